Context: an optimization exercise on an open-source flow, tuned for small area. The choices shown serve that exercise and are no tape-out recipe.
At most, simulation tests tie the RTL to the original design; equivalence was not proved.
Runs are listed by start time; runs that overlapped did not see each other's results, and the first one shown may already differ from the original design.
The series may have gaps, and a smaller design here may also do less where the tests do not look.
Function not checked in runs 2 to 5, 7, 8, 10, 15, 16 and 19 to 21: the RTL went through the layout flow alone.
In runs 8 to 26 the design's own scripts or RTL, not TritonCTS, make the clock network.
The clock port is modelled as an ideal driver, which makes a skipped or thinned clock tree look cheaper than it is; a real chip needs a root buffer or a tree.
No activity file was given, so power comes from the tool's default toggle rates.

[flow/config.mk]
export PLATFORM = sky130hd
export DESIGN_NAME = top
export DESIGN_NICKNAME = top
export VERILOG_FILES = /design/flow/design.v
export SDC_FILE = /design/flow/constraint.sdc
export NUM_CORES = 4
export LEC_CHECK = 0
export CAP_MARGIN = 20
export CORE_MARGIN = 2
export CORE_UTILIZATION = 40
export SLEW_MARGIN = 20
[flow/constraint.sdc]
create_clock -name core_clock -period 10.0 [get_ports {ck}]
set_input_delay 2.0000 -clock core_clock [delete_from_list [all_inputs] [get_ports {ck}]]
set_output_delay 2.0000 -clock core_clock [all_outputs]
set_load 0.01 [all_outputs]
[flow/design.v]
`timescale 1ns/1ps
module count24(
    input ck, reset,
    input up24,
    output reg [3:0] display3, display4
);
    reg [7:0] display3_next, display4_next;
    always @(posedge ck, posedge reset) begin
        if (reset) begin
            display4 <= 0;
            display3 <= 0;
        end
        else begin
            display4 <= display4_next;
            display3 <= display3_next;
        end
    end
    always @(up24, display3, display4) begin
        if (up24) begin
            if (display4 == 2 && display3 == 3) begin
                {display4_next, display3_next} = 8'd0;
            end
            else if (display3 == 9) begin
                display4_next = display4 + 1;
                display3_next = 4'd0;
            end
            else begin
                display4_next = display4;
                display3_next = display3 + 1;
            end
        end
        else begin
            display4_next = display4;
            display3_next = display3;
        end
    end
endmodule
`timescale 1ns/1ps
module count10(
    input ck, reset,
    input inc,
    output carry_out,
    output reg [3:0] count
);
    reg [3:0] count_next;
    always @(posedge ck, posedge reset) begin
        if (reset) count <= 0;
        else count <= count_next;
    end
    always @(count, inc) begin
        if (inc) begin
            if (count == 9) count_next = 0;
            else count_next = count + 1;
        end
        else begin
            count_next = count;
        end
    end
    assign carry_out = (count == 9 && inc) ? 1 : 0;
endmodule
module count6(
    input ck, reset,
    input inc,
    output carry_out,
    output reg [3:0] count
);
    reg [3:0] count_next;
    always @(posedge ck, posedge reset) begin
        if (reset) count <= 0;
        else count <= count_next;
    end
    always @(count, inc) begin
        if (inc) begin
            if (count == 5) count_next = 0;
            else count_next = count + 1;
        end
        else begin
            count_next = count;
        end
    end
    assign carry_out = (count == 5 && inc) ? 1 : 0;
endmodule
module count60(
    input ck, reset,
    input up60,
    output carry_to_hours,
    output [3:0] display0, display1
);
    wire carry_out;
    count10 u0(ck, reset, up60, carry_out, display0);
    count6  u1(ck, reset, carry_out, carry_to_hours, display1);
endmodule
`timescale 1ns/1ps
module count_ms(
    input ck, reset,
    input clear,
    output hit
);
    parameter [16:0] COUNT_MAX = 17'd10;
    reg [16:0] count, count_next;
    always @(posedge ck, posedge reset) begin
        if (reset) count <= 0;
        else count <= count_next;
    end
    always @(count, clear) begin
        if (count == COUNT_MAX || clear) count_next = 0;
        else count_next = count + 1;
    end
    assign hit = (count == COUNT_MAX) ? 1 : 0;
endmodule
module debounce_control(
    input ck, reset,
    input button, ms,
    output reg clear, button_deb
);
    parameter [1:0]
        IDLE = 0,
        PUSH = 1,
        STILL_PUSH = 2,
        NOT_PUSH = 3;
    reg [1:0] state, state_next;
    always @(posedge ck, posedge reset) begin
        if (reset) state <= IDLE;
        else state <= state_next;
    end
    always @(state, ms, button) begin
        case (state)
            IDLE: begin
                if (button) state_next = PUSH;
                else state_next = IDLE;
            end
            PUSH: begin
                if (ms) state_next = STILL_PUSH;
                else state_next = PUSH;
            end
            STILL_PUSH: begin
                if (button) state_next = STILL_PUSH;
                else state_next = NOT_PUSH;
            end
            NOT_PUSH: begin
                if (ms) state_next = IDLE;
                else state_next = NOT_PUSH;
            end
            default: state_next = IDLE;
        endcase
    end
    always @(state) begin
        case (state)
            IDLE: begin
                clear = 1;
                button_deb = 0;
            end
            PUSH: begin
                clear = 0;
                button_deb = 1;
            end
            STILL_PUSH: begin
                clear = 1;
                button_deb = 1;
            end
            NOT_PUSH: begin
                clear = 0;
                button_deb = 0;
            end
            default: begin
                clear = 0;
                button_deb = 0;
            end
        endcase
    end
endmodule
module debounce(
    input ck, reset,
    input button,
    output button_deb
);
    wire ms, clear;
    debounce_control u0(ck, reset, button, ms, clear, button_deb);
    count_ms u1(ck, reset, clear, ms);
endmodule
`timescale 1ns/1ps
module cnt_4(
    input ck, reset,
    input refresh,
    output reg [1:0] sel
    );
    reg [1:0] sel_next;
    always @(posedge ck, posedge reset) begin
        if (reset) sel <= 0;
        else sel <= sel_next;
    end
    always @(sel, refresh) begin
        if (refresh) sel_next = sel + 1;
        else sel_next = sel;
    end
endmodule
module dec2_4(
    input [1:0] sel,
    output reg [7:0] an
    );
    always @(sel) begin
        case (sel)
            3'h0: an = 8'b1111_1110;
            3'h1: an = 8'b1111_1101;
            3'h2: an = 8'b1111_1011;
            3'h3: an = 8'b1111_0111;
            default: an = 8'b1111_1111;
        endcase
    end
endmodule
module mux_4(
    input [3:0] seg0, seg1, seg2, seg3,
    input [1:0] sel,
    output reg [3:0] in_seg
    );
    always @(seg0, seg1, seg2, seg3, sel) begin
        case (sel)
            4'h0: in_seg = seg0;
            4'h1: in_seg = seg1;
            4'h2: in_seg = seg2;
            4'h3: in_seg = seg3;
            default: in_seg = 4'h0;
        endcase
    end
endmodule
module seven_segments(
	input [3:0] in_seg,
	output reg [6:0] c  
    );
	always @(in_seg) begin
		case (in_seg)
			4'h0: c = 7'b0000001;
			4'h1: c = 7'b1001111;
			4'h2: c = 7'b0010010;
			4'h3: c = 7'b0000110;
			4'h4: c = 7'b1001100;
			4'h5: c = 7'b0100100;
			4'h6: c = 7'b0100000;
			4'h7: c = 7'b0001111;
			4'h8: c = 7'b0000000;
			4'h9: c = 7'b0000100;
			4'hA: c = 7'b0001000;
			4'hB: c = 7'b1100000;
			4'hC: c = 7'b0110001;
			4'hD: c = 7'b1000010;
			4'hE: c = 7'b0110000;
			4'hF: c = 7'b0111000;
			default: c = 7'b1111111;
		endcase
	end
endmodule
module four_display(
    input ck, reset,
    input refresh,
    input [3:0] seg0, seg1, seg2, seg3,
    output [7:0] an,
    output [6:0] c
    );
    wire [1:0] sel;
    wire [3:0] in_seg;
    cnt_4 u1(ck, reset, refresh, sel);
    mux_4 u2(seg0, seg1, seg2, seg3, sel, in_seg);
    dec2_4 u3(sel, an);
    seven_segments u4(in_seg, c);
endmodule
`timescale 1ns/1ps
module half_seconds_enable(
    input ck, reset,
    input clear,
    output hit
);
    parameter [25:0] MAX_COUNT = 26'd5_000;
    reg [25:0] count, count_next;
    always @(posedge ck, posedge reset) begin
        if (reset) count <= 0;
        else count <= count_next;
    end
    always @(count, clear) begin
        if (count == MAX_COUNT || clear) count_next = 0;
        else count_next = count + 1;
    end
    assign hit = (count == MAX_COUNT) ? 1 : 0;
endmodule
`timescale 1ns/1ps
module minutes_enable(
    input ck, reset,
    output hit
);
    parameter [32:0] MAX_COUNT = 33'd600_000;
    reg [32:0] count, count_next;
    always @(posedge ck, posedge reset) begin
        if (reset) count <= 0;
        else count <= count_next;
    end
    always @(count) begin
        if (count == MAX_COUNT) count_next = 0;
        else count_next = count + 1;
    end
    assign hit = (count == MAX_COUNT) ? 1 : 0;
endmodule
`timescale 1ns/1ps
module refresh_enable(
    input ck, reset,
    output refresh
);
    reg [16:0] cnt, cnt_next;
    parameter [16:0] MAX_CNT = 17'd9;
    always @(posedge ck, posedge reset) begin
        if (reset) cnt <= 0;
        else cnt <= cnt_next;
    end
    always @(cnt) begin
        if (cnt == MAX_CNT) cnt_next = 0;
        else cnt_next = cnt + 1;
    end
    assign refresh = (cnt == MAX_CNT) ? 1 : 0;
endmodule
`timescale 1ns/1ps
module time_gen(
    input ck, reset,
    output sec, min, refresh
);
    wire clear = 0;
    half_seconds_enable u0(ck, reset, clear, sec);
    minutes_enable u1(ck, reset, min);
    refresh_enable u2(ck, reset, refresh);
endmodule
`timescale 1ns/1ps
module toggle(
    input ck, reset,
    input signal,
    output reg signal_tog
    );
    reg signal_tog_next;
    always @(posedge ck, posedge reset) begin
        if (reset) signal_tog <= 0;
        else signal_tog <= signal_tog_next;
    end
    always @(signal_tog, signal) begin
        if (signal) signal_tog_next = ~signal_tog;
        else signal_tog_next = signal_tog;
    end
endmodule
`timescale 1ns/1ps
module mode_control(
    input ck, reset,
    input mode,
    output reg clock_alarm
);
    parameter [1:0]
        IDLE_CLOCK = 0,
        ALARM = 1,
        IDLE_ALARM = 2,
        CLOCK = 3;
    reg [1:0] state, state_next;
    always @(posedge ck, posedge reset) begin
        if (reset) state <= IDLE_CLOCK;
        else state <= state_next;
    end
    always @(state, mode) begin
        case (state)
            IDLE_CLOCK: begin
                if (mode) state_next = ALARM;
                else state_next = IDLE_CLOCK;
            end
            ALARM: begin
                if (mode) state_next = ALARM;
                else state_next = IDLE_ALARM;
            end
            IDLE_ALARM: begin
                if (mode) state_next = CLOCK;
                else state_next = IDLE_ALARM;
            end
            CLOCK: begin
                if (mode) state_next = CLOCK;
                else state_next = IDLE_CLOCK;
            end
            default: state_next = IDLE_CLOCK;
        endcase
    end
    always @(state) begin
        case (state)
            IDLE_CLOCK: clock_alarm = 1;
            CLOCK:      clock_alarm = 1;
            IDLE_ALARM: clock_alarm = 0;
            ALARM:      clock_alarm = 0;
            default:    clock_alarm = 1;
        endcase
    end
endmodule
`timescale 1ns/1ps
module hh_control(
    input ck, reset,
    input hh,
    input clock_alarm, carry_from_minutes,
    output reg up_clock24, up_alarm24
);
    parameter [1:0]
        IDLE = 0,
        UP_CLOCK = 1,
        UP_ALARM = 2,
        WAIT = 3;
    reg [1:0] state, state_next;
    always @(posedge ck, posedge reset) begin
        if (reset) state <= IDLE;
        else state <= state_next;
    end
    always @(state, clock_alarm, hh) begin
        case (state)
            IDLE: begin
                if (hh && clock_alarm) state_next = UP_CLOCK;
                else if (hh && !clock_alarm) state_next = UP_ALARM;
                else state_next = IDLE;
            end
            UP_CLOCK: state_next = WAIT;
            UP_ALARM: state_next = WAIT;
            WAIT: begin
                if (hh) state_next = WAIT;
                else state_next = IDLE;
            end
            default: state_next = IDLE;
        endcase
    end
    always @(state, carry_from_minutes) begin
        case (state)
            IDLE: begin
                up_clock24 = carry_from_minutes;
                up_alarm24 = 0;
            end
            UP_CLOCK: begin
                up_clock24 = 1;
                up_alarm24 = 0;
            end
            UP_ALARM: begin
                up_clock24 = carry_from_minutes;
                up_alarm24 = 1;
            end
            WAIT: begin
                up_clock24 = carry_from_minutes;
                up_alarm24 = 0;
            end
            default: begin
                up_clock24 = carry_from_minutes;
                up_alarm24 = 0;
            end
        endcase
    end
endmodule
`timescale 1ns/1ps
module mm_control(
    input ck, reset,
    input mm,
    input clock_alarm, min,
    output reg up_clock60, up_alarm60
);
    reg clear;
    wire hit;
    half_seconds_enable u0(ck, reset, clear, hit);
    parameter [2:0]
        IDLE = 0,
        EN_MM = 1,
        WAIT_SEC = 2,
        AUTO1 = 3,
        INC_UP1 = 4,
        AUTO2 = 5,
        INC_UP2 = 6,
        STOP_AUTO = 7;
    reg [2:0] state, state_next;
    always @(posedge ck, posedge reset) begin
        if (reset) state <= IDLE;
        else state <= state_next;
    end
    always @(state, mm, hit) begin
        case (state)
            IDLE: begin
                if (mm) state_next = EN_MM;
                else state_next = IDLE;
            end
            EN_MM: begin
                state_next = WAIT_SEC;
            end
            WAIT_SEC: begin
                if (hit && mm) state_next = AUTO1;
                else if (!mm) state_next = IDLE;
                else state_next = WAIT_SEC;
            end
            AUTO1: begin
                if (!mm) state_next = AUTO2;
                else if (hit) state_next = INC_UP1;
                else state_next = AUTO1;
            end
            INC_UP1: begin
                state_next = AUTO1;
            end
            AUTO2: begin
                if (mm) state_next = STOP_AUTO;
                else if (hit) state_next = INC_UP2;
                else state_next = AUTO2;
            end
            INC_UP2: begin
                state_next = AUTO2;
            end
            STOP_AUTO: begin
                if (!mm) state_next = IDLE;
                else state_next = STOP_AUTO;
            end
            default: state_next = IDLE;
        endcase
    end
    always @(state, min, clock_alarm) begin
        case (state)
            IDLE: begin
                up_clock60 = min;
                up_alarm60 = 0;
                clear = 1'bx;
            end
            EN_MM: begin
                up_clock60 = clock_alarm | min;
                up_alarm60 = ~clock_alarm;
                clear = 1'b1;
            end
            WAIT_SEC: begin
                up_clock60 = min;
                up_alarm60 = 0;
                clear = 0;
            end
            AUTO1: begin
                up_clock60 = 0;
                up_alarm60 = 0;
                clear = 0;
            end
            INC_UP1: begin
                up_clock60 = clock_alarm;
                up_alarm60 = ~clock_alarm;
                clear = 0;
            end
            AUTO2: begin
                up_clock60 = 0;
                up_alarm60 = 0;
                clear = 0;
            end
            INC_UP2: begin
                up_clock60 = clock_alarm;
                up_alarm60 = ~clock_alarm;
                clear = 0;
            end
            STOP_AUTO: begin
                up_clock60 = min;
                up_alarm60 = 0;
                clear = 1'bx;
            end
            default: begin
                up_clock60 = min;
                up_alarm60 = 0;
                clear = 1'bx;
            end
        endcase
    end
endmodule
`timescale 1ns/1ps
module top(
    input ck, reset,
    input mode, hh, mm, switch,
    output alarm, mode0, mode1,
    output CA, CB, CC, CD, CE, CF, CG, DP,
    output [7:0] AN
    );
    wire mode_deb, hh_deb, mm_deb, switch_deb;
    debounce u0(ck, reset, mode, mode_deb);
    debounce u1(ck, reset, hh, hh_deb);
    debounce u2(ck, reset, mm, mm_deb);
    debounce u3(ck, reset, switch, switch_deb);
    wire clock_alarm;
    mode_control u4(ck, reset, mode_deb, clock_alarm);
    wire sec, min, refresh;
    time_gen u5(ck, reset, sec, min, refresh);
    wire up_clock60, up_alarm60, up_clock24, up_alarm24, carry, carry_null;
    mm_control u6(ck, reset, mm_deb, clock_alarm, min, up_clock60, up_alarm60);
    hh_control u7(ck, reset, hh_deb, clock_alarm, carry, up_clock24, up_alarm24);
    wire [3:0] h0, h1, h2, h3, a0, a1, a2, a3;
    count24 clock24(ck, reset, up_clock24, h2, h3);
    count60 clock60(ck, reset, up_clock60, carry, h0, h1);
    count24 alarm24(ck, reset, up_alarm24, a2, a3);
    count60 alarm60(ck, reset, up_alarm60, carry_null, a0, a1);
    wire [3:0] seg0, seg1, seg2, seg3;
    assign seg0 = (clock_alarm) ? h0 : a0;
    assign seg1 = (clock_alarm) ? h1 : a1;
    assign seg2 = (clock_alarm) ? h2 : a2;
    assign seg3 = (clock_alarm) ? h3 : a3;
    four_display u8(ck, reset, refresh, seg0, seg1, seg2, seg3, AN, {CA, CB, CC, CD, CE, CF, CG});
    wire sec_tog;
    toggle u9(ck, reset, sec, sec_tog);
    assign DP = (clock_alarm) ? ~(sec_tog & ~AN[2]) : AN[2];
    assign alarm = (switch_deb && ({h3, h2, h1, h0} == {a3, a2, a1, a0})) ? 1 : 0;
    assign mode0 = clock_alarm;
    assign mode1 = ~clock_alarm;
endmodule
[flow/run.sh]
#!/bin/bash
# synth_recipe.tcl (not shown) runs the flow's synth.tcl, then flattens the netlist and writes it again
# the make line also repeats each setting of config.mk as NAME=value (left out here)
make -C /OpenROAD-flow-scripts/flow DESIGN_CONFIG=/design/flow/config.mk WORK_HOME=/design/flow/orfs CLKGATE_MAP_FILE= SYNTH_SCRIPT=/design/flow/synth_recipe.tcl finish
==> run_results.csv, run 1 <==
group,metric,value,unit
route,top_layer,"met4",
cts,post_cts_buffers,0,
cells_and_area,areaGrowthSynthToFinish,11.87,%
cells_and_area,drive_above_1_share,0.06777,
synth,yosysTopAreaCellShare,0.4537,
power,pwr-share-seq,0.376,
critical_path,worstPathMaxFanout,19,
synth,synthTopCellsByArea,"dfrtp_1 45%, xnor2_1 7.6%, ha_1 6.1%",
floorplanning,die_w,178.2,um
worst_hold_path,hold_class,"reg -> reg",
floorplanning,die_area,31740,um^2
worst_hold_path,min_path_cells,1,
critical_path,crit_path_end_kind,"output pin",
cts,cts_buffers,26,
power,power.clock.fraction,0.320,
timing,tightest_slew,1.043,ns
global_route,grt_usage,0.1575,
cts,postCtsHoldBufs,0,
synth,yosysSeqAreaShare,0.4537,
cts,cts_tree,"done",
global_route,antenna_found_initial,0,
power,ir_drop,0.1200,mV
power,leakage,5.816,nW
cells_and_area,antennaDiodeCount,0,
timing,post-route-min-period,5.802,ns
synth,synth_ff_type,"dfrtp_1",
power,finalPower,2.969,mW
timing,setup_tns,0,ns
cts,clk_pin_slew,0.06,ns
power,swShare,0.3375,
critical_path,crit_type,"reg -> out",
power,power_switching,1.002,mW
placed_design,place.gp.congestion,0.8390,
cts,clockBufferDepth,3,
timing,hold_violations,0,
synth,ys_seq_elements,220,
synth,async_flop_share,1.000,
timing,fmax,172.4,MHz
power,p_comb_frac,0.303,
synth,syn_avg_cell_area,9.857,um^2
worst_hold_path,holdCritStartpoint,"u5.u2.cnt[16]$_DFF_PP0_",
route,viasPerCell,5.190,
timing,fin_hold_ws,0.4759,ns
timing,slew_headroom,0.3000,
cells_and_area,fill_cells,2779,
cts,clock-root-buffer,"clkbuf_16",
critical_path,reg2reg_slack,7.34,ns
timing,clock_skew,0.008803,ns
critical_path,cp-start-kind,"flip-flop",
placed_design,dpl.hpwl,16340,um
floorplanning,io_pins,25,
run,drv_cap,0,
route,routedWlPerCell,14.44,um
global_route,grt_first_pass_wirelength,41770,um
critical_path,cp.arrival,3.80,ns
global_route,grt_pass1_vias,8435,
route,ant_nets,0,
critical_path,r2r_start,"u4.state[0]$_DFF_PP0_",
route,wl,23960,um
floorplanning,rows,63,
synth,yosysUniqueCellTypes,72,
synth,ys_warn_count,16,
cts,cts_htree_levels,1,
route,vias,8611,
route,wl_met1,11550,um
floorplanning,core-area,29720,um^2
cells_and_area,final_common_cell,"dfrtp_1",
power,power_density,218.7,nW/um^2
critical_path,r2r_cells,7,
synth,yosys.area.top_type,"dfrtp_1",
timing,final-setup-viol-count,0,
floorplanning,fp.dieH,178.2,um
worst_hold_path,whs_endpoint,"u5.u2.cnt[16]$_DFF_PP0_",
cts,cts.sinks,220,
outcome,status,"finished clean",
timing,finalCritPeriodShare,0.5802,
cells_and_area,final_cell_mix,"220 x dfrtp_1, 152 x nor2_1, 105 x xnor2_1, 72 x nand2_1, 72 x nand3_1",
timing,rsz0062_at_grt,"no",
route,drc,0,
timing,setup_ws,4.198,ns
synth,netlist_area,12130,um^2
critical_path,worstPathRequired,8.00,ns
global_route,grt_max_degree,81,
cts,cts_resized,0,
global_route,grt_overflow_total,0,
placed_design,preCtsSetupSlack,4.742,ns
route,wl_met2,11130,um
route,drtIter0Drc,501,
critical_path,r2r_end,"clock24.display3[0]$_DFFE_PP0P_",
synth,synth_edf_count,0,
cells_and_area,fin_nets,1315,
route,met3_length,922,um
floorplanning,initial_core_util,0.4083,
synth,syn_inst,1231,
cts,clk_latency,0.52,ns
route,first_pass_iters,5,
power,p_int,1.967,mW
placed_design,port_buffers,20,
timing,drv_slew,0,
-- kinds of logic (layout without fill, tap and decap cells) --
logic type	after synthesis	in the layout	share of synthesized area
other cells	1	4	0.0003090
mux	27	27	0.02475
buf+inv	110	145	0.03753
compound gates	123	123	0.06785
simple gates	521	521	0.2323
xor+xnor	170	170	0.1227
flops	220	220	0.4537
fa+ha+maj	59	59	0.06084
-- synth_stat cells (8+ instances only) --
cell type  instances
nor2_1           152
and4_1            15
nor4b_1           19
and3_1            19
a21oi_1           23
nor4_1            28
xnor2_1          105
nand2b_1           8
o21ai_0           36
clkbuf_1          22
ha_1              59
dfrtp_1          220
a22oi_1            8
nand3_1           72
or3_1             13
mux2i_1           12
inv_1             72
nor2b_1            9
mux2_2             9
nand4_1           54
xor2_1            65
nor3_1            22
nand2_1           72
-- per-layer routing --
| metal | vias up | track usage |
|---|---|---|
| met5 | - | 0 |
| met4 | 0 | 0.03523 |
| met3 | 24 | 0.02856 |
| met2 | 88 | 0.2624 |
| met1 | 4168 | 0.2141 |
| li1 | 4331 | - |
-- critical path, stage by stage (launching register included) --
cell and delay [ns]:
dfrtp_1 0.38, inv_1 0.08, ha_1 0.74, nand3_1 0.14, o21ai_1 0.84, xnor2_1 0.13
a211oi_1 0.29, clkdlybuf4s50_1 0.66
-- stage by stage --
step,util,area (um^2),std cells
2_1_floorplan,-,12150,1234
3_3_place_gp,0.4276,12710,1612
3_5_place_dp,0.4276,12710,1612
4_1_cts,0.4567,13570,1659
5_1_grt,0.4568,13570,1659
6_report,0.4568,13570,1659
-- power groups by stage --
stage	Combinational, mW	Sequential, mW	Clock [mW]
2_1_floorplan	0.686	1.07	0
3_3_place_gp	0.889	1.13	0
3_5_place_dp	0.906	1.13	0
4_1_cts	0.912	1.12	0.986
5_1_grt	1.02	1.14	1.02
6_report	0.900	1.12	0.951
-- sequential cells by signal, indices dropped and copies added (netlist names), 17 cells and up --
register,flops
u0.u1.count,17
u1.u1.count,17
u2.u1.count,17
u3.u1.count,17
u5.u0.count,26
u5.u1.count,33
u5.u2.cnt,17
u6.u0.count,26
-- worst max path at each step --
stage / from / to / slack, ns
after floorplan: reset / alarm24.display3[0]$_DFFE_PP0P_ / 1.98
after global placement: u4.state[0]$_DFF_PP0_ / CG / 4.86
after detailed placement: u4.state[0]$_DFF_PP0_ / CA / 4.74
after CTS: u4.state[0]$_DFF_PP0_ / CA / 4.16
after global routing: u4.state[0]$_DFF_PP0_ / CA / 3.92
final: u4.state[0]$_DFF_PP0_ / CA / 4.20
-- layout make-up --
cell class / count / area, um^2 / area share
clock buffers: 41 / 778.2 / 0.05733
repair buffers: 26 / 249.0 / 0.01834
well taps: 390 / 488.0 / 0.03595
clock inverters: 6 / 86.33 / 0.006360
inverters: 72 / 277.8 / 0.02046
multi-input cells: 904 / 6190 / 0.4560
flip-flops and latches: 220 / 5505 / 0.4056
==> inputs of run 2 (changes only) <==
==> flow/design.v (replaced) <==
`timescale 1ns/1ps
module deb(
    input ck, reset,
    input button,
    output reg d,
    output p0, p1           
);
    reg [3:0] c;
    wire hold = (c == 4'd0);
    always @(posedge ck, posedge reset) begin
        if (reset) begin
            d <= 1'b0;
            c <= 4'd0;
        end else begin
            if (hold) begin
                if (button != d) begin
                    d <= button;
                    c <= 4'd11;
                end
            end else
                c <= c - 4'd1;
        end
    end
    assign p0 = d & c[3] & c[1] & c[0];
    assign p1 = d & c[3] & c[1] & ~c[0];
endmodule
module lfsr #(parameter W = 4, parameter K = 0, parameter XN = 0, parameter [W-1:0] E = 0, parameter [W-1:0] X = 0) (
    input ck, reset,
    input clear,
    output hit
);
    reg [W-1:0] q;
    assign hit = (q == E);
    wire fb = q[W-1] ^ q[K] ^ XN[0] ^ hit;
    always @(posedge ck, posedge reset)
        if (reset) q <= X;
        else if (clear) q <= X;
        else q <= {q[W-2:0], fb};
endmodule
module top(
    input ck, reset,
    input mode, hh, mm, switch,
    output alarm, mode0, mode1,
    output CA, CB, CC, CD, CE, CF, CG, DP,
    output [7:0] AN
    );
    wire mode_d, mode_p0, mode_p1;
    wire hh_d, hh_p0, hh_p1;
    wire mm_d, mm_p0, mm_p1;
    wire sw_d, sw_p0, sw_p1;
    deb u0(ck, reset, mode, mode_d, mode_p0, mode_p1);
    deb u1(ck, reset, hh, hh_d, hh_p0, hh_p1);
    deb u2(ck, reset, mm, mm_d, mm_p0, mm_p1);
    deb u3(ck, reset, switch, sw_d, sw_p0, sw_p1);
    reg ca;
    always @(posedge ck, posedge reset)
        if (reset) ca <= 1'b1;
        else if (mode_p0) ca <= ~ca;
    wire sec, min, refresh, hit;
    lfsr #(13, 9, 0, 13'h23, 13'h47) t_hs(ck, reset, 1'b0, sec);
    lfsr #(20, 0, 1, 20'h58b0a, 20'hb1614) t_mn(ck, reset, 1'b0, min);
    lfsr #(4, 2, 1, 4'hc, 4'h8) t_rf(ck, reset, 1'b0, refresh);
    lfsr #(13, 9, 0, 13'h23, 13'h47) t_mt(ck, reset, mm_p1, hit);
    localparam IDLE = 3'b000, WAIT = 3'b001, A1 = 3'b100, I1 = 3'b101, A2 = 3'b110, I2 = 3'b111;
    reg [2:0] s;
    always @(posedge ck, posedge reset)
        if (reset) s <= IDLE;
        else case (s)
            IDLE: if (mm_p0) s <= WAIT;
            WAIT: if (!mm_d) s <= IDLE;
                  else if (hit && !mm_p1) s <= A1;
            A1:   if (!mm_d) s <= A2;
                  else if (hit) s <= I1;
            I1:   s <= A1;
            A2:   if (mm_d) s <= IDLE;
                  else if (hit) s <= I2;
            I2:   s <= A2;
            default: s <= IDLE;
        endcase
    wire inc = s[0] & (s[2] | mm_p1);
    wire up_clock60 = (inc & ca) | (min & ~s[2]);
    wire up_alarm60 = inc & ~ca;
    wire ca_prev = ca ^ mode_p1;
    wire up_alarm24 = hh_p1 & ~ca_prev;
    reg [3:0] h0, h2, a0, a2;
    reg [2:0] h1, a1;
    reg [1:0] h3, a3;
    wire c0 = up_clock60 & (h0 == 4'd9);
    wire carry = c0 & (h1 == 3'd5);
    wire up_clock24 = carry | (hh_p1 & ca_prev);
    wire ac0 = up_alarm60 & (a0 == 4'd9);
    always @(posedge ck, posedge reset)
        if (reset) begin
            h0 <= 0; h1 <= 0; h2 <= 0; h3 <= 0;
            a0 <= 0; a1 <= 0; a2 <= 0; a3 <= 0;
        end else begin
            if (up_clock60) h0 <= (h0 == 4'd9) ? 4'd0 : h0 + 4'd1;
            if (c0) h1 <= (h1 == 3'd5) ? 3'd0 : h1 + 3'd1;
            if (up_clock24) begin
                if (h3 == 2'd2 && h2 == 4'd3) begin h3 <= 0; h2 <= 0; end
                else if (h2 == 4'd9) begin h3 <= h3 + 2'd1; h2 <= 0; end
                else h2 <= h2 + 4'd1;
            end
            if (up_alarm60) a0 <= (a0 == 4'd9) ? 4'd0 : a0 + 4'd1;
            if (ac0) a1 <= (a1 == 3'd5) ? 3'd0 : a1 + 3'd1;
            if (up_alarm24) begin
                if (a3 == 2'd2 && a2 == 4'd3) begin a3 <= 0; a2 <= 0; end
                else if (a2 == 4'd9) begin a3 <= a3 + 2'd1; a2 <= 0; end
                else a2 <= a2 + 4'd1;
            end
        end
    reg [1:0] sel;
    always @(posedge ck, posedge reset)
        if (reset) sel <= 0;
        else if (refresh) sel <= sel + 2'd1;
    reg [3:0] dig;
    always @(*)
        case (sel)
            2'd0: dig = ca ? h0 : a0;
            2'd1: dig = ca ? {1'b0, h1} : {1'b0, a1};
            2'd2: dig = ca ? h2 : a2;
            default: dig = ca ? {2'b0, h3} : {2'b0, a3};
        endcase
    reg [6:0] c;
    always @(*)
        case (dig)
            4'h0: c = 7'b0000001;
            4'h1: c = 7'b1001111;
            4'h2: c = 7'b0010010;
            4'h3: c = 7'b0000110;
            4'h4: c = 7'b1001100;
            4'h5: c = 7'b0100100;
            4'h6: c = 7'b0100000;
            4'h7: c = 7'b0001111;
            4'h8: c = 7'b0000000;
            4'h9: c = 7'b0000100;
            default: c = 7'b0000000;
        endcase
    assign {CA, CB, CC, CD, CE, CF, CG} = c;
    assign AN = {4'b1111, ~(4'b0001 << sel)};
    reg sec_tog;
    always @(posedge ck, posedge reset)
        if (reset) sec_tog <= 1'b0;
        else if (sec) sec_tog <= ~sec_tog;
    assign DP = ~((sel == 2'd2) & (~ca | sec_tog));
    assign alarm = sw_d & ({h3, h2, h1, h0} == {a3, a2, a1, a0});
    assign mode0 = ca;
    assign mode1 = ~ca;
endmodule
==> run 2 against run 1 <==
Against the previous run:
- critical endpoint is now CE
- synthesized cell count down 65%
- routed wire length is 65% lower
- combinational power down 61%
- cell area decreased by 60%
- area after synthesis shrank 61%
- register-to-register slack better by 0.40 ns
- first-iteration DRC count down 46%
==> run_results.csv, run 2 <==
group,metric,value,unit
placed_design,place.gp.congestion,0.8244,
synth,ys_warn_count,5,
synth,yosysTopAreaCellShare,0.4442,
power,p_int,900.5,uW
critical_path,worstPathRequired,8.00,ns
power,p_comb_frac,0.263,
timing,fmax,192.2,MHz
floorplanning,die_area,12860,um^2
critical_path,cp.arrival,3.20,ns
timing,post-route-min-period,5.202,ns
route,viasPerCell,5.206,
synth,synth_adder_area_share,0.03920,
global_route,antenna_found_initial,0,
critical_path,crit_type,"reg -> out",
timing,clock_skew,0.01070,ns
synth,yosysUniqueCellTypes,62,
critical_path,cp-start-kind,"flip-flop",
critical_path,r2r_cells,6,
critical_path,worstPathMaxFanout,8,
floorplanning,die_w,113.4,um
worst_hold_path,min_path_cells,0,
cts,clockBufferDepth,2,
floorplanning,rows,39,
worst_hold_path,hold_class,"reg -> reg",
floorplanning,initial_core_util,0.4140,
cells_and_area,instances_no_fill,598,
worst_hold_path,holdCritStartpoint,"t_mn.q[16]$_DFF_PP1_",
route,drtIter0Drc,273,
global_route,grt_usage,0.1412,
synth,async_flop_share,1.000,
timing,rsz0062_at_grt,"no",
run,drv_cap,0,
route,first_pass_iters,4,
global_route,grt_overflow_total,0,
cts,cts.sinks,103,
critical_path,r2r_start,"u2.c[0]$_DFFE_PP0P_",
worst_hold_path,whs_endpoint,"t_mn.q[17]$_DFF_PP1_",
route,drc,0,
cells_and_area,fin_nets,471,
synth,syn_avg_cell_area,11.19,um^2
cells_and_area,top_regs,"t_mn.q (20), t_hs.q (13), t_mt.q (13)",
cts,cts_buffers,9,
cells_and_area,areaGrowthSynthToFinish,12.96,%
power,power.clock.fraction,0.258,
route,routedWlPerCell,13.98,um
synth,synthTopCellsByArea,"dfrtp_1 44%, dfstp_2 9.9%, xnor2_1 4.4%",
power,leakage,2.350,nW
cells_and_area,drive_above_1_share,0.1209,
power,swShare,0.3301,
timing,slew_headroom,0.4912,
synth,syn_inst,428,
power,pwr-share-seq,0.479,
synth,post-synth-top-count-cell,"dfrtp_1",
critical_path,startpoint,"sel[0]$_DFFE_PP0P_",
cells_and_area,final_cell_mix,"85 x dfrtp_1, 33 x inv_1, 31 x nor2_1, 24 x xnor2_1, 21 x nand2_1",
synth,yosys.area.top_type,"dfrtp_1",
synth,synth-simple-area-share,0.1633,
timing,final-setup-viol-count,0,
timing,setup_tns,0,ns
timing,finalCritPeriodShare,0.5202,
placed_design,preCtsSetupSlack,5.204,ns
placed_design,dpl.hpwl,6059,um
global_route,grt_pass1_vias,3042,
floorplanning,io_pins,25,
power,power_density,248.5,nW/um^2
timing,drv_slew,0,
route,vias,3113,
cts,clk_pin_slew,0.07,ns
route,ant_nets,0,
cts,clk_latency,0.34,ns
synth,synth_ff_type,"dfrtp_1",
cells_and_area,regMostFlops,"t_mn.q",
critical_path,r2r_end,"h2[3]$_DFFE_PP0P_",
synth,ys_seq_elements,103,
cts,clock-root-buffer,"clkbuf_16",
synth,synth_top_family_by_area,"simple AND/OR/NAND/NOR gates",
timing,hold_violations,0,
synth,yosysSeqAreaShare,0.5430,
timing,tightest_slew,0.7632,ns
placed_design,port_buffers,20,
outcome,status,"finished clean",
floorplanning,core-area,11560,um^2
cells_and_area,antennaDiodeCount,0,
cells_and_area,final_common_cell,"dfrtp_1",
power,power_switching,443.8,uW
synth,synth_compound_gate_area_share,0.1011,
synth,synth_edf_count,0,
cts,post_cts_buffers,0,
cts,cts_htree_levels,3,
global_route,grt_max_degree,64,
cells_and_area,largest_reg_flops,20,
global_route,grt_first_pass_wirelength,14660,um
cts,postCtsHoldBufs,0,
route,wl,8361,um
critical_path,reg2reg_slack,7.74,ns
critical_path,crit_path_end_kind,"output pin",
cts,cts_resized,0,
synth,synth-xor-area-share,0.06036,
timing,setup_ws,4.798,ns
synth,netlist_area,4788,um^2
synth,synth.area.mux_share,0.04965,
floorplanning,fp.dieH,113.4,um
power,ir_drop,0.09453,mV
cts,cts_tree,"done",
placed_design,placed_cells,582,
synth,synth_commonest_cells,"85 x dfrtp_1, 34 x inv_1, 31 x nor2_1",
power,finalPower,1.344,mW
[run 2: cell types whose count changed in the layout (fill, tap and decap cells not counted), moves of 20 or more]
cell     before  now
dfrtp_1     220   85
ha_1         59   15
inv_1        71   33
nand2_1      72   21
nand3_1      72    8
nand4_1      54    8
nor2_1      152   31
nor4_1       28    8
xnor2_1     105   24
xor2_1       65    9
[run 2: cell families after synthesis]
logic type,after synthesis
buffers and inverters,47
and+or+nand+nor,138
xor gates and xnor gates,33
muxes,20
AOI/OAI and AO/OA,71
adders and majority gates,15
other,1
DFF,103
[run 2: worst max-delay path by stage]
stage,end,slack (ns),cells after the start
after floorplan,a0[0]$_DFFE_PP0N_,5.33,1
after global placement,CE,5.33,10
after detailed placement,CE,5.20,10
after CTS,CE,4.82,10
after global routing,CE,4.65,10
final,CE,4.80,10
[run 2: area by class of cell]
type / instances / area, um^2
Fill cell: 1041 / 6156
Sequential cell: 103 / 2600
Multi-Input combinational cell: 281 / 1996
Clock buffer: 11 / 232.7
Timing Repair Buffer: 21 / 207.7
Tap cell: 143 / 178.9
Inverter: 34 / 130.1
Clock inverter: 5 / 63.81
[run 2: worst max-delay path, cell delays in order (launching register included)]
cell and delay (ns):
dfrtp_1 0.43, inv_1 0.14, ha_1 0.33, a222oi_1 0.17
mux4_2 0.54, inv_1 0.12, ha_1 0.19, nor2b_1 0.14
a21oi_1 0.07, o22ai_1 0.17, clkdlybuf4s50_1 0.56
[run 2: power groups by stage]
stage / combinational [mW] / clock (mW) / sequential (mW)
finish: 0.354 / 0.347 / 0.643
global placement: 0.349 / 0 / 0.647
global route: 0.406 / 0.375 / 0.661
floorplan: 0.306 / 0 / 0.595
CTS: 0.360 / 0.360 / 0.642
detailed placement: 0.359 / 0 / 0.648
[run 2: routing by layer]
layer | global-route usage | up-vias | routed length (um)
met5 | 0 | - | 0
met4 | 0.05366 | 0 | 155
met3 | 0.03029 | 15 | 226
met2 | 0.2112 | 42 | 3755
met1 | 0.2029 | 1528 | 4224
li1 | - | 1528 | -
[run 2: metrics by stage]
| step | util | hold WS (ns) | area (um^2) |
|---|---|---|---|
| floorplan | - | 0.3465 | 4800 |
| global placement | 0.4421 | 0.3540 | 5112 |
| detailed placement | 0.4421 | 0.3544 | 5112 |
| CTS | 0.4677 | 0.3662 | 5409 |
| global route | 0.4677 | 0.3732 | 5409 |
| finish | 0.4677 | 0.3642 | 5409 |
==> inputs of run 3 (changes only) <==
==> flow/design.v (replaced) <==
`timescale 1ns/1ps
module deb #(parameter ASYNC = 0) (
    input ck, reset,
    input button,
    output reg d,
    output p0, p1           
);
    localparam [3:0] P = 4'b1010;
    reg [3:0] s;
    wire [3:0] c = s ^ P;
    wire hold = (c == 4'd0);
    wire go = hold & (button ^ d);
    wire g = (~c[3] & ~c[2] & (c[1] | c[0])) | (c[3] & c[2] & ~c[1]);
    wire [3:0] nc = {c[2:0], g | go};
    always @(posedge ck)
        s <= reset ? P : (nc ^ P);
    if (ASYNC) begin : g_async
        always @(posedge ck, posedge reset)
            if (reset) d <= 1'b0;
            else d <= d ^ go;
    end else begin : g_sync
        always @(posedge ck)
            d <= ~reset & (d ^ go);
    end
    assign p0 = d & c[0] & ~c[1] & ~c[2] & ~c[3];
    assign p1 = d & c[0] & c[1] & ~c[2];
endmodule
module lfsr #(parameter W = 4, parameter K = 0, parameter XN = 0,
              parameter [W-1:0] E = 0, parameter [W-1:0] X = 0) (
    input ck,
    input load,
    output hit
);
    localparam [W-1:0] P = {(W+1)/2{2'b10}};
    reg [W-1:0] s;
    wire [W-1:0] q = s ^ P;
    assign hit = (q == E);
    wire fb = q[W-1] ^ q[K] ^ XN[0] ^ hit;
    always @(posedge ck)
        s <= load ? (X ^ P) : ({q[W-2:0], fb} ^ P);
endmodule
module top(
    input ck, reset,
    input mode, hh, mm, switch,
    output alarm, mode0, mode1,
    output CA, CB, CC, CD, CE, CF, CG, DP,
    output [7:0] AN
    );
    wire mode_d, mode_p0, mode_p1;
    wire hh_d, hh_p0, hh_p1;
    wire mm_d, mm_p0, mm_p1;
    wire sw_d, sw_p0, sw_p1;
    deb #(0) u0(ck, reset, mode, mode_d, mode_p0, mode_p1);
    deb #(0) u1(ck, reset, hh, hh_d, hh_p0, hh_p1);
    deb #(0) u2(ck, reset, mm, mm_d, mm_p0, mm_p1);
    deb #(1) u3(ck, reset, switch, sw_d, sw_p0, sw_p1);
    reg ca;
    always @(posedge ck, posedge reset)
        if (reset) ca <= 1'b1;
        else ca <= ca ^ mode_p0;
    wire sec, min, refresh, hit;
    lfsr #(13, 9, 0, 13'h23, 13'h47) t_hs(ck, reset, sec);
    lfsr #(20, 0, 1, 20'h58b0a, 20'hb1614) t_mn(ck, reset, min);
    lfsr #(4, 2, 1, 4'hc, 4'h8) t_rf(ck, reset, refresh);
    lfsr #(13, 9, 0, 13'h23, 13'h47) t_mt(ck, mm_p1, hit);
    localparam IDLE = 3'b000, WAIT = 3'b001, A1 = 3'b100, I1 = 3'b101, A2 = 3'b110, I2 = 3'b111;
    reg [2:0] s;
    reg [2:0] s_next;
    always @(*)
        case (s)
            IDLE: s_next = mm_p0 ? WAIT : IDLE;
            WAIT: s_next = !mm_d ? IDLE : (hit && !mm_p1) ? A1 : WAIT;
            A1:   s_next = !mm_d ? A2 : hit ? I1 : A1;
            I1:   s_next = A1;
            A2:   s_next = mm_d ? IDLE : hit ? I2 : A2;
            I2:   s_next = A2;
            default: s_next = IDLE;
        endcase
    always @(posedge ck)
        s <= reset ? IDLE : s_next;
    wire inc = s[0] & (s[2] | mm_p1);
    wire up_clock60 = (inc & ca) | (min & ~s[2]);
    wire up_alarm60 = inc & ~ca;
    wire ca_prev = ca ^ mode_p1;
    wire up_alarm24 = hh_p1 & ~ca_prev;
    reg [3:0] h0, h2, a0, a2;
    reg [2:0] h1, a1;
    reg [1:0] h3, a3;
    wire c0 = up_clock60 & h0[3] & h0[0];
    wire carry = c0 & h1[2] & h1[0];
    wire up_clock24 = carry | (hh_p1 & ca_prev);
    wire ac0 = up_alarm60 & a0[3] & a0[0];
    wire hw = h3[1] & h2[1] & h2[0];            
    wire aw = a3[1] & a2[1] & a2[0];
    always @(posedge ck, posedge reset)
        if (reset) begin
            h0 <= 0; h1 <= 0; h2 <= 0; h3 <= 0;
            a0 <= 0; a1 <= 0; a2 <= 0; a3 <= 0;
        end else begin
            h0 <= h0 ^ ({4{up_clock60}} & {h0[0] & (h0[1] & h0[2] | h0[3]), h0[0] & h0[1], h0[0] & ~h0[3], 1'b1});
            h1 <= h1 ^ ({3{c0}} & {h1[0] & (h1[1] | h1[2]), h1[0] & ~h1[2], 1'b1});
            h2 <= hw ? (up_clock24 ? 4'd0 : h2) : h2 ^ ({4{up_clock24}} & {h2[0] & (h2[1] & h2[2] | h2[3]), h2[0] & h2[1], h2[0] & ~h2[3], 1'b1});
            h3 <= hw ? (up_clock24 ? 2'd0 : h3) : h3 ^ ({2{up_clock24 & h2[3] & h2[0]}} & {h3[0], 1'b1});
            a0 <= a0 ^ ({4{up_alarm60}} & {a0[0] & (a0[1] & a0[2] | a0[3]), a0[0] & a0[1], a0[0] & ~a0[3], 1'b1});
            a1 <= a1 ^ ({3{ac0}} & {a1[0] & (a1[1] | a1[2]), a1[0] & ~a1[2], 1'b1});
            a2 <= aw ? (up_alarm24 ? 4'd0 : a2) : a2 ^ ({4{up_alarm24}} & {a2[0] & (a2[1] & a2[2] | a2[3]), a2[0] & a2[1], a2[0] & ~a2[3], 1'b1});
            a3 <= aw ? (up_alarm24 ? 2'd0 : a3) : a3 ^ ({2{up_alarm24 & a2[3] & a2[0]}} & {a3[0], 1'b1});
        end
    reg [1:0] sel;
    always @(posedge ck, posedge reset)
        if (reset) sel <= 0;
        else sel <= sel ^ {refresh & sel[0], refresh};
    reg [3:0] dig;
    always @(*)
        case (sel)
            2'd0: dig = ca ? h0 : a0;
            2'd1: dig = ca ? {1'b0, h1} : {1'b0, a1};
            2'd2: dig = ca ? h2 : a2;
            default: dig = ca ? {2'b0, h3} : {2'b0, a3};
        endcase
    reg [6:0] c;
    always @(*)
        case (dig)
            4'h0: c = 7'b0000001;
            4'h1: c = 7'b1001111;
            4'h2: c = 7'b0010010;
            4'h3: c = 7'b0000110;
            4'h4: c = 7'b1001100;
            4'h5: c = 7'b0100100;
            4'h6: c = 7'b0100000;
            4'h7: c = 7'b0001111;
            4'h8: c = 7'b0000000;
            4'h9: c = 7'b0000100;
            default: c = 7'b0000000;
        endcase
    assign {CA, CB, CC, CD, CE, CF, CG} = c;
    assign AN = {4'b1111, ~(4'b0001 << sel)};
    reg sec_tog;
    always @(posedge ck, posedge reset)
        if (reset) sec_tog <= 1'b0;
        else sec_tog <= sec_tog ^ sec;
    assign DP = ~((sel == 2'd2) & (~ca | sec_tog));
    assign alarm = sw_d & ({h3, h2, h1, h0} == {a3, a2, a1, a0});
    assign mode0 = ca;
    assign mode1 = ~ca;
endmodule
==> run 3 against run 2 <==
Against the previous run:
- still clean on timing, DRC and antenna
- routed wire length decreased by 4.1%
- global-route usage up 1.1 points
- count of clock-buffer cells in the layout increased by 1
- sequential cell count unchanged
- sequential power fell by 17%
- first-iteration DRC count shrank 63%
- via count decreased by 6.6%
- synthesized cell count is 1.9% higher
- clock power decreased by about 30%
- hold slack improved by 0.016 ns
- highest routed layer unchanged
==> run_results.csv, run 3 <==
group,metric,value,unit
cts,cts_resized,0,
cells_and_area,regMostFlops,"t_mn.s",
synth,async_flop_share,0.3010,
synth,ys_seq_elements,103,
route,drc,0,
synth,netlist_area,4310,um^2
cells_and_area,final_common_cell,"dfxtp_1",
cts,cts_tree,"done",
cells_and_area,top_regs,"t_mn.s (20), t_hs.s (13), t_mt.s (13)",
power,ir_drop,0.09512,mV
critical_path,crit_type,"reg -> out",
synth,yosys.area.top_type,"dfxtp_1",
global_route,grt_usage,0.1525,
synth,synthTopCellsByArea,"dfxtp_1 33%, dfrtp_1 17%, nand2_1 5.7%",
critical_path,cp_top_family,"buffers and inverters",
outcome,status,"finished clean",
floorplanning,die_area,11620,um^2
floorplanning,io_pins,25,
cells_and_area,fin_nets,463,
worst_hold_path,hold_class,"reg -> reg",
synth,synth_ff_type,"dfxtp_1",
route,first_pass_iters,4,
cells_and_area,drive_above_1_share,0.07301,
synth,syn_avg_cell_area,9.886,um^2
timing,slew_headroom,0.5197,
timing,setup_ws,4.865,ns
global_route,grt_max_degree,36,
route,ant_nets,0,
placed_design,place.gp.congestion,0.8129,
floorplanning,core-area,10420,um^2
placed_design,port_buffers,20,
timing,finalCritPeriodShare,0.5135,
timing,rsz0062_at_grt,"no",
critical_path,cp.arrival,3.14,ns
timing,hold_violations,0,
critical_path,cp_cell_sequence,"nor2b_1 > inv_1 > o22ai_1 > a211oi_1 > inv_1 > ha_1 > nor2_1 > nor2_1 > a21oi_1 > clkdlybuf4s50_1",
cells_and_area,final_cell_mix,"72 x dfxtp_1, 65 x nand2_1, 51 x nor2_1, 30 x dfrtp_1, 21 x xnor2_1",
cts,clk_pin_slew,0.09,ns
synth,synth_commonest_cells,"72 x dfxtp_1, 65 x nand2_1, 51 x nor2_1",
floorplanning,rows,37,
cells_and_area,largest_reg_flops,20,
cts,postCtsHoldBufs,0,
timing,setup_tns,0,ns
critical_path,worstPathRequired,8.00,ns
timing,drv_slew,0,
global_route,grt_pass1_vias,2867,
floorplanning,initial_core_util,0.4138,
timing,post-route-min-period,5.135,ns
timing,tightest_slew,0.7156,ns
synth,ys_warn_count,6,
cts,cts.sinks,103,
cts,cts_htree_levels,3,
timing,final-setup-viol-count,0,
global_route,antenna_found_initial,0,
cells_and_area,antennaDiodeCount,0,
critical_path,max_stage_delay,0.69,ns
route,routedWlPerCell,13.63,um
cts,clk_latency,0.36,ns
critical_path,cp-start-kind,"flip-flop",
timing,clock_skew,0.009768,ns
timing,fmax,194.7,MHz
placed_design,preCtsSetupSlack,5.224,ns
critical_path,crit_path_end_kind,"output pin",
cts,post_cts_buffers,0,
synth,yosysTopAreaCellShare,0.3344,
power,power_density,215.5,nW/um^2
route,viasPerCell,4.942,
route,wl,8016,um
global_route,grt_first_pass_wirelength,13940,um
synth,post-synth-top-count-cell,"dfxtp_1",
global_route,grt_overflow_total,0,
cells_and_area,fin_util,0.4572,
floorplanning,die_w,107.8,um
critical_path,worstPathMaxFanout,15,
synth,yosysUniqueCellTypes,58,
route,drtIter0Drc,102,
synth,synth_edf_count,0,
route,vias,2906,
critical_path,worst-path-buf-inv,3,
synth,yosysSeqAreaShare,0.5147,
synth,syn_inst,436,
power,leakage,2.087,nW
cts,clockBufferDepth,2,
run,drv_cap,0,
placed_design,dpl.hpwl,5738,um
floorplanning,fp.dieH,107.8,um
cts,clock-root-buffer,"clkbuf_8",
critical_path,cp_slowest_cell,"dfrtp_1",
cts,cts_buffers,9,
cells_and_area,areaGrowthSynthToFinish,10.48,%
run 3: worst reg2reg max path, cell delays in order (launching register included):
cell and delay [ns]:
dfxtp_1 0.43, and4bb_1 0.31, o2111a_1 0.28, a21o_4 0.22, a41oi_4 0.37, nand2b_4 0.22, nor2_1 0.05, ha_1 0.28
nand2_1 0.05, o21ai_0 0.07
run 3: layout make-up:
class                   instances  area [um^2]
clock buffers                  12        165.2
flip-flops and latches        103         2218
clock inverters                 3        16.27
well taps                     136        170.2
multi-input cells             300         1932
inverters                      12        45.04
fillers                      1000         5654
repair buffers                 22        215.2
run 3: report_power, final:
part	switching [mW]	internal [mW]
Sequential	0.0645	0.469
Combinational	0.113	0.138
Clock	0.133	0.109
Total	0.311	0.716
run 3: worst paths after layout:
| check | slack (ns) | endpoint | cells after the start | startpoint |
|---|---|---|---|---|
| max in group asynchronous | 6.93 | ca$_DFF_PP1_ | 4 | reset |
| min in group asynchronous | 2.72 | h0[0]$_DFF_PP0_ | 4 | reset |
| worst min register to register | 0.38 | t_rf.s[1]$_SDFF_PP1_ | 1 | t_rf.s[0]$_SDFF_PP0_ |
| worst max register to register | 7.61 | h3[0]$_DFFE_PP0P_ | 9 | u2.s[2]$_SDFF_PP0_ |
| worst min-delay path | 0.38 | t_rf.s[1]$_SDFF_PP1_ | 1 | t_rf.s[0]$_SDFF_PP0_ |
| worst max-delay path | 4.86 | CE | 10 | sel[0]$_DFF_PP0_ |
run 3: through the flow:
stage | hold slack, ns | total power, mW | area, um^2 | std cells
2_1_floorplan | 0.3532 | 0.6890 | 4322 | 439
3_3_place_gp | 0.3585 | 0.7890 | 4581 | 573
3_5_place_dp | 0.3628 | 0.7957 | 4581 | 573
4_1_cts | 0.3848 | 1.039 | 4762 | 588
5_1_grt | 0.3970 | 1.094 | 4762 | 588
6_report | 0.3803 | 1.026 | 4762 | 588
run 3: kinds of logic after synthesis:
logic type | after synthesis | synth area share
buf+inv | 36 | 0.03977
other cells | 1 | 0.0008700
fa+ha+maj | 9 | 0.02613
simple gates | 185 | 0.2157
compound gates | 47 | 0.07634
mux | 18 | 0.05138
xor+xnor | 37 | 0.07518
flops | 103 | 0.5147
run 3: metal layers:
| layer | global-route usage | wire length, um |
|---|---|---|
| met5 | 0 | 0 |
| met4 | 0.05220 | 135 |
| met3 | 0.03269 | 209 |
| met2 | 0.2345 | 3578 |
| met1 | 0.2123 | 4092 |
==> inputs of run 4 (changes only) <==
--- a/flow/config.mk
+++ b/flow/config.mk
@@ -8,4 +8,6 @@
 export CAP_MARGIN = 20
 export CORE_MARGIN = 2
 export CORE_UTILIZATION = 40
+export CTS_CLUSTER_DIAMETER = 200
+export CTS_CLUSTER_SIZE = 50
 export SLEW_MARGIN = 20
==> run 4 against run 3 <==
Against the previous run:
- sequential power about the same
- area after synthesis is the same
- die area stayed put
- clock power about the same
- largest power group unchanged
- first-iteration DRC count did not move
- cell area stayed put
- highest routed layer unchanged
- combinational power barely moved
- fmax unchanged
- still clean
- utilization did not move
- critical path depth unchanged
- largest cell class unchanged
==> run_results.csv, run 4 <==
group,metric,value,unit
critical_path,cp-start-kind,"flip-flop",
cts,post_cts_buffers,0,
timing,fin_hold_ws,0.3803,ns
synth,ys_seq_elements,103,
cts,clk_latency,0.36,ns
cts,cts_tree,"done",
cells_and_area,antennaDiodeCount,0,
floorplanning,io_pins,25,
synth,async_flop_share,0.3010,
worst_hold_path,hold_class,"reg -> reg",
global_route,antenna_found_initial,0,
timing,drv_slew,0,
synth,synth_commonest_cells,"72 x dfxtp_1, 65 x nand2_1, 51 x nor2_1",
cts,postCtsHoldBufs,0,
synth,syn_inst,436,
critical_path,worstPathMaxFanout,15,
timing,tightest_slew,0.7156,ns
floorplanning,fp.dieH,107.8,um
cts,clock-root-buffer,"clkbuf_8",
critical_path,cp_slowest_cell,"dfrtp_1",
cts,cts.sinks,103,
cells_and_area,fin_nets,463,
global_route,grt_usage,0.1525,
cells_and_area,regMostFlops,"t_mn.s",
route,drtIter0Drc,102,
cells_and_area,fill_cells,1000,
cells_and_area,final_cell_mix,"72 x dfxtp_1, 65 x nand2_1, 51 x nor2_1, 30 x dfrtp_1, 21 x xnor2_1",
cells_and_area,final_common_cell,"dfxtp_1",
floorplanning,die_w,107.8,um
cells_and_area,top_regs,"t_mn.s (20), t_hs.s (13), t_mt.s (13)",
synth,yosysUniqueCellTypes,58,
synth,netlist_area,4310,um^2
synth,synth_ff_type,"dfxtp_1",
global_route,grt_pass1_vias,2867,
floorplanning,initial_core_util,0.4138,
synth,yosysTopAreaCellShare,0.3344,
placed_design,port_buffers,20,
route,drc,0,
floorplanning,rows,37,
route,vias,2906,
cells_and_area,drive_above_1_share,0.07301,
timing,slew_headroom,0.5197,
cells_and_area,fin_util,0.4572,
placed_design,dpl.hpwl,5738,um
critical_path,r2r_cells,9,
critical_path,cp_cell_sequence,"nor2b_1 > inv_1 > o22ai_1 > a211oi_1 > inv_1 > ha_1 > nor2_1 > nor2_1 > a21oi_1 > clkdlybuf4s50_1",
timing,hold_violations,0,
critical_path,reg2reg_slack,7.61,ns
global_route,grt_overflow_total,0,
synth,ys_warn_count,6,
cells_and_area,areaGrowthSynthToFinish,10.48,%
timing,post-route-min-period,5.135,ns
critical_path,max_stage_delay,0.69,ns
route,viasPerCell,4.942,
critical_path,crit_path_end_kind,"output pin",
placed_design,place.gp.congestion,0.8129,
synth,synth_edf_count,0,
timing,finalCritPeriodShare,0.5135,
cts,cts_htree_levels,3,
timing,final-setup-viol-count,0,
cells_and_area,largest_reg_flops,20,
floorplanning,core-area,10420,um^2
route,ant_nets,0,
cts,clockBufferDepth,2,
power,power_density,215.5,nW/um^2
timing,clock_skew,0.009768,ns
cells_and_area,seq_area,2218,um^2
synth,post-synth-top-count-cell,"dfxtp_1",
route,first_pass_iters,4,
synth,synthTopCellsByArea,"dfxtp_1 33%, dfrtp_1 17%, nand2_1 5.7%",
critical_path,crit_type,"reg -> out",
timing,fmax,194.7,MHz
outcome,status,"finished clean",
run,drv_cap,0,
timing,setup_tns,0,ns
synth,yosysSeqAreaShare,0.5147,
power,finalPower,1.026,mW
global_route,grt_first_pass_wirelength,13940,um
power,ir_drop,0.09512,mV
critical_path,worstPathRequired,8.00,ns
route,routedWlPerCell,13.63,um
cells_and_area,design_area,4762,um^2
placed_design,dpl-instance-area,4581,um^2
global_route,grt_max_degree,36,
synth,syn_avg_cell_area,9.886,um^2
route,wl,8016,um
cts,cts_buffers,9,
cts,clk_pin_slew,0.09,ns
cts,cts_resized,0,
worst_hold_path,min_path_cells,1,
floorplanning,die_area,11620,um^2
synth,yosys.area.top_type,"dfxtp_1",
timing,rsz0062_at_grt,"no",
cells_and_area,multi_input_area,1932,um^2
critical_path,cp.arrival,3.14,ns
power,leakage,2.087,nW
[run 4: cell type report]
cell class	count	share of cell area
clock buffer	12	0.03468
clock inverter	3	0.003416
inverter	12	0.009459
multi-input combinational	300	0.4057
sequential	103	0.4658
tap	136	0.03573
timing repair buffer	22	0.04519
[run 4: power breakdown]
group          total (mW)  switching [mW]  leakage [nW]  internal (mW)
clock network       0.242           0.133        0.0986          0.109
registers           0.533          0.0645          1.02          0.469
logic               0.251           0.113         0.969          0.138
total                1.03           0.311          2.09          0.716
[run 4: path summary, 6_finish.rpt]
path / start / to
worst max-delay path: sel[0]$_DFF_PP0_ / CE
worst min-delay path: t_rf.s[0]$_SDFF_PP0_ / t_rf.s[1]$_SDFF_PP1_
worst max register to register: u2.s[2]$_SDFF_PP0_ / h3[0]$_DFFE_PP0P_
worst min register to register: t_rf.s[0]$_SDFF_PP0_ / t_rf.s[1]$_SDFF_PP1_
max in group asynchronous: reset / ca$_DFF_PP1_
min in group asynchronous: reset / h0[0]$_DFF_PP0_
[run 4: cell families after synthesis]
group           count (synthesis)  synth area share
compound gates                 47           0.07634
xor+xnor                       37           0.07518
fa+ha+maj                       9           0.02613
buf+inv                        36           0.03977
flops                         103            0.5147
mux                            18           0.05138
other cells                     1         0.0008700
simple gates                  185            0.2157
[run 4: per-layer routing]
metal  track usage  wire length, um
met5             0                0
met4       0.05220              135
met3       0.03269              209
met2        0.2345             3578
met1        0.2123             4092
[run 4: through the flow]
step,instances,setup slack [ns]
3_3_place_gp,573,5.362
5_1_grt,588,4.469
6_report,588,4.865
4_1_cts,588,4.819
3_5_place_dp,573,5.224
2_1_floorplan,439,5.897
[run 4: worst max-delay path: cells and delay by family (launching register included)]
kind | cells | cell delay [ns]
buf+inv | 3 | 0.83
compound gates | 3 | 0.71
flops | 1 | 0.69
simple gates | 3 | 0.34
fa+ha+maj | 1 | 0.23
==> inputs of run 5 (changes only) <==
==> flow/flow/run.sh (new file) <==
#!/bin/bash
# Layout flow: the standard layout (standard.sh), with smaller port
# buffers, a clock tree without dummy loads, and power recovery (downsizing
# of cells off the critical paths) after global routing.
set -euo pipefail
export BUFFER_PORTS_ARGS="-buffer_cell sky130_fd_sc_hd__buf_1"
export CTS_ARGS="-sink_clustering_enable -repair_clock_nets -dont_use_dummy_load"
export RECOVER_POWER=100
bash standard.sh finish > standard_flow.log 2>&1
==> flow/standard.sh (new file) <==
#!/bin/bash
# synth_recipe.tcl (not shown) runs the flow's synth.tcl, then flattens the netlist and writes it again
# the make line also repeats each setting of config.mk as NAME=value (left out here)
make -C /OpenROAD-flow-scripts/flow DESIGN_CONFIG=/design/flow/config.mk WORK_HOME=/design/flow/orfs CLKGATE_MAP_FILE= SYNTH_SCRIPT=/design/flow/synth_recipe.tcl "${@:-finish}"
--- a/flow/config.mk
+++ b/flow/config.mk
@@ -8,6 +8,4 @@
 export CAP_MARGIN = 20
 export CORE_MARGIN = 2
 export CORE_UTILIZATION = 40
-export CTS_CLUSTER_DIAMETER = 200
-export CTS_CLUSTER_SIZE = 50
 export SLEW_MARGIN = 20
removed: flow/run.sh
==> run 5 against run 4 <==
Against the previous run:
- the layout now fails its checks (max-capacitance violations, max-slew violations)
- hold slack got worse by 0.0086 ns
- non-clock buffer count did not move
- total power fell by 8.7%
==> run_results.csv, run 5 <==
group,metric,value,unit
critical_path,crit_cells,5,
critical_path,cp_slowest_cell,"clkbuf_1",
placed_design,dpl.hpwl,5506,um
critical_path,crit_type,"in -> reg",
global_route,grt_overflow_total,0,
critical_path,crit_path_end_kind,"flip-flop",
synth,synth_adder_area_share,0.02612,
synth,ys_warn_count,6,
global_route,grt_usage,0.1473,
cells_and_area,largest_reg_flops,20,
synth,synth_top_family_by_area,"simple AND/OR/NAND/NOR gates",
cts,cts_resized,0,
timing,tightest_slew,2.266,ns
critical_path,reg2reg_slack,7.13,ns
synth,yosysSeqAreaShare,0.5147,
timing,drv_slew,46,
placed_design,place.gp.congestion,0.8130,
global_route,use_met1,0.1980,
cts,clk_pin_slew,0.09,ns
power,power_density,206.4,nW/um^2
floorplanning,rows,37,
global_route,antenna_found_initial,0,
power,finalPower,936.6,uW
route,wl,7678,um
placed_design,dpl-instance-area,4456,um^2
synth,synth_edf_count,0,
timing,final-setup-viol-count,0,
synth,synth_compound_gate_area_share,0.07634,
cells_and_area,design_area,4538,um^2
cells_and_area,fill_cells,1036,
power,leakage,1.984,nW
worst_hold_path,holdCritStartpoint,"t_hs.s[10]$_SDFF_PP0_",
synth,ys_seq_elements,103,
cts,postCtsHoldBufs,0,
cts,clock-root-buffer,"clkbuf_8",
timing,post-route-min-period,4.968,ns
worst_hold_path,hold_class,"reg -> reg",
critical_path,cp_common_cell,"clkbuf_1",
route,routedWlPerCell,13.19,um
cells_and_area,fin_nets,463,
route,viasPerCell,5.005,
cells_and_area,drive_above_1_share,0.04484,
timing,hold_violations,0,
global_route,grt_max_degree,46,
synth,yosysUniqueCellTypes,58,
synth,netlist_area,4310,um^2
synth,yosys.area.top_type,"dfxtp_1",
cts,post_cts_buffers,0,
cts,cts_tree,"done",
timing,slew_headroom,-0.5108,
outcome,status,"failed layout checks",
run,drv_cap,1,
synth,synth.area.mux_share,0.05138,
cts,cts_buffers,9,
synth,syn_avg_cell_area,9.886,um^2
route,vias,2913,
route,first_pass_iters,4,
cells_and_area,final_cell_mix,"72 x dfxtp_1, 65 x nand2_1, 51 x nor2_1, 30 x dfrtp_1, 21 x xnor2_1",
cells_and_area,areaGrowthSynthToFinish,5.283,%
global_route,grtUsageMet2,0.2332,
synth,yosysTopAreaCellShare,0.3344,
synth,synth-simple-area-share,0.2157,
global_route,top_usage_layer,"met2",
critical_path,cp.arrival,5.25,ns
cts,clk_latency,0.35,ns
cts,cts.sinks,103,
cells_and_area,regMostFlops,"t_mn.s",
route,ant_nets,0,
timing,finalCritPeriodShare,0.4968,
critical_path,startpoint,"reset",
power,ir_drop,0.08981,mV
critical_path,cp_top_family,"buffers and inverters",
synth,syn_inst,436,
route,drc,0,
synth,async_flop_share,0.3010,
global_route,grt_pass1_vias,2874,
critical_path,r2r_end,"h3[0]$_DFFE_PP0P_",
global_route,use_met3,0.03632,
critical_path,worstPathMaxFanout,45,
global_route,grt_first_pass_wirelength,13610,um
timing,clock_skew,0.02075,ns
cells_and_area,fin_util,0.4357,
cts,cts_htree_levels,3,
critical_path,worstPathRequired,10.28,ns
outcome,so.violations,"max-capacitance violations, max-slew violations",
floorplanning,core-area,10420,um^2
critical_path,worst-path-buf-inv,4,
synth,synthTopCellsByArea,"dfxtp_1 33%, dfrtp_1 17%, nand2_1 5.7%",
critical_path,r2r_start,"ca$_DFF_PP1_",
critical_path,endpoint,"s[1]$_SDFF_PP0_",
cells_and_area,top_regs,"t_mn.s (20), t_hs.s (13), t_mt.s (13)",
route,drtIter0Drc,161,
critical_path,r2r_cells,9,
timing,setup_tns,0,ns
timing,fmax,201.3,MHz
cts,clockBufferDepth,2,
floorplanning,die_w,107.8,um
placed_design,port_buffers,20,
critical_path,cp-start-kind,"input pin",
floorplanning,io_pins,25,
floorplanning,die_area,11620,um^2
critical_path,cp_cell_sequence,"buf_1 > clkbuf_1 > inv_1 > clkbuf_1 > and3_1",
timing,rsz0062_at_grt,"no",
synth,synth-xor-area-share,0.07518,
floorplanning,initial_core_util,0.4138,
floorplanning,fp.dieH,107.8,um
synth,synth_ff_type,"dfxtp_1",
critical_path,max_stage_delay,1.67,ns
synth,synth_commonest_cells,"72 x dfxtp_1, 65 x nand2_1, 51 x nor2_1",
synth,post-synth-top-count-cell,"dfxtp_1",
cells_and_area,final_common_cell,"dfxtp_1",
cells_and_area,antennaDiodeCount,0,
## run 5: worst min-delay path by stage
stage,end,cells after the start
CTS,t_hs.s[11]$_SDFF_PP1_,1
finish,t_hs.s[11]$_SDFF_PP1_,1
global route,t_hs.s[11]$_SDFF_PP1_,1
floorplan,t_mn.s[2]$_SDFF_PP1_,1
detailed placement,t_mt.s[2]$_SDFF_PP1_,1
global placement,t_rf.s[1]$_SDFF_PP1_,1
## run 5: metal layers
metal,up-vias,share of wire
li1,1477,-
met1,1387,0.51
met4,0,0.0091
met5,-,0
met2,43,0.45
met3,6,0.035
## run 5: power by group
| group | switching, mW | internal (mW) | total (mW) |
|---|---|---|---|
| Combinational | 0.112 | 0.0920 | 0.204 |
| Clock | 0.121 | 0.0811 | 0.202 |
| Sequential | 0.0627 | 0.468 | 0.531 |
| Total | 0.295 | 0.641 | 0.937 |
## run 5: final cells by class
cell class,count,area [um^2],area share
well taps,136,170.2,0.03750
flip-flops and latches,103,2218,0.4888
clock buffers,9,123.9,0.02730
repair buffers,22,82.58,0.01820
inverters,12,45.04,0.009926
multi-input cells,300,1898,0.4183
## run 5: kinds of logic after synthesis
group           after synthesis
simple gates                185
flops                       103
mux                          18
buf+inv                      36
fa+ha+maj                     9
other cells                   1
compound gates               47
xor+xnor                     37
## run 5: per-stage QoR
stage | hold slack [ns] | setup WS (ns) | cells
floorplan | 0.3532 | 5.897 | 439
CTS | 0.3777 | 5.254 | 582
global route | 0.3954 | 4.503 | 582
finish | 0.3717 | 5.032 | 582
global placement | 0.3578 | 5.750 | 573
detailed placement | 0.3612 | 5.646 | 573
==> inputs of run 6 (changes only) <==
--- a/flow/design.v
+++ b/flow/design.v
@@ -131,7 +131,12 @@
             4'h7: c = 7'b0001111;
             4'h8: c = 7'b0000000;
             4'h9: c = 7'b0000100;
-            default: c = 7'b0000000;
+            4'hA: c = 7'b0010000;
+            4'hB: c = 7'b0000110;
+            4'hC: c = 7'b0000100;
+            4'hD: c = 7'b0100100;
+            4'hE: c = 7'b0100000;
+            default: c = 7'b0001111;
         endcase
     assign {CA, CB, CC, CD, CE, CF, CG} = c;
     assign AN = {4'b1111, ~(4'b0001 << sel)};
==> flow/flow/run.sh (replaced) <==
#!/bin/bash
# Layout flow: the standard layout (standard.sh) with three changes:
#  1. after the standard synthesis, the combinational logic is mapped again
#     for area (flow/area.abc); the flip-flops are kept exactly as the
#     standard synthesis made them (same instances, names and cells);
#  2. the port buffers are buf_1 cells;
#  3. the clock tree is built without dummy loads.
# Each tool's output goes to a log file of its own in this folder.
set -euo pipefail
export BUFFER_PORTS_ARGS="-buffer_cell sky130_fd_sc_hd__buf_1"
export CTS_ARGS="-sink_clustering_enable -repair_clock_nets -dont_use_dummy_load"
R="orfs/results/${FLOW_PLATFORM}/top/base"
LIB="${FLOW_HOME}/platforms/${FLOW_PLATFORM}/lib/sky130_fd_sc_hd__tt_025C_1v80.lib"
YOSYS="$(command -v yosys || echo "${FLOW_HOME}/../tools/install/yosys/bin/yosys")"

bash standard.sh synth > standard_synth.log 2>&1

cp "$R/1_2_yosys.v" "$R/1_2_yosys_standard.v"
DU="-dont_use sky130_fd_sc_hd__probe_p_8 -dont_use sky130_fd_sc_hd__probec_p_8 -dont_use sky130_fd_sc_hd__lpflow_*"
"$YOSYS" -p "read_liberty -ignore_miss_func $LIB; blackbox sky130_fd_sc_hd__df*; \
  read_verilog $R/1_2_yosys_standard.v; hierarchy -top $FLOW_TOP; flatten; opt_clean; \
  abc -liberty $LIB $DU -script flow/area.abc; opt_clean -purge; splitnets; opt_clean -purge; \
  hilomap -singleton -hicell sky130_fd_sc_hd__conb_1 HI -locell sky130_fd_sc_hd__conb_1 LO; \
  insbuf -buf sky130_fd_sc_hd__buf_4 A X; \
  read_liberty -lib -overwrite -ignore_miss_func $LIB; hierarchy -top $FLOW_TOP; \
  check -assert -mapped; tee -o resynth_stat.txt stat -liberty $LIB; \
  write_verilog -noattr -nohex -nodec $R/1_2_yosys.v" > resynth.log 2>&1

bash standard.sh finish > standard_finish.log 2>&1
==> flow/flow/area.abc (new file) <==
strash
dc2
dch -f
amap
strash
dc2
dch -f
amap
topo
==> run 6 against run 5 <==
Against the previous run:
- now clean on timing, DRC and antenna
- fmax fell by 1.9%
- critical path depth rose by 5
- cell count grew 7.0%
- critical path type is now reg -> out
- critical endpoint is now CD
- largest cell class unchanged
==> run_results.csv, run 6 <==
group,metric,value,unit
cts,cts_tree,"done",
cts,clk_pin_slew,0.08,ns
outcome,status,"finished clean",
global_route,antenna_found_initial,0,
cells_and_area,final_common_cell,"nor2_1",
critical_path,crit_type,"reg -> out",
synth,syn_avg_cell_area,8.551,um^2
critical_path,r2r_end,"h2[3]$_DFFE_PP0P_",
power,power_density,210.1,nW/um^2
cts,postCtsHoldBufs,0,
route,met3_length,485,um
placed_design,place.gp.congestion,0.8961,
route,top_layer,"met4",
cts,cts_buffers,9,
worst_hold_path,holdCritStartpoint,"t_mt.s[8]$_SDFF_PP0_",
placed_design,port_buffers,20,
floorplanning,die_area,10620,um^2
timing,final-setup-viol-count,0,
timing,drv_slew,0,
timing,post-route-min-period,5.066,ns
cts,post_cts_buffers,0,
cells_and_area,areaGrowthSynthToFinish,9.404,%
synth,netlist_area,3925,um^2
route,wl_met2,3699,um
cells_and_area,antennaDiodeCount,0,
critical_path,worstPathMaxFanout,6,
floorplanning,core-area,9639,um^2
critical_path,cp.arrival,3.07,ns
cells_and_area,top_regs,"t_mn.s (20), t_hs.s (13), t_mt.s (13)",
critical_path,cp_cell_sequence,"clkinv_1 > nor2_1 > clkinv_1 > o22ai_1 > a2111oi_0 > a31oi_1 > nor2_1 > a2111oi_0 > o21bai_1 > buf_1",
cells_and_area,seq_area,2218,um^2
critical_path,worstPathRequired,8.00,ns
cells_and_area,regMostFlops,"t_mn.s",
floorplanning,rows,36,
timing,rsz0062_at_grt,"no",
worst_hold_path,min_path_cells,1,
synth,syn_inst,459,
power,leakage,1.703,nW
timing,fmax,197.4,MHz
cells_and_area,largest_reg_flops,20,
route,ant_nets,0,
global_route,grt_first_pass_wirelength,13660,um
cells_and_area,fin_nets,498,
cts,clk_latency,0.37,ns
route,routedWlPerCell,12.94,um
timing,clock_skew,0.03130,ns
route,wl,8059,um
timing,tightest_slew,0.6979,ns
floorplanning,io_pins,25,
critical_path,cp-start-kind,"flip-flop",
route,vias,3171,
global_route,grt_usage,0.1663,
floorplanning,fp.dieH,103.1,um
synth,ys_warn_count,6,
floorplanning,die_w,103.1,um
placed_design,dpl.hpwl,5898,um
cts,cts_htree_levels,3,
timing,slew_headroom,0.5348,
critical_path,cp_slowest_cell,"a2111oi_0",
floorplanning,initial_core_util,0.4072,
cells_and_area,final_cell_mix,"84 x nor2_1, 72 x dfxtp_1, 67 x nand2_1, 58 x clkinv_1, 30 x dfrtp_1",
critical_path,max_stage_delay,0.52,ns
placed_design,placed_cells,614,
route,drtIter0Drc,162,
timing,setup_tns,0,ns
timing,fin_hold_ws,0.3841,ns
run,drv_cap,0,
cts,clockBufferDepth,2,
cells_and_area,fill_cells,999,
timing,finalCritPeriodShare,0.5066,
global_route,grt_pass1_vias,2969,
route,viasPerCell,5.090,
power,ir_drop,0.1113,mV
worst_hold_path,whs_endpoint,"t_mt.s[9]$_SDFF_PP1_",
route,first_pass_iters,4,
critical_path,r2r_cells,15,
cts,clock-root-buffer,"clkbuf_8",
route,wl_met1,3765,um
worst_hold_path,hold_class,"reg -> reg",
power,finalPower,902.4,uW
cells_and_area,multi_input_area,1466,um^2
cells_and_area,drive_above_1_share,0.02857,
global_route,grt_overflow_total,0,
global_route,grt_max_degree,65,
critical_path,reg2reg_slack,6.48,ns
cts,cts_resized,0,
critical_path,r2r_start,"t_mn.s[14]$_SDFF_PP0_",
timing,hold_violations,0,
route,drc,0,
cts,cts.sinks,103,
critical_path,crit_path_end_kind,"output pin",
cells_and_area,instances_no_fill,623,
[run 6: cell types whose count changed in the layout (fill, tap and decap cells not counted), moves of 7 or more]
cell      previous run  this run
mux2i_1             12         0
a21oi_1              5        24
ha_1                 9         0
clkinv_1             0        58
xnor2_1             21         0
o22ai_1              2        20
inv_1               12         0
xor2_1              16         0
nor2_1              51        84
o21a_1               0         7
nor2b_1              9         2
[run 6: area by class of cell]
| cell class | instances | share of cell area |
|---|---|---|
| tap | 133 | 0.03875 |
| clock buffer | 9 | 0.02885 |
| sequential | 103 | 0.5166 |
| timing repair buffer | 23 | 0.02273 |
| inverter | 59 | 0.05157 |
| multi-input combinational | 296 | 0.3415 |
[run 6: critical path, delay by kind of cell, from the launching register on]
kind            cells  cell delay (ns)
flops               1             0.39
simple gates        2             0.45
compound gates      5             1.36
buf+inv             3             0.52
[run 6: where the power goes]
part | leakage [nW] | internal (mW) | switching (mW)
Combinational | 0.618 | 0.0673 | 0.122
Clock | 0.0647 | 0.0810 | 0.123
Sequential | 1.02 | 0.468 | 0.0415
[run 6: how the worst max path moves through the flow]
stage	slack, ns	cells past startpoint	endpoint	start
after floorplan	5.37	9	CD	sel[1]$_DFF_PP0_
after global placement	5.53	10	CD	sel[1]$_DFF_PP0_
after detailed placement	5.33	10	CD	sel[1]$_DFF_PP0_
after CTS	4.93	10	CD	sel[1]$_DFF_PP0_
after global routing	4.67	10	CD	sel[1]$_DFF_PP0_
final	4.93	10	CD	sel[1]$_DFF_PP0_
[run 6: per-stage QoR]
| stage | setup WS (ns) | area, um^2 | utilization |
|---|---|---|---|
| 2_1_floorplan | 5.371 | 3936 | - |
| 3_3_place_gp | 5.530 | 4170 | 0.4326 |
| 3_5_place_dp | 5.332 | 4170 | 0.4326 |
| 4_1_cts | 4.928 | 4294 | 0.4455 |
| 5_1_grt | 4.667 | 4294 | 0.4455 |
| 6_report | 4.934 | 4294 | 0.4455 |
[run 6: layer usage]
metal / up-vias / global-route usage
met5: - / 0
met4: 0 / 0.05364
met3: 11 / 0.05627
met2: 70 / 0.2652
met1: 1470 / 0.2131
li1: 1620 / -
==> inputs of run 7 (changes only) <==
--- a/flow/design.v
+++ b/flow/design.v
@@ -93,11 +93,13 @@
     wire hw = h3[1] & h2[1] & h2[0];            
     wire aw = a3[1] & a2[1] & a2[0];
     always @(posedge ck, posedge reset)
+        if (reset) h0 <= 0;
+        else h0 <= h0 ^ ({4{up_clock60}} & {h0[0] & (h0[1] & h0[2] | h0[3]), h0[0] & h0[1], h0[0] & ~h0[3], 1'b1});
+    always @(posedge ck)
         if (reset) begin
-            h0 <= 0; h1 <= 0; h2 <= 0; h3 <= 0;
+            h1 <= 0; h2 <= 0; h3 <= 0;
             a0 <= 0; a1 <= 0; a2 <= 0; a3 <= 0;
         end else begin
-            h0 <= h0 ^ ({4{up_clock60}} & {h0[0] & (h0[1] & h0[2] | h0[3]), h0[0] & h0[1], h0[0] & ~h0[3], 1'b1});
             h1 <= h1 ^ ({3{c0}} & {h1[0] & (h1[1] | h1[2]), h1[0] & ~h1[2], 1'b1});
             h2 <= hw ? (up_clock24 ? 4'd0 : h2) : h2 ^ ({4{up_clock24}} & {h2[0] & (h2[1] & h2[2] | h2[3]), h2[0] & h2[1], h2[0] & ~h2[3], 1'b1});
             h3 <= hw ? (up_clock24 ? 2'd0 : h3) : h3 ^ ({2{up_clock24 & h2[3] & h2[0]}} & {h3[0], 1'b1});
@@ -141,9 +143,8 @@
     assign {CA, CB, CC, CD, CE, CF, CG} = c;
     assign AN = {4'b1111, ~(4'b0001 << sel)};
     reg sec_tog;
-    always @(posedge ck, posedge reset)
-        if (reset) sec_tog <= 1'b0;
-        else sec_tog <= sec_tog ^ sec;
+    always @(posedge ck)
+        sec_tog <= ~reset & (sec_tog ^ sec);
     assign DP = ~((sel == 2'd2) & (~ca | sec_tog));
     assign alarm = sw_d & ({h3, h2, h1, h0} == {a3, a2, a1, a0});
     assign mode0 = ca;
==> run 7 against run 6 <==
Against the previous run:
- fmax increased by 2.9%
- area after synthesis fell by 1.1%
- first-iteration DRC count increased by 5.6%
- sequential share of layout area is 2.0 points lower
- clock skew down 0.0054 ns
- count of clock-buffer cells in the layout unchanged
- register-to-register slack gained 0.13 ns
- global-route usage is 0.11 points lower
- routed wire length decreased by 1.9%
- setup slack better by 0.14 ns
- critical endpoint unchanged
- largest power group unchanged
==> run_results.csv, run 7 <==
group,metric,value,unit
outcome,status,"finished clean",
power,ir_drop,0.1037,mV
critical_path,crit_path_end_kind,"output pin",
cells_and_area,top_regs,"t_mn.s (20), t_hs.s (13), t_mt.s (13)",
cts,postCtsHoldBufs,0,
timing,finalCritPeriodShare,0.4922,
timing,drv_slew,0,
route,wl,7904,um
cts,cts_resized,0,
timing,setup_ws,5.078,ns
global_route,top_usage_layer,"met2",
synth,syn_avg_cell_area,8.220,um^2
floorplanning,fp.dieH,102.5,um
global_route,grt_first_pass_wirelength,13710,um
placed_design,preCtsSetupSlack,5.451,ns
timing,hold_violations,0,
cts,cts_buffers,9,
timing,fmax,203.2,MHz
critical_path,cp-start-kind,"flip-flop",
cells_and_area,drive_above_1_share,0.02590,
global_route,grt_max_degree,40,
floorplanning,initial_core_util,0.4160,
timing,slew_headroom,0.4170,
power,power.clock.fraction,0.230,
cells_and_area,fin_nets,510,
critical_path,worstPathMaxFanout,12,
cells_and_area,largest_reg_flops,20,
synth,ys_warn_count,6,
cells_and_area,fill_cells,951,
timing,post-route-min-period,4.922,ns
placed_design,dpl-instance-area,4114,um^2
placed_design,dpl.hpwl,5734,um
cts,cts_tree,"done",
synth,netlist_area,3880,um^2
cts,clock-root-buffer,"clkbuf_8",
route,ant_nets,0,
power,leakage,1.555,nW
critical_path,reg2reg_slack,6.61,ns
global_route,grtUsageMet2,0.2655,
route,drtIter0Drc,171,
cts,cts_htree_levels,3,
cts,clk_pin_slew,0.10,ns
timing,fin_hold_ws,0.3792,ns
floorplanning,io_pins,25,
cts,clockBufferDepth,2,
power,p_int,606.9,uW
cts,post_cts_buffers,0,
route,viasPerCell,5.130,
timing,setup_tns,0,ns
placed_design,place.gp.congestion,0.9363,
global_route,use_met1,0.2092,
run,drv_cap,0,
cells_and_area,antennaDiodeCount,0,
power,power_density,207.0,nW/um^2
synth,syn_inst,472,
cells_and_area,final_cell_mix,"95 x dfxtp_1, 94 x nor2_1, 62 x clkinv_1, 57 x nand2_1, 22 x a21oi_1",
timing,rsz0062_at_grt,"no",
floorplanning,die_w,102.5,um
power,swShare,0.3082,
global_route,grt_usage,0.1653,
cells_and_area,areaGrowthSynthToFinish,9.223,%
cells_and_area,regMostFlops,"t_mn.s",
global_route,grt_pass1_vias,3039,
critical_path,crit_type,"reg -> out",
timing,tightest_slew,0.8745,ns
timing,final-setup-viol-count,0,
floorplanning,core-area,9328,um^2
global_route,antenna_found_initial,0,
critical_path,r2r_start,"t_mn.s[11]$_SDFF_PP1_",
timing,clock_skew,0.02592,ns
route,first_pass_iters,4,
worst_hold_path,hold_class,"reg -> reg",
floorplanning,die_area,10500,um^2
global_route,use_met3,0.05424,
critical_path,startpoint,"ca$_DFF_PP1_",
critical_path,cp.arrival,2.92,ns
cells_and_area,design_area,4238,um^2
floorplanning,rows,35,
critical_path,worstPathRequired,8.00,ns
global_route,grt_overflow_total,0,
route,drc,0,
power,power_switching,270.4,uW
cts,clk_latency,0.37,ns
route,vias,3237,
placed_design,port_buffers,20,
cts,cts.sinks,103,
power,p_comb_frac,0.206,
cells_and_area,final_common_cell,"dfxtp_1",
route,routedWlPerCell,12.53,um
worst_hold_path,holdCritStartpoint,"t_mn.s[2]$_SDFF_PP1_",
power,pwr-share-seq,0.564,
run 7: through the flow:
stage / util / total power [mW] / instances
after global routing: 0.4543 / 0.9311 / 631
after detailed placement: 0.4410 / 0.6860 / 622
after global placement: 0.4410 / 0.6809 / 622
after floorplan: - / 0.6257 / 475
after CTS: 0.4543 / 0.8893 / 631
final: 0.4543 / 0.8773 / 631
run 7: cell type report:
type,count,area (um^2),area share
Sequential cell,103,2103,0.4963
Inverter,62,232.7,0.05492
Tap cell,129,161.4,0.03809
Clock buffer,9,123.9,0.02923
Multi-Input combinational cell,306,1525,0.3599
Timing Repair Buffer,22,91.34,0.02155
run 7: critical path: stages, from the launching register on:
cell and delay, ns:
dfstp_2 0.64, clkinv_1 0.36, a2111oi_0 0.47, a21oi_1 0.17, a2111oi_0 0.64, a21o_1 0.15
buf_1 0.15
run 7: final timing paths:
path | to | depth (start not counted)
worst min-delay path | t_mn.s[3]$_SDFF_PP1_ | 1
worst max register to register | h2[2]$_SDFFE_PP0P_ | 15
worst max-delay path | CD | 6
worst min register to register | t_mn.s[3]$_SDFF_PP1_ | 1
min in group asynchronous | asynchronous set/reset pin | 3
max in group asynchronous | ca$_DFF_PP1_ | 3
run 7: metal layers:
layer | share of wire | wire, um
met5 | 0 | 0
met4 | 0.015 | 117
met3 | 0.062 | 487
met2 | 0.44 | 3501
met1 | 0.48 | 3798
run 7: power by group through the flow:
stage / combinational (mW) / sequential [mW] / clock [mW]
finish: 0.181 / 0.495 / 0.202
global route: 0.205 / 0.501 / 0.225
CTS: 0.182 / 0.495 / 0.212
detailed placement: 0.182 / 0.504 / 0
global placement: 0.177 / 0.504 / 0
floorplan: 0.130 / 0.496 / 0
==> inputs of run 8 (changes only) <==
--- a/flow/flow/run.sh
+++ b/flow/flow/run.sh
@@ -4,11 +4,15 @@
 #     for area (flow/area.abc); the flip-flops are kept exactly as the
 #     standard synthesis made them (same instances, names and cells);
 #  2. the port buffers are buf_1 cells;
-#  3. the clock tree is built without dummy loads.
+#  3. the clock tree is built by flow/manual_cts.tcl: four clkbuf_16 driven
+#     by the clock port, each driving the flip-flops of a quarter of the die.
 # Each tool's output goes to a log file of its own in this folder.
 set -euo pipefail
 export BUFFER_PORTS_ARGS="-buffer_cell sky130_fd_sc_hd__buf_1"
-export CTS_ARGS="-sink_clustering_enable -repair_clock_nets -dont_use_dummy_load"
+export PRE_CTS_TCL="$PWD/flow/manual_cts.tcl"
+export MCTS_ROOT=none
+export MCTS_LEAVES=4
+export MCTS_LEAF=sky130_fd_sc_hd__clkbuf_16
 R="orfs/results/${FLOW_PLATFORM}/top/base"
 LIB="${FLOW_HOME}/platforms/${FLOW_PLATFORM}/lib/sky130_fd_sc_hd__tt_025C_1v80.lib"
 YOSYS="$(command -v yosys || echo "${FLOW_HOME}/../tools/install/yosys/bin/yosys")"
==> flow/flow/manual_cts.tcl (new file) <==
# Replaces clock_tree_synthesis: the clock port drives one root clock buffer
# (MCTS_ROOT, or none) which drives MCTS_LEAVES leaf clock buffers (MCTS_LEAF), each driving the flip-flops nearest to it
# (or, with NB = 0, the root drives every flip-flop).
proc clock_tree_synthesis {args} {
  set block [ord::get_db_block]
  set db [ord::get_db]
  set clk [$block findNet ck]
  set rootm ""
  if {$::env(MCTS_ROOT) ne "none"} { set rootm [$db findMaster $::env(MCTS_ROOT)] }
  set sinks [$clk getITerms]
  set xs 0; set ys 0; set n 0
  foreach it $sinks {
    set loc [[$it getInst] getLocation]
    set xs [expr {$xs + [lindex $loc 0]}]; set ys [expr {$ys + [lindex $loc 1]}]; incr n
  }
  set cx [expr {int($xs / $n)}]; set cy [expr {int($ys / $n)}]
  if {$rootm eq "NULL" || $rootm eq ""} {
    set rnet $clk
  } else {
    set root [odb::dbInst_create $block $rootm clkbuf_root]
    set rnet [odb::dbNet_create $block clknet_root]
    $rnet setSigType CLOCK
    [$root findITerm A] connect $clk
    [$root findITerm X] connect $rnet
    $root setLocation $cx $cy
    $root setPlacementStatus PLACED
  }
  set nb $::env(MCTS_LEAVES)
  if {$nb == 0} {
    foreach it $sinks { $it disconnect; $it connect $rnet }
    return
  }
  # split sinks into a grid of nb groups: columns by x, then rows by y
  set lst {}
  foreach it $sinks { set loc [[$it getInst] getLocation]; lappend lst [list [lindex $loc 0] [lindex $loc 1] $it] }
  set lst [lsort -integer -index 0 $lst]
  set ncol [expr {int(ceil(sqrt($nb)))}]
  set nrow [expr {int(ceil(double($nb) / $ncol))}]
  set groups {}
  set percol [expr {int(ceil(double([llength $lst]) / $ncol))}]
  for {set c 0} {$c < $ncol} {incr c} {
    set col [lsort -integer -index 1 [lrange $lst [expr {$c*$percol}] [expr {($c+1)*$percol - 1}]]]
    set per [expr {int(ceil(double([llength $col]) / $nrow))}]
    for {set r 0} {$r < $nrow} {incr r} {
      lappend groups [lrange $col [expr {$r*$per}] [expr {($r+1)*$per - 1}]]
    }
  }
  set nb [llength $groups]
  set leafm [$db findMaster $::env(MCTS_LEAF)]
  for {set g 0} {$g < $nb} {incr g} {
    set grp [lindex $groups $g]
    if {[llength $grp] == 0} continue
    set xs 0; set ys 0
    foreach e $grp { set xs [expr {$xs + [lindex $e 0]}]; set ys [expr {$ys + [lindex $e 1]}] }
    set lx [expr {int($xs / [llength $grp])}]; set ly [expr {int($ys / [llength $grp])}]
    set b [odb::dbInst_create $block $leafm clkbuf_leaf_$g]
    set nn [odb::dbNet_create $block clknet_leaf_$g]
    $nn setSigType CLOCK
    [$b findITerm A] connect $rnet
    [$b findITerm X] connect $nn
    $b setLocation $lx $ly
    $b setPlacementStatus PLACED
    foreach e $grp { set it [lindex $e 2]; $it disconnect; $it connect $nn }
  }
}
==> run 8 against run 7 <==
Against the previous run:
- still clean on timing, DRC and antenna
- synthesized cell count unchanged
- cell count fell by 0.79%
- largest cell class unchanged
- clock skew is 0.015 ns lower
- hold slack improved by 0.014 ns
- die area is the same
- largest power group unchanged
- global-route usage fell by 1.3 points
- setup slack improved by 0.19 ns
- critical path type unchanged
- critical path depth did not move
- sequential power about the same
==> run_results.csv, run 8 <==
group,metric,value,unit
global_route,grt_usage,0.1527,
route,drc,0,
synth,netlist_area,3880,um^2
global_route,grt_pass1_vias,2977,
placed_design,place.gp.congestion,0.9363,
cts,clk_pin_slew,0.09,ns
route,routedWlPerCell,12.46,um
synth,syn_inst,472,
cells_and_area,areaGrowthSynthToFinish,8.610,%
cts,post_cts_buffers,0,
critical_path,cp-start-kind,"flip-flop",
synth,syn_avg_cell_area,8.220,um^2
cells_and_area,fin_nets,505,
timing,drv_slew,0,
power,ir_drop,0.1127,mV
critical_path,worstPathMaxFanout,12,
route,wl,7803,um
global_route,grt_first_pass_wirelength,13540,um
timing,fin_hold_ws,0.3929,ns
placed_design,dpl-instance-area,4114,um^2
cells_and_area,top_regs,"t_mn.s (20), t_hs.s (13), t_mt.s (13)",
global_route,antenna_found_initial,0,
worst_hold_path,holdCritStartpoint,"t_mn.s[9]$_SDFF_PP0_",
cells_and_area,design_area,4214,um^2
global_route,grt_max_degree,40,
critical_path,r2r_cells,15,
floorplanning,io_pins,25,
global_route,grt_overflow_total,0,
route,viasPerCell,5.112,
placed_design,port_buffers,20,
timing,hold_violations,0,
worst_hold_path,min_path_cells,1,
timing,final-setup-viol-count,0,
route,drtIter0Drc,156,
cells_and_area,regMostFlops,"t_mn.s",
timing,rsz0062_at_grt,"no",
route,ant_nets,0,
floorplanning,rows,35,
power,leakage,1.539,nW
floorplanning,die_w,102.5,um
floorplanning,core-area,9328,um^2
timing,finalCritPeriodShare,0.4732,
cts,postCtsHoldBufs,0,
cells_and_area,final_cell_mix,"95 x dfxtp_1, 94 x nor2_1, 62 x clkinv_1, 57 x nand2_1, 22 x a21oi_1",
route,vias,3200,
worst_hold_path,hold_class,"reg -> reg",
timing,fmax,211.3,MHz
timing,setup_tns,0,ns
cts,clk_latency,0.16,ns
critical_path,worstPathRequired,8.00,ns
outcome,status,"finished clean",
power,power_density,201.4,nW/um^2
timing,slew_headroom,0.4038,
cells_and_area,final_common_cell,"dfxtp_1",
cells_and_area,largest_reg_flops,20,
critical_path,reg2reg_slack,6.62,ns
cells_and_area,antennaDiodeCount,0,
critical_path,crit_path_end_kind,"output pin",
cts,cts_resized,0,
cells_and_area,fill_cells,939,
critical_path,r2r_start,"t_mn.s[11]$_SDFF_PP1_",
route,first_pass_iters,4,
run,drv_cap,0,
timing,tightest_slew,0.8943,ns
placed_design,dpl.hpwl,5734,um
timing,clock_skew,0.01063,ns
floorplanning,initial_core_util,0.4160,
synth,ys_warn_count,6,
floorplanning,fp.dieH,102.5,um
floorplanning,die_area,10500,um^2
cells_and_area,drive_above_1_share,0.01610,
timing,post-route-min-period,4.732,ns
worst_hold_path,whs_endpoint,"t_mn.s[10]$_SDFF_PP1_",
critical_path,r2r_end,"h2[2]$_SDFFE_PP0P_",
critical_path,crit_type,"reg -> out",
critical_path,cp.arrival,2.73,ns
## run 8: where the power goes
part	switching (mW)	internal, mW
Combinational	0.117	0.0636
Clock	0.0993	0.0736
Sequential	0.0323	0.462
Total	0.249	0.599
## run 8: stage by stage
| stage | util | cells | total power [mW] | setup slack, ns |
|---|---|---|---|---|
| 5_1_grt | 0.4518 | 626 | 0.8995 | 5.119 |
| 2_1_floorplan | - | 475 | 0.6257 | 5.613 |
| 4_1_cts | 0.4518 | 626 | 0.8221 | 5.457 |
| 3_3_place_gp | 0.4410 | 622 | 0.6809 | 5.566 |
| 3_5_place_dp | 0.4410 | 622 | 0.6860 | 5.451 |
| 6_report | 0.4518 | 626 | 0.8485 | 5.268 |
## run 8: final cells by class
cell class	instances	area [um^2]	share of cell area
multi-input cells	306	1525	0.3619
flip-flops and latches	103	2103	0.4991
inverters	62	232.7	0.05523
repair buffers	22	91.34	0.02167
well taps	129	161.4	0.03830
plain buffers	4	100.1	0.02375
## run 8: metal layers
metal	GRT usage	share of wire	vias to the layer above
met3	0.01153	0.051	10
li1	-	-	1658
met2	0.2594	0.44	86
met5	0	0	-
met1	0.2149	0.49	1446
met4	0.03179	0.018	0
## run 8: worst max-delay path by stage
stage          slack [ns]  end              from
2_1_floorplan        5.61   CD      ca$_DFF_PP1_
3_3_place_gp         5.57   CD      ca$_DFF_PP1_
3_5_place_dp         5.45   CD      ca$_DFF_PP1_
4_1_cts              5.46   CD      ca$_DFF_PP1_
5_1_grt              5.12   CD  sel[0]$_DFF_PP0_
6_report             5.27   CD      ca$_DFF_PP1_
## run 8: worst max-delay path, cell delays in order (launching register included)
cell and delay [ns]:
dfstp_2 0.64, clkinv_1 0.35, a2111oi_0 0.48, a21oi_1 0.17, a2111oi_0 0.64, a21o_1 0.15
buf_1 0.15
==> inputs of run 9 (changes only) <==
--- a/flow/design.v
+++ b/flow/design.v
@@ -112,14 +112,15 @@
     always @(posedge ck, posedge reset)
         if (reset) sel <= 0;
         else sel <= sel ^ {refresh & sel[0], refresh};
-    reg [3:0] dig;
+    reg [3:0] hd, ad;
     always @(*)
         case (sel)
-            2'd0: dig = ca ? h0 : a0;
-            2'd1: dig = ca ? {1'b0, h1} : {1'b0, a1};
-            2'd2: dig = ca ? h2 : a2;
-            default: dig = ca ? {2'b0, h3} : {2'b0, a3};
+            2'd0: begin hd = h0; ad = a0; end
+            2'd1: begin hd = {1'b0, h1}; ad = {1'b0, a1}; end
+            2'd2: begin hd = h2; ad = a2; end
+            default: begin hd = {2'b0, h3}; ad = {2'b0, a3}; end
         endcase
+    wire [3:0] dig = ca ? hd : ad;
     reg [6:0] c;
     always @(*)
         case (dig)
==> run 9 against run 8 <==
Against the previous run:
- clock skew down 0.0025 ns
- total power rose by 1.5%
- setup slack improved by 0.059 ns
- critical path depth rose by 2
- die area down 0.28%
- combinational power is 4% higher
- cell area down 0.27%
- critical path type unchanged
- critical endpoint unchanged
==> run_results.csv, run 9 <==
group,metric,value,unit
synth,netlist_area,3869,um^2
power,ir_drop,0.1077,mV
floorplanning,rows,35,
cells_and_area,design_area,4203,um^2
placed_design,port_buffers,20,
placed_design,dpl.hpwl,5734,um
critical_path,crit_path_end_kind,"output pin",
global_route,grt_overflow_total,0,
power,finalPower,861.0,uW
worst_hold_path,hold_class,"reg -> reg",
timing,tightest_slew,0.8695,ns
cts,postCtsHoldBufs,0,
cts,post_cts_buffers,0,
cells_and_area,fin_nets,500,
synth,syn_inst,467,
floorplanning,die_w,102.3,um
cells_and_area,final_common_cell,"dfxtp_1",
timing,rsz0062_at_grt,"no",
timing,slew_headroom,0.4204,
timing,hold_violations,0,
floorplanning,fp.dieH,102.3,um
route,drtIter0Drc,241,
cells_and_area,top_regs,"t_mn.s (20), t_hs.s (13), t_mt.s (13)",
global_route,grt_max_degree,41,
cells_and_area,antennaDiodeCount,0,
power,swShare,0.3006,
timing,fin_hold_ws,0.3889,ns
global_route,grt_usage,0.1529,
power,pwr-share-seq,0.579,
route,vias,3150,
run,drv_cap,0,
cells_and_area,fill_cells,925,
timing,fmax,214.0,MHz
cells_and_area,regMostFlops,"t_mn.s",
route,first_pass_iters,4,
cts,clk_pin_slew,0.09,ns
global_route,grt_pass1_vias,2862,
critical_path,cp-start-kind,"flip-flop",
power,p_comb_frac,0.219,
timing,drv_slew,0,
critical_path,cp.arrival,2.67,ns
outcome,status,"finished clean",
cts,cts_resized,0,
placed_design,dpl-instance-area,4103,um^2
cells_and_area,final_cell_mix,"95 x dfxtp_1, 85 x nor2_1, 61 x clkinv_1, 55 x nand2_1, 24 x nor3_1",
synth,syn_avg_cell_area,8.284,um^2
critical_path,worstPathRequired,8.00,ns
timing,setup_tns,0,ns
power,power_switching,258.8,uW
timing,final-setup-viol-count,0,
route,ant_nets,0,
power,leakage,1.524,nW
cells_and_area,drive_above_1_share,0.01626,
cells_and_area,areaGrowthSynthToFinish,8.635,%
timing,clock_skew,0.008148,ns
floorplanning,core-area,9328,um^2
route,viasPerCell,5.072,
cts,clk_latency,0.16,ns
floorplanning,io_pins,25,
global_route,grt_first_pass_wirelength,13430,um
power,p_int,602.2,uW
synth,ys_warn_count,6,
global_route,antenna_found_initial,0,
route,drc,0,
route,wl,7889,um
power,power_density,204.9,nW/um^2
route,routedWlPerCell,12.70,um
critical_path,worstPathMaxFanout,6,
timing,finalCritPeriodShare,0.4673,
floorplanning,initial_core_util,0.4148,
cells_and_area,largest_reg_flops,20,
critical_path,crit_type,"reg -> out",
placed_design,place.gp.congestion,0.8282,
floorplanning,die_area,10470,um^2
power,power.clock.fraction,0.202,
timing,post-route-min-period,4.673,ns
run 9: path summary, 6_finish.rpt:
kind / from / endpoint / slack [ns] / cells past startpoint
max: sel[1]$_DFF_PP0_ / CD / 5.33 / 8
min: t_hs.s[1]$_SDFF_PP0_ / t_hs.s[2]$_SDFF_PP1_ / 0.39 / 1
max reg2reg: t_mn.s[2]$_SDFF_PP1_ / h3[1]$_SDFFE_PP0P_ / 6.64 / 12
min reg2reg: t_hs.s[1]$_SDFF_PP0_ / t_hs.s[2]$_SDFF_PP1_ / 0.39 / 1
max in group asynchronous: reset / ca$_DFF_PP1_ / 6.82 / 3
min in group asynchronous: reset / h0[3]$_DFF_PP0_ / 2.92 / 3
run 9: power groups by stage:
stage	Sequential (mW)	Combinational [mW]	Clock, mW
global route	0.506	0.217	0.193
detailed placement	0.508	0.189	0
global placement	0.507	0.185	0
finish	0.499	0.189	0.174
floorplan	0.499	0.134	0
CTS	0.509	0.190	0.135
run 9: layer usage:
metal / GRT usage / vias up / share of wire
met1: 0.2214 / 1433 / 0.50
met5: 0 / - / 0
met3: 0.01573 / 6 / 0.041
li1: - / 1656 / -
met4: 0.02154 / 0 / 0.012
met2: 0.2540 / 55 / 0.45
run 9: critical path, cell delays in order, from the launching register on:
cell and delay, ns:
dfrtp_1 0.41, clkinv_1 0.11, nor2_1 0.36, a222oi_1 0.19, a21oi_1 0.34, clkinv_1 0.21
a2111oi_0 0.61, a21o_1 0.14, buf_1 0.15
run 9: area by class of cell:
type | instances | area, um^2 | share of cell area
Multi-Input combinational cell | 302 | 1518 | 0.3611
Tap cell | 129 | 161.4 | 0.03840
Inverter | 61 | 229.0 | 0.05448
Timing Repair Buffer | 22 | 91.34 | 0.02173
Buffer | 4 | 100.1 | 0.02382
Sequential cell | 103 | 2103 | 0.5004
run 9: metrics by stage:
step / setup slack (ns) / cells / utilization
2_1_floorplan: 5.696 / 470 / -
3_3_place_gp: 5.492 / 617 / 0.4398
3_5_place_dp: 5.468 / 617 / 0.4398
4_1_cts: 5.461 / 621 / 0.4506
5_1_grt: 5.034 / 621 / 0.4506
6_report: 5.327 / 621 / 0.4506
==> inputs of run 10 (changes only) <==
--- a/flow/design.v
+++ b/flow/design.v
@@ -63,7 +63,7 @@
     lfsr #(20, 0, 1, 20'h58b0a, 20'hb1614) t_mn(ck, reset, min);
     lfsr #(4, 2, 1, 4'hc, 4'h8) t_rf(ck, reset, refresh);
     lfsr #(13, 9, 0, 13'h23, 13'h47) t_mt(ck, mm_p1, hit);
-    localparam IDLE = 3'b000, WAIT = 3'b001, A1 = 3'b100, I1 = 3'b101, A2 = 3'b110, I2 = 3'b111;
+    localparam IDLE = 3'b000, WAIT = 3'b001, A1 = 3'b011, I1 = 3'b111, A2 = 3'b010, I2 = 3'b110;
     reg [2:0] s;
     reg [2:0] s_next;
     always @(*)
@@ -78,8 +78,9 @@
         endcase
     always @(posedge ck)
         s <= reset ? IDLE : s_next;
-    wire inc = s[0] & (s[2] | mm_p1);
-    wire up_clock60 = (inc & ca) | (min & ~s[2]);
+    wire autom = (s == A1) | (s == I1) | (s == A2) | (s == I2);
+    wire inc = (s == I1) | (s == I2) | ((s == WAIT) & mm_p1);
+    wire up_clock60 = (inc & ca) | (min & ~autom);
     wire up_alarm60 = inc & ~ca;
     wire ca_prev = ca ^ mode_p1;
     wire up_alarm24 = hh_p1 & ~ca_prev;
--- a/flow/config.mk
+++ b/flow/config.mk
@@ -7,5 +7,5 @@
 export LEC_CHECK = 0
 export CAP_MARGIN = 20
 export CORE_MARGIN = 2
-export CORE_UTILIZATION = 40
+export CORE_UTILIZATION = 65
 export SLEW_MARGIN = 20
==> run 10 against run 9 <==
Against the previous run:
- global-route usage up 7.9 points
- register-to-register slack worse by 0.95 ns
- still clean
- fmax down 4.1%
- sequential power about the same
- sequential share of layout area up 0.94 points
- via count up 3.2%
- critical endpoint unchanged
- clock power down 2%
- setup slack worse by 0.20 ns
==> run_results.csv, run 10 <==
group,metric,value,unit
outcome,status,"finished clean",
global_route,grt_first_pass_wirelength,12520,um
cells_and_area,drive_above_1_share,0.01639,
route,wl,7623,um
power,power.clock.fraction,0.200,
cts,postCtsHoldBufs,0,
critical_path,worst-path-buf-inv,4,
route,first_pass_iters,5,
cells_and_area,fill_cells,490,
cells_and_area,final_common_cell,"dfxtp_1",
power,p_int,599.7,uW
critical_path,r2r_end,"h3[1]$_SDFFE_PP0P_",
worst_hold_path,min_path_cells,1,
critical_path,cp_top_family,"compound AO/OA/AOI/OAI gates",
critical_path,cp-start-kind,"flip-flop",
floorplanning,initial_core_util,0.6635,
critical_path,cp_common_cell,"clkinv_1",
power,swShare,0.2938,
critical_path,worstPathRequired,8.00,ns
synth,netlist_area,3859,um^2
worst_hold_path,holdCritStartpoint,"t_mt.s[8]$_SDFF_PP0_",
power,pwr-share-seq,0.588,
power,power_switching,249.5,uW
placed_design,dpl.hpwl,5581,um
route,ant_nets,0,
global_route,grt_pass1_vias,2815,
cells_and_area,fin_nets,496,
global_route,grt_overflow_total,0,
timing,final-setup-viol-count,0,
synth,syn_avg_cell_area,8.334,um^2
cells_and_area,seq_area,2103,um^2
critical_path,cp_slowest_cell,"a2111oi_0",
timing,hold_violations,0,
floorplanning,rows,28,
route,vias,3251,
critical_path,crit_path_end_kind,"output pin",
route,drtIter0Drc,209,
global_route,grt_max_degree,49,
cts,clk_pin_slew,0.10,ns
cells_and_area,areaGrowthSynthToFinish,6.907,%
timing,clock_skew,0.01480,ns
critical_path,cp_cell_sequence,"clkinv_1 > nor2_1 > clkinv_1 > o22ai_1 > nor4_1 > a31oi_1 > clkinv_1 > a2111oi_0 > a21o_1 > buf_1",
global_route,antenna_found_initial,0,
synth,ys_warn_count,6,
floorplanning,io_pins,25,
route,routedWlPerCell,13.54,um
critical_path,crit_type,"reg -> out",
timing,slew_headroom,0.4144,
floorplanning,core-area,5816,um^2
timing,finalCritPeriodShare,0.4873,
power,power_density,205.9,nW/um^2
critical_path,cp.arrival,2.87,ns
cells_and_area,largest_reg_flops,20,
cells_and_area,antennaDiodeCount,0,
critical_path,max_stage_delay,0.61,ns
floorplanning,die_area,6569,um^2
timing,drv_slew,0,
critical_path,worstPathMaxFanout,6,
critical_path,r2r_cells,16,
critical_path,r2r_start,"u2.d$_DFF_P_",
power,p_comb_frac,0.211,
route,drc,0,
cts,cts_resized,0,
cts,post_cts_buffers,0,
timing,post-route-min-period,4.873,ns
floorplanning,fp.dieH,81.05,um
power,leakage,1.541,nW
global_route,grt_usage,0.2318,
power,ir_drop,0.1983,mV
route,viasPerCell,5.774,
synth,syn_inst,463,
placed_design,place.gp.congestion,0.9948,
timing,setup_tns,0,ns
cells_and_area,multi_input_area,1526,um^2
run,drv_cap,0,
power,finalPower,849.2,uW
timing,tightest_slew,0.8704,ns
placed_design,port_buffers,20,
cells_and_area,regMostFlops,"t_mn.s",
cts,clk_latency,0.16,ns
critical_path,reg2reg_slack,5.69,ns
cells_and_area,top_regs,"t_mn.s (20), t_hs.s (13), t_mt.s (13)",
floorplanning,die_w,81.05,um
worst_hold_path,whs_endpoint,"t_mt.s[9]$_SDFF_PP1_",
worst_hold_path,hold_class,"reg -> reg",
cells_and_area,final_cell_mix,"95 x dfxtp_1, 89 x nor2_1, 60 x nand2_1, 56 x clkinv_1, 22 x nor3_1",
timing,rsz0062_at_grt,"no",
timing,fmax,205.2,MHz
run 10: through the flow:
step | std cells | hold slack, ns | utilization | area (um^2) | worst slack (ns)
6_report | 563 | 0.3894 | 0.7093 | 4125 | 5.127
5_1_grt | 563 | 0.4096 | 0.7093 | 4125 | 4.828
4_1_cts | 563 | 0.3669 | 0.7093 | 4125 | 5.377
3_5_place_dp | 559 | 0.3671 | 0.6921 | 4025 | 5.392
3_3_place_gp | 559 | 0.3598 | 0.6921 | 4025 | 5.643
2_1_floorplan | 466 | 0.3527 | - | 3870 | 5.493
run 10: metal layers:
metal  track usage  vias up  wire length, um
met5             0        -                0
met4       0.04068        0              111
met3       0.01556       15              357
met2        0.3992       88             3476
met1        0.3264     1506             3678
li1              -     1642                -
run 10: worst max path at each step:
stage	from	endpoint	cells past startpoint
detailed placement	sel[1]$_DFF_PP0_	CD	10
global route	sel[1]$_DFF_PP0_	CD	10
finish	sel[1]$_DFF_PP0_	CD	10
CTS	sel[1]$_DFF_PP0_	CD	10
floorplan	sel[1]$_DFF_PP0_	CD	9
global placement	sel[1]$_DFF_PP0_	CD	10
run 10: cell type report:
type | instances | share of cell area
Buffer | 4 | 0.02426
Inverter | 56 | 0.05096
Multi-Input combinational cell | 303 | 0.3700
Sequential cell | 103 | 0.5099
Tap cell | 75 | 0.02275
Timing Repair Buffer | 22 | 0.02214
run 10: power groups by stage:
stage          Combinational (mW)  Clock [mW]  Sequential, mW
2_1_floorplan               0.127           0           0.498
3_5_place_dp                0.179           0           0.508
6_report                    0.179       0.170           0.500
5_1_grt                     0.203       0.187           0.507
4_1_cts                     0.179       0.135           0.509
3_3_place_gp                0.173           0           0.507
==> inputs of run 11 (changes only) <==
--- a/flow/design.v
+++ b/flow/design.v
@@ -59,10 +59,10 @@
         if (reset) ca <= 1'b1;
         else ca <= ca ^ mode_p0;
     wire sec, min, refresh, hit;
-    lfsr #(13, 9, 0, 13'h23, 13'h47) t_hs(ck, reset, sec);
-    lfsr #(20, 0, 1, 20'h58b0a, 20'hb1614) t_mn(ck, reset, min);
+    lfsr #(13, 8, 1, 13'h1d7, 13'h3af) t_hs(ck, reset, sec);
+    lfsr #(20, 0, 0, 20'ha74f5, 20'h4e9eb) t_mn(ck, reset, min);
     lfsr #(4, 2, 1, 4'hc, 4'h8) t_rf(ck, reset, refresh);
-    lfsr #(13, 9, 0, 13'h23, 13'h47) t_mt(ck, mm_p1, hit);
+    lfsr #(13, 8, 1, 13'h1d7, 13'h3af) t_mt(ck, mm_p1, hit);
     localparam IDLE = 3'b000, WAIT = 3'b001, A1 = 3'b011, I1 = 3'b111, A2 = 3'b010, I2 = 3'b110;
     reg [2:0] s;
     reg [2:0] s_next;
@@ -102,12 +102,12 @@
             a0 <= 0; a1 <= 0; a2 <= 0; a3 <= 0;
         end else begin
             h1 <= h1 ^ ({3{c0}} & {h1[0] & (h1[1] | h1[2]), h1[0] & ~h1[2], 1'b1});
-            h2 <= hw ? (up_clock24 ? 4'd0 : h2) : h2 ^ ({4{up_clock24}} & {h2[0] & (h2[1] & h2[2] | h2[3]), h2[0] & h2[1], h2[0] & ~h2[3], 1'b1});
-            h3 <= hw ? (up_clock24 ? 2'd0 : h3) : h3 ^ ({2{up_clock24 & h2[3] & h2[0]}} & {h3[0], 1'b1});
+            h2 <= h2 ^ ({4{up_clock24}} & {h2[0] & (h2[1] & h2[2] | h2[3]), h2[0] & h2[1] & ~h3[1], h2[0] & ~h2[3], 1'b1});
+            h3 <= h3 ^ ({2{up_clock24}} & {h2[3] & h2[0] & h3[0] | hw, h2[3] & h2[0]});
             a0 <= a0 ^ ({4{up_alarm60}} & {a0[0] & (a0[1] & a0[2] | a0[3]), a0[0] & a0[1], a0[0] & ~a0[3], 1'b1});
             a1 <= a1 ^ ({3{ac0}} & {a1[0] & (a1[1] | a1[2]), a1[0] & ~a1[2], 1'b1});
-            a2 <= aw ? (up_alarm24 ? 4'd0 : a2) : a2 ^ ({4{up_alarm24}} & {a2[0] & (a2[1] & a2[2] | a2[3]), a2[0] & a2[1], a2[0] & ~a2[3], 1'b1});
-            a3 <= aw ? (up_alarm24 ? 2'd0 : a3) : a3 ^ ({2{up_alarm24 & a2[3] & a2[0]}} & {a3[0], 1'b1});
+            a2 <= a2 ^ ({4{up_alarm24}} & {a2[0] & (a2[1] & a2[2] | a2[3]), a2[0] & a2[1] & ~a3[1], a2[0] & ~a2[3], 1'b1});
+            a3 <= a3 ^ ({2{up_alarm24}} & {a2[3] & a2[0] & a3[0] | aw, a2[3] & a2[0]});
         end
     reg [1:0] sel;
     always @(posedge ck, posedge reset)
--- a/flow/flow/run.sh
+++ b/flow/flow/run.sh
@@ -3,12 +3,14 @@
 #  1. after the standard synthesis, the combinational logic is mapped again
 #     for area (flow/area.abc); the flip-flops are kept exactly as the
 #     standard synthesis made them (same instances, names and cells);
-#  2. the port buffers are buf_1 cells;
+#  2. the port buffers are buf_1 cells, and one tie cell drives all the
+#     constant outputs;
 #  3. the clock tree is built by flow/manual_cts.tcl: four clkbuf_16 driven
 #     by the clock port, each driving the flip-flops of a quarter of the die.
 # Each tool's output goes to a log file of its own in this folder.
 set -euo pipefail
 export BUFFER_PORTS_ARGS="-buffer_cell sky130_fd_sc_hd__buf_1"
+export SKIP_REPAIR_TIE_FANOUT=1
 export PRE_CTS_TCL="$PWD/flow/manual_cts.tcl"
 export MCTS_ROOT=none
 export MCTS_LEAVES=4
--- a/flow/config.mk
+++ b/flow/config.mk
@@ -7,5 +7,5 @@
 export LEC_CHECK = 0
 export CAP_MARGIN = 20
 export CORE_MARGIN = 2
-export CORE_UTILIZATION = 65
+export CORE_UTILIZATION = 70
 export SLEW_MARGIN = 20
==> run 11 against run 10 <==
Against the previous run:
- via count about the same
- clock skew down 0.0023 ns
- sequential power about the same
- fmax up 4.9%
- synthesized cell count is 0.22% lower
- cell area shrank 1.3%
- hold slack better by 0.00090 ns
- global-route usage increased by 3.7 points
- critical path type unchanged
- critical endpoint unchanged
- highest routed layer unchanged
==> run_results.csv, run 11 <==
group,metric,value,unit
outcome,status,"finished clean",
timing,rsz0062_at_grt,"no",
power,ir_drop,0.2089,mV
cells_and_area,final_cell_mix,"100 x nor2_1, 95 x dfxtp_1, 55 x clkinv_1, 53 x nand2_1, 24 x a21oi_1",
critical_path,cp-start-kind,"flip-flop",
critical_path,crit_path_end_kind,"output pin",
cells_and_area,design_area,4070,um^2
cells_and_area,drive_above_1_share,0.01653,
floorplanning,rows,26,
route,wl,7872,um
cts,postCtsHoldBufs,0,
floorplanning,die_area,6066,um^2
cells_and_area,final_common_cell,"nor2_1",
cells_and_area,antennaDiodeCount,0,
global_route,grt_overflow_total,0,
timing,hold_violations,0,
critical_path,crit_type,"reg -> out",
cells_and_area,fin_util,0.7869,
global_route,grt_first_pass_wirelength,13610,um
floorplanning,die_w,77.89,um
power,leakage,1.491,nW
critical_path,worstPathRequired,8.00,ns
floorplanning,core-area,5172,um^2
cells_and_area,seq_area,2103,um^2
route,first_pass_iters,5,
timing,setup_ws,5.356,ns
critical_path,crit_cells,11,
synth,ys_warn_count,6,
route,drc,0,
cells_and_area,multi_input_area,1481,um^2
timing,tightest_slew,0.5342,ns
floorplanning,fp.dieH,77.89,um
critical_path,cp_top_family,"compound AO/OA/AOI/OAI gates",
global_route,antenna_found_initial,0,
placed_design,dpl.hpwl,5825,um
critical_path,worst-path-buf-inv,3,
cts,clk_pin_slew,0.10,ns
critical_path,cp_cell_sequence,"clkinv_1 > nor2_1 > clkinv_1 > o22ai_1 > a2111oi_0 > a31oi_1 > a22oi_1 > nor3_1 > nor2_1 > nor2_1 > buf_1",
timing,drv_slew,0,
floorplanning,io_pins,25,
route,vias,3252,
route,ant_nets,0,
cells_and_area,largest_reg_flops,20,
timing,setup_tns,0,ns
critical_path,r2r_cells,14,
synth,netlist_area,3821,um^2
cells_and_area,fin_nets,492,
critical_path,max_stage_delay,0.44,ns
critical_path,cp_common_cell,"nor2_1",
timing,fmax,215.3,MHz
synth,syn_avg_cell_area,8.271,um^2
timing,post-route-min-period,4.644,ns
global_route,grt_pass1_vias,3138,
placed_design,place.gp.congestion,1.041,
critical_path,reg2reg_slack,6.79,ns
cells_and_area,areaGrowthSynthToFinish,6.516,%
global_route,use_met1,0.3425,
critical_path,cp_slowest_cell,"dfrtp_1",
global_route,grt_max_degree,54,
critical_path,worstPathMaxFanout,6,
global_route,grtUsageMet2,0.4879,
critical_path,r2r_end,"h2[2]$_SDFF_PP0_",
cts,post_cts_buffers,0,
critical_path,endpoint,"CD",
synth,syn_inst,462,
cells_and_area,top_regs,"t_mn.s (20), t_hs.s (13), t_mt.s (13)",
route,drtIter0Drc,238,
timing,finalCritPeriodShare,0.4644,
cts,clk_latency,0.16,ns
critical_path,cp.arrival,2.64,ns
worst_hold_path,holdCritStartpoint,"t_mn.s[16]$_SDFF_PP0_",
cells_and_area,regMostFlops,"t_mn.s",
run,drv_cap,0,
route,routedWlPerCell,14.21,um
route,viasPerCell,5.870,
timing,clock_skew,0.01255,ns
floorplanning,initial_core_util,0.7388,
cells_and_area,fill_cells,361,
critical_path,startpoint,"sel[1]$_DFF_PP0_",
timing,slew_headroom,0.6425,
placed_design,preCtsSetupSlack,5.690,ns
power,finalPower,855.3,uW
power,power_density,210.1,nW/um^2
placed_design,port_buffers,20,
global_route,top_usage_layer,"met2",
cts,cts_resized,0,
worst_hold_path,hold_class,"reg -> reg",
global_route,use_met3,0.03023,
placed_design,dpl-instance-area,3970,um^2
critical_path,r2r_start,"t_mn.s[16]$_SDFF_PP0_",
global_route,grt_usage,0.2683,
timing,final-setup-viol-count,0,
run 11: how the worst min path moves through the flow:
stage,cells after the start,slack [ns],end
6_report,1,0.39,t_mn.s[17]$_SDFF_PP1_
3_3_place_gp,1,0.37,t_rf.s[1]$_SDFF_PP1_
3_5_place_dp,1,0.37,t_rf.s[1]$_SDFF_PP1_
2_1_floorplan,1,0.36,t_hs.s[8]$_SDFF_PP1_
5_1_grt,1,0.41,t_rf.s[1]$_SDFF_PP1_
4_1_cts,1,0.37,t_rf.s[1]$_SDFF_PP1_
run 11: power by group:
| group | switching (mW) | internal, mW | leakage [nW] |
|---|---|---|---|
| sequential | 0.0382 | 0.463 | 0.886 |
| combinational | 0.121 | 0.0636 | 0.556 |
| clock | 0.0956 | 0.0734 | 0.0493 |
run 11: cell type report:
cell class	count	area share
buffer	4	0.02459
timing repair buffer	22	0.02244
tap	70	0.02152
inverter	55	0.05072
multi-input combinational	300	0.3640
sequential	103	0.5168
run 11: worst register-to-register path: cells and delay by family, from the launching register on:
kind	cells	cell delay, ns
DFF	1	0.32
AOI/OAI and AO/OA	3	0.60
buffers and inverters	3	0.40
and+or+nand+nor	8	1.82
run 11: metal layers:
metal	routed length (um)	vias up
li1	-	1630
met3	470	26
met2	3767	121
met1	3448	1475
met4	185	0
met5	0	-
run 11: through the flow:
step	std cells	hold WS, ns
2_1_floorplan	462	0.3611
3_3_place_gp	550	0.3663
3_5_place_dp	550	0.3702
4_1_cts	554	0.3713
5_1_grt	554	0.4117
6_report	554	0.3903
==> inputs of run 12 (changes only) <==
--- a/flow/config.mk
+++ b/flow/config.mk
@@ -7,5 +7,5 @@
 export LEC_CHECK = 0
 export CAP_MARGIN = 20
 export CORE_MARGIN = 2
-export CORE_UTILIZATION = 70
+export CORE_UTILIZATION = 40
 export SLEW_MARGIN = 20
==> run 12 against run 11 <==
Against the previous run:
- highest routed layer unchanged
- critical path type unchanged
- combinational power about the same
- global-route usage down 11 points
- critical endpoint is now CF
- area after synthesis unchanged
- setup slack better by 0.031 ns
==> run_results.csv, run 12 <==
group,metric,value,unit
placed_design,port_buffers,20,
floorplanning,die_area,10350,um^2
global_route,grt_overflow_total,0,
synth,syn_avg_cell_area,8.271,um^2
power,p_comb_frac,0.214,
power,finalPower,857.8,uW
global_route,grt_usage,0.1573,
critical_path,crit_type,"reg -> out",
cells_and_area,final_cell_mix,"100 x nor2_1, 95 x dfxtp_1, 55 x clkinv_1, 53 x nand2_1, 24 x a21oi_1",
cells_and_area,antennaDiodeCount,0,
cts,postCtsHoldBufs,0,
route,routedWlPerCell,13.13,um
cells_and_area,fin_nets,492,
cells_and_area,fill_cells,924,
critical_path,cp_slowest_cell,"dfrtp_1",
critical_path,reg2reg_slack,6.63,ns
placed_design,placed_cells,609,
placed_design,preCtsSetupSlack,5.688,ns
synth,syn_inst,462,
cts,clk_pin_slew,0.10,ns
outcome,status,"finished clean",
global_route,antenna_found_initial,0,
placed_design,place.gp.congestion,0.9442,
critical_path,r2r_cells,14,
power,power.clock.fraction,0.202,
route,first_pass_iters,4,
timing,setup_tns,0,ns
cells_and_area,drive_above_1_share,0.01653,
global_route,grt_pass1_vias,2857,
power,ir_drop,0.09968,mV
power,p_int,600.4,uW
cts,clk_latency,0.16,ns
timing,finalCritPeriodShare,0.4613,
cts,post_cts_buffers,0,
floorplanning,io_pins,25,
critical_path,crit_path_end_kind,"output pin",
placed_design,dpl.hpwl,5944,um
cells_and_area,areaGrowthSynthToFinish,8.448,%
worst_hold_path,holdCritStartpoint,"t_rf.s[0]$_SDFF_PP0_",
floorplanning,initial_core_util,0.4135,
power,swShare,0.3001,
power,leakage,1.491,nW
route,wl,8047,um
timing,rsz0062_at_grt,"no",
power,pwr-share-seq,0.584,
floorplanning,rows,35,
critical_path,worstPathRequired,8.00,ns
timing,clock_skew,0.007598,ns
timing,fmax,216.8,MHz
critical_path,r2r_start,"t_mn.s[16]$_SDFF_PP0_",
route,vias,3153,
floorplanning,fp.dieH,101.7,um
cells_and_area,final_common_cell,"nor2_1",
run,drv_cap,0,
floorplanning,core-area,9240,um^2
critical_path,max_stage_delay,0.44,ns
timing,drv_slew,0,
timing,hold_violations,0,
critical_path,r2r_end,"h2[2]$_SDFF_PP0_",
global_route,grt_first_pass_wirelength,13500,um
synth,ys_warn_count,6,
synth,netlist_area,3821,um^2
timing,setup_ws,5.387,ns
critical_path,cp_cell_sequence,"clkinv_1 > nor2_1 > clkinv_1 > o22ai_1 > a2111oi_0 > a31oi_1 > clkinv_1 > nor2_1 > nor2_1 > nor2_1 > buf_1",
route,viasPerCell,5.144,
worst_hold_path,hold_class,"reg -> reg",
timing,tightest_slew,0.5607,ns
cells_and_area,top_regs,"t_mn.s (20), t_hs.s (13), t_mt.s (13)",
critical_path,cp-start-kind,"flip-flop",
worst_hold_path,min_path_cells,1,
critical_path,worstPathMaxFanout,6,
power,power_density,207.0,nW/um^2
floorplanning,die_w,101.7,um
cells_and_area,largest_reg_flops,20,
cts,cts_resized,0,
route,drtIter0Drc,126,
cells_and_area,regMostFlops,"t_mn.s",
cells_and_area,instances_no_fill,613,
route,ant_nets,0,
power,power_switching,257.4,uW
timing,final-setup-viol-count,0,
global_route,grt_max_degree,54,
critical_path,cp_common_cell,"nor2_1",
timing,post-route-min-period,4.613,ns
route,drc,0,
worst_hold_path,whs_endpoint,"t_rf.s[1]$_SDFF_PP1_",
timing,slew_headroom,0.6248,
critical_path,cp.arrival,2.61,ns
run 12: layer usage:
metal,global-route usage,wire length (um)
met1,0.2187,3921
met3,0.01380,353
met4,0.04262,238
met2,0.2627,3533
met5,0,0
run 12: metrics by stage:
step | hold slack, ns | area, um^2 | util
6_report | 0.3856 | 4144 | 0.4485
5_1_grt | 0.4038 | 4144 | 0.4485
4_1_cts | 0.3686 | 4144 | 0.4485
3_5_place_dp | 0.3686 | 4044 | 0.4376
3_3_place_gp | 0.3681 | 4044 | 0.4376
2_1_floorplan | 0.3611 | 3821 | -
run 12: power groups by stage:
stage / combinational [mW] / sequential (mW) / clock [mW]
2_1_floorplan: 0.130 / 0.501 / 0
3_3_place_gp: 0.176 / 0.508 / 0
3_5_place_dp: 0.182 / 0.509 / 0
4_1_cts: 0.182 / 0.510 / 0.135
5_1_grt: 0.210 / 0.508 / 0.193
6_report: 0.184 / 0.501 / 0.173
run 12: cell type report:
class / count / area, um^2 / area share
plain buffers: 4 / 100.1 / 0.02415
repair buffers: 22 / 91.34 / 0.02204
flip-flops and latches: 103 / 2103 / 0.5075
inverters: 55 / 206.4 / 0.04982
well taps: 129 / 161.4 / 0.03895
multi-input cells: 300 / 1481 / 0.3575
run 12: worst max-delay path by stage:
stage	startpoint	endpoint	slack, ns	depth (start not counted)
detailed placement	sel[1]$_DFF_PP0_	CF	5.69	11
finish	sel[1]$_DFF_PP0_	CF	5.39	11
global route	sel[1]$_DFF_PP0_	CD	5.11	12
floorplan	sel[1]$_DFF_PP0_	CD	5.82	10
global placement	sel[1]$_DFF_PP0_	CD	5.85	11
CTS	sel[1]$_DFF_PP0_	CF	5.69	11
run 12: critical path, delay by kind of cell, from the launching register on:
kind                   cells  cell delay, ns
buffers and inverters      4            0.70
DFF                        1            0.44
and+or+nand+nor            4            0.67
AOI/OAI and AO/OA          3            0.66
==> inputs of run 13 (changes only) <==
--- a/flow/flow/run.sh
+++ b/flow/flow/run.sh
@@ -12,9 +12,9 @@
 export BUFFER_PORTS_ARGS="-buffer_cell sky130_fd_sc_hd__buf_1"
 export SKIP_REPAIR_TIE_FANOUT=1
 export PRE_CTS_TCL="$PWD/flow/manual_cts.tcl"
-export MCTS_ROOT=none
-export MCTS_LEAVES=4
-export MCTS_LEAF=sky130_fd_sc_hd__clkbuf_16
+export MCTS_ROOT=sky130_fd_sc_hd__clkbuf_2
+export MCTS_LEAVES=6
+export MCTS_LEAF=sky130_fd_sc_hd__clkbuf_8
 R="orfs/results/${FLOW_PLATFORM}/top/base"
 LIB="${FLOW_HOME}/platforms/${FLOW_PLATFORM}/lib/sky130_fd_sc_hd__tt_025C_1v80.lib"
 YOSYS="$(command -v yosys || echo "${FLOW_HOME}/../tools/install/yosys/bin/yosys")"
==> run 13 against run 12 <==
Against the previous run:
- critical path depth is the same
- combinational power is essentially flat
- first-iteration DRC count grew 5.6%
- critical endpoint unchanged
- largest cell class unchanged
==> run_results.csv, run 13 <==
group,metric,value,unit
outcome,status,"finished clean",
critical_path,reg2reg_slack,6.68,ns
critical_path,crit_type,"reg -> out",
global_route,grt_first_pass_wirelength,13550,um
critical_path,worst-path-buf-inv,4,
timing,setup_tns,0,ns
critical_path,cp_common_cell,"nor2_1",
cts,post_cts_buffers,0,
power,leakage,1.489,nW
cells_and_area,drive_above_1_share,0.02259,
timing,fmax,202.5,MHz
critical_path,startpoint,"sel[1]$_DFF_PP0_",
global_route,grt_overflow_total,0,
route,first_pass_iters,4,
route,drtIter0Drc,133,
critical_path,max_stage_delay,0.44,ns
cells_and_area,largest_reg_flops,20,
placed_design,place.gp.congestion,0.9442,
critical_path,worstPathMaxFanout,6,
critical_path,crit_cells,11,
route,viasPerCell,5.065,
critical_path,r2r_end,"h2[2]$_SDFF_PP0_",
route,routedWlPerCell,13.07,um
timing,finalCritPeriodShare,0.4939,
global_route,antenna_found_initial,0,
timing,rsz0062_at_grt,"no",
floorplanning,io_pins,25,
timing,hold_violations,0,
synth,netlist_area,3821,um^2
placed_design,dpl.hpwl,5944,um
power,swShare,0.3173,
floorplanning,initial_core_util,0.4135,
critical_path,r2r_start,"t_mn.s[16]$_SDFF_PP0_",
timing,drv_slew,0,
timing,final-setup-viol-count,0,
cells_and_area,fill_cells,935,
critical_path,worstPathRequired,8.00,ns
cells_and_area,top_regs,"t_mn.s (20), t_hs.s (13), t_mt.s (13)",
critical_path,cp-start-kind,"flip-flop",
cells_and_area,antennaDiodeCount,0,
cts,clk_pin_slew,0.11,ns
power,power_density,206.6,nW/um^2
route,ant_nets,0,
critical_path,crit_path_end_kind,"output pin",
cells_and_area,final_cell_mix,"100 x nor2_1, 95 x dfxtp_1, 55 x clkinv_1, 53 x nand2_1, 24 x a21oi_1",
floorplanning,die_w,101.7,um
synth,ys_warn_count,6,
timing,post-route-min-period,4.939,ns
timing,fin_hold_ws,0.3923,ns
cts,postCtsHoldBufs,0,
placed_design,port_buffers,20,
cells_and_area,design_area,4131,um^2
floorplanning,core-area,9240,um^2
power,power_switching,270.8,uW
critical_path,endpoint,"CF",
power,p_int,582.7,uW
route,wl,8054,um
floorplanning,fp.dieH,101.7,um
critical_path,r2r_cells,14,
run,drv_cap,0,
global_route,grt_max_degree,54,
cells_and_area,fin_nets,495,
timing,clock_skew,0.01208,ns
cells_and_area,areaGrowthSynthToFinish,8.120,%
cts,cts_resized,0,
route,drc,0,
critical_path,cp_cell_sequence,"clkinv_1 > nor2_1 > clkinv_1 > o22ai_1 > a2111oi_0 > a31oi_1 > clkinv_1 > nor2_1 > nor2_1 > nor2_1 > buf_1",
power,pwr-share-seq,0.586,
power,ir_drop,0.09978,mV
floorplanning,rows,35,
power,p_comb_frac,0.215,
critical_path,cp_slowest_cell,"dfrtp_1",
route,vias,3120,
critical_path,cp.arrival,2.94,ns
global_route,grt_usage,0.1579,
worst_hold_path,hold_class,"reg -> reg",
cts,clk_latency,0.49,ns
global_route,grt_pass1_vias,2878,
floorplanning,die_area,10350,um^2
synth,syn_inst,462,
timing,slew_headroom,0.6242,
critical_path,cp_top_family,"buffers and inverters",
cells_and_area,final_common_cell,"nor2_1",
timing,tightest_slew,0.5616,ns
synth,syn_avg_cell_area,8.271,um^2
placed_design,dpl-instance-area,4044,um^2
cells_and_area,regMostFlops,"t_mn.s",
power,power.clock.fraction,0.199,
## run 13: through the flow
stage | total power [mW] | setup slack (ns) | instances | utilization
2_1_floorplan | 0.6304 | 5.824 | 462 | -
3_3_place_gp | 0.6845 | 5.845 | 609 | 0.4376
3_5_place_dp | 0.6904 | 5.688 | 609 | 0.4376
4_1_cts | 0.8200 | 5.688 | 616 | 0.4471
5_1_grt | 0.9115 | 4.718 | 616 | 0.4471
6_report | 0.8535 | 5.061 | 616 | 0.4471
## run 13: how the worst min path moves through the flow
stage	startpoint	end	slack, ns	depth (start not counted)
after floorplan	t_hs.s[7]$_SDFF_PP0_	t_hs.s[8]$_SDFF_PP1_	0.36	1
after global placement	t_rf.s[0]$_SDFF_PP0_	t_rf.s[1]$_SDFF_PP1_	0.37	1
after detailed placement	t_rf.s[0]$_SDFF_PP0_	t_rf.s[1]$_SDFF_PP1_	0.37	1
after CTS	t_rf.s[0]$_SDFF_PP0_	t_rf.s[1]$_SDFF_PP1_	0.37	1
after global routing	t_rf.s[0]$_SDFF_PP0_	t_rf.s[1]$_SDFF_PP1_	0.41	1
final	t_rf.s[0]$_SDFF_PP0_	t_rf.s[1]$_SDFF_PP1_	0.39	1
## run 13: layout make-up
type,instances,area [um^2],share of cell area
inverter,55,206.4,0.04997
sequential,103,2103,0.5091
timing repair buffer,22,91.34,0.02211
tap,129,161.4,0.03907
buffer,7,87.58,0.02120
multi-input combinational,300,1481,0.3586
## run 13: power by group through the flow
stage | clock [mW] | combinational, mW | sequential (mW)
3_5_place_dp | 0 | 0.182 | 0.509
3_3_place_gp | 0 | 0.176 | 0.508
5_1_grt | 0.193 | 0.210 | 0.508
4_1_cts | 0.128 | 0.182 | 0.510
2_1_floorplan | 0 | 0.130 | 0.501
6_report | 0.170 | 0.183 | 0.500
## run 13: layer usage
| layer | routed length (um) | global-route usage | part of all wire | vias to the layer above |
|---|---|---|---|---|
| met5 | 0 | 0 | 0 | - |
| met4 | 257 | 0.03742 | 0.032 | 0 |
| met3 | 412 | 0.02070 | 0.051 | 23 |
| met2 | 3513 | 0.2647 | 0.44 | 77 |
| met1 | 3871 | 0.2165 | 0.48 | 1389 |
| li1 | - | - | - | 1631 |
## run 13: worst register-to-register path: stages, from the launching register on
cell and delay (ns):
dfxtp_1 0.32, or4b_1 0.53, nor4_1 0.41, clkinv_1 0.17, o22ai_1 0.22, nand2_1 0.12, nor2_1 0.15, clkinv_1 0.09
nor2_1 0.18, clkinv_1 0.15, o22ai_1 0.17, nand2_1 0.16, nor3_1 0.28, nor2_1 0.07, a211oi_1 0.21
==> inputs of run 14 (changes only) <==
--- a/flow/design.v
+++ b/flow/design.v
@@ -3,7 +3,9 @@
     input ck, reset,
     input button,
     output reg d,
-    output p0, p1           
+    output p0, p1,          
+    output p01,             
+    output n0               
 );
     localparam [3:0] P = 4'b1010;
     reg [3:0] s;
@@ -22,8 +24,11 @@
         always @(posedge ck)
             d <= ~reset & (d ^ go);
     end
-    assign p0 = d & c[0] & ~c[1] & ~c[2] & ~c[3];
+    wire first = c[0] & ~c[1] & ~c[2] & ~c[3];    
+    assign p0 = d & first;
+    assign n0 = ~d & first;
     assign p1 = d & c[0] & c[1] & ~c[2];
+    assign p01 = d & c[0] & ~c[2] & ~c[3];           
 endmodule
 module lfsr #(parameter W = 4, parameter K = 0, parameter XN = 0,
               parameter [W-1:0] E = 0, parameter [W-1:0] X = 0) (
@@ -48,12 +53,12 @@
     );
     wire mode_d, mode_p0, mode_p1;
     wire hh_d, hh_p0, hh_p1;
-    wire mm_d, mm_p0, mm_p1;
+    wire mm_d, mm_p0, mm_p1, mm_p01, mm_n0;
     wire sw_d, sw_p0, sw_p1;
-    deb #(0) u0(ck, reset, mode, mode_d, mode_p0, mode_p1);
-    deb #(0) u1(ck, reset, hh, hh_d, hh_p0, hh_p1);
-    deb #(0) u2(ck, reset, mm, mm_d, mm_p0, mm_p1);
-    deb #(1) u3(ck, reset, switch, sw_d, sw_p0, sw_p1);
+    deb #(0) u0(.ck(ck), .reset(reset), .button(mode), .d(mode_d), .p0(mode_p0), .p1(mode_p1));
+    deb #(0) u1(.ck(ck), .reset(reset), .button(hh), .d(hh_d), .p0(hh_p0), .p1(hh_p1));
+    deb #(0) u2(.ck(ck), .reset(reset), .button(mm), .d(mm_d), .p0(mm_p0), .p1(mm_p1), .p01(mm_p01), .n0(mm_n0));
+    deb #(1) u3(.ck(ck), .reset(reset), .button(switch), .d(sw_d), .p0(sw_p0), .p1(sw_p1));
     reg ca;
     always @(posedge ck, posedge reset)
         if (reset) ca <= 1'b1;
@@ -63,23 +68,20 @@
     lfsr #(20, 0, 0, 20'ha74f5, 20'h4e9eb) t_mn(ck, reset, min);
     lfsr #(4, 2, 1, 4'hc, 4'h8) t_rf(ck, reset, refresh);
     lfsr #(13, 8, 1, 13'h1d7, 13'h3af) t_mt(ck, mm_p1, hit);
-    localparam IDLE = 3'b000, WAIT = 3'b001, A1 = 3'b011, I1 = 3'b111, A2 = 3'b010, I2 = 3'b110;
-    reg [2:0] s;
-    reg [2:0] s_next;
+    localparam IDLE = 2'b00, WAIT = 2'b01, AUTO = 2'b10, INC = 2'b11;
+    reg [1:0] s;
+    reg [1:0] s_next;
     always @(*)
         case (s)
             IDLE: s_next = mm_p0 ? WAIT : IDLE;
-            WAIT: s_next = !mm_d ? IDLE : (hit && !mm_p1) ? A1 : WAIT;
-            A1:   s_next = !mm_d ? A2 : hit ? I1 : A1;
-            I1:   s_next = A1;
-            A2:   s_next = mm_d ? IDLE : hit ? I2 : A2;
-            I2:   s_next = A2;
-            default: s_next = IDLE;
+            WAIT: s_next = !mm_d ? IDLE : (hit && !mm_p1) ? AUTO : WAIT;
+            AUTO: s_next = mm_p01 ? IDLE : (hit && !mm_n0) ? INC : AUTO;
+            default: s_next = AUTO;
         endcase
     always @(posedge ck)
         s <= reset ? IDLE : s_next;
-    wire autom = (s == A1) | (s == I1) | (s == A2) | (s == I2);
-    wire inc = (s == I1) | (s == I2) | ((s == WAIT) & mm_p1);
+    wire autom = s[1];
+    wire inc = (s == INC) | ((s == WAIT) & mm_p1);
     wire up_clock60 = (inc & ca) | (min & ~autom);
     wire up_alarm60 = inc & ~ca;
     wire ca_prev = ca ^ mode_p1;
==> run 14 against run 13 <==
Against the previous run:
- cell count shrank 4.5%
- die area shrank 1.1%
- fmax shrank 3.9%
- synthesized cell count shrank 2.2%
- total power is essentially flat
- global-route usage shrank 0.11 points
- setup slack lost 0.20 ns
- routed wire length shrank 2.2%
- combinational power grew 4%
- utilization shrank 0.52 points
- first-iteration DRC count shrank 8.3%
==> run_results.csv, run 14 <==
group,metric,value,unit
timing,fin_hold_ws,0.3921,ns
floorplanning,fp.dieH,101.2,um
cells_and_area,fill_cells,923,
global_route,grt_overflow_total,0,
floorplanning,initial_core_util,0.4106,
placed_design,dpl.hpwl,5717,um
route,viasPerCell,5.221,
critical_path,crit_path_end_kind,"output pin",
floorplanning,die_w,101.2,um
critical_path,cp.arrival,3.14,ns
outcome,status,"finished clean",
cells_and_area,regMostFlops,"t_mn.s",
timing,slew_headroom,0.5903,
timing,clock_skew,0.01570,ns
critical_path,worstPathRequired,8.00,ns
cells_and_area,seq_area,2083,um^2
critical_path,cp-start-kind,"flip-flop",
cells_and_area,final_common_cell,"nor2_1",
route,drc,0,
critical_path,crit_type,"reg -> out",
power,power_density,210.2,nW/um^2
power,leakage,1.479,nW
cts,post_cts_buffers,0,
critical_path,cp_slowest_cell,"dfstp_2",
global_route,grt_first_pass_wirelength,13460,um
synth,syn_inst,452,
synth,netlist_area,3776,um^2
floorplanning,rows,35,
timing,finalCritPeriodShare,0.5141,
critical_path,worstPathMaxFanout,11,
cts,cts_resized,0,
placed_design,place.gp.congestion,0.9067,
global_route,antenna_found_initial,0,
global_route,grt_usage,0.1568,
cts,clk_latency,0.51,ns
synth,syn_avg_cell_area,8.354,um^2
timing,final-setup-viol-count,0,
timing,rsz0062_at_grt,"no",
cts,postCtsHoldBufs,0,
cells_and_area,antennaDiodeCount,0,
timing,post-route-min-period,5.141,ns
cells_and_area,top_regs,"t_mn.s (20), t_hs.s (13), t_mt.s (13)",
cts,clk_pin_slew,0.11,ns
synth,ys_warn_count,6,
route,drtIter0Drc,122,
run,drv_cap,0,
timing,hold_violations,0,
route,ant_nets,0,
floorplanning,io_pins,25,
cells_and_area,final_cell_mix,"100 x nor2_1, 94 x dfxtp_1, 53 x clkinv_1, 42 x nand2_1, 25 x a21oi_1",
global_route,grt_max_degree,57,
critical_path,cp_cell_sequence,"clkinv_1 > a21o_1 > o32ai_1 > clkinv_1 > nor4_1 > a21o_1 > buf_1",
cells_and_area,drive_above_1_share,0.02306,
worst_hold_path,hold_class,"reg -> reg",
route,wl,7875,um
cells_and_area,largest_reg_flops,20,
cells_and_area,multi_input_area,1464,um^2
timing,drv_slew,0,
route,vias,3070,
route,first_pass_iters,4,
critical_path,max_stage_delay,0.63,ns
cells_and_area,fin_nets,485,
timing,setup_tns,0,ns
floorplanning,core-area,9196,um^2
power,ir_drop,0.09944,mV
placed_design,port_buffers,20,
floorplanning,die_area,10230,um^2
cells_and_area,areaGrowthSynthToFinish,7.621,%
timing,tightest_slew,0.6122,ns
route,routedWlPerCell,13.39,um
global_route,grt_pass1_vias,2909,
timing,fmax,194.5,MHz
## run 14: changes by cell type in the layout (fill, tap and decap cells not counted), moves of 3 or more
cell | previous run | this run
a31oi_1 | 3 | 6
or4_1 | 4 | 1
nand2_1 | 53 | 42
a22oi_1 | 6 | 0
nand3_1 | 6 | 9
o21ai_0 | 17 | 14
## run 14: final cells by class
| type | instances | share of cell area |
|---|---|---|
| Timing Repair Buffer | 22 | 0.02248 |
| Sequential cell | 102 | 0.5126 |
| Multi-Input combinational cell | 293 | 0.3602 |
| Tap cell | 111 | 0.03417 |
| Inverter | 53 | 0.04895 |
| Buffer | 7 | 0.02155 |
## run 14: critical path: cells and delay by family, from the launching register on
kind	cells	cell delay (ns)
buf+inv	3	0.70
simple gates	1	0.48
compound gates	3	0.81
flops	1	0.63
## run 14: routing by layer
layer | track usage | vias to the layer above | share of wire
li1 | - | 1605 | -
met1 | 0.2225 | 1403 | 0.49
met2 | 0.2608 | 51 | 0.45
met3 | 0.02139 | 11 | 0.048
met4 | 0.02495 | 0 | 0.016
met5 | 0 | - | 0
## run 14: through the flow
step | setup slack, ns | util | cell area (um^2) | power [mW] | cells
2_1_floorplan | 5.662 | - | 3776 | 0.6268 | 452
3_3_place_gp | 5.612 | 0.4324 | 3976 | 0.6883 | 581
3_5_place_dp | 5.421 | 0.4324 | 3976 | 0.6945 | 581
4_1_cts | 5.427 | 0.4419 | 4064 | 0.8229 | 588
5_1_grt | 4.624 | 0.4419 | 4064 | 0.9131 | 588
6_report | 4.859 | 0.4419 | 4064 | 0.8541 | 588
## run 14: worst paths after layout
kind / from / endpoint / slack [ns] / depth (start not counted)
setup / recovery: ca$_DFF_PP1_ / CD / 4.86 / 7
hold / removal: t_mn.s[17]$_SDFF_PP1_ / t_mn.s[18]$_SDFF_PP1_ / 0.39 / 1
setup reg to reg: u2.d$_DFF_P_ / h3[1]$_SDFF_PP0_ / 6.46 / 14
hold reg to reg: t_mn.s[17]$_SDFF_PP1_ / t_mn.s[18]$_SDFF_PP1_ / 0.39 / 1
max in group asynchronous: reset / ca$_DFF_PP1_ / 7.59 / 4
min in group asynchronous: reset / sel[1]$_DFF_PP0_ / 2.14 / 4
## run 14: power breakdown
part | leakage [nW] | switching, mW | internal (mW)
combinational | 0.554 | 0.125 | 0.0660
clock | 0.0473 | 0.114 | 0.0558
sequential | 0.877 | 0.0339 | 0.459
total | 1.48 | 0.274 | 0.580
==> inputs of run 15 (changes only) <==
--- a/flow/design.v
+++ b/flow/design.v
@@ -67,14 +67,14 @@
     lfsr #(13, 8, 1, 13'h1d7, 13'h3af) t_hs(ck, reset, sec);
     lfsr #(20, 0, 0, 20'ha74f5, 20'h4e9eb) t_mn(ck, reset, min);
     lfsr #(4, 2, 1, 4'hc, 4'h8) t_rf(ck, reset, refresh);
-    lfsr #(13, 8, 1, 13'h1d7, 13'h3af) t_mt(ck, mm_p1, hit);
+    lfsr #(13, 8, 1, 13'h1d7, 13'h3af) t_mt(ck, mm_p01, hit);
     localparam IDLE = 2'b00, WAIT = 2'b01, AUTO = 2'b10, INC = 2'b11;
     reg [1:0] s;
     reg [1:0] s_next;
     always @(*)
         case (s)
             IDLE: s_next = mm_p0 ? WAIT : IDLE;
-            WAIT: s_next = !mm_d ? IDLE : (hit && !mm_p1) ? AUTO : WAIT;
+            WAIT: s_next = !mm_d ? IDLE : hit ? AUTO : WAIT;
             AUTO: s_next = mm_p01 ? IDLE : (hit && !mm_n0) ? INC : AUTO;
             default: s_next = AUTO;
         endcase
==> run 15 against run 14 <==
Against the previous run:
- setup slack improved by 0.23 ns
- area after synthesis rose by 0.36%
- routed wire length is 2.8% lower
- synthesized cell count increased by 0.22%
- still clean on timing, DRC and antenna
- cell count increased by 0.17%
- register-to-register slack improved by 0.33 ns
- cell area up 0.34%
- fmax increased by 4.6%
- total power shrank 1.1%
- via count grew 0.20%
- sequential share of layout area is 0.17 points lower
==> run_results.csv, run 15 <==
group,metric,value,unit
outcome,status,"finished clean",
route,first_pass_iters,4,
cells_and_area,design_area,4078,um^2
global_route,use_met1,0.1993,
critical_path,cp.arrival,2.92,ns
route,vias,3076,
run,drv_cap,0,
route,wl,7658,um
floorplanning,io_pins,25,
synth,ys_warn_count,6,
synth,syn_avg_cell_area,8.366,um^2
power,finalPower,844.5,uW
timing,setup_tns,0,ns
cells_and_area,final_common_cell,"nor2_1",
synth,syn_inst,453,
critical_path,crit_type,"reg -> out",
timing,finalCritPeriodShare,0.4916,
floorplanning,rows,35,
worst_hold_path,holdCritStartpoint,"t_mn.s[16]$_SDFF_PP0_",
critical_path,worstPathRequired,8.00,ns
global_route,antenna_found_initial,0,
cells_and_area,areaGrowthSynthToFinish,7.593,%
cells_and_area,multi_input_area,1478,um^2
global_route,grt_overflow_total,0,
route,drtIter0Drc,89,
global_route,grt_pass1_vias,2775,
timing,tightest_slew,1.022,ns
cells_and_area,largest_reg_flops,20,
timing,hold_violations,0,
timing,slew_headroom,0.3134,
cells_and_area,final_cell_mix,"105 x nor2_1, 94 x dfxtp_1, 53 x clkinv_1, 45 x nand2_1, 25 x nor3_1",
power,p_int,578.8,uW
cells_and_area,instances_no_fill,589,
timing,rsz0062_at_grt,"no",
cts,postCtsHoldBufs,0,
cts,clk_pin_slew,0.10,ns
timing,clock_skew,0.008388,ns
global_route,grt_usage,0.1472,
route,drc,0,
cells_and_area,fill_cells,910,
cts,clk_latency,0.51,ns
cts,cts_resized,0,
power,pwr-share-seq,0.585,
global_route,grt_max_degree,57,
floorplanning,core-area,9196,um^2
critical_path,startpoint,"sel[1]$_DFF_PP0_",
floorplanning,fp.dieH,101.3,um
timing,post-route-min-period,4.916,ns
critical_path,cp-start-kind,"flip-flop",
route,ant_nets,0,
power,p_comb_frac,0.214,
power,leakage,1.509,nW
global_route,grtUsageMet2,0.2603,
global_route,use_met3,0.01863,
placed_design,dpl.hpwl,5638,um
floorplanning,initial_core_util,0.4121,
cells_and_area,regMostFlops,"t_mn.s",
worst_hold_path,hold_class,"reg -> reg",
timing,final-setup-viol-count,0,
placed_design,place.gp.congestion,0.8953,
global_route,top_usage_layer,"met2",
power,power.clock.fraction,0.201,
route,routedWlPerCell,13.00,um
global_route,grt_first_pass_wirelength,12730,um
placed_design,placed_cells,582,
timing,fmax,203.4,MHz
cells_and_area,fin_nets,486,
cells_and_area,drive_above_1_share,0.02301,
critical_path,cp_slowest_cell,"dfrtp_1",
floorplanning,die_w,101.3,um
placed_design,dpl-instance-area,3990,um^2
critical_path,r2r_start,"t_mn.s[17]$_SDFF_PP1_",
critical_path,worstPathMaxFanout,5,
power,power_switching,265.7,uW
synth,netlist_area,3790,um^2
critical_path,cp_cell_sequence,"clkinv_1 > nor2_1 > clkinv_1 > o22ai_1 > a221oi_1 > a32oi_1 > nor2_1 > nor4_1 > o21bai_1 > buf_1",
power,power_density,207.1,nW/um^2
power,swShare,0.3146,
cts,post_cts_buffers,0,
floorplanning,die_area,10270,um^2
timing,drv_slew,0,
critical_path,max_stage_delay,0.39,ns
power,ir_drop,0.1223,mV
cells_and_area,seq_area,2083,um^2
cells_and_area,top_regs,"t_mn.s (20), t_hs.s (13), t_mt.s (13)",
route,viasPerCell,5.222,
cells_and_area,antennaDiodeCount,0,
placed_design,port_buffers,20,
critical_path,crit_path_end_kind,"output pin",
## run 15: power groups by stage
stage / combinational [mW] / sequential (mW) / clock, mW
after floorplan: 0.130 / 0.494 / 0
after global placement: 0.178 / 0.501 / 0
after detailed placement: 0.183 / 0.502 / 0
after CTS: 0.183 / 0.503 / 0.128
after global routing: 0.207 / 0.500 / 0.191
final: 0.181 / 0.494 / 0.170
## run 15: cell type report
class,instances,area share
sequential,102,0.5109
buffer,7,0.02148
timing repair buffer,22,0.02240
inverter,53,0.04879
tap,111,0.03406
multi-input combinational,294,0.3624
## run 15: routing by layer
| metal | part of all wire | up-vias |
|---|---|---|
| met3 | 0.037 | 6 |
| met1 | 0.48 | 1407 |
| met5 | 0 | - |
| li1 | - | 1611 |
| met2 | 0.47 | 52 |
| met4 | 0.0089 | 0 |
## run 15: worst paths after layout
kind	to	slack, ns	cells after the start
min in group asynchronous	asynchronous set/reset pin	2.13	4
setup reg to reg	h3[1]$_SDFF_PP0_	6.79	15
max in group asynchronous	ca$_DFF_PP1_	7.59	4
hold reg to reg	t_mn.s[17]$_SDFF_PP1_	0.39	1
hold / removal	t_mn.s[17]$_SDFF_PP1_	0.39	1
setup / recovery	CD	5.08	10
## run 15: through the flow
step | hold slack (ns) | worst slack, ns | utilization
6_report | 0.3877 | 5.084 | 0.4434
5_1_grt | 0.3994 | 4.741 | 0.4434
4_1_cts | 0.3691 | 5.645 | 0.4434
3_5_place_dp | 0.3630 | 5.647 | 0.4339
3_3_place_gp | 0.3656 | 5.817 | 0.4339
2_1_floorplan | 0.3527 | 5.767 | -
## run 15: worst max-delay path: cells and delay by family, from the launching register on
kind,cells,cell delay (ns)
AO/OA/AOI/OAI,4,0.79
buffers and inverters,3,0.47
flip-flops,1,0.39
AND/OR/NAND/NOR,3,0.76
==> inputs of run 16 (changes only) <==
--- a/flow/design.v
+++ b/flow/design.v
@@ -86,9 +86,21 @@
     wire up_alarm60 = inc & ~ca;
     wire ca_prev = ca ^ mode_p1;
     wire up_alarm24 = hh_p1 & ~ca_prev;
-    reg [3:0] h0, h2, a0, a2;
-    reg [2:0] h1, a1;
-    reg [1:0] h3, a3;
+    reg [3:0] h0;
+    reg [2:0] h1_n;
+    wire [2:0] h1 = ~h1_n;
+    reg [3:0] h2_n;
+    wire [3:0] h2 = ~h2_n;
+    reg [1:0] h3_n;
+    wire [1:0] h3 = ~h3_n;
+    reg [3:0] a0_n;
+    wire [3:0] a0 = ~a0_n;
+    reg [2:0] a1_n;
+    wire [2:0] a1 = ~a1_n;
+    reg [3:0] a2_n;
+    wire [3:0] a2 = ~a2_n;
+    reg [1:0] a3_n;
+    wire [1:0] a3 = ~a3_n;
     wire c0 = up_clock60 & h0[3] & h0[0];
     wire carry = c0 & h1[2] & h1[0];
     wire up_clock24 = carry | (hh_p1 & ca_prev);
@@ -100,16 +112,16 @@
         else h0 <= h0 ^ ({4{up_clock60}} & {h0[0] & (h0[1] & h0[2] | h0[3]), h0[0] & h0[1], h0[0] & ~h0[3], 1'b1});
     always @(posedge ck)
         if (reset) begin
-            h1 <= 0; h2 <= 0; h3 <= 0;
-            a0 <= 0; a1 <= 0; a2 <= 0; a3 <= 0;
+            h1_n <= {3{1'b1}}; h2_n <= {4{1'b1}}; h3_n <= {2{1'b1}};
+            a0_n <= {4{1'b1}}; a1_n <= {3{1'b1}}; a2_n <= {4{1'b1}}; a3_n <= {2{1'b1}};
         end else begin
-            h1 <= h1 ^ ({3{c0}} & {h1[0] & (h1[1] | h1[2]), h1[0] & ~h1[2], 1'b1});
-            h2 <= h2 ^ ({4{up_clock24}} & {h2[0] & (h2[1] & h2[2] | h2[3]), h2[0] & h2[1] & ~h3[1], h2[0] & ~h2[3], 1'b1});
-            h3 <= h3 ^ ({2{up_clock24}} & {h2[3] & h2[0] & h3[0] | hw, h2[3] & h2[0]});
-            a0 <= a0 ^ ({4{up_alarm60}} & {a0[0] & (a0[1] & a0[2] | a0[3]), a0[0] & a0[1], a0[0] & ~a0[3], 1'b1});
-            a1 <= a1 ^ ({3{ac0}} & {a1[0] & (a1[1] | a1[2]), a1[0] & ~a1[2], 1'b1});
-            a2 <= a2 ^ ({4{up_alarm24}} & {a2[0] & (a2[1] & a2[2] | a2[3]), a2[0] & a2[1] & ~a3[1], a2[0] & ~a2[3], 1'b1});
-            a3 <= a3 ^ ({2{up_alarm24}} & {a2[3] & a2[0] & a3[0] | aw, a2[3] & a2[0]});
+            h1_n <= ~(h1 ^ ({3{c0}} & {h1[0] & (h1[1] | h1[2]), h1[0] & ~h1[2], 1'b1}));
+            h2_n <= ~(h2 ^ ({4{up_clock24}} & {h2[0] & (h2[1] & h2[2] | h2[3]), h2[0] & h2[1] & ~h3[1], h2[0] & ~h2[3], 1'b1}));
+            h3_n <= ~(h3 ^ ({2{up_clock24}} & {h2[3] & h2[0] & h3[0] | hw, h2[3] & h2[0]}));
+            a0_n <= ~(a0 ^ ({4{up_alarm60}} & {a0[0] & (a0[1] & a0[2] | a0[3]), a0[0] & a0[1], a0[0] & ~a0[3], 1'b1}));
+            a1_n <= ~(a1 ^ ({3{ac0}} & {a1[0] & (a1[1] | a1[2]), a1[0] & ~a1[2], 1'b1}));
+            a2_n <= ~(a2 ^ ({4{up_alarm24}} & {a2[0] & (a2[1] & a2[2] | a2[3]), a2[0] & a2[1] & ~a3[1], a2[0] & ~a2[3], 1'b1}));
+            a3_n <= ~(a3 ^ ({2{up_alarm24}} & {a2[3] & a2[0] & a3[0] | aw, a2[3] & a2[0]}));
         end
     reg [1:0] sel;
     always @(posedge ck, posedge reset)
==> run 16 against run 15 <==
Against the previous run:
- clock skew grew 0.0076 ns
- sequential cell count is the same
- cell count grew 3.4%
- highest routed layer unchanged
- setup slack lost 0.026 ns
- sequential power is essentially flat
- area after synthesis is essentially flat
- routed wire length grew 3.5%
- largest power group unchanged
- register-to-register slack gained 0.32 ns
- sequential share of layout area shrank 0.40 points
- still clean on timing, DRC and antenna
- largest cell class unchanged
- utilization grew 0.14 points
- clock power is essentially flat
==> run_results.csv, run 16 <==
group,metric,value,unit
outcome,status,"finished clean",
critical_path,cp_cell_sequence,"clkinv_1 > nand2_1 > o22ai_1 > o41ai_1 > clkinv_1 > nor2_1 > nor2_1 > a21oi_1 > buf_1",
cells_and_area,top_regs,"t_mn.s (20), t_hs.s (13), t_mt.s (13)",
worst_hold_path,hold_class,"reg -> reg",
global_route,antenna_found_initial,0,
cts,post_cts_buffers,0,
cts,postCtsHoldBufs,0,
floorplanning,io_pins,25,
timing,tightest_slew,0.8063,ns
global_route,grt_usage,0.1586,
power,leakage,1.547,nW
cells_and_area,fill_cells,928,
cells_and_area,regMostFlops,"t_mn.s",
route,drc,0,
floorplanning,die_w,101.4,um
cells_and_area,final_common_cell,"nor2_1",
route,vias,3172,
timing,setup_tns,0,ns
synth,ys_warn_count,6,
cts,clk_latency,0.51,ns
critical_path,worstPathMaxFanout,6,
placed_design,dpl.hpwl,5816,um
cells_and_area,drive_above_1_share,0.02500,
floorplanning,die_area,10280,um^2
cells_and_area,fin_nets,488,
timing,post-route-min-period,4.941,ns
cts,clk_pin_slew,0.11,ns
critical_path,cp-start-kind,"flip-flop",
route,viasPerCell,5.209,
global_route,grt_max_degree,53,
critical_path,max_stage_delay,0.73,ns
route,first_pass_iters,5,
global_route,grt_first_pass_wirelength,13770,um
power,power_density,215.9,nW/um^2
synth,syn_avg_cell_area,8.353,um^2
timing,slew_headroom,0.4555,
floorplanning,fp.dieH,101.4,um
cells_and_area,largest_reg_flops,20,
route,drtIter0Drc,147,
critical_path,worstPathRequired,8.00,ns
route,routedWlPerCell,13.02,um
cts,cts_resized,0,
cells_and_area,areaGrowthSynthToFinish,8.380,%
power,ir_drop,0.1579,mV
cells_and_area,antennaDiodeCount,0,
placed_design,port_buffers,20,
global_route,grt_pass1_vias,2938,
timing,drv_slew,0,
global_route,grt_overflow_total,0,
floorplanning,rows,35,
run,drv_cap,0,
timing,rsz0062_at_grt,"no",
floorplanning,core-area,9240,um^2
synth,netlist_area,3792,um^2
timing,clock_skew,0.01595,ns
timing,final-setup-viol-count,0,
cells_and_area,final_cell_mix,"95 x nor2_1, 94 x dfxtp_1, 56 x clkinv_1, 48 x nand2_1",
synth,syn_inst,454,
floorplanning,initial_core_util,0.4104,
timing,fmax,202.4,MHz
route,wl,7928,um
placed_design,place.gp.congestion,0.9256,
placed_design,placed_cells,602,
critical_path,crit_type,"reg -> out",
critical_path,cp.arrival,2.94,ns
timing,finalCritPeriodShare,0.4941,
route,ant_nets,0,
cells_and_area,instances_no_fill,609,
critical_path,cp_slowest_cell,"o41ai_1",
critical_path,crit_path_end_kind,"output pin",
timing,hold_violations,0,
==> run 16: power breakdown <==
part	internal (mW)	total (mW)	leakage (nW)	switching, mW
clock network	0.0559	0.173	0.0473	0.117
registers	0.458	0.494	0.879	0.0357
logic	0.0788	0.221	0.620	0.142
total	0.593	0.888	1.55	0.295
==> run 16: layout make-up <==
type                    count  area, um^2  area share
multi-input cells         292        1469      0.3574
plain buffers               7       87.58     0.02131
inverters                  56       210.2     0.05114
repair buffers             23       98.84     0.02405
well taps                 129       161.4     0.03927
flip-flops and latches    102        2083      0.5069
==> run 16: path summary, 6_finish.rpt <==
path	start	endpoint	slack (ns)	cells after the start
min	t_mt.s[7]$_SDFF_PP0_	t_mt.s[8]$_SDFF_PP1_	0.39	1
max reg2reg	t_mn.s[13]$_SDFF_PP0_	h3_n[1]$_SDFF_PP1_	7.11	11
max in group asynchronous	reset	ca$_DFF_PP1_	7.64	4
min reg2reg	t_mt.s[7]$_SDFF_PP0_	t_mt.s[8]$_SDFF_PP1_	0.39	1
max	sel[1]$_DFF_PP0_	CG	5.06	9
min in group asynchronous	reset	sel[1]$_DFF_PP0_	2.07	4
==> run 16: per-layer routing <==
layer  GRT usage  vias up  part of all wire
li1            -     1599                 -
met1      0.2319     1480              0.48
met2      0.2552       83              0.44
met3     0.01863       10             0.062
met4     0.03015        0             0.015
met5           0        -                 0
==> run 16: metrics by stage <==
| stage | utilization | worst slack (ns) | instance area (um^2) | power [mW] | hold slack [ns] |
|---|---|---|---|---|---|
| floorplan | - | 5.987 | 3792 | 0.6512 | 0.3527 |
| global placement | 0.4353 | 5.821 | 4023 | 0.7137 | 0.3664 |
| detailed placement | 0.4353 | 5.679 | 4023 | 0.7224 | 0.3633 |
| CTS | 0.4448 | 5.655 | 4110 | 0.8521 | 0.3639 |
| global route | 0.4448 | 4.718 | 4110 | 0.9510 | 0.3998 |
| finish | 0.4448 | 5.059 | 4110 | 0.8875 | 0.3861 |
==> run 16: critical path, delay by kind of cell (launching register included) <==
kind | cells | cell delay [ns]
and+or+nand+nor | 3 | 0.51
DFF | 1 | 0.43
buffers and inverters | 3 | 0.53
AOI/OAI and AO/OA | 3 | 0.96
==> inputs of run 17 (changes only) <==
==> flow/design.v: back to that of run 14 <==
==> flow/flow/run.sh (replaced) <==
#!/bin/bash
# Layout flow: the standard layout (standard.sh) with these changes:
#  1. after the standard synthesis, the combinational logic is mapped again
#     for area with each ABC script flow/abc_*.abc, and the smallest result
#     is laid out; the flip-flops are kept exactly as the standard synthesis
#     made them (same instances, names and cells);
#  2. the port buffers are buf_1 cells, and one tie cell drives all the
#     constant outputs;
#  3. the clock tree is built by flow/manual_cts.tcl in place of TritonCTS:
#     a clkbuf_2 at the clock port drives six clkbuf_8, each driving the
#     flip-flops of one sixth of the die (no dummy loads).
# Each tool's output goes to a log file of its own in this folder.
set -euo pipefail
export BUFFER_PORTS_ARGS="-buffer_cell sky130_fd_sc_hd__buf_1"
export SKIP_REPAIR_TIE_FANOUT=1
export PRE_CTS_TCL="$PWD/flow/manual_cts.tcl"
export MCTS_ROOT=sky130_fd_sc_hd__clkbuf_2
export MCTS_LEAVES=6
export MCTS_LEAF=sky130_fd_sc_hd__clkbuf_8
R="orfs/results/${FLOW_PLATFORM}/top/base"
LIB="${FLOW_HOME}/platforms/${FLOW_PLATFORM}/lib/sky130_fd_sc_hd__tt_025C_1v80.lib"
YOSYS="$(command -v yosys || echo "${FLOW_HOME}/../tools/install/yosys/bin/yosys")"

bash standard.sh synth > standard_synth.log 2>&1

cp "$R/1_2_yosys.v" "$R/1_2_yosys_standard.v"
DU="-dont_use sky130_fd_sc_hd__probe_p_8 -dont_use sky130_fd_sc_hd__probec_p_8 -dont_use sky130_fd_sc_hd__lpflow_*"
best=""
best_area=""
for script in flow/abc_*.abc; do
  name="$(basename "$script" .abc)"
  out="$R/1_2_yosys_$name.v"
  if "$YOSYS" -p "read_liberty -ignore_miss_func $LIB; blackbox sky130_fd_sc_hd__df*; \
      read_verilog $R/1_2_yosys_standard.v; hierarchy -top $FLOW_TOP; flatten; opt_clean; \
      abc -liberty $LIB $DU -script $script; opt_clean -purge; splitnets; opt_clean -purge; \
      hilomap -singleton -hicell sky130_fd_sc_hd__conb_1 HI -locell sky130_fd_sc_hd__conb_1 LO; \
      insbuf -buf sky130_fd_sc_hd__buf_4 A X; \
      read_liberty -lib -overwrite -ignore_miss_func $LIB; hierarchy -top $FLOW_TOP; \
      check -assert -mapped; tee -o resynth_$name.stat stat -liberty $LIB; \
      write_verilog -noattr -nohex -nodec $out" > resynth_$name.log 2>&1; then
    area="$(awk '/Chip area for module/ {print $NF}' resynth_$name.stat | tail -1)"
    if [[ -n "$area" ]] && { [[ -z "$best_area" ]] || awk -v a="$area" -v b="$best_area" 'BEGIN {exit !(a < b)}'; }; then
      best="$out"; best_area="$area"
    fi
  fi
done
echo "chosen: $best ($best_area um2)" > resynth_choice.txt
if [[ -n "$best" ]]; then
  cp "$best" "$R/1_2_yosys.v"
fi

bash standard.sh finish > standard_finish.log 2>&1
==> flow/flow/abc_amap.abc (new file) <==
strash
dc2
dch -f
amap
strash
dc2
dch -f
amap
topo
==> flow/flow/abc_amap_mfs.abc (new file) <==
strash
dc2
dch -f
amap
mfs3 -a
topo
==> flow/flow/abc_nf.abc (new file) <==
strash
&get -n
&st
&syn2
&dch -f
&nf -a -R 1000
&put
topo
==> flow/flow/abc_nf_mfs.abc (new file) <==
strash
&get -n
&st
&syn2
&dch -f
&nf -a -R 1000
&put
mfs3 -a
topo
removed: flow/flow/area.abc
==> run 17 against run 16 <==
Against the previous run:
- still clean
- via count down 11%
- hold slack improved by 0.0061 ns
- total power grew 2.5%
- area after synthesis fell by 0.89%
- utilization fell by 0.43 points
- sequential power is 2% higher
- setup slack better by 0.53 ns
- largest cell class unchanged
==> run_results.csv, run 17 <==
group,metric,value,unit
outcome,status,"finished clean",
global_route,top_usage_layer,"met2",
power,p_int,604.7,uW
timing,slew_headroom,0.5313,
critical_path,cp_slowest_cell,"dfstp_2",
route,drtIter0Drc,126,
route,wl,7300,um
cells_and_area,final_common_cell,"dfxtp_1",
power,leakage,1.542,nW
critical_path,crit_type,"reg -> out",
critical_path,worstPathRequired,8.00,ns
route,drc,0,
critical_path,crit_path_end_kind,"output pin",
route,vias,2833,
critical_path,cp-start-kind,"flip-flop",
timing,drv_slew,0,
timing,rsz0062_at_grt,"no",
critical_path,cp_common_cell,"o21ai_0",
critical_path,max_stage_delay,0.67,ns
power,power.clock.fraction,0.189,
power,pwr-share-seq,0.551,
global_route,use_met1,0.2049,
cells_and_area,final_cell_mix,"94 x dfxtp_1, 75 x nor2_1, 51 x nand2_1, 22 x nor3_1, 22 x a21oi_1",
power,power_switching,305.1,uW
placed_design,dpl-instance-area,3964,um^2
synth,syn_avg_cell_area,9.079,um^2
cells_and_area,largest_reg_flops,20,
cts,clk_latency,0.52,ns
worst_hold_path,hold_class,"reg -> reg",
floorplanning,core-area,9196,um^2
run,drv_cap,0,
global_route,grt_max_degree,56,
global_route,grt_usage,0.1487,
cts,cts_resized,0,
power,p_comb_frac,0.259,
floorplanning,io_pins,25,
placed_design,dpl.hpwl,5135,um
power,swShare,0.3354,
floorplanning,initial_core_util,0.4087,
critical_path,worstPathMaxFanout,11,
global_route,grt_pass1_vias,2734,
timing,fmax,226.7,MHz
timing,final-setup-viol-count,0,
global_route,grt_first_pass_wirelength,12830,um
power,power_density,224.6,nW/um^2
floorplanning,die_area,10190,um^2
critical_path,cp_cell_sequence,"clkinv_1 > o21ai_0 > nor3_1 > nor2_1 > nand2_1 > o2111ai_1 > o21ai_0 > buf_1",
synth,ys_warn_count,6,
synth,syn_inst,414,
power,ir_drop,0.1101,mV
synth,netlist_area,3759,um^2
critical_path,cp.arrival,2.41,ns
floorplanning,die_w,100.9,um
cells_and_area,areaGrowthSynthToFinish,7.790,%
global_route,grtUsageMet2,0.2544,
route,viasPerCell,5.151,
cells_and_area,regMostFlops,"t_mn.s",
timing,finalCritPeriodShare,0.4412,
timing,post-route-min-period,4.412,ns
timing,tightest_slew,0.6992,ns
global_route,antenna_found_initial,0,
placed_design,place.gp.congestion,0.9523,
global_route,use_met3,0.01803,
timing,clock_skew,0.01619,ns
route,ant_nets,0,
cells_and_area,design_area,4051,um^2
timing,hold_violations,0,
cells_and_area,drive_above_1_share,0.02961,
cells_and_area,fin_nets,447,
cts,post_cts_buffers,0,
route,routedWlPerCell,13.27,um
floorplanning,fp.dieH,100.9,um
timing,setup_tns,0,ns
route,first_pass_iters,4,
cts,postCtsHoldBufs,0,
cells_and_area,antennaDiodeCount,0,
floorplanning,rows,35,
global_route,grt_overflow_total,0,
cells_and_area,top_regs,"t_mn.s (20), t_hs.s (13), t_mt.s (13)",
cts,clk_pin_slew,0.10,ns
placed_design,port_buffers,20,
## run 17: metal layers
metal / part of all wire / vias up
met5: 0 / -
met4: 0.019 / 0
met3: 0.048 / 13
met2: 0.44 / 50
met1: 0.49 / 1286
li1: - / 1484
## run 17: metrics by stage
stage	setup slack (ns)	utilization	hold WS (ns)	cells	total power, mW
5_1_grt	5.292	0.4405	0.4103	550	0.9759
4_1_cts	6.149	0.4405	0.3696	550	0.8758
2_1_floorplan	6.340	-	0.3529	414	0.6709
3_5_place_dp	6.149	0.4310	0.3690	543	0.7466
6_report	5.588	0.4405	0.3923	550	0.9098
3_3_place_gp	6.145	0.4305	0.3696	543	0.7418
## run 17: worst max-delay path, delay by kind of cell (launching register included)
family,cells,cell delay [ns]
compound gates,3,0.40
buf+inv,2,0.38
flops,1,0.67
simple gates,3,0.44
## run 17: area by class of cell
type	count	area, um^2
repair buffers	22	91.34
flip-flops and latches	102	2083
well taps	111	138.9
fillers	929	5145
multi-input cells	300	1620
plain buffers	7	87.58
inverters	8	30.03
## run 17: final timing paths
check                                 startpoint               endpoint  slack, ns  cells after the start
setup / recovery                    ca$_DFF_PP1_                     CD       5.59                      8
hold / removal             t_mt.s[10]$_SDFF_PP0_  t_mt.s[11]$_SDFF_PP1_       0.39                      1
setup reg to reg                    u2.d$_DFF_P_       h2[2]$_SDFF_PP0_       7.34                      8
hold reg to reg            t_mt.s[10]$_SDFF_PP0_  t_mt.s[11]$_SDFF_PP1_       0.39                      1
max in group asynchronous                  reset           ca$_DFF_PP1_       7.62                      4
min in group asynchronous                  reset        h0[2]$_DFF_PP0_       2.10                      4
## run 17: power by group through the flow
stage / logic, mW / registers [mW] / clock network (mW)
after global placement: 0.233 / 0.509 / 0
after CTS: 0.237 / 0.512 / 0.128
after global routing: 0.270 / 0.510 / 0.196
after floorplan: 0.170 / 0.501 / 0
after detailed placement: 0.235 / 0.511 / 0
final: 0.236 / 0.502 / 0.172
==> inputs of run 18 (changes only) <==
--- a/flow/config.mk
+++ b/flow/config.mk
@@ -5,7 +5,7 @@
 export SDC_FILE = /design/flow/constraint.sdc
 export NUM_CORES = 4
 export LEC_CHECK = 0
-export CAP_MARGIN = 20
+export CAP_MARGIN = 0
 export CORE_MARGIN = 2
 export CORE_UTILIZATION = 40
-export SLEW_MARGIN = 20
+export SLEW_MARGIN = 0
==> run 18 against run 17 <==
Against the previous run:
- still clean
- total power hardly changed
- sequential share of layout area is 0.064 points higher
- area after synthesis stayed put
- clock skew is 0.0011 ns lower
- critical path depth is 1 higher
- die area stayed put
- cell area is 0.12% lower
- hold slack better by 0.0030 ns
- clock power hardly changed
- global-route usage hardly changed
- critical path type unchanged
- highest routed layer unchanged
==> run_results.csv, run 18 <==
group,metric,value,unit
outcome,status,"finished clean",
route,drc,0,
timing,finalCritPeriodShare,0.4445,
cts,cts_resized,0,
floorplanning,fp.dieH,100.9,um
worst_hold_path,hold_class,"reg -> reg",
timing,post-route-min-period,4.445,ns
run,drv_cap,0,
cells_and_area,largest_reg_flops,20,
floorplanning,die_area,10190,um^2
cells_and_area,areaGrowthSynthToFinish,7.656,%
critical_path,cp_common_cell,"nand2_1",
timing,drv_slew,0,
timing,final-setup-viol-count,0,
floorplanning,io_pins,25,
critical_path,cp.arrival,2.45,ns
timing,clock_skew,0.01509,ns
route,first_pass_iters,4,
critical_path,worstPathMaxFanout,7,
cells_and_area,regMostFlops,"t_mn.s",
timing,hold_violations,0,
synth,netlist_area,3759,um^2
floorplanning,die_w,100.9,um
synth,ys_warn_count,6,
route,viasPerCell,5.149,
timing,slew_headroom,0.1804,
global_route,antenna_found_initial,0,
critical_path,max_stage_delay,0.42,ns
synth,syn_avg_cell_area,9.079,um^2
global_route,grt_max_degree,56,
cts,post_cts_buffers,0,
route,drtIter0Drc,134,
floorplanning,rows,35,
power,leakage,1.541,nW
placed_design,place.gp.congestion,0.9523,
cells_and_area,top_regs,"t_mn.s (20), t_hs.s (13), t_mt.s (13)",
critical_path,crit_type,"reg -> out",
cts,clk_latency,0.53,ns
global_route,grt_first_pass_wirelength,12790,um
cells_and_area,fin_nets,447,
global_route,grt_pass1_vias,2709,
critical_path,cp_slowest_cell,"dfrtp_1",
critical_path,cp-start-kind,"flip-flop",
critical_path,cp_cell_sequence,"clkinv_1 > nand2_1 > o21ai_0 > o22ai_1 > nand2_1 > nand2_1 > o2111ai_1 > o21ai_0 > buf_1",
critical_path,worstPathRequired,8.00,ns
route,wl,7276,um
route,routedWlPerCell,13.23,um
synth,syn_inst,414,
cells_and_area,fin_util,0.4400,
power,ir_drop,0.1102,mV
cells_and_area,antennaDiodeCount,0,
timing,fmax,225.0,MHz
power,power_density,224.7,nW/um^2
cells_and_area,final_cell_mix,"94 x dfxtp_1, 75 x nor2_1, 51 x nand2_1, 23 x nor3_1, 22 x a21oi_1",
placed_design,dpl.hpwl,5135,um
floorplanning,core-area,9196,um^2
route,ant_nets,0,
placed_design,port_buffers,20,
global_route,grt_usage,0.1491,
cts,postCtsHoldBufs,0,
global_route,grt_overflow_total,0,
floorplanning,initial_core_util,0.4087,
timing,setup_tns,0,ns
cells_and_area,drive_above_1_share,0.02733,
critical_path,crit_path_end_kind,"output pin",
cells_and_area,final_common_cell,"dfxtp_1",
timing,rsz0062_at_grt,"no",
cts,clk_pin_slew,0.11,ns
route,vias,2832,
timing,tightest_slew,1.220,ns
[run 18: stage by stage]
step	power (mW)	worst slack, ns	hold slack (ns)	instance area, um^2	instances
6_report	0.9093	5.555	0.3953	4046	550
5_1_grt	0.9774	5.262	0.4123	4046	550
4_1_cts	0.8759	6.141	0.3720	4046	550
3_5_place_dp	0.7464	6.134	0.3713	3959	543
3_3_place_gp	0.7418	6.145	0.3696	3959	543
2_1_floorplan	0.6709	6.340	0.3529	3759	414
[run 18: final timing paths]
kind	from	endpoint	slack [ns]	cells after the start
min in group asynchronous	reset	sel[0]$_DFF_PP0_	2.10	4
worst min register to register	t_mt.s[1]$_SDFF_PP0_	t_mt.s[2]$_SDFF_PP1_	0.40	1
max in group asynchronous	reset	ca$_DFF_PP1_	7.62	4
worst max-delay path	sel[0]$_DFF_PP0_	CD	5.55	9
worst min-delay path	t_mt.s[1]$_SDFF_PP0_	t_mt.s[2]$_SDFF_PP1_	0.40	1
worst max register to register	u2.d$_DFF_P_	h2[2]$_SDFF_PP0_	6.88	8
[run 18: critical path, delay by kind of cell (launching register included)]
kind	cells	cell delay, ns
flops	1	0.42
buf+inv	2	0.36
simple gates	3	0.56
compound gates	4	0.56
[run 18: layer usage]
layer  vias up  GRT usage  wire, um  share of wire
met5         -          0         0              0
met4         0    0.02391       129          0.018
met3        12    0.01526       339          0.047
met2        56     0.2564      3270           0.45
met1      1287     0.2070      3536           0.49
li1       1477          -         -              -
[run 18: final cells by class]
class | count | area [um^2]
Inverter | 8 | 30.03
Buffer | 7 | 87.58
Timing Repair Buffer | 22 | 91.34
Sequential cell | 102 | 2083
Multi-Input combinational cell | 300 | 1615
Tap cell | 111 | 138.9
Fill cell | 901 | 5150
[run 18: where the power goes]
part	switching (mW)	internal (mW)	leakage, nW
combinational	0.148	0.0888	0.615
clock	0.115	0.0558	0.0473
sequential	0.0414	0.460	0.878
==> inputs of run 19 (changes only) <==
--- a/flow/design.v
+++ b/flow/design.v
@@ -68,7 +68,7 @@
     lfsr #(20, 0, 0, 20'ha74f5, 20'h4e9eb) t_mn(ck, reset, min);
     lfsr #(4, 2, 1, 4'hc, 4'h8) t_rf(ck, reset, refresh);
     lfsr #(13, 8, 1, 13'h1d7, 13'h3af) t_mt(ck, mm_p1, hit);
-    localparam IDLE = 2'b00, WAIT = 2'b01, AUTO = 2'b10, INC = 2'b11;
+    localparam IDLE = 2'b00, WAIT = 2'b01, AUTO = 2'b11, INC = 2'b10;
     reg [1:0] s;
     reg [1:0] s_next;
     always @(*)
==> run 19 against run 18 <==
Against the previous run:
- combinational power hardly changed
- cell area grew 0.49%
- die area is 0.52% higher
- still clean on timing, DRC and antenna
- routed wire length up 3.5%
==> run_results.csv, run 19 <==
group,metric,value,unit
placed_design,dpl.hpwl,5479,um
cts,postCtsHoldBufs,0,
synth,ys_warn_count,6,
timing,clock_skew,0.01279,ns
timing,setup_tns,0,ns
cells_and_area,drive_above_1_share,0.02697,
placed_design,port_buffers,20,
power,leakage,1.497,nW
global_route,top_usage_layer,"met2",
critical_path,r2r_start,"u2.d$_DFF_P_",
global_route,grt_first_pass_wirelength,12850,um
global_route,use_met1,0.2106,
outcome,status,"finished clean",
route,ant_nets,0,
cells_and_area,antennaDiodeCount,0,
critical_path,crit_path_end_kind,"output pin",
cells_and_area,fill_cells,916,
global_route,grt_max_degree,56,
critical_path,cp-start-kind,"flip-flop",
timing,setup_ws,5.563,ns
placed_design,preCtsSetupSlack,6.009,ns
route,drc,0,
critical_path,worstPathMaxFanout,9,
route,first_pass_iters,4,
floorplanning,initial_core_util,0.4109,
critical_path,r2r_cells,10,
critical_path,r2r_end,"h2[2]$_SDFF_PP0_",
cts,clk_pin_slew,0.10,ns
global_route,grtUsageMet2,0.2506,
global_route,grt_usage,0.1490,
floorplanning,core-area,9196,um^2
cells_and_area,final_cell_mix,"94 x dfxtp_1, 79 x nor2_1, 49 x nand2_1, 24 x a21oi_1, 19 x buf_1",
power,p_int,607.7,uW
route,drtIter0Drc,114,
cells_and_area,regMostFlops,"t_mn.s",
timing,final-setup-viol-count,0,
critical_path,startpoint,"sel[1]$_DFF_PP0_",
floorplanning,fp.dieH,101.2,um
power,power.clock.fraction,0.187,
timing,post-route-min-period,4.437,ns
route,vias,2913,
cts,cts_resized,0,
timing,tightest_slew,1.131,ns
power,swShare,0.3321,
cells_and_area,top_regs,"t_mn.s (20), t_hs.s (13), t_mt.s (13)",
worst_hold_path,whs_endpoint,"t_mn.s[19]$_SDFF_PP1_",
global_route,grt_overflow_total,0,
critical_path,worstPathRequired,8.00,ns
power,pwr-share-seq,0.554,
worst_hold_path,hold_class,"reg -> reg",
route,wl,7532,um
global_route,antenna_found_initial,0,
power,finalPower,909.8,uW
critical_path,cp.arrival,2.44,ns
critical_path,crit_type,"reg -> out",
timing,finalCritPeriodShare,0.4437,
timing,fin_hold_ws,0.3859,ns
cells_and_area,final_common_cell,"dfxtp_1",
floorplanning,die_w,101.2,um
route,routedWlPerCell,13.55,um
timing,hold_violations,0,
power,power_switching,302.1,uW
cts,post_cts_buffers,0,
cells_and_area,largest_reg_flops,20,
synth,syn_avg_cell_area,8.997,um^2
floorplanning,die_area,10240,um^2
synth,syn_inst,420,
floorplanning,io_pins,25,
timing,rsz0062_at_grt,"no",
timing,drv_slew,0,
cts,clk_latency,0.51,ns
cells_and_area,fin_nets,453,
run,drv_cap,0,
global_route,use_met3,0.01449,
global_route,grt_pass1_vias,2720,
cells_and_area,areaGrowthSynthToFinish,7.616,%
floorplanning,rows,35,
worst_hold_path,holdCritStartpoint,"t_mn.s[18]$_SDFF_PP1_",
power,ir_drop,0.1533,mV
worst_hold_path,min_path_cells,1,
synth,netlist_area,3779,um^2
timing,slew_headroom,0.2405,
critical_path,reg2reg_slack,6.60,ns
power,power_density,223.7,nW/um^2
placed_design,place.gp.congestion,0.9267,
timing,fmax,225.4,MHz
power,p_comb_frac,0.259,
route,viasPerCell,5.239,
[run 19: area by class of cell]
type	count	area, um^2	share of cell area
inverter	18	67.56	0.01662
timing repair buffer	22	91.34	0.02246
sequential	102	2083	0.5123
tap	111	138.9	0.03415
multi-input combinational	296	1598	0.3929
buffer	7	87.58	0.02154
[run 19: worst max path at each step]
stage / endpoint / slack, ns / cells after the start
after global placement: u1.s[0]$_SDFF_PP0_ / 6.05 / 8
after CTS: u1.s[0]$_SDFF_PP0_ / 5.99 / 8
after floorplan: CD / 6.33 / 7
final: CF / 5.56 / 8
after global routing: CD / 5.25 / 8
after detailed placement: u1.s[0]$_SDFF_PP0_ / 6.01 / 8
[run 19: stage by stage]
step | util | area [um^2] | instances
4_1_cts | 0.4422 | 4066 | 556
3_5_place_dp | 0.4327 | 3979 | 549
6_report | 0.4422 | 4066 | 556
3_3_place_gp | 0.4327 | 3979 | 549
5_1_grt | 0.4422 | 4066 | 556
2_1_floorplan | - | 3779 | 420
[run 19: per-layer routing]
layer  share of wire  vias to the layer above
met5               0                        -
met4           0.017                        0
met3           0.030                       12
li1                -                     1503
met1            0.49                     1357
met2            0.46                       41
[run 19: worst max-delay path, stage by stage (launching register included)]
cell and delay (ns):
dfrtp_1 0.50, or2_0 0.36, o221ai_1 0.23, nor2_1 0.07
nor2_1 0.25, nor2_1 0.12, a21oi_1 0.19, nor2_1 0.07
buf_1 0.13
[run 19: power by group through the flow]
stage / logic [mW] / registers, mW / clock network (mW)
after floorplan: 0.171 / 0.502 / 0
after global placement: 0.232 / 0.512 / 0
after detailed placement: 0.237 / 0.514 / 0
after CTS: 0.238 / 0.515 / 0.128
after global routing: 0.268 / 0.513 / 0.192
final: 0.235 / 0.504 / 0.170
==> inputs of run 20 (changes only) <==
--- a/flow/design.v
+++ b/flow/design.v
@@ -68,7 +68,7 @@
     lfsr #(20, 0, 0, 20'ha74f5, 20'h4e9eb) t_mn(ck, reset, min);
     lfsr #(4, 2, 1, 4'hc, 4'h8) t_rf(ck, reset, refresh);
     lfsr #(13, 8, 1, 13'h1d7, 13'h3af) t_mt(ck, mm_p1, hit);
-    localparam IDLE = 2'b00, WAIT = 2'b01, AUTO = 2'b11, INC = 2'b10;
+    localparam IDLE = 2'b00, WAIT = 2'b01, AUTO = 2'b10, INC = 2'b11;
     reg [1:0] s;
     reg [1:0] s_next;
     always @(*)
@@ -86,9 +86,21 @@
     wire up_alarm60 = inc & ~ca;
     wire ca_prev = ca ^ mode_p1;
     wire up_alarm24 = hh_p1 & ~ca_prev;
-    reg [3:0] h0, h2, a0, a2;
-    reg [2:0] h1, a1;
-    reg [1:0] h3, a3;
+    reg [3:0] h0;
+    reg [2:0] h1_n;
+    wire [2:0] h1 = ~h1_n;
+    reg [3:0] h2_n;
+    wire [3:0] h2 = ~h2_n;
+    reg [1:0] h3_n;
+    wire [1:0] h3 = ~h3_n;
+    reg [3:0] a0_n;
+    wire [3:0] a0 = ~a0_n;
+    reg [2:0] a1_n;
+    wire [2:0] a1 = ~a1_n;
+    reg [3:0] a2_n;
+    wire [3:0] a2 = ~a2_n;
+    reg [1:0] a3_n;
+    wire [1:0] a3 = ~a3_n;
     wire c0 = up_clock60 & h0[3] & h0[0];
     wire carry = c0 & h1[2] & h1[0];
     wire up_clock24 = carry | (hh_p1 & ca_prev);
@@ -100,16 +112,16 @@
         else h0 <= h0 ^ ({4{up_clock60}} & {h0[0] & (h0[1] & h0[2] | h0[3]), h0[0] & h0[1], h0[0] & ~h0[3], 1'b1});
     always @(posedge ck)
         if (reset) begin
-            h1 <= 0; h2 <= 0; h3 <= 0;
-            a0 <= 0; a1 <= 0; a2 <= 0; a3 <= 0;
+            h1_n <= {3{1'b1}}; h2_n <= {4{1'b1}}; h3_n <= {2{1'b1}};
+            a0_n <= {4{1'b1}}; a1_n <= {3{1'b1}}; a2_n <= {4{1'b1}}; a3_n <= {2{1'b1}};
         end else begin
-            h1 <= h1 ^ ({3{c0}} & {h1[0] & (h1[1] | h1[2]), h1[0] & ~h1[2], 1'b1});
-            h2 <= h2 ^ ({4{up_clock24}} & {h2[0] & (h2[1] & h2[2] | h2[3]), h2[0] & h2[1] & ~h3[1], h2[0] & ~h2[3], 1'b1});
-            h3 <= h3 ^ ({2{up_clock24}} & {h2[3] & h2[0] & h3[0] | hw, h2[3] & h2[0]});
-            a0 <= a0 ^ ({4{up_alarm60}} & {a0[0] & (a0[1] & a0[2] | a0[3]), a0[0] & a0[1], a0[0] & ~a0[3], 1'b1});
-            a1 <= a1 ^ ({3{ac0}} & {a1[0] & (a1[1] | a1[2]), a1[0] & ~a1[2], 1'b1});
-            a2 <= a2 ^ ({4{up_alarm24}} & {a2[0] & (a2[1] & a2[2] | a2[3]), a2[0] & a2[1] & ~a3[1], a2[0] & ~a2[3], 1'b1});
-            a3 <= a3 ^ ({2{up_alarm24}} & {a2[3] & a2[0] & a3[0] | aw, a2[3] & a2[0]});
+            h1_n <= ~(h1 ^ ({3{c0}} & {h1[0] & (h1[1] | h1[2]), h1[0] & ~h1[2], 1'b1}));
+            h2_n <= ~(h2 ^ ({4{up_clock24}} & {h2[0] & (h2[1] & h2[2] | h2[3]), h2[0] & h2[1] & ~h3[1], h2[0] & ~h2[3], 1'b1}));
+            h3_n <= ~(h3 ^ ({2{up_clock24}} & {h2[3] & h2[0] & h3[0] | hw, h2[3] & h2[0]}));
+            a0_n <= ~(a0 ^ ({4{up_alarm60}} & {a0[0] & (a0[1] & a0[2] | a0[3]), a0[0] & a0[1], a0[0] & ~a0[3], 1'b1}));
+            a1_n <= ~(a1 ^ ({3{ac0}} & {a1[0] & (a1[1] | a1[2]), a1[0] & ~a1[2], 1'b1}));
+            a2_n <= ~(a2 ^ ({4{up_alarm24}} & {a2[0] & (a2[1] & a2[2] | a2[3]), a2[0] & a2[1] & ~a3[1], a2[0] & ~a2[3], 1'b1}));
+            a3_n <= ~(a3 ^ ({2{up_alarm24}} & {a2[3] & a2[0] & a3[0] | aw, a2[3] & a2[0]}));
         end
     reg [1:0] sel;
     always @(posedge ck, posedge reset)
==> run 20 against run 19 <==
Against the previous run:
- still clean
- highest routed layer unchanged
- sequential cell count is the same
- clock power about the same
- utilization increased by 0.095 points
- combinational power fell by 3%
- first-iteration DRC count grew 12%
- fmax fell by 15%
==> run_results.csv, run 20 <==
group,metric,value,unit
timing,clock_skew,0.02138,ns
route,viasPerCell,5.240,
floorplanning,initial_core_util,0.4112,
floorplanning,die_w,101.2,um
route,first_pass_iters,5,
cts,post_cts_buffers,0,
route,routedWlPerCell,13.55,um
synth,netlist_area,3781,um^2
worst_hold_path,min_path_cells,1,
route,drc,0,
cells_and_area,antennaDiodeCount,0,
critical_path,crit_path_end_kind,"output pin",
route,drtIter0Drc,128,
placed_design,port_buffers,20,
critical_path,crit_type,"reg -> out",
cells_and_area,seq_area,2083,um^2
timing,setup_tns,0,ns
global_route,grt_usage,0.1557,
cells_and_area,final_common_cell,"dfxtp_1",
placed_design,dpl.hpwl,5699,um
cells_and_area,largest_reg_flops,20,
route,vias,3034,
timing,final-setup-viol-count,0,
placed_design,preCtsSetupSlack,5.374,ns
critical_path,worstPathMaxFanout,7,
global_route,grt_first_pass_wirelength,13340,um
timing,setup_ws,4.809,ns
timing,tightest_slew,1.078,ns
cts,clk_pin_slew,0.10,ns
critical_path,cp_common_cell,"clkinv_1",
cts,postCtsHoldBufs,0,
critical_path,cp-start-kind,"flip-flop",
floorplanning,die_area,10250,um^2
worst_hold_path,whs_endpoint,"t_mn.s[17]$_SDFF_PP1_",
timing,post-route-min-period,5.191,ns
critical_path,cp_top_family,"compound AO/OA/AOI/OAI gates",
cells_and_area,fill_cells,901,
worst_hold_path,hold_class,"reg -> reg",
critical_path,max_stage_delay,0.86,ns
synth,syn_inst,443,
cells_and_area,multi_input_area,1479,um^2
critical_path,cp_cell_sequence,"clkinv_1 > nand2_1 > nor2_1 > o41ai_1 > clkinv_1 > o22ai_1 > o211ai_1 > nand2b_1 > buf_1",
global_route,antenna_found_initial,0,
synth,ys_warn_count,6,
critical_path,worstPathRequired,8.00,ns
critical_path,reg2reg_slack,6.55,ns
placed_design,place.gp.congestion,0.8546,
timing,drv_slew,0,
worst_hold_path,holdCritStartpoint,"t_mn.s[16]$_SDFF_PP0_",
critical_path,r2r_start,"u2.s[0]$_SDFF_PP0_",
timing,fmax,192.6,MHz
timing,finalCritPeriodShare,0.5191,
cells_and_area,drive_above_1_share,0.02564,
floorplanning,core-area,9196,um^2
floorplanning,fp.dieH,101.2,um
route,wl,7846,um
cells_and_area,top_regs,"t_mn.s (20), t_hs.s (13), t_mt.s (13)",
floorplanning,rows,35,
critical_path,cp_slowest_cell,"o41ai_1",
synth,syn_avg_cell_area,8.535,um^2
global_route,grt_max_degree,50,
cts,clk_latency,0.53,ns
power,power_density,218.8,nW/um^2
cells_and_area,fin_nets,476,
cells_and_area,regMostFlops,"t_mn.s",
global_route,grt_pass1_vias,2809,
global_route,grt_overflow_total,0,
power,leakage,1.532,nW
critical_path,r2r_end,"h2_n[2]$_SDFF_PP1_",
power,ir_drop,0.1044,mV
floorplanning,io_pins,25,
outcome,status,"finished clean",
critical_path,r2r_cells,11,
timing,slew_headroom,0.2756,
cells_and_area,areaGrowthSynthToFinish,7.776,%
cts,cts_resized,0,
cells_and_area,final_cell_mix,"94 x dfxtp_1, 90 x nor2_1, 52 x clkinv_1, 45 x nand2_1, 21 x o22ai_1",
run,drv_cap,0,
timing,hold_violations,0,
timing,rsz0062_at_grt,"no",
route,ant_nets,0,
critical_path,cp.arrival,3.19,ns
critical_path,worst-path-buf-inv,3,
## run 20: stage by stage
stage,utilization,total power [mW],std cells,hold slack (ns),area (um^2)
floorplan,-,0.6568,443,0.3608,3781
global placement,0.4336,0.7243,572,0.3694,3988
detailed placement,0.4336,0.7293,572,0.3755,3988
CTS,0.4431,0.8582,579,0.3758,4075
global route,0.4431,0.9538,579,0.4113,4075
finish,0.4431,0.8918,579,0.3872,4075
## run 20: power by group
part | leakage, nW | internal [mW] | switching (mW)
clock network | 0.0473 | 0.0558 | 0.117
logic | 0.607 | 0.0830 | 0.145
registers | 0.878 | 0.458 | 0.0325
## run 20: layer usage
| layer | vias up | part of all wire | global-route usage |
|---|---|---|---|
| li1 | 1578 | - | - |
| met4 | 0 | 0.020 | 0.02599 |
| met5 | - | 0 | 0 |
| met2 | 55 | 0.45 | 0.2557 |
| met1 | 1386 | 0.49 | 0.2238 |
| met3 | 15 | 0.043 | 0.02001 |
## run 20: worst max path at each step
stage,startpoint,end,slack (ns),cells past startpoint
finish,sel[1]$_DFF_PP0_,CD,4.81,9
floorplan,sel[1]$_DFF_PP0_,CD,5.81,8
global route,sel[1]$_DFF_PP0_,CD,4.39,9
CTS,sel[1]$_DFF_PP0_,CD,5.36,9
detailed placement,sel[1]$_DFF_PP0_,CD,5.37,9
global placement,sel[1]$_DFF_PP0_,CD,5.53,9
## run 20: layout make-up
type,instances,area share
well taps,111,0.03408
multi-input cells,285,0.3629
plain buffers,7,0.02149
repair buffers,22,0.02241
inverters,52,0.04790
flip-flops and latches,102,0.5112
==> inputs of run 21 (changes only) <==
==> flow/design.v: back to that of run 15 <==
==> run 21 against run 20 <==
Against the previous run:
- register-to-register slack better by 0.55 ns
- total power up 4.6%
- cell count shrank 4.3%
- hold slack lost 0.0011 ns
- area after synthesis down 0.40%
- die area shrank 0.38%
- largest cell class unchanged
- still clean on timing, DRC and antenna
- critical path type unchanged
- fmax increased by 8.5%
- critical endpoint unchanged
- global-route usage is 0.52 points lower
- sequential power grew 3%
- clock power barely moved
- synthesized cell count shrank 5.6%
- setup slack better by 0.41 ns
==> run_results.csv, run 21 <==
group,metric,value,unit
placed_design,port_buffers,20,
route,drtIter0Drc,147,
global_route,grt_overflow_total,0,
floorplanning,die_area,10210,um^2
critical_path,worstPathMaxFanout,13,
floorplanning,rows,35,
cells_and_area,antennaDiodeCount,0,
route,ant_nets,0,
timing,rsz0062_at_grt,"no",
outcome,status,"finished clean",
cts,postCtsHoldBufs,0,
timing,final-setup-viol-count,0,
cells_and_area,largest_reg_flops,20,
cells_and_area,top_regs,"t_mn.s (20), t_hs.s (13), t_mt.s (13)",
cts,cts_resized,0,
critical_path,worstPathRequired,8.00,ns
floorplanning,initial_core_util,0.4095,
floorplanning,core-area,9196,um^2
placed_design,preCtsSetupSlack,5.807,ns
synth,ys_warn_count,6,
global_route,grt_pass1_vias,2752,
route,routedWlPerCell,13.35,um
power,p_comb_frac,0.275,
power,p_int,615.5,uW
timing,slew_headroom,0.4217,
cells_and_area,design_area,4054,um^2
cells_and_area,fin_nets,451,
placed_design,dpl-instance-area,3966,um^2
floorplanning,io_pins,25,
worst_hold_path,hold_class,"reg -> reg",
route,viasPerCell,5.191,
timing,tightest_slew,0.8584,ns
timing,setup_tns,0,ns
cells_and_area,instances_no_fill,554,
critical_path,cp.arrival,2.78,ns
power,leakage,1.561,nW
route,drc,0,
global_route,grt_max_degree,57,
critical_path,cp_slowest_cell,"dfstp_2",
cells_and_area,drive_above_1_share,0.02483,
global_route,grt_first_pass_wirelength,13030,um
cts,post_cts_buffers,0,
timing,finalCritPeriodShare,0.4784,
power,power_density,230.1,nW/um^2
synth,netlist_area,3766,um^2
cells_and_area,areaGrowthSynthToFinish,7.641,%
synth,syn_avg_cell_area,9.010,um^2
route,first_pass_iters,4,
power,swShare,0.3402,
placed_design,placed_cells,547,
route,vias,2876,
critical_path,cp-start-kind,"flip-flop",
route,wl,7398,um
cells_and_area,fill_cells,920,
timing,fin_hold_ws,0.3861,ns
timing,hold_violations,0,
power,power_switching,317.4,uW
power,power.clock.fraction,0.184,
power,finalPower,932.9,uW
cells_and_area,final_cell_mix,"94 x dfxtp_1, 72 x nor2_1, 49 x nand2_1, 21 x o21ai_0",
critical_path,cp_cell_sequence,"clkinv_1 > o21ai_0 > nor3_1 > nor2_1 > o21ai_0 > or3_1 > o21ai_0 > buf_1",
synth,syn_inst,418,
timing,fmax,209.0,MHz
cts,clk_pin_slew,0.10,ns
cells_and_area,final_common_cell,"dfxtp_1",
floorplanning,fp.dieH,101.0,um
global_route,grt_usage,0.1505,
cts,clk_latency,0.51,ns
global_route,antenna_found_initial,0,
critical_path,cp_common_cell,"o21ai_0",
critical_path,crit_path_end_kind,"output pin",
critical_path,max_stage_delay,0.69,ns
floorplanning,die_w,101.0,um
cells_and_area,regMostFlops,"t_mn.s",
timing,post-route-min-period,4.784,ns
placed_design,place.gp.congestion,0.9299,
timing,drv_slew,0,
placed_design,dpl.hpwl,5194,um
cells_and_area,fin_util,0.4408,
power,pwr-share-seq,0.541,
critical_path,crit_type,"reg -> out",
run,drv_cap,0,
power,ir_drop,0.1337,mV
timing,setup_ws,5.216,ns
timing,clock_skew,0.005775,ns
run 21: final timing paths:
check,from,endpoint,slack (ns),depth (start not counted)
worst max-delay path,ca$_DFF_PP1_,CD,5.22,8
worst max register to register,u2.d$_DFF_P_,h2[1]$_SDFF_PP0_,7.10,12
worst min register to register,t_mt.s[10]$_SDFF_PP0_,t_mt.s[11]$_SDFF_PP1_,0.39,1
max in group asynchronous,reset,ca$_DFF_PP1_,7.68,4
worst min-delay path,t_mt.s[10]$_SDFF_PP0_,t_mt.s[11]$_SDFF_PP1_,0.39,1
min in group asynchronous,reset,asynchronous set/reset pin,2.03,4
run 21: worst max-delay path, delay by kind of cell, from the launching register on:
family | cells | cell delay [ns]
AND/OR/NAND/NOR | 3 | 0.72
flip-flops | 1 | 0.69
AO/OA/AOI/OAI | 3 | 0.46
buffers and inverters | 2 | 0.40
run 21: power by group through the flow:
| stage | registers (mW) | logic (mW) | clock network (mW) |
|---|---|---|---|
| 2_1_floorplan | 0.504 | 0.186 | 0 |
| 3_3_place_gp | 0.512 | 0.251 | 0 |
| 3_5_place_dp | 0.514 | 0.257 | 0 |
| 4_1_cts | 0.514 | 0.257 | 0.128 |
| 5_1_grt | 0.516 | 0.295 | 0.197 |
| 6_report | 0.504 | 0.257 | 0.172 |
run 21: layer usage:
metal  vias up  track usage  wire length (um)  share of wire
met5         -            0                 0              0
met4         0      0.02391               104          0.014
met3        11      0.01803               273          0.037
met2        41       0.2497              3245           0.44
met1      1324       0.2148              3775           0.51
li1       1500            -                 -              -
run 21: area by class of cell:
class	instances	area, um^2	area share
Inverter	15	56.30	0.01389
Tap cell	111	138.9	0.03426
Timing Repair Buffer	22	91.34	0.02253
Buffer	7	87.58	0.02160
Multi-Input combinational cell	297	1597	0.3938
Sequential cell	102	2083	0.5139
==> inputs of run 22 (changes only) <==
--- a/flow/design.v
+++ b/flow/design.v
@@ -67,14 +67,14 @@
     lfsr #(13, 8, 1, 13'h1d7, 13'h3af) t_hs(ck, reset, sec);
     lfsr #(20, 0, 0, 20'ha74f5, 20'h4e9eb) t_mn(ck, reset, min);
     lfsr #(4, 2, 1, 4'hc, 4'h8) t_rf(ck, reset, refresh);
-    lfsr #(13, 8, 1, 13'h1d7, 13'h3af) t_mt(ck, mm_p01, hit);
+    lfsr #(13, 8, 1, 13'h1d7, 13'h3af) t_mt(ck, mm_p1, hit);
     localparam IDLE = 2'b00, WAIT = 2'b01, AUTO = 2'b10, INC = 2'b11;
     reg [1:0] s;
     reg [1:0] s_next;
     always @(*)
         case (s)
             IDLE: s_next = mm_p0 ? WAIT : IDLE;
-            WAIT: s_next = !mm_d ? IDLE : hit ? AUTO : WAIT;
+            WAIT: s_next = !mm_d ? IDLE : (hit && !mm_p1) ? AUTO : WAIT;
             AUTO: s_next = mm_p01 ? IDLE : (hit && !mm_n0) ? INC : AUTO;
             default: s_next = AUTO;
         endcase
--- a/flow/flow/run.sh
+++ b/flow/flow/run.sh
@@ -15,7 +15,7 @@
 export SKIP_REPAIR_TIE_FANOUT=1
 export PRE_CTS_TCL="$PWD/flow/manual_cts.tcl"
 export MCTS_ROOT=sky130_fd_sc_hd__clkbuf_2
-export MCTS_LEAVES=6
+export MCTS_LEAVES=5
 export MCTS_LEAF=sky130_fd_sc_hd__clkbuf_8
 R="orfs/results/${FLOW_PLATFORM}/top/base"
 LIB="${FLOW_HOME}/platforms/${FLOW_PLATFORM}/lib/sky130_fd_sc_hd__tt_025C_1v80.lib"
--- a/flow/config.mk
+++ b/flow/config.mk
@@ -7,5 +7,5 @@
 export LEC_CHECK = 0
 export CAP_MARGIN = 0
 export CORE_MARGIN = 2
-export CORE_UTILIZATION = 40
+export CORE_UTILIZATION = 70
 export SLEW_MARGIN = 0
==> run 22 against run 21 <==
Against the previous run:
- cell area is 1.5% lower
- clock power barely moved
- synthesized cell count down 0.96%
- fmax grew 4.9%
- combinational power down 7%
- setup slack better by 0.22 ns
- global-route usage increased by 9.0 points
- cell count shrank 8.1%
- sequential power is essentially flat
- sequential share of layout area increased by 0.76 points
- register-to-register slack improved by 0.60 ns
- largest cell class unchanged
- largest power group unchanged
- highest routed layer unchanged
==> run_results.csv, run 22 <==
group,metric,value,unit
timing,hold_violations,0,
route,first_pass_iters,5,
critical_path,cp.arrival,2.56,ns
cells_and_area,largest_reg_flops,20,
outcome,status,"finished clean",
cells_and_area,fin_util,0.7773,
power,swShare,0.3386,
global_route,grt_max_degree,56,
route,ant_nets,0,
floorplanning,core-area,5140,um^2
timing,fmax,219.3,MHz
cts,postCtsHoldBufs,0,
timing,rsz0062_at_grt,"no",
power,finalPower,914.1,uW
placed_design,preCtsSetupSlack,5.871,ns
timing,clock_skew,0.01654,ns
timing,tightest_slew,0.9783,ns
timing,finalCritPeriodShare,0.4559,
synth,ys_warn_count,6,
route,drc,0,
global_route,grt_overflow_total,0,
run,drv_cap,0,
route,drtIter0Drc,184,
worst_hold_path,hold_class,"reg -> reg",
timing,slew_headroom,0.3438,
cells_and_area,antennaDiodeCount,0,
cts,cts_resized,0,
floorplanning,rows,26,
cells_and_area,fill_cells,389,
timing,setup_ws,5.441,ns
floorplanning,die_w,77.28,um
route,viasPerCell,5.713,
timing,final-setup-viol-count,0,
critical_path,cp_slowest_cell,"dfstp_2",
synth,syn_avg_cell_area,9.079,um^2
route,wl,6990,um
power,power_density,228.8,nW/um^2
cells_and_area,fin_nets,447,
floorplanning,initial_core_util,0.7313,
critical_path,cp_cell_sequence,"clkinv_1 > o21ai_0 > nor3_1 > nor2_1 > nand2_1 > o2111ai_1 > o21ai_0 > buf_1",
critical_path,crit_type,"reg -> out",
power,leakage,1.542,nW
cts,clk_latency,0.51,ns
synth,netlist_area,3759,um^2
cells_and_area,regMostFlops,"t_mn.s",
power,ir_drop,0.1718,mV
cells_and_area,final_cell_mix,"94 x dfxtp_1, 75 x nor2_1, 51 x nand2_1, 23 x nor3_1, 22 x a21oi_1",
critical_path,cp_common_cell,"o21ai_0",
power,power.clock.fraction,0.185,
critical_path,cp-start-kind,"flip-flop",
placed_design,port_buffers,20,
placed_design,dpl.hpwl,4952,um
floorplanning,die_area,5971,um^2
timing,drv_slew,0,
critical_path,max_stage_delay,0.69,ns
critical_path,cp_top_family,"flip-flops",
floorplanning,fp.dieH,77.28,um
floorplanning,io_pins,25,
placed_design,place.gp.congestion,0.8950,
timing,fin_hold_ws,0.3925,ns
critical_path,worstPathMaxFanout,11,
power,power_switching,309.5,uW
power,p_int,604.5,uW
timing,post-route-min-period,4.559,ns
global_route,grt_pass1_vias,2763,
cells_and_area,areaGrowthSynthToFinish,6.292,%
route,vias,2908,
global_route,grt_first_pass_wirelength,12170,um
global_route,grt_usage,0.2402,
cells_and_area,drive_above_1_share,0.02733,
synth,syn_inst,414,
timing,setup_tns,0,ns
cells_and_area,top_regs,"t_mn.s (20), t_hs.s (13), t_mt.s (13)",
global_route,antenna_found_initial,0,
critical_path,crit_path_end_kind,"output pin",
power,pwr-share-seq,0.553,
critical_path,worst-path-buf-inv,2,
critical_path,worstPathRequired,8.00,ns
cts,post_cts_buffers,0,
cts,clk_pin_slew,0.10,ns
power,p_comb_frac,0.262,
cells_and_area,final_common_cell,"dfxtp_1",
route,routedWlPerCell,13.73,um
[run 22: final timing paths]
path / startpoint / endpoint / slack (ns) / depth (start not counted)
min in group asynchronous: reset / h0[2]$_DFF_PP0_ / 1.96 / 3
min reg2reg: t_mn.s[8]$_SDFF_PP1_ / t_mn.s[9]$_SDFF_PP1_ / 0.39 / 1
max reg2reg: u2.s[1]$_SDFF_PP1_ / h2[2]$_SDFF_PP0_ / 7.70 / 8
min: t_mn.s[8]$_SDFF_PP1_ / t_mn.s[9]$_SDFF_PP1_ / 0.39 / 1
max in group asynchronous: reset / sel[1]$_DFF_PP0_ / 7.58 / 3
max: ca$_DFF_PP1_ / CD / 5.44 / 8
[run 22: layout make-up]
type                            instances  area, um^2  area share
Sequential cell                       102        2083      0.5215
Multi-Input combinational cell        300        1615      0.4043
Timing Repair Buffer                   22       91.34     0.02286
Buffer                                  7       87.58     0.02192
Tap cell                               70       87.58     0.02192
Inverter                                8       30.03    0.007516
[run 22: worst reg2reg max path, stage by stage, from the launching register on]
cell,delay (ns)
dfxtp_1,0.46
nor3_1,0.09
buf_4,0.18
o21ai_0,0.34
o32ai_1,0.15
o21ai_0,0.53
nor2_1,0.14
and3_1,0.22
nor3_1,0.11
[run 22: metrics by stage]
step / cell area, um^2 / instances
floorplan: 3759 / 414
global placement: 3908 / 502
detailed placement: 3908 / 502
CTS: 3995 / 509
global route: 3995 / 509
finish: 3995 / 509
[run 22: power by group through the flow]
stage          registers (mW)  clock network (mW)  logic (mW)
2_1_floorplan           0.501                   0       0.170
3_3_place_gp            0.511                   0       0.230
3_5_place_dp            0.513                   0       0.237
4_1_cts                 0.514               0.128       0.238
5_1_grt                 0.513               0.188       0.266
6_report                0.506               0.169       0.240
[run 22: per-layer routing]
layer / global-route usage / vias to the layer above / wire [um]
met5: 0 / - / 0
met4: 0.04286 / 0 / 99
met3: 0.02471 / 12 / 317
met2: 0.4165 / 56 / 3309
met1: 0.3310 / 1366 / 3264
li1: - / 1474 / -
==> inputs of run 23 (changes only) <==
--- a/flow/flow/run.sh
+++ b/flow/flow/run.sh
@@ -7,8 +7,8 @@
 #  2. the port buffers are buf_1 cells, and one tie cell drives all the
 #     constant outputs;
 #  3. the clock tree is built by flow/manual_cts.tcl in place of TritonCTS:
-#     a clkbuf_2 at the clock port drives six clkbuf_8, each driving the
-#     flip-flops of one sixth of the die (no dummy loads).
+#     a clkbuf_2 at the clock port drives five clkbuf_8, each driving the
+#     flip-flops of one fifth of the die (no dummy loads).
 # Each tool's output goes to a log file of its own in this folder.
 set -euo pipefail
 export BUFFER_PORTS_ARGS="-buffer_cell sky130_fd_sc_hd__buf_1"
--- a/flow/flow/manual_cts.tcl
+++ b/flow/flow/manual_cts.tcl
@@ -30,20 +30,29 @@
     foreach it $sinks { $it disconnect; $it connect $rnet }
     return
   }
-  # split sinks into a grid of nb groups: columns by x, then rows by y
+  # split sinks into nb groups of (nearly) equal size: columns by x, each
+  # column then split into rows by y
   set lst {}
   foreach it $sinks { set loc [[$it getInst] getLocation]; lappend lst [list [lindex $loc 0] [lindex $loc 1] $it] }
   set lst [lsort -integer -index 0 $lst]
+  set total [llength $lst]
   set ncol [expr {int(ceil(sqrt($nb)))}]
-  set nrow [expr {int(ceil(double($nb) / $ncol))}]
   set groups {}
-  set percol [expr {int(ceil(double([llength $lst]) / $ncol))}]
+  set start 0
+  set done 0
   for {set c 0} {$c < $ncol} {incr c} {
-    set col [lsort -integer -index 1 [lrange $lst [expr {$c*$percol}] [expr {($c+1)*$percol - 1}]]]
-    set per [expr {int(ceil(double([llength $col]) / $nrow))}]
-    for {set r 0} {$r < $nrow} {incr r} {
-      lappend groups [lrange $col [expr {$r*$per}] [expr {($r+1)*$per - 1}]]
+    set rows [expr {$nb / $ncol + ($c < $nb % $ncol ? 1 : 0)}]
+    set stop [expr {int(round(double($total) * ($done + $rows) / $nb))}]
+    set col [lsort -integer -index 1 [lrange $lst $start [expr {$stop - 1}]]]
+    set n [llength $col]
+    set rstart 0
+    for {set r 0} {$r < $rows} {incr r} {
+      set rstop [expr {int(round(double($n) * ($r + 1) / $rows))}]
+      lappend groups [lrange $col $rstart [expr {$rstop - 1}]]
+      set rstart $rstop
     }
+    set start $stop
+    incr done $rows
   }
   set nb [llength $groups]
   set leafm [$db findMaster $::env(MCTS_LEAF)]
==> run 23 against run 22 <==
Against the previous run:
- clock power down 7%
- largest cell class unchanged
- setup slack better by 0.044 ns
- critical path type unchanged
- global-route usage about the same
- critical path depth unchanged
- critical endpoint unchanged
- routed wire length is 0.30% higher
- largest power group unchanged
- sequential power hardly changed
- hold slack improved by 0.0058 ns
- sequential cell count unchanged
- clock skew fell by 0.0038 ns
- sequential share of layout area increased by 0.18 points
- cell count fell by 0.20%
- area after synthesis unchanged
==> run_results.csv, run 23 <==
group,metric,value,unit
timing,setup_tns,0,ns
route,vias,2889,
cells_and_area,largest_reg_flops,20,
cells_and_area,drive_above_1_share,0.02511,
power,swShare,0.3394,
worst_hold_path,holdCritStartpoint,"t_mt.s[10]$_SDFF_PP0_",
power,power.clock.fraction,0.174,
cells_and_area,design_area,3981,um^2
power,leakage,1.534,nW
global_route,grt_overflow_total,0,
cts,postCtsHoldBufs,0,
critical_path,r2r_end,"h2[2]$_SDFF_PP0_",
cts,clk_latency,0.47,ns
critical_path,crit_path_end_kind,"output pin",
synth,netlist_area,3759,um^2
power,p_int,596.3,uW
floorplanning,fp.dieH,77.28,um
floorplanning,core-area,5140,um^2
synth,syn_inst,414,
timing,slew_headroom,0.3505,
critical_path,cp.arrival,2.52,ns
cells_and_area,multi_input_area,1615,um^2
floorplanning,io_pins,25,
power,p_comb_frac,0.266,
placed_design,dpl.hpwl,4952,um
cells_and_area,seq_area,2083,um^2
power,ir_drop,0.1651,mV
synth,syn_avg_cell_area,9.079,um^2
global_route,antenna_found_initial,0,
route,drc,0,
run,drv_cap,0,
cells_and_area,final_common_cell,"dfxtp_1",
critical_path,r2r_cells,8,
placed_design,place.gp.congestion,0.8950,
cells_and_area,regMostFlops,"t_mn.s",
global_route,grt_pass1_vias,2761,
global_route,grt_usage,0.2403,
floorplanning,rows,26,
floorplanning,initial_core_util,0.7313,
power,power_switching,306.4,uW
outcome,status,"finished clean",
critical_path,r2r_start,"u2.s[1]$_SDFF_PP1_",
cells_and_area,areaGrowthSynthToFinish,5.925,%
route,routedWlPerCell,13.80,um
timing,fmax,221.5,MHz
cells_and_area,top_regs,"t_mn.s (20), t_hs.s (13), t_mt.s (13)",
power,power_density,226.8,nW/um^2
timing,drv_slew,0,
route,viasPerCell,5.687,
timing,rsz0062_at_grt,"no",
cts,cts_resized,0,
route,ant_nets,0,
critical_path,worstPathMaxFanout,11,
timing,hold_violations,0,
placed_design,dpl-instance-area,3908,um^2
floorplanning,die_area,5971,um^2
timing,clock_skew,0.01274,ns
timing,finalCritPeriodShare,0.4515,
route,wl,7011,um
worst_hold_path,hold_class,"reg -> reg",
timing,tightest_slew,0.9682,ns
worst_hold_path,min_path_cells,1,
cells_and_area,final_cell_mix,"94 x dfxtp_1, 75 x nor2_1, 51 x nand2_1, 23 x nor3_1, 22 x a21oi_1",
cts,clk_pin_slew,0.11,ns
timing,final-setup-viol-count,0,
route,drtIter0Drc,175,
global_route,grt_max_degree,56,
cts,post_cts_buffers,0,
cells_and_area,fill_cells,391,
route,first_pass_iters,5,
placed_design,port_buffers,20,
critical_path,crit_type,"reg -> out",
worst_hold_path,whs_endpoint,"t_mt.s[11]$_SDFF_PP1_",
timing,post-route-min-period,4.515,ns
critical_path,worstPathRequired,8.00,ns
global_route,grt_first_pass_wirelength,12190,um
critical_path,reg2reg_slack,7.68,ns
critical_path,cp-start-kind,"flip-flop",
power,pwr-share-seq,0.560,
synth,ys_warn_count,6,
cells_and_area,fin_nets,446,
cells_and_area,antennaDiodeCount,0,
floorplanning,die_w,77.28,um
run 23: worst max path at each step:
| stage | to | slack [ns] | from |
|---|---|---|---|
| 6_report | CD | 5.48 | ca$_DFF_PP1_ |
| 5_1_grt | CD | 5.24 | ca$_DFF_PP1_ |
| 4_1_cts | u1.s[0]$_SDFF_PP0_ | 5.85 | reset |
| 3_5_place_dp | u1.s[0]$_SDFF_PP0_ | 5.87 | reset |
| 3_3_place_gp | u1.s[0]$_SDFF_PP0_ | 5.90 | reset |
| 2_1_floorplan | CB | 6.34 | ca$_DFF_PP1_ |
run 23: worst max-delay path, cell delays in order (launching register included):
cell and delay [ns]:
dfstp_2 0.70, clkinv_1 0.25, o21ai_0 0.14, nor3_1 0.07, nor2_1 0.31, nand2_1 0.13, o2111ai_1 0.17, o21ai_0 0.13
buf_1 0.14
run 23: cell type report:
| class | count | area share |
|---|---|---|
| inverter | 8 | 0.007542 |
| multi-input combinational | 300 | 0.4057 |
| buffer | 6 | 0.01854 |
| tap | 70 | 0.02200 |
| sequential | 102 | 0.5233 |
| timing repair buffer | 22 | 0.02294 |
run 23: metal layers:
metal	wire, um	vias to the layer above	track usage
met5	0	-	0
met4	71	0	0.03036
met3	307	7	0.02235
met2	3356	58	0.4243
met1	3276	1352	0.3310
li1	-	1472	-
run 23: power by group through the flow:
| stage | clock (mW) | sequential, mW | combinational [mW] |
|---|---|---|---|
| after floorplan | 0 | 0.501 | 0.170 |
| after CTS | 0.117 | 0.515 | 0.238 |
| final | 0.157 | 0.506 | 0.240 |
| after global placement | 0 | 0.511 | 0.230 |
| after global routing | 0.172 | 0.513 | 0.266 |
| after detailed placement | 0 | 0.513 | 0.237 |
run 23: through the flow:
step                worst slack [ns]  hold slack, ns  power [mW]  std cells    util
detailed placement             5.871          0.3658      0.7505        502  0.7602
floorplan                      6.340          0.3529      0.6709        414       -
global route                   5.238          0.4156      0.9512        508  0.7746
global placement               5.898          0.3709      0.7408        502  0.7602
finish                         5.485          0.3983      0.9028        508  0.7746
CTS                            5.851          0.3728      0.8704        508  0.7746
==> inputs of run 24 (changes only) <==
--- a/flow/config.mk
+++ b/flow/config.mk
@@ -7,5 +7,5 @@
 export LEC_CHECK = 0
 export CAP_MARGIN = 0
 export CORE_MARGIN = 2
-export CORE_UTILIZATION = 70
+export CORE_UTILIZATION = 40
 export SLEW_MARGIN = 0
==> run 24 against run 23 <==
Against the previous run:
- still clean on timing, DRC and antenna
- sequential share of layout area fell by 0.67 points
- fmax rose by 3.4%
- synthesized cell count did not move
- clock skew fell by 0.0035 ns
- critical path depth did not move
- total power fell by 0.57%
- sequential cell count did not move
- via count fell by 1.5%
- first-iteration DRC count fell by 2.3%
- critical endpoint is now CF
- largest cell class unchanged
==> run_results.csv, run 24 <==
group,metric,value,unit
outcome,status,"finished clean",
placed_design,dpl.hpwl,5135,um
cts,post_cts_buffers,0,
timing,clock_skew,0.009219,ns
timing,tightest_slew,1.227,ns
critical_path,crit_path_end_kind,"output pin",
route,vias,2845,
timing,final-setup-viol-count,0,
floorplanning,die_area,10190,um^2
cts,clk_latency,0.47,ns
route,drc,0,
timing,setup_tns,0,ns
cts,postCtsHoldBufs,0,
cells_and_area,antennaDiodeCount,0,
cells_and_area,seq_area,2083,um^2
cells_and_area,areaGrowthSynthToFinish,7.290,%
cts,clk_pin_slew,0.12,ns
route,viasPerCell,5.182,
global_route,grt_overflow_total,0,
route,first_pass_iters,6,
synth,ys_warn_count,6,
route,wl,7239,um
global_route,grt_max_degree,56,
placed_design,port_buffers,20,
cells_and_area,top_regs,"t_mn.s (20), t_hs.s (13), t_mt.s (13)",
timing,finalCritPeriodShare,0.4366,
critical_path,cp.arrival,2.37,ns
power,power_density,222.6,nW/um^2
floorplanning,fp.dieH,100.9,um
floorplanning,die_w,100.9,um
cells_and_area,fin_nets,446,
cells_and_area,final_common_cell,"dfxtp_1",
cells_and_area,multi_input_area,1615,um^2
cells_and_area,final_cell_mix,"94 x dfxtp_1, 75 x nor2_1, 51 x nand2_1, 23 x nor3_1, 22 x a21oi_1",
power,finalPower,897.6,uW
timing,rsz0062_at_grt,"no",
power,ir_drop,0.1036,mV
cells_and_area,regMostFlops,"t_mn.s",
route,routedWlPerCell,13.19,um
synth,netlist_area,3759,um^2
timing,drv_slew,0,
global_route,grt_usage,0.1481,
cts,cts_resized,0,
cells_and_area,fill_cells,908,
worst_hold_path,hold_class,"reg -> reg",
timing,fmax,229.1,MHz
route,drtIter0Drc,171,
synth,syn_inst,414,
global_route,grt_pass1_vias,2717,
floorplanning,initial_core_util,0.4087,
synth,syn_avg_cell_area,9.079,um^2
timing,hold_violations,0,
floorplanning,rows,35,
floorplanning,io_pins,25,
route,ant_nets,0,
cells_and_area,largest_reg_flops,20,
timing,post-route-min-period,4.366,ns
run,drv_cap,0,
floorplanning,core-area,9196,um^2
timing,slew_headroom,0.1759,
global_route,grt_first_pass_wirelength,12720,um
power,leakage,1.534,nW
critical_path,crit_type,"reg -> out",
critical_path,worstPathRequired,8.00,ns
cells_and_area,drive_above_1_share,0.02511,
critical_path,worstPathMaxFanout,11,
global_route,antenna_found_initial,0,
critical_path,cp-start-kind,"flip-flop",
placed_design,place.gp.congestion,0.9523,
[run 24: worst paths after layout]
check                                startpoint                   end  slack [ns]  cells past startpoint
max in group asynchronous                 reset          ca$_DFF_PP1_        7.56                      4
min                        t_mt.s[1]$_SDFF_PP0_  t_mt.s[2]$_SDFF_PP1_        0.40                      1
max reg2reg                        u2.d$_DFF_P_      h2[2]$_SDFF_PP0_        6.86                      8
min in group asynchronous                 reset       h0[1]$_DFF_PP0_        2.18                      4
max                                ca$_DFF_PP1_                    CF        5.63                      8
min reg2reg                t_mt.s[1]$_SDFF_PP0_  t_mt.s[2]$_SDFF_PP1_        0.40                      1
[run 24: power breakdown]
part	leakage [nW]	internal, mW	total, mW	switching (mW)
sequential	0.878	0.460	0.502	0.0414
clock	0.0401	0.0477	0.160	0.112
combinational	0.615	0.0888	0.236	0.148
total	1.53	0.597	0.898	0.301
[run 24: layer usage]
layer  GRT usage  vias to the layer above  part of all wire
li1            -                     1476                 -
met1      0.2065                     1296              0.48
met2      0.2538                       59              0.45
met3     0.01456                       14             0.044
met4     0.02391                        0             0.018
met5           0                        -                 0
[run 24: layout make-up]
class / instances / share of cell area
Tap cell: 111 / 0.03444
Multi-Input combinational cell: 300 / 0.4006
Sequential cell: 102 / 0.5166
Buffer: 6 / 0.01831
Timing Repair Buffer: 22 / 0.02265
Inverter: 8 / 0.007446
[run 24: per-stage QoR]
stage / util / instances / hold WS [ns] / instance area [um^2] / worst slack, ns
detailed placement: 0.4305 / 543 / 0.3713 / 3959 / 6.134
floorplan: - / 414 / 0.3529 / 3759 / 6.340
global placement: 0.4305 / 543 / 0.3696 / 3959 / 6.145
finish: 0.4385 / 549 / 0.3975 / 4033 / 5.634
CTS: 0.4385 / 549 / 0.3720 / 4033 / 6.143
global route: 0.4385 / 549 / 0.4165 / 4033 / 5.289
[run 24: worst max-delay path, stage by stage (launching register included)]
cell,delay (ns)
dfstp_2,0.67
clkinv_1,0.24
o21ai_0,0.14
nor3_1,0.08
nor2_1,0.27
nor2_1,0.12
a21oi_1,0.18
nor2_1,0.08
buf_1,0.13
==> inputs of run 25 (changes only) <==
==> flow/flow/abc_nf_mfs_x2.abc (new file) <==
strash
&get -n
&st
&syn2
&dch -f
&nf -a -R 1000
&put
mfs3 -a
strash
&get -n
&st
&dch -f
&nf -a -R 1000
&put
mfs3 -a
topo
==> flow/flow/abc_nf_mfs_x3.abc (new file) <==
strash
&get -n
&st
&syn2
&dch -f
&nf -a -R 1000
&put
mfs3 -a
strash
&get -n
&st
&dch -f
&nf -a -R 1000
&put
mfs3 -a
strash
&get -n
&st
&dch -f
&nf -a -R 1000
&put
mfs3 -a
topo
==> flow/flow/abc_nf_mfs_x5.abc (new file) <==
strash
&get -n
&st
&syn2
&dch -f
&nf -a -R 1000
&put
mfs3 -a
strash
&get -n
&st
&dch -f
&nf -a -R 1000
&put
mfs3 -a
strash
&get -n
&st
&dch -f
&nf -a -R 1000
&put
mfs3 -a
strash
&get -n
&st
&dch -f
&nf -a -R 1000
&put
mfs3 -a
strash
&get -n
&st
&dch -f
&nf -a -R 1000
&put
mfs3 -a
topo
==> run 25 against run 24 <==
Against the previous run:
- fmax decreased by 2.4%
- total power increased by 0.82%
- hold slack got worse by 0.0091 ns
- first-iteration DRC count decreased by 19%
- via count increased by 0.63%
- sequential cell count unchanged
- sequential power about the same
- cell area decreased by 0.47%
- clock skew increased by 0.0045 ns
- synthesized cell count decreased by 0.24%
- setup slack got worse by 0.11 ns
- register-to-register slack improved by 0.03 ns
- largest power group unchanged
- highest routed layer unchanged
==> run_results.csv, run 25 <==
group,metric,value,unit
route,vias,2863,
synth,ys_warn_count,6,
placed_design,place.gp.congestion,0.8493,
cts,cts_resized,0,
timing,post-route-min-period,4.473,ns
critical_path,worstPathMaxFanout,7,
cts,clk_pin_slew,0.12,ns
timing,fmax,223.6,MHz
critical_path,cp_cell_sequence,"clkinv_1 > nand2_1 > o22ai_1 > o31a_1 > nor2_1 > a21oi_1 > a21oi_1 > buf_1",
run,drv_cap,0,
critical_path,worstPathRequired,8.00,ns
global_route,antenna_found_initial,0,
critical_path,cp_common_cell,"a21oi_1",
worst_hold_path,hold_class,"reg -> reg",
power,p_int,599.5,uW
global_route,grt_overflow_total,0,
floorplanning,core-area,9153,um^2
timing,finalCritPeriodShare,0.4473,
route,drtIter0Drc,139,
floorplanning,fp.dieH,100.7,um
critical_path,cp-start-kind,"flip-flop",
cells_and_area,instances_no_fill,548,
critical_path,cp_top_family,"compound AO/OA/AOI/OAI gates",
cells_and_area,seq_area,2083,um^2
critical_path,r2r_cells,8,
route,drc,0,
power,pwr-share-seq,0.555,
power,finalPower,904.9,uW
route,wl,7358,um
timing,hold_violations,0,
cells_and_area,antennaDiodeCount,0,
timing,drv_slew,0,
critical_path,crit_cells,8,
cts,post_cts_buffers,0,
cells_and_area,final_cell_mix,"94 x dfxtp_1, 77 x nor2_1, 48 x nand2_1, 24 x o21ai_0, 23 x a21oi_1",
timing,clock_skew,0.01369,ns
timing,final-setup-viol-count,0,
power,leakage,1.594,nW
cells_and_area,final_common_cell,"dfxtp_1",
power,ir_drop,0.1245,mV
cells_and_area,regMostFlops,"t_mn.s",
timing,rsz0062_at_grt,"no",
placed_design,dpl.hpwl,5213,um
power,power_switching,305.5,uW
cells_and_area,fill_cells,911,
floorplanning,initial_core_util,0.4086,
route,first_pass_iters,4,
timing,tightest_slew,1.147,ns
cts,postCtsHoldBufs,0,
floorplanning,io_pins,25,
floorplanning,die_w,100.7,um
cells_and_area,fin_nets,445,
synth,syn_avg_cell_area,9.055,um^2
placed_design,port_buffers,20,
route,viasPerCell,5.224,
timing,setup_tns,0,ns
route,routedWlPerCell,13.43,um
synth,netlist_area,3740,um^2
critical_path,crit_type,"reg -> out",
outcome,status,"finished clean",
placed_design,placed_cells,542,
critical_path,cp_slowest_cell,"dfrtp_1",
power,power_density,225.5,nW/um^2
cells_and_area,areaGrowthSynthToFinish,7.327,%
synth,syn_inst,413,
power,power.clock.fraction,0.178,
cells_and_area,multi_input_area,1600,um^2
critical_path,crit_path_end_kind,"output pin",
power,swShare,0.3375,
critical_path,worst-path-buf-inv,2,
cts,clk_latency,0.49,ns
critical_path,max_stage_delay,0.43,ns
global_route,grt_max_degree,52,
global_route,grt_first_pass_wirelength,12590,um
power,p_comb_frac,0.267,
critical_path,cp.arrival,2.47,ns
global_route,grt_usage,0.1473,
timing,slew_headroom,0.2296,
cells_and_area,largest_reg_flops,20,
worst_hold_path,min_path_cells,1,
cells_and_area,drive_above_1_share,0.02517,
floorplanning,die_area,10140,um^2
floorplanning,rows,35,
route,ant_nets,0,
global_route,grt_pass1_vias,2657,
cells_and_area,top_regs,"t_mn.s (20), t_hs.s (13), t_mt.s (13)",
==> run 25: per-layer routing <==
| metal | share of wire | wire, um | track usage | up-vias |
|---|---|---|---|---|
| li1 | - | - | - | 1471 |
| met1 | 0.48 | 3519 | 0.2088 | 1324 |
| met4 | 0.021 | 158 | 0.03056 | 0 |
| met5 | 0 | 0 | 0 | - |
| met3 | 0.043 | 320 | 0.01387 | 15 |
| met2 | 0.46 | 3360 | 0.2451 | 53 |
==> run 25: path summary, 6_finish.rpt <==
path	start	end	slack, ns
max in group asynchronous	reset	ca$_DFF_PP1_	7.62
hold / removal	t_mt.s[10]$_SDFF_PP0_	t_mt.s[11]$_SDFF_PP1_	0.39
hold reg to reg	t_mt.s[10]$_SDFF_PP0_	t_mt.s[11]$_SDFF_PP1_	0.39
setup reg to reg	u2.d$_DFF_P_	h2[2]$_SDFF_PP0_	6.89
setup / recovery	sel[0]$_DFF_PP0_	CG	5.53
min in group asynchronous	reset	h0[1]$_DFF_PP0_	1.75
==> run 25: metrics by stage <==
stage	instance area, um^2	utilization	hold WS, ns	worst slack, ns
2_1_floorplan	3740	-	0.3527	6.297
3_3_place_gp	3940	0.4305	0.3590	6.194
3_5_place_dp	3940	0.4305	0.3644	6.112
4_1_cts	4014	0.4386	0.3644	6.107
5_1_grt	4014	0.4386	0.4126	5.304
6_report	4014	0.4386	0.3883	5.527
==> run 25: final cells by class <==
class                           instances  share of cell area
Inverter                                7            0.006546
Tap cell                              111             0.03460
Buffer                                  6             0.01839
Multi-Input combinational cell        300              0.3987
Timing Repair Buffer                   22             0.02276
Sequential cell                       102              0.5190
==> run 25: power groups by stage <==
stage                     clock network, mW  logic [mW]  registers (mW)
after global routing                  0.184       0.271           0.511
after detailed placement                  0       0.241           0.511
after CTS                             0.117       0.242           0.512
final                                 0.161       0.242           0.502
after floorplan                           0       0.173           0.501
after global placement                    0       0.233           0.509
==> inputs of run 26 (changes only) <==
--- a/flow/flow/run.sh
+++ b/flow/flow/run.sh
@@ -7,15 +7,15 @@
 #  2. the port buffers are buf_1 cells, and one tie cell drives all the
 #     constant outputs;
 #  3. the clock tree is built by flow/manual_cts.tcl in place of TritonCTS:
-#     a clkbuf_2 at the clock port drives five clkbuf_8, each driving the
-#     flip-flops of one fifth of the die (no dummy loads).
+#     a clkbuf_2 at the clock port drives six clkbuf_8, each driving the
+#     flip-flops of one sixth of the die (no dummy loads).
 # Each tool's output goes to a log file of its own in this folder.
 set -euo pipefail
 export BUFFER_PORTS_ARGS="-buffer_cell sky130_fd_sc_hd__buf_1"
 export SKIP_REPAIR_TIE_FANOUT=1
 export PRE_CTS_TCL="$PWD/flow/manual_cts.tcl"
 export MCTS_ROOT=sky130_fd_sc_hd__clkbuf_2
-export MCTS_LEAVES=5
+export MCTS_LEAVES=6
 export MCTS_LEAF=sky130_fd_sc_hd__clkbuf_8
 R="orfs/results/${FLOW_PLATFORM}/top/base"
 LIB="${FLOW_HOME}/platforms/${FLOW_PLATFORM}/lib/sky130_fd_sc_hd__tt_025C_1v80.lib"
==> run 26 against run 25 <==
Against the previous run:
- register-to-register slack worse by 0.03 ns
- combinational power about the same
- hold slack worse by 0.0018 ns
- total power rose by 1.3%
- critical path type unchanged
- still clean
- via count decreased by 0.59%
- clock power is 7% higher
- setup slack got worse by 0.033 ns
- clock skew grew 0.00087 ns
==> run_results.csv, run 26 <==
group,metric,value,unit
outcome,status,"finished clean",
route,first_pass_iters,4,
synth,ys_warn_count,6,
cells_and_area,areaGrowthSynthToFinish,7.695,%
critical_path,cp.arrival,2.51,ns
placed_design,placed_cells,542,
timing,hold_violations,0,
floorplanning,die_area,10140,um^2
power,leakage,1.601,nW
cells_and_area,seq_area,2083,um^2
route,wl_met2,3283,um
critical_path,max_stage_delay,0.43,ns
cells_and_area,top_regs,"t_mn.s (20), t_hs.s (13), t_mt.s (13)",
placed_design,port_buffers,20,
timing,rsz0062_at_grt,"no",
global_route,grt_usage,0.1470,
timing,finalCritPeriodShare,0.4506,
floorplanning,core-area,9153,um^2
timing,fmax,221.9,MHz
synth,syn_avg_cell_area,9.055,um^2
power,power_density,227.5,nW/um^2
cells_and_area,antennaDiodeCount,0,
cells_and_area,regMostFlops,"t_mn.s",
critical_path,worstPathMaxFanout,7,
critical_path,crit_type,"reg -> out",
route,drtIter0Drc,142,
timing,final-setup-viol-count,0,
route,routedWlPerCell,13.41,um
route,met3_length,293,um
timing,slew_headroom,0.1924,
global_route,antenna_found_initial,0,
cts,clk_pin_slew,0.11,ns
route,vias,2846,
floorplanning,rows,35,
route,wl,7364,um
global_route,grt_max_degree,52,
cells_and_area,multi_input_area,1600,um^2
timing,clock_skew,0.01456,ns
critical_path,worstPathRequired,8.00,ns
floorplanning,fp.dieH,100.7,um
cts,postCtsHoldBufs,0,
critical_path,cp_cell_sequence,"clkinv_1 > nand2_1 > o22ai_1 > o31a_1 > nor2_1 > a21oi_1 > a21oi_1 > buf_1",
placed_design,place.gp.congestion,0.8493,
cells_and_area,final_common_cell,"dfxtp_1",
cells_and_area,fin_nets,446,
global_route,grt_first_pass_wirelength,12530,um
critical_path,cp_slowest_cell,"dfrtp_1",
floorplanning,die_w,100.7,um
cells_and_area,drive_above_1_share,0.02740,
global_route,grt_pass1_vias,2606,
route,drc,0,
critical_path,cp-start-kind,"flip-flop",
power,ir_drop,0.1144,mV
timing,drv_slew,0,
worst_hold_path,hold_class,"reg -> reg",
placed_design,preCtsSetupSlack,6.112,ns
synth,syn_inst,413,
global_route,grt_overflow_total,0,
route,wl_met1,3670,um
cts,clk_latency,0.52,ns
timing,tightest_slew,1.202,ns
route,ant_nets,0,
route,viasPerCell,5.184,
timing,setup_tns,0,ns
cts,post_cts_buffers,0,
cells_and_area,instances_no_fill,549,
route,top_layer,"met4",
cells_and_area,final_cell_mix,"94 x dfxtp_1, 77 x nor2_1, 48 x nand2_1, 24 x o21ai_0, 23 x a21oi_1",
placed_design,dpl.hpwl,5213,um
critical_path,crit_path_end_kind,"output pin",
synth,netlist_area,3740,um^2
cts,cts_resized,0,
cells_and_area,fill_cells,913,
power,finalPower,916.5,uW
timing,post-route-min-period,4.506,ns
cells_and_area,largest_reg_flops,20,
run,drv_cap,0,
timing,setup_ws,5.494,ns
floorplanning,initial_core_util,0.4086,
floorplanning,io_pins,25,
critical_path,cp_common_cell,"a21oi_1",
cells_and_area,fin_util,0.4401,
==> run 26: area by class of cell <==
type                    instances  area share
flip-flops and latches        102      0.5172
multi-input cells             300      0.3973
well taps                     111     0.03448
repair buffers                 22     0.02268
plain buffers                   7     0.02175
inverters                       7    0.006524
==> run 26: critical path, delay by kind of cell, from the launching register on <==
kind / cells / cell delay (ns)
AOI/OAI and AO/OA: 4 / 0.72
buffers and inverters: 2 / 0.37
DFF: 1 / 0.43
and+or+nand+nor: 2 / 0.47
==> run 26: routing by layer <==
| metal | global-route usage | vias up |
|---|---|---|
| li1 | - | 1474 |
| met1 | 0.2149 | 1321 |
| met2 | 0.2379 | 41 |
| met3 | 0.01734 | 10 |
| met4 | 0.02318 | 0 |
| met5 | 0 | - |
==> run 26: report_power, final <==
part | switching [mW] | internal [mW]
Sequential | 0.0421 | 0.460
Clock | 0.116 | 0.0558
Combinational | 0.151 | 0.0919
==> run 26: worst paths after layout <==
| kind | from | endpoint | slack, ns | cells after the start |
|---|---|---|---|---|
| max in group asynchronous | reset | ca$_DFF_PP1_ | 7.63 | 4 |
| min in group asynchronous | reset | asynchronous set/reset pin | 1.72 | 3 |
| setup / recovery | sel[0]$_DFF_PP0_ | CG | 5.49 | 8 |
| hold / removal | t_mt.s[10]$_SDFF_PP0_ | t_mt.s[11]$_SDFF_PP1_ | 0.39 | 1 |
| setup reg to reg | u2.d$_DFF_P_ | h2[2]$_SDFF_PP0_ | 6.86 | 8 |
| hold reg to reg | t_mt.s[10]$_SDFF_PP0_ | t_mt.s[11]$_SDFF_PP1_ | 0.39 | 1 |
==> run 26: per-stage QoR <==
step | hold WS, ns | area (um^2)
3_3_place_gp | 0.3590 | 3940
6_report | 0.3865 | 4028
2_1_floorplan | 0.3527 | 3740
3_5_place_dp | 0.3644 | 3940
5_1_grt | 0.4176 | 4028
4_1_cts | 0.3644 | 4028

re-timing with driven ports:
The results above use ideal ports. As a check the final layouts listed here were re-extracted and re-timed, cells and wires unchanged. Step 1 (the two cells are an assumption about what drives the block):
set clk [get_ports {ck}]
set_driving_cell -lib_cell sky130_fd_sc_hd__clkbuf_16 $clk
set_driving_cell -lib_cell sky130_fd_sc_hd__buf_2 [delete_from_list [all_inputs] $clk]
Step 2, shift: input delay + t, output delay - t, t = (earliest + latest rising clock arrival at the registers) / 2. This alone moves slack from input paths to output paths. Slacks: ideal ports / drivers / drivers and shift; pairs: ideal ports / drivers.
run	t, ns	slack for setup (ns)	clock arrival spread, ns	worst slew at a driven data input, ns
run 1	0.562	4.198 / 4.155 / 4.717	0.011 / 0.011	0.05
run 2	0.376	4.798 / 4.760 / 5.135	0.011 / 0.011	0.03
run 3	0.386	4.865 / 4.832 / 5.218	0.010 / 0.010	0.03
run 4	0.386	4.865 / 4.832 / 5.218	0.010 / 0.010	0.03
run 5	0.374	5.032 / 5.040 / 4.666	0.021 / 0.021	0.03
run 6	0.389	4.934 / 4.902 / 5.290	0.032 / 0.031	0.03
run 7	0.386	5.078 / 5.048 / 5.434	0.026 / 0.026	0.03
run 8	0.234	5.268 / 5.191 / 5.426	0.010 / 0.011	0.03
run 9	0.233	5.327 / 5.249 / 5.482	0.009 / 0.009	0.03
run 10	0.230	5.127 / 5.053 / 5.283	0.016 / 0.016	0.03
run 11	0.228	5.356 / 5.283 / 5.511	0.013 / 0.014	0.03
run 12	0.235	5.387 / 5.308 / 5.544	0.008 / 0.007	0.03
run 13	0.512	5.061 / 5.036 / 5.548	0.012 / 0.012	0.03
run 14	0.529	4.859 / 4.833 / 5.362	0.015 / 0.016	0.03
run 15	0.528	5.084 / 5.058 / 5.586	0.009 / 0.009	0.03
run 16	0.530	5.059 / 5.034 / 5.564	0.017 / 0.016	0.03
run 17	0.539	5.588 / 5.563 / 6.102	0.017 / 0.016	0.03
run 18	0.547	5.555 / 5.529 / 6.076	0.016 / 0.016	0.03
run 19	0.532	5.563 / 5.538 / 6.039	0.013 / 0.013	0.04
run 20	0.546	4.809 / 4.782 / 5.328	0.023 / 0.023	0.03
run 21	0.538	5.216 / 5.189 / 5.727	0.006 / 0.006	0.04
run 22	0.530	5.441 / 5.415 / 5.886	0.017 / 0.016	0.03
run 23	0.491	5.485 / 5.458 / 5.900	0.015 / 0.015	0.03
run 24	0.486	5.634 / 5.609 / 6.095	0.010 / 0.010	0.03
run 25	0.508	5.527 / 5.501 / 6.009	0.014 / 0.014	0.03
run 26	0.536	5.494 / 5.468 / 6.004	0.014 / 0.015	0.03
The setup slack of run 5, which loses most, moves by +0.008 ns with the drivers and by -0.366 ns with both steps.
